Context: an optimization exercise on an open-source flow, tuned for small area. The choices shown serve that exercise and are no tape-out recipe. RTL that was checked went through simulation tests only; none was proved equivalent to the original. Order is by start time. A run may have started before the one above it ended, and the first run may already hold edits. Not every run is shown, and edits may drop behaviour that the tests do not exercise. Function not checked in run 13: the RTL went through the layout flow alone. The clock cells of runs 8 to 16 come from the design's own scripts or RTL, not from TritonCTS. No driver is modelled on the clock port, so clock power and skew are understated where the tree is cut down; a real chip needs a root buffer or a tree. No activity file was given, so power comes from the tool's default toggle rates.

## config.mk

```make
export PLATFORM = sky130hd
export DESIGN_NAME = step_tracker
export DESIGN_NICKNAME = step_tracker
export VERILOG_FILES = /design/flow/design.v
export SDC_FILE = /design/flow/constraint.sdc
export NUM_CORES = 4
export LEC_CHECK = 0
export CAP_MARGIN = 20
export CORE_MARGIN = 2
export CORE_UTILIZATION = 40
export PLACE_DENSITY = 0.6
export SLEW_MARGIN = 20
```

## constraint.sdc

```tcl
create_clock -name core_clock -period 20.0 [get_ports {clk}]
set_input_delay 4.0000 -clock core_clock [delete_from_list [all_inputs] [get_ports {clk}]]
set_output_delay 4.0000 -clock core_clock [all_outputs]
set_load 0.01 [all_outputs]
```

## design.v

```verilog
module tracker(clk, reset, step, one_Hz_clk, si, step_counter_bcd3, step_counter_bcd2, step_counter_bcd1, step_counter_bcd0,
               distance_covered_bcd3, distance_covered_bcd2, distance_covered_bcd1, distance_covered_bcd0, active_secs);
input clk, reset, step, one_Hz_clk;
output si;
output [4:0] step_counter_bcd3, step_counter_bcd2, step_counter_bcd1, step_counter_bcd0;
output [4:0] distance_covered_bcd3, distance_covered_bcd2, distance_covered_bcd1, distance_covered_bcd0;
output [3:0] active_secs;
reg [15:0] step_counter; 
reg [5:0] shift_register;
reg [15:0] steps_in_one_sec_counter;
reg [3:0] up_to_nine_sec_counter;
reg [3:0] steps_over_32_per_sec_counter;
wire one_Hz_clk_SP, adder_sel, adder_in, clk_sel, first_nine_sec_pulse; 
always @(posedge clk or posedge reset) 
begin
	if(reset == 1'b1) step_counter <= 16'b0;
	else if(step) step_counter <= step_counter + 1;
end
assign si = (step_counter > 9999) ?	1'b1 : 1'b0;
assign step_counter_bcd0 = (step_counter > 9999) ? 5'd9 : (step_counter % 10); 
assign step_counter_bcd1 = (step_counter > 9999) ? 5'd9 : ((step_counter/10) % 10);
assign step_counter_bcd2 = (step_counter > 9999) ? 5'd9 : ((step_counter/100) % 10);
assign step_counter_bcd3 = (step_counter > 9999) ? 5'd9 : ((step_counter/1000) % 10);
always @(posedge clk or posedge reset)
begin
	if(reset == 1'b1) shift_register <= 6'b0;
	else if(step) shift_register <= step_counter[15:10];  
end													 
assign distance_covered_bcd3 = 5'd0;
assign distance_covered_bcd2 = shift_register[5:1];  
assign distance_covered_bcd1 = 5'h1F;
assign distance_covered_bcd0 = (shift_register[0] == 1'b1) ? 5'd5 : 5'd0;
single_pulse single_pulser(clk, reset, one_Hz_clk, one_Hz_clk_SP);
always @(posedge clk or posedge reset)   
begin
	if(reset == 1'b1) steps_in_one_sec_counter <= 16'b0;
	else if(one_Hz_clk_SP) steps_in_one_sec_counter <= 16'b0;
	else if(step) steps_in_one_sec_counter <= steps_in_one_sec_counter + 1;
end
always @(posedge clk or posedge reset)  
begin
	if(reset == 1'b1) up_to_nine_sec_counter <= 4'b0;
	else if(first_nine_sec_pulse) up_to_nine_sec_counter <= up_to_nine_sec_counter + 1;
end
always @(posedge clk or posedge reset)  
begin
	if(reset == 1'b1) steps_over_32_per_sec_counter <= 4'b0;
	else if(first_nine_sec_pulse) steps_over_32_per_sec_counter <= steps_over_32_per_sec_counter + adder_in;
end
assign adder_sel = (steps_in_one_sec_counter > 32) ? 1'b1 : 1'b0;
assign clk_sel = (up_to_nine_sec_counter < 9) ? 1'b1 : 1'b0;
assign adder_in = adder_sel ? 1'b1 : 1'b0;
assign first_nine_sec_pulse = clk_sel ? one_Hz_clk_SP : 1'b0;
assign active_secs = steps_over_32_per_sec_counter;
endmodule 
module AND(a, b, out);
input a, b;
output out;
assign out = a & b;
endmodule
module DFF(clk, reset, d, q, q_bar);
input clk, reset, d;
output q, q_bar;
reg q, q_bar;
always @(posedge clk or posedge reset)
begin
  if (reset) begin
    q <= 1'b0;
    q_bar <= 1'b1;
  end else begin
    q <= d;
    q_bar <= ~d;
  end
end
endmodule
module debounce(clk, reset, D, SYNCPRESS);
input clk, reset, D;
output SYNCPRESS;
wire flop1_Q, unused1, unused2;
DFF flop1(clk, reset, D, flop1_Q, unused1);
DFF flop2(clk, reset, flop1_Q, SYNCPRESS, unused2);
endmodule
module single_pulse(clk, reset, press, SP);
input clk, reset, press;
output SP;
wire sync_press, unused, q_bar;
debounce debouncer(clk, reset, press, sync_press);
DFF flip_flop(clk, reset, sync_press, unused, q_bar);
AND and_gate(sync_press, q_bar, SP);
endmodule
module seven_seg_display( input clk, input reset,
 input [4:0] bcd0, bcd1, bcd2, bcd3,   
 output a, b, c, d, e, f, g, dp,  
 output [3:0] an    
 );
localparam N = 17;  
reg [N-1:0]count;  
reg [4:0]sseg;  
reg [3:0]an_temp;  
reg [7:1] sseg_temp;  
always @ (posedge clk or posedge reset)
begin
   if (reset) count <= 0;
   else count <= count + 1;
end
always @ (*)
 begin
  case(count[N-1:N-2])  
   2'b00 :   
    begin
     sseg = bcd0;
     an_temp = 4'b1110;
    end
   2'b01:   
    begin
     sseg = bcd1;
     an_temp = 4'b1101;
    end
   2'b10:   
    begin
     sseg = bcd2;
     an_temp = 4'b1011;
    end
   2'b11:   
    begin
     sseg = bcd3;
     an_temp = 4'b0111;
    end
  endcase
 end
assign an = an_temp;
always @ (*)
 begin
  case(sseg)
   5'd0 : sseg_temp = 7'b1000000;  
   5'd1 : sseg_temp = 7'b1111001;  
   5'd2 : sseg_temp = 7'b0100100;  
   5'd3 : sseg_temp = 7'b0110000;  
   5'd4 : sseg_temp = 7'b0011001;  
   5'd5 : sseg_temp = 7'b0010010;  
   5'd6 : sseg_temp = 7'b0000010;  
   5'd7 : sseg_temp = 7'b1111000;  
   5'd8 : sseg_temp = 7'b0000000;  
   5'd9 : sseg_temp = 7'b0010000;  
   5'h0A : sseg_temp = 7'b0001000;  
   5'h0B : sseg_temp = 7'b0000011;  
   5'h0C : sseg_temp = 7'b1000110;  
   5'h0D : sseg_temp = 7'b0100001;  
   5'h0E : sseg_temp = 7'b0000110;  
   5'h0F : sseg_temp = 7'b0001110;  
   5'h1F : sseg_temp = 7'b1111111;  
   default : sseg_temp = 7'b1111111;  
  endcase
 end
assign {g, f, e, d, c, b, a} = sseg_temp;  
assign dp = 1'b1;  
endmodule
module step_tracker(clk, rst, step, one_hz, disp_sel, si, steps_bcd, miles, half_mile, active_secs, seg, an);
input clk, rst, step, one_hz;
input [1:0] disp_sel;
output si;
output [15:0] steps_bcd;    
output [4:0] miles;         
output half_mile;           
output [3:0] active_secs;   
output [6:0] seg;           
output [3:0] an;            
wire [4:0] bcd0, bcd1, bcd2, bcd3;   
wire [4:0] s3, s2, s1, s0, d3, d2, d1, d0;
wire a, b, c, d, e, f, g, dp;
tracker tracker_inst(clk, rst, step, one_hz, si, s3, s2, s1, s0, d3, d2, d1, d0, active_secs);
assign steps_bcd = {s3[3:0], s2[3:0], s1[3:0], s0[3:0]};
assign miles = d2;
assign half_mile = (d0 == 5'd5);
assign bcd0 = (disp_sel == 2'b00) ? s0 : (disp_sel == 2'b01) ? d0 : {1'b0, active_secs};
assign bcd1 = (disp_sel == 2'b00) ? s1 : (disp_sel == 2'b01) ? d1 : 5'd0;
assign bcd2 = (disp_sel == 2'b00) ? s2 : (disp_sel == 2'b01) ? d2 : 5'd0;
assign bcd3 = (disp_sel == 2'b00) ? s3 : (disp_sel == 2'b01) ? d3 : 5'd0;
seven_seg_display seven_seg_display_inst(clk, rst, bcd0, bcd1, bcd2, bcd3, a, b, c, d, e, f, g, dp, an);
assign seg = {g, f, e, d, c, b, a};
endmodule
```

## run.sh

```bash
#!/bin/bash
# synth_recipe.tcl (not shown) runs the flow's synth.tcl, then flattens the netlist and writes it again
# the make line also repeats each setting of config.mk as NAME=value (left out here)
make -C /OpenROAD-flow-scripts/flow DESIGN_CONFIG=/design/flow/config.mk WORK_HOME=/design/flow/orfs CLKGATE_MAP_FILE= SYNTH_SCRIPT=/design/flow/synth_recipe.tcl finish
```

==> results of run 1 <==
## path summary, 6_finish.rpt
check	cells past startpoint	slack (ns)	endpoint	start
max	41	1.59	seg[4]	tracker_inst.step_counter[14]
min	0	0.35	tracker_inst.single_pulser.debouncer.flop2.q	tracker_inst.single_pulser.debouncer.flop1.q
max in group asynchronous	3	15.17	seven_seg_display_inst.count[1]	rst
min in group asynchronous	3	4.24	tracker_inst.single_pulser.debouncer.flop2.q	rst
min reg2reg	0	0.35	tracker_inst.single_pulser.debouncer.flop2.q	tracker_inst.single_pulser.debouncer.flop1.q
max reg2reg	7	16.84	tracker_inst.step_counter[14]	tracker_inst.step_counter[5]
## per-stage QoR
stage               total power (µW)  setup WS (ns)  utilization [%]  area, µm²  hold WS, ns
detailed placement              1190           2.23             42.2      15800        0.346
finish                          1380           1.59             43.0      16100        0.348
global route                    1500          0.536             43.0      16100        0.369
global placement                1170           2.42             42.2      15800        0.335
floorplan                        971           5.58                -      15100        0.331
CTS                             1370           1.77             43.0      16100        0.356
## power groups by stage
stage,combinational (µW),sequential (µW),clock (µW)
5_1_grt,1140,179,178
3_3_place_gp,998,177,0
4_1_cts,1020,175,173
2_1_floorplan,806,165,0
6_report,1040,176,170
3_5_place_dp,1010,178,0
## cells in the mapped netlist, types with 18 or more instances
cell	count
nor2_1	227
nand2_1	202
a21oi_1	132
o21ai_0	123
nand3_1	103
xnor2_1	103
nor3_1	82
clkbuf_1	77
dfrtp_1	65
inv_1	57
nand4_1	42
and3_1	41
mux2i_1	38
o211ai_1	38
a31oi_1	37
nor4_1	35
ha_1	34
and2_1	30
buf_2	29
a211oi_1	28
nand2b_1	27
xor2_1	24
or2_2	23
o2111ai_1	21
o31ai_1	21
a311oi_1	20
nor2b_1	20
o21a_1	20
a21o_1	19
maj3_1	19
a211o_1	18
or3_1	18
## layout by cell type (no fill, tap or decap), types with 12 or more instances in the layout
cell	count
nand3_1	103
mux2_2	14
a2111oi_0	13
and2_1	30
or3_1	18
or2_2	23
a211o_1	18
xor2_1	24
dfrtp_1	65
mux2i_1	38
o22ai_1	17
nor3_1	82
clkdlybuf4s50_1	43
maj3_1	19
nand2b_1	27
o21a_1	20
o21ai_0	123
o2111ai_1	21
a311oi_1	20
a31oi_1	37
o31a_1	12
buf_4	31
xnor2_1	103
o211a_1	12
nor2_1	225
a21oi_1	132
ha_1	34
nand4_1	42
a21o_1	19
o211ai_1	38
inv_1	56
nor4_1	35
nor2b_1	20
o31ai_1	21
a211oi_1	27
a221oi_1	12
and3_1	41
nand2_1	202
o21ai_1	17
## logic make-up (layout without fill, tap and decap cells)
group | after synthesis | count (layout) | share of synthesized area [%]
XOR/XNOR | 127 | 127 | 7.36
buffers and inverters | 209 | 160 | 5.99
AO/OA/AOI/OAI | 750 | 750 | 36.3
adder cells (fa/ha/maj) | 54 | 54 | 4.15
multiplexers | 55 | 55 | 3.81
AND/OR/NAND/NOR | 929 | 929 | 31.4
flip-flops | 66 | 66 | 10.9
## layer usage
layer / wire [µm] / global-route usage (%) / share of wire [%] / up-vias
met5: 0 / 0 / 0 / -
met4: 1800 / 9.89 / 3.4 / 0
met3: 3300 / 2.33 / 6.3 / 117
met2: 24200 / 43.8 / 46 / 781
met1: 23200 / 35.6 / 44 / 8401
li1: - / - / - / 8289
## state kept, by name, summed over array words and instances (netlist names)
register and flops:
tracker_inst.single_pulser.flip_flop.q_bar 1, seven_seg_display_inst.count 17, tracker_inst.up_to_nine_sec_counter 4, tracker_inst.single_pulser.debouncer.flop2.q 1, tracker_inst.steps_over_32_per_sec_counter 4, tracker_inst.steps_in_one_sec_counter 16, tracker_inst.single_pulser.debouncer.flop1.q 1, tracker_inst.step_counter 16
tracker_inst.shift_register 6
## final cells by class
class / instances / share of cell area (%)
Multi-Input combinational cell: 1915 / 78.1
Clock inverter: 7 / 0.467
Timing Repair Buffer: 74 / 4.12
Clock buffer: 9 / 1.40
Tap cell: 511 / 3.98
Sequential cell: 66 / 10.3
Inverter: 70 / 1.64
==> impl_summary.txt, run 1 <==
----------------------------------------------------
[Critical path]
  Critical path type ... register to primary output
  Data arrival time of the worst path ... 14.41 ns
  Crit path max-delay cell type ... a211oi_2
  Startpoint Class ... register
  Critical path required time ... 16.00 ns
  Critical path peak fanout ... 39
  Capturing element type of the critical path ... primary output
  CP delay by family, top ... compound AO/OA/AOI/OAI gates
  Max stage delay on crit path ... 0.76 ns
  Bufs and invs on worst path ... 6

[Logic synthesis]
  Synth warn ... 3
  Async set-or-reset flop fraction in the synthesized netlist ... 100%
  Top cells by area in the synthesized netlist ... dfrtp_1, xnor2_1, nor2_1
  Prevailing post-synth register cell ... dfrtp_1
  Sequential-to-total area share from yosys stat ... 10.9%
  Syn_nets ... 2230
  Synthesis-stage register bit count ... 66
  Number of enable-type register cells in the synthesized netlist ... 0
  Fraction of post-synthesis cell area in the top cell type by area ... 10.8%
  Post-synthesis cell type count ... 127
  Area of the mapped netlist ... 15100 µm²
  Cell taking the most area after synthesis ... dfrtp_1
  Number of instances in the synthesized netlist ... 2190
  Synthesized area per cell ... 6.90 µm²

[STA]
  Worst Max-Slew Pin Slew ... 1.00 ns
  Max Slew Vio Count ... 0
  Period utilization ... 92.0%
  Relative slew margins ... 32.8%
  Setup Skew ... 0.0230 ns
  Final hold violation count ... 0
  Setup repair after global routing missed its margin ... no
  Max Clock Freq ... 54.3 MHz
  Final count of negative-setup-slack endpoints ... 0
  Setup total negative slack ... 0 ns
  Clock period minus worst slack ... 18.41 ns

[GRT]
  Via count of the first global-routing pass ... 16.3k
  Overall Global Routing Usage ... 26.4%
  Largest net degree at the start of global routing ... 67
  Number of antenna violations at the first check in global routing ... 0
  First-pass GRT wire length ... 85400 µm
  Overflow left after global routing ... 0

[Pwr]
  Total power divided by cell area ... 86.0 nW/µm²
  Switching pwr ... 743 µW
  Share of total power in the clock network ... 12.3%
  IR drop worst, VDD ... 0.102 mV
  Leakage dissipation ... 0.00611 µW
  Switching share of power ... 53.8%
  Fraction of power consumed by combinational cells ... 75.0%
  Share of power burned in registers ... 12.7%
  Cell internal power dissipation ... 640 µW

[Routing]
  Iteration count of the initial detailed-routing pass ... 6
  Average vias per placed instance ... 6.63
  Total number of vias ... 17.6k
  DRT antenna net count ... 0
  Total wire length after detailed routing ... 52500 µm
  DR DRC count ... 0
  Average wire per cell in the routed design ... 19.8 µm
  Starting DRC count in detailed routing ... 1919

[Clock tree]
  Clock tree from TritonCTS ... built
  Later-pin clock latency in the skew report ... 0.36 ns
  Number of H-tree levels ... 3
  CTS hold repair buffers ... 0
  Postcts setup bufs ... 0
  Clock transition at the registers of the reported paths ... 0.07 ns
  Buffer depth of the longest clock path ... 2
  Sink Count ... 66
  Clock root buffer ... clkbuf_16
  Clock buffer count from CTS ... 9
  Post-cts sizing count ... 0

[Placement]
  Count of buffers inserted at the top-level ports ... 43
  Total placed cells including tap cells ... 2636
  HPWL after DPL ... 39200 µm
  Weighted congestion reported at the end of routability-driven placement ... 0.924

[Die]
  Count of pins on the block boundary ... 44
  Full die area ... 39300 µm²
  Row count ... 71
  Width of the chip ... 198 µm
  Die Y-Extent ... 198 µm
  Effective utilization at floorplan ... 40.4%
  Core footprint ... 37400 µm²

[Finish]
  Fin cells ... 2652
  Multi-input logic area ... 12600 µm²
  Area added between synthesis and finish ... 6.44%
  FILL cells ... 3869
  Sequential cell area ... 1650 µm²
  Net count of the finished layout ... 2176
  Share of cells above drive strength 1 ... 8.08%
  Number of antenna cells inserted ... 0

[Hold path]
  Path class of the lowest-slack min-delay path ... register to register

[Run status]
  Result of the run ... no timing/DRC/antenna violations

[Run]
  Max Cap Viol ... 0

----------------------------------------------------
==> inputs of run 2 (changes only) <==
==> design.v (replaced) <==
module tracker(clk, rst, step, one_hz, count, miles_reg, active);
input clk, rst, step, one_hz;
output reg [15:0] count;    
output [5:0] miles_reg;     
output reg [3:0] active;    
reg no_step;
reg s1, s2, s3;
reg [15:0] sec;
reg [3:0] nsec;
wire tick = s2 & ~s3;
wire nine = nsec[3] & nsec[0];
assign miles_reg = count[15:10] - {5'd0, ~no_step & (count[9:0] == 10'd0)};
always @(posedge clk or posedge rst) begin
  if (rst) begin
    count <= 16'd0;
    no_step <= 1'b1;
    s1 <= 1'b0; s2 <= 1'b0; s3 <= 1'b0;
    sec <= 16'd0;
    nsec <= 4'd0;
    active <= 4'd0;
  end else begin
    if (step) begin
      count <= count + 16'd1;
      no_step <= 1'b0;
    end
    s1 <= one_hz; s2 <= s1; s3 <= s2;
    if (tick) sec <= 16'd0;
    else if (step) sec <= sec + 16'd1;
    if (tick & ~nine) begin
      nsec <= nsec + 4'd1;
      if (sec > 16'd32) active <= active + 4'd1;
    end
  end
end
endmodule
module bcd(clk, rst, step, wrap, dec);
input clk, rst, step, wrap;
output reg [15:0] dec;
wire [3:0] nine;
genvar i;
generate for (i = 0; i < 4; i = i + 1) begin : g
  assign nine[i] = dec[4*i+3] & dec[4*i];
end endgenerate
wire full = &nine;
wire [3:0] inc = {step & ~full & nine[2] & nine[1] & nine[0],
                  step & ~full & nine[1] & nine[0],
                  step & ~full & nine[0],
                  step & ~full};
integer j;
always @(posedge clk or posedge rst) begin
  if (rst) dec <= 16'd0;
  else if (wrap) dec <= 16'd0;
  else
    for (j = 0; j < 4; j = j + 1)
      if (inc[j]) dec[4*j +: 4] <= nine[j] ? 4'd0 : dec[4*j +: 4] + 4'd1;
end
endmodule
module step_tracker(clk, rst, step, one_hz, disp_sel, si, steps_bcd, miles, half_mile, active_secs, seg, an);
input clk, rst, step, one_hz;
input [1:0] disp_sel;
output si;
output [15:0] steps_bcd;    
output [4:0] miles;         
output half_mile;           
output [3:0] active_secs;   
output reg [6:0] seg;       
output reg [3:0] an;        
wire [15:0] count;
wire [5:0] miles_reg;
tracker tracker_inst(clk, rst, step, one_hz, count, miles_reg, active_secs);
bcd bcd_inst(clk, rst, step, step & (&count), steps_bcd);
assign si = (count > 16'd9999);
assign miles = miles_reg[5:1];
assign half_mile = miles_reg[0];
reg [14:0] lfsr;
reg [1:0] k;
wire lz = (lfsr[13:0] == 14'd0);
always @(posedge clk or posedge rst)
  if (rst) begin
    lfsr <= 15'd0;
    k <= 2'd0;
  end else begin
    lfsr <= {lfsr[13:0], lfsr[14] ^ lfsr[13] ^ lz};
    if (lfsr[14] & lz) k <= k + 2'd1;
  end
reg [4:0] code;
always @(*) begin
  case (disp_sel)
    2'd0: code = {1'b0, steps_bcd[4*k +: 4]};
    2'd1: case (k)
            2'd0: code = half_mile ? 5'd5 : 5'd0;
            2'd1: code = 5'd31;
            2'd2: code = miles;
            default: code = 5'd0;
          endcase
    default: code = (k == 2'd0) ? {1'b0, active_secs} : 5'd0;
  endcase
  case (k)
    2'd0: an = 4'b1110;
    2'd1: an = 4'b1101;
    2'd2: an = 4'b1011;
    default: an = 4'b0111;
  endcase
  case (code)
    5'd0: seg = 7'b1000000;
    5'd1: seg = 7'b1111001;
    5'd2: seg = 7'b0100100;
    5'd3: seg = 7'b0110000;
    5'd4: seg = 7'b0011001;
    5'd5: seg = 7'b0010010;
    5'd6: seg = 7'b0000010;
    5'd7: seg = 7'b1111000;
    5'd8: seg = 7'b0000000;
    5'd9: seg = 7'b0010000;
    5'd10: seg = 7'b0001000;
    5'd11: seg = 7'b0000011;
    5'd12: seg = 7'b1000110;
    5'd13: seg = 7'b0100001;
    5'd14: seg = 7'b0000110;
    5'd15: seg = 7'b0001110;
    default: seg = 7'b1111111;
  endcase
end
endmodule
==> run 2 against run 1 <==
  * Largest power group is now registers
  * Sequential share of layout area up 29 points
  * Sequential cell count up 11
  * Maximum frequency up 68%
  * Synthesized cell count down 82%
  * Combinational power down 89%
  * Critical endpoint unchanged
  * Sequential power up 14%
  * Clock skew down 0.011 ns
  * Wire length down 84%
  * Cell count down 78%
  * Hold slack better by 0.0055 ns
==> impl_summary.txt, run 2 <==
----------------------------------------------------
[Critical path]
  Critical path type ... primary input to primary output (was register to primary output)
  Startpoint Class ... primary input (was register)
  Data arrival time of the worst path ... 6.96 ns (was 14.41 ns)
  Worst r2r path cells ... 6 (was 7)
  Critical path peak fanout ... 9 (was 39)
  Critical path required time ... 16.00 ns (about the same)
  Capturing element type of the critical path ... primary output (unchanged)

[Logic synthesis]
  Synthesized area per cell ... 10.5 µm² (was 6.90 µm²)
  Async set-or-reset flop fraction in the synthesized netlist ... 100% (unchanged)
  Area of the mapped netlist ... 4130 µm² (was 15100 µm²)
  Syn_nets ... 423 (was 2230)
  Number of enable-type register cells in the synthesized netlist ... 0 (unchanged)
  Synth warn ... 3 (unchanged)
  Prevailing post-synth register cell ... dfrtp_1 (unchanged)
  Sequential-to-total area share from yosys stat ... 46.7% (was 10.9%)
  Cell taking the most area after synthesis ... dfrtp_1 (unchanged)
  Most instantiated library cell after synthesis ... dfrtp_1 (was nor2_1)
  Top cells by area in the synthesized netlist ... dfrtp_1, ha_1, xnor2_1 (was dfrtp_1, xnor2_1, nor2_1)
  Fraction of post-synthesis cell area in the top cell type by area ... 46.1% (was 10.8%)
  Synthesis-stage register bit count ... 77 (was 66)
  Most instantiated cells after synthesis ... dfrtp_1, nor2_1, nand2_1 (was nor2_1, nand2_1, a21oi_1)
  Number of instances in the synthesized netlist ... 393 (was 2190)
  Post-synthesis cell type count ... 64 (was 127)

[Placement]
  HPWL after DPL ... 5970 µm (was 39200 µm)
  Count of buffers inserted at the top-level ports ... 43 (unchanged)
  Post-place instance area ... 4670 µm² (was 15800 µm²)
  Total placed cells including tap cells ... 561 (was 2636)
  Weighted congestion reported at the end of routability-driven placement ... 0.797 (was 0.924)
  Setup WS pre-CTS ... 8.77 ns (was 2.23 ns)

[Die]
  Effective utilization at floorplan ... 40.5% (was 40.4%)
  Count of pins on the block boundary ... 44 (unchanged)
  Width of the chip ... 106 µm (was 198 µm)
  Core footprint ... 10200 µm² (was 37400 µm²)
  Row count ... 37 (was 71)
  Die Y-Extent ... 106 µm (was 198 µm)
  Full die area ... 11100 µm² (was 39300 µm²)

[Routing]
  DR DRC count ... 0 (unchanged)
  Starting DRC count in detailed routing ... 171 (was 1919)
  Total number of vias ... 2992 (was 17.6k)
  DRT antenna net count ... 0 (unchanged)
  Average wire per cell in the routed design ... 14.5 µm (was 19.8 µm)
  Total wire length after detailed routing ... 8380 µm (was 52500 µm)
  Average vias per placed instance ... 5.18 (was 6.63)
  Iteration count of the initial detailed-routing pass ... 4 (was 6)

[Finish]
  FILL cells ... 965 (was 3869)
  Net count of the finished layout ... 467 (was 2176)
  Share of cells above drive strength 1 ... 9.73% (was 8.08%)
  Most common cell after layout, fill and taps aside ... dfrtp_1 (was nor2_1)
  Number of antenna cells inserted ... 0 (unchanged)
  Area added between synthesis and finish ... 18.0% (was 6.44%)
  Top Registers ... bcd_inst.dec: 16 flops, tracker_inst.count: 16 flops, tracker_inst.sec: 16 flops (was seven_seg_display_inst.count: 17 flops, tracker_inst.step_counter: 16 flops, tracker_inst.steps_in_one_sec_counter: 16 flops)
  Fin cells ... 578 (was 2652)
  Final instance area ... 4870 µm² (was 16100 µm²)
  Commonest cells after routing, fill and taps aside ... dfrtp_1, clkdlybuf4s50_1, nor2_1, nand2_1 (was nor2_1, nand2_1, a21oi_1, o21ai_0)

[Clock tree]
  Clock root buffer ... clkbuf_8 (was clkbuf_16)
  Clock tree from TritonCTS ... built (unchanged)
  Clock buffer count from CTS ... 9 (unchanged)
  Post-cts sizing count ... 0 (unchanged)
  CTS hold repair buffers ... 0 (unchanged)
  Postcts setup bufs ... 0 (unchanged)
  Sink Count ... 77 (was 66)
  Number of H-tree levels ... 3 (unchanged)
  Later-pin clock latency in the skew report ... 0.35 ns (was 0.36 ns)
  Buffer depth of the longest clock path ... 2 (unchanged)
  Clock transition at the registers of the reported paths ... 0.09 ns (was 0.07 ns)

[STA]
  Setup total negative slack ... 0 ns (unchanged)
  Setup repair after global routing missed its margin ... no (unchanged)
  Relative slew margins ... 46.6% (was 32.8%)
  Worst Max-Slew Pin Slew ... 0.798 ns (was 1.00 ns)
  Final hold violation count ... 0 (unchanged)
  Final count of negative-setup-slack endpoints ... 0 (unchanged)
  Clock period minus worst slack ... 10.96 ns (was 18.41 ns)
  Max Clock Freq ... 91.3 MHz (was 54.3 MHz)
  Max Slew Vio Count ... 0 (unchanged)
  Post-layout worst setup margin ... 9.04 ns (was 1.59 ns)
  Setup Skew ... 0.0123 ns (was 0.0230 ns)
  Period utilization ... 54.8% (was 92.0%)

[Run status]
  Result of the run ... no timing/DRC/antenna violations (unchanged)

[GRT]
  Via count of the first global-routing pass ... 2942 (was 16.3k)
  Overflow left after global routing ... 0 (unchanged)
  Largest net degree at the start of global routing ... 78 (was 67)
  First-pass GRT wire length ... 14600 µm (was 85400 µm)
  Overall Global Routing Usage ... 16.3% (was 26.4%)
  Number of antenna violations at the first check in global routing ... 0 (unchanged)

[Pwr]
  Total power divided by cell area ... 86.2 nW/µm² (was 86.0 nW/µm²)
  Leakage dissipation ... 0.00211 µW (was 0.00611 µW)
  IR drop worst, VDD ... 0.0598 mV (was 0.102 mV)

[Hold path]
  Number of cells on the worst hold path ... 0 (unchanged)
  Path class of the lowest-slack min-delay path ... register to register (unchanged)

[Run]
  Max Cap Viol ... 0 (unchanged)

----------------------------------------------------
-- run 2: layout make-up --
class,instances,area [µm²],area share [%]
tap,136,170,3.50
clock inverter,7,57.6,1.18
clock buffer,9,124,2.54
sequential,77,1930,39.6
multi-input combinational,281,2040,41.9
timing repair buffer,46,465,9.56
inverter,22,82.6,1.70
-- run 2: cells by family (layout without fill, tap and decap cells) --
logic type               after synthesis  after routing  synth area share [%]
adder cells (fa/ha/maj)               24             24                  7.28
AND/OR/NAND/NOR                      141            141                  18.0
AO/OA/AOI/OAI                         56             56                  9.98
flip-flops                            77             77                  46.7
buffers and inverters                 35             84                  3.82
XOR/XNOR                              44             44                  9.52
multiplexers                          16             16                  4.67
-- run 2: critical path, stage by stage --
cell,delay [ns]
clkdlybuf4s50_1,0.55
nand2b_1,0.26
o21ai_0,0.55
inv_1,0.20
ha_1,0.32
or2_2,0.32
o211ai_1,0.09
o311ai_0,0.14
clkdlybuf4s50_1,0.52
-- run 2: per-stage QoR --
stage	utilization, %	hold slack, ns	power, µW
6_report	47.8	0.353	419
5_1_grt	47.8	0.376	449
4_1_cts	47.6	0.357	426
3_5_place_dp	45.8	0.336	314
3_3_place_gp	45.8	0.334	309
2_1_floorplan	-	0.331	268
-- run 2: power breakdown --
| group | total (µW) | leakage [µW] | internal (µW) | switching [µW] |
|---|---|---|---|---|
| logic | 110 | 0.00101 | 57.9 | 52.2 |
| registers | 200 | 0.00101 | 175 | 25.2 |
| clock network | 110 | 0.0000881 | 46.7 | 62.8 |
| total | 419 | 0.00211 | 279 | 140 |
-- run 2: final timing paths --
kind | slack [ns] | from | endpoint
hold reg to reg | 0.35 | tracker_inst.s1 | tracker_inst.s2
max in group asynchronous | 15.37 | rst | tracker_inst.active[0]
min in group asynchronous | 4.04 | rst | tracker_inst.s1
hold / removal | 0.35 | tracker_inst.s1 | tracker_inst.s2
setup reg to reg | 17.61 | tracker_inst.sec[0] | tracker_inst.active[1]
setup / recovery | 9.04 | disp_sel[1] | seg[4]
-- run 2: layer usage --
metal  global-route usage [%]  vias up  routed length (µm)  part of all wire (%)
met2                     26.1       43                3950                    47
met1                     22.1     1467                3990                    48
met4                     5.26        0                 123                   1.5
met3                     3.65       10                 306                   3.7
li1                         -     1472                   -                     -
met5                        0        -                   0                     0
==> inputs of run 3 (changes only) <==
--- a/design.v
+++ b/design.v
@@ -42,14 +42,14 @@
   assign nine[i] = dec[4*i+3] & dec[4*i];
 end endgenerate
 wire full = &nine;
-wire [3:0] inc = {step & ~full & nine[2] & nine[1] & nine[0],
-                  step & ~full & nine[1] & nine[0],
-                  step & ~full & nine[0],
-                  step & ~full};
+wire [3:0] inc;
+assign inc[0] = step & (~full | wrap);
+assign inc[1] = inc[0] & nine[0];
+assign inc[2] = inc[1] & nine[1];
+assign inc[3] = inc[2] & nine[2];
 integer j;
 always @(posedge clk or posedge rst) begin
   if (rst) dec <= 16'd0;
-  else if (wrap) dec <= 16'd0;
   else
     for (j = 0; j < 4; j = j + 1)
       if (inc[j]) dec[4*j +: 4] <= nine[j] ? 4'd0 : dec[4*j +: 4] + 4'd1;
@@ -86,7 +86,12 @@
 reg [4:0] code;
 always @(*) begin
   case (disp_sel)
-    2'd0: code = {1'b0, steps_bcd[4*k +: 4]};
+    2'd0: case (k)
+            2'd0: code = {1'b0, steps_bcd[3:0]};
+            2'd1: code = {1'b0, steps_bcd[7:4]};
+            2'd2: code = {1'b0, steps_bcd[11:8]};
+            default: code = {1'b0, steps_bcd[15:12]};
+          endcase
     2'd1: case (k)
             2'd0: code = half_mile ? 5'd5 : 5'd0;
             2'd1: code = 5'd31;
--- a/config.mk
+++ b/config.mk
@@ -8,5 +8,8 @@
 export CAP_MARGIN = 20
 export CORE_MARGIN = 2
 export CORE_UTILIZATION = 40
+export CTS_BUF_LIST = sky130_fd_sc_hd__clkbuf_8
+export CTS_CLUSTER_DIAMETER = 100
+export CTS_CLUSTER_SIZE = 40
 export PLACE_DENSITY = 0.6
 export SLEW_MARGIN = 20
==> run 3 against run 2 <==
  * Synthesized cell count rose by 1.3%
  * Non-clock buffer count did not move
  * Area after synthesis fell by 0.45%
  * Highest routed layer unchanged
  * Critical endpoint is now seg[3]
  * Combinational power barely moved
  * Global-route usage fell by 0.23 points
  * Largest cell class unchanged
  * Sequential cell count did not move
  * Clock-buffer cell count rose by 1
  * Core utilization rose by 1.3 points
  * Hold slack improved by 0.00094 ns
  * First-iteration DRC count fell by 18%
==> impl_summary.txt, run 3 <==
----------------------------------------------------
[Pwr]
  Total design power ... 414 µW (was 419 µW)
  Total power divided by cell area ... 85.5 nW/µm² (was 86.2 nW/µm²)
  Cell internal power dissipation ... 281 µW (was 279 µW)
  Switching pwr ... 133 µW (was 140 µW)
  Switching share of power ... 32.1% (was 33.4%)
  IR drop worst, VDD ... 0.0427 mV (was 0.0598 mV)
  Fraction of power consumed by combinational cells ... 25.8% (was 26.2%)
  Share of power burned in registers ... 49.3% (was 47.7%)
  Share of total power in the clock network ... 24.8% (was 26.1%)
  Leakage dissipation ... 0.00213 µW (was 0.00211 µW)

[Critical path]
  Worst setup path startpoint ... disp_sel[1] (unchanged)
  Source of the worst register-to-register timing path ... tracker_inst.sec[0] (unchanged)
  Critical path peak fanout ... 8 (was 9)
  Capturing element type of the critical path ... primary output (unchanged)
  Startpoint Class ... primary input (unchanged)
  Critical path type ... primary input to primary output (unchanged)
  Max stage delay on crit path ... 0.55 ns (about the same)
  Critical path required time ... 16.00 ns (about the same)
  Crit path max-delay cell type ... clkdlybuf4s50_1 (unchanged)
  Cell-by-cell listing of the critical path ... clkdlybuf4s50_1 > nand2b_1 > nand2b_1 > o211ai_1 > inv_1 > ha_1 > o21ai_0 > o21ai_0 > a32oi_1 > clkdlybuf4s50_1 (was clkdlybuf4s50_1 > nand2b_1 > o21ai_0 > inv_1 > ha_1 > or2_2 > o211ai_1 > o311ai_0 > clkdlybuf4s50_1)
  Data arrival time of the worst path ... 6.72 ns (was 6.96 ns)

[Logic synthesis]
  Cell taking the most area after synthesis ... dfrtp_1 (unchanged)
  Post-synthesis cell type count ... 66 (was 64)
  Most instantiated library cell after synthesis ... dfrtp_1 (unchanged)
  Synthesis-stage register bit count ... 77 (unchanged)
  Async set-or-reset flop fraction in the synthesized netlist ... 100% (unchanged)
  Syn_nets ... 428 (was 423)
  Synthesized area per cell ... 10.3 µm² (was 10.5 µm²)
  Most instantiated cells after synthesis ... dfrtp_1, nor2_1, nand2_1 (unchanged)
  Top cells by area in the synthesized netlist ... dfrtp_1, ha_1, xnor2_1 (unchanged)
  Area of the mapped netlist ... 4110 µm² (was 4130 µm²)
  Number of enable-type register cells in the synthesized netlist ... 0 (unchanged)
  Fraction of post-synthesis cell area in the top cell type by area ... 46.3% (was 46.1%)
  Sequential-to-total area share from yosys stat ... 47.0% (was 46.7%)
  Synth warn ... 3 (unchanged)
  Number of instances in the synthesized netlist ... 398 (was 393)
  Prevailing post-synth register cell ... dfrtp_1 (unchanged)

[STA]
  Final hold violation count ... 0 (unchanged)
  Final count of negative-setup-slack endpoints ... 0 (unchanged)
  Setup repair after global routing missed its margin ... no (unchanged)
  Setup total negative slack ... 0 ns (unchanged)
  Setup Skew ... 0.0109 ns (was 0.0123 ns)
  Max Clock Freq ... 93.3 MHz (was 91.3 MHz)
  Period utilization ... 53.6% (was 54.8%)
  Max Slew Vio Count ... 0 (unchanged)
  Relative slew margins ... 36.0% (was 46.6%)
  Clock period minus worst slack ... 10.72 ns (was 10.96 ns)
  Worst Max-Slew Pin Slew ... 0.960 ns (was 0.798 ns)

[Finish]
  Final standard cell utilization of the core ... 49.1% (was 47.8%)
  FILL cells ... 940 (was 965)
  Sequential cell area ... 1930 µm² (unchanged)
  Commonest cells after routing, fill and taps aside ... dfrtp_1, clkdlybuf4s50_1, nor2_1, nand2_1, inv_1 (was dfrtp_1, clkdlybuf4s50_1, nor2_1, nand2_1)
  Multi-input logic area ... 2020 µm² (was 2040 µm²)
  Number of antenna cells inserted ... 0 (unchanged)
  Top Registers ... bcd_inst.dec: 16 flops, tracker_inst.count: 16 flops, tracker_inst.sec: 16 flops (unchanged)
  Share of cells above drive strength 1 ... 7.33% (was 9.73%)
  Area added between synthesis and finish ... 17.9% (was 18.0%)
  Net count of the finished layout ... 475 (was 467)
  Most common cell after layout, fill and taps aside ... dfrtp_1 (unchanged)

[Placement]
  HPWL after DPL ... 5960 µm (was 5970 µm)
  Weighted congestion reported at the end of routability-driven placement ... 0.862 (was 0.797)
  Count of buffers inserted at the top-level ports ... 43 (unchanged)

[Hold path]
  Worst Min Path Start ... tracker_inst.s1 (unchanged)
  Path class of the lowest-slack min-delay path ... register to register (unchanged)

[Clock tree]
  Later-pin clock latency in the skew report ... 0.34 ns (was 0.35 ns)
  Clock buffer count from CTS ... 9 (unchanged)
  Post-cts sizing count ... 0 (unchanged)
  Postcts setup bufs ... 0 (unchanged)
  Clock transition at the registers of the reported paths ... 0.08 ns (was 0.09 ns)
  Sink Count ... 77 (unchanged)
  Buffer depth of the longest clock path ... 2 (unchanged)
  Clock tree from TritonCTS ... built (unchanged)
  CTS hold repair buffers ... 0 (unchanged)
  Number of H-tree levels ... 3 (unchanged)
  Clock root buffer ... clkbuf_8 (unchanged)

[GRT]
  Largest net degree at the start of global routing ... 78 (unchanged)
  Overflow left after global routing ... 0 (unchanged)
  First-pass GRT wire length ... 14400 µm (was 14600 µm)
  Number of antenna violations at the first check in global routing ... 0 (unchanged)
  Via count of the first global-routing pass ... 3035 (was 2942)
  Overall Global Routing Usage ... 16.1% (was 16.3%)

[Die]
  Core footprint ... 9860 µm² (was 10200 µm²)
  Die Y-Extent ... 105 µm (was 106 µm)
  Count of pins on the block boundary ... 44 (unchanged)
  Width of the chip ... 105 µm (was 106 µm)
  Effective utilization at floorplan ... 41.6% (was 40.5%)
  Full die area ... 11100 µm² (about the same)
  Row count ... 36 (was 37)

[Run]
  Max Cap Viol ... 0 (unchanged)

[Routing]
  Total wire length after detailed routing ... 8270 µm (was 8380 µm)
  Starting DRC count in detailed routing ... 140 (was 171)
  DR DRC count ... 0 (unchanged)
  Average vias per placed instance ... 5.22 (was 5.18)
  Total number of vias ... 3044 (was 2992)
  DRT antenna net count ... 0 (unchanged)
  Average wire per cell in the routed design ... 14.2 µm (was 14.5 µm)
  Iteration count of the initial detailed-routing pass ... 4 (unchanged)

[Run status]
  Result of the run ... no timing/DRC/antenna violations (unchanged)

----------------------------------------------------
[run 3: path summary, 6_finish.rpt]
| path | endpoint | slack, ns | depth (start not counted) |
|---|---|---|---|
| worst max-delay path | seg[3] | 9.28 | 10 |
| worst min-delay path | tracker_inst.s2 | 0.35 | 0 |
| worst max register to register | tracker_inst.active[1] | 17.64 | 6 |
| worst min register to register | tracker_inst.s2 | 0.35 | 0 |
| max in group asynchronous | tracker_inst.sec[15] | 15.11 | 3 |
| min in group asynchronous | lfsr[7] | 4.27 | 3 |
[run 3: power groups by stage]
stage / Sequential, µW / Combinational [µW] / Clock (µW)
final: 204 / 107 / 103
after global routing: 209 / 120 / 115
after CTS: 204 / 109 / 108
after detailed placement: 207 / 108 / 0
after global placement: 207 / 106 / 0
after floorplan: 203 / 66.8 / 0
[run 3: critical path, delay by kind of cell]
| family | cells | cell delay [ns] |
|---|---|---|
| AND/OR/NAND/NOR | 2 | 0.44 |
| AO/OA/AOI/OAI | 4 | 0.72 |
| buffers and inverters | 3 | 1.25 |
| adder cells (fa/ha/maj) | 1 | 0.32 |
[run 3: stage by stage]
stage	cell area [µm²]	setup slack [ns]	std cells	hold WS, ns
after global routing	4840	8.96	583	0.361
final	4840	9.28	583	0.354
after floorplan	4110	10.50	398	0.331
after detailed placement	4670	9.28	567	0.340
after global placement	4670	9.34	567	0.331
after CTS	4840	9.27	583	0.358
[run 3: logic make-up (layout without fill, tap and decap cells)]
| family | Yosys count | after routing | share of synthesized area [%] |
|---|---|---|---|
| XOR/XNOR | 39 | 39 | 8.32 |
| adder cells (fa/ha/maj) | 24 | 24 | 7.31 |
| AO/OA/AOI/OAI | 61 | 61 | 11.4 |
| flip-flops | 77 | 77 | 47.0 |
| buffers and inverters | 37 | 89 | 3.78 |
| multiplexers | 10 | 10 | 2.56 |
| AND/OR/NAND/NOR | 150 | 150 | 19.7 |
[run 3: per-layer routing]
metal  up-vias  wire length, µm  track usage (%)
met3        10              275             4.51
li1       1517                -                -
met4         0              114             5.90
met2        53             3920             25.8
met5         -                0                0
met1      1464             3960             20.7
[run 3: final cells by class]
type / count / share of cell area, %
Clock buffer: 10 / 2.84
Clock inverter: 6 / 0.672
Sequential cell: 77 / 39.8
Multi-Input combinational cell: 284 / 41.8
Timing Repair Buffer: 46 / 9.35
Inverter: 27 / 2.09
Tap cell: 133 / 3.44
==> inputs of run 4 (changes only) <==
--- a/config.mk
+++ b/config.mk
@@ -8,8 +8,6 @@
 export CAP_MARGIN = 20
 export CORE_MARGIN = 2
 export CORE_UTILIZATION = 40
-export CTS_BUF_LIST = sky130_fd_sc_hd__clkbuf_8
-export CTS_CLUSTER_DIAMETER = 100
-export CTS_CLUSTER_SIZE = 40
+export CTS_BUF_LIST = sky130_fd_sc_hd__clkbuf_4
 export PLACE_DENSITY = 0.6
 export SLEW_MARGIN = 20
==> run 4 against run 3 <==
  * Still clean on timing, DRC and antenna
  * Area after synthesis stayed put
  * Maximum frequency barely moved
  * Sequential cell count unchanged
  * Non-clock buffer count unchanged
  * Final area decreased by 1.2%
  * Critical path type unchanged
==> impl_summary.txt, run 4 <==
----------------------------------------------------
[Logic synthesis]
  Top cells by area in the synthesized netlist ... dfrtp_1, ha_1, xnor2_1 (unchanged)
  Number of instances in the synthesized netlist ... 398 (unchanged)
  Area of the mapped netlist ... 4110 µm² (unchanged)
  Sequential-to-total area share from yosys stat ... 47.0% (unchanged)
  Most instantiated library cell after synthesis ... dfrtp_1 (unchanged)
  Syn_nets ... 428 (unchanged)
  Prevailing post-synth register cell ... dfrtp_1 (unchanged)
  Cell taking the most area after synthesis ... dfrtp_1 (unchanged)
  Number of enable-type register cells in the synthesized netlist ... 0 (unchanged)
  Synthesis-stage register bit count ... 77 (unchanged)
  Synth warn ... 3 (unchanged)
  Fraction of post-synthesis cell area in the top cell type by area ... 46.3% (unchanged)
  Post-synthesis cell type count ... 66 (unchanged)
  Synthesized area per cell ... 10.3 µm² (unchanged)
  Most instantiated cells after synthesis ... dfrtp_1, nor2_1, nand2_1 (unchanged)
  Async set-or-reset flop fraction in the synthesized netlist ... 100% (unchanged)

[Pwr]
  Switching pwr ... 131 µW (was 133 µW)
  IR drop worst, VDD ... 0.0437 mV (was 0.0427 mV)
  Fraction of power consumed by combinational cells ... 27.3% (was 25.8%)
  Cell internal power dissipation ... 261 µW (was 281 µW)
  Leakage dissipation ... 0.00210 µW (was 0.00213 µW)
  Share of power burned in registers ... 52.1% (was 49.3%)
  Switching share of power ... 33.4% (was 32.1%)
  Share of total power in the clock network ... 20.6% (was 24.8%)
  Total power divided by cell area ... 81.9 nW/µm² (was 85.5 nW/µm²)

[Routing]
  Average wire per cell in the routed design ... 14.1 µm (was 14.2 µm)
  Total number of vias ... 3058 (was 3044)
  Average vias per placed instance ... 5.25 (was 5.22)
  DR DRC count ... 0 (unchanged)
  DRT antenna net count ... 0 (unchanged)
  Iteration count of the initial detailed-routing pass ... 4 (unchanged)
  Starting DRC count in detailed routing ... 140 (unchanged)
  Total wire length after detailed routing ... 8240 µm (was 8270 µm)

[Finish]
  Top Registers ... bcd_inst.dec: 16 flops, tracker_inst.count: 16 flops, tracker_inst.sec: 16 flops (unchanged)
  Commonest cells after routing, fill and taps aside ... dfrtp_1, clkdlybuf4s50_1, nor2_1, nand2_1, inv_1 (unchanged)
  FILL cells ... 947 (was 940)
  Most common cell after layout, fill and taps aside ... dfrtp_1 (unchanged)
  Net count of the finished layout ... 475 (unchanged)
  Number of antenna cells inserted ... 0 (unchanged)
  Final standard cell utilization of the core ... 48.5% (was 49.1%)
  Fin cells ... 583 (unchanged)
  Area added between synthesis and finish ... 16.5% (was 17.9%)
  Share of cells above drive strength 1 ... 7.56% (was 7.33%)

[STA]
  Final count of negative-setup-slack endpoints ... 0 (unchanged)
  Relative slew margins ... 35.6% (was 36.0%)
  Final worst hold slack ... 0.365 ns (was 0.354 ns)
  Setup total negative slack ... 0 ns (unchanged)
  Max Slew Vio Count ... 0 (unchanged)
  Final hold violation count ... 0 (unchanged)
  Period utilization ... 53.6% (about the same)
  Max Clock Freq ... 93.2 MHz (was 93.3 MHz)
  Setup Skew ... 0.00931 ns (was 0.0109 ns)
  Clock period minus worst slack ... 10.73 ns (was 10.72 ns)
  Worst Max-Slew Pin Slew ... 0.966 ns (was 0.960 ns)
  Post-layout worst setup margin ... 9.27 ns (was 9.28 ns)
  Setup repair after global routing missed its margin ... no (unchanged)

[Critical path]
  Reg2Reg Setup Slack ... 17.62 ns (was 17.64 ns)
  Startpoint Class ... primary input (unchanged)
  Source of the worst register-to-register timing path ... tracker_inst.sec[0] (unchanged)
  Worst r2r path cells ... 6 (unchanged)
  Critical path peak fanout ... 8 (unchanged)
  Worst R2R End ... tracker_inst.active[1] (unchanged)
  Critical path required time ... 16.00 ns (about the same)
  Data arrival time of the worst path ... 6.73 ns (was 6.72 ns)
  Capturing element type of the critical path ... primary output (unchanged)
  Critical path type ... primary input to primary output (unchanged)

[Clock tree]
  Number of H-tree levels ... 3 (unchanged)
  Later-pin clock latency in the skew report ... 0.42 ns (was 0.34 ns)
  Sink Count ... 77 (unchanged)
  Postcts setup bufs ... 0 (unchanged)
  Clock transition at the registers of the reported paths ... 0.12 ns (was 0.08 ns)
  Buffer depth of the longest clock path ... 2 (unchanged)
  CTS hold repair buffers ... 0 (unchanged)
  Clock tree from TritonCTS ... built (unchanged)
  Clock root buffer ... clkbuf_4 (was clkbuf_8)
  Post-cts sizing count ... 0 (unchanged)
  Clock buffer count from CTS ... 9 (unchanged)

[GRT]
  Fraction of met2 tracks used by global routing ... 25.6% (was 25.8%)
  Via count of the first global-routing pass ... 3034 (was 3035)
  Overflow left after global routing ... 0 (unchanged)
  Global routing met3 resource utilization ... 3.77% (was 4.51%)
  Number of antenna violations at the first check in global routing ... 0 (unchanged)
  Largest net degree at the start of global routing ... 78 (unchanged)
  Met1 demand-to-capacity share in global routing ... 20.5% (was 20.7%)
  Grt peak-use layer ... met2 (unchanged)
  First-pass GRT wire length ... 14300 µm (was 14400 µm)
  Overall Global Routing Usage ... 15.9% (was 16.1%)

[Placement]
  HPWL after DPL ... 5960 µm (unchanged)
  Setup WS pre-CTS ... 9.28 ns (unchanged)
  Weighted congestion reported at the end of routability-driven placement ... 0.862 (unchanged)
  Total placed cells including tap cells ... 567 (unchanged)
  Count of buffers inserted at the top-level ports ... 43 (unchanged)

[Die]
  Row count ... 36 (unchanged)
  Full die area ... 11100 µm² (unchanged)
  Core footprint ... 9860 µm² (unchanged)
  Die Y-Extent ... 105 µm (unchanged)
  Width of the chip ... 105 µm (unchanged)
  Count of pins on the block boundary ... 44 (unchanged)
  Effective utilization at floorplan ... 41.6% (unchanged)

[Hold path]
  Worst hold endpoint ... tracker_inst.s2 (unchanged)
  Number of cells on the worst hold path ... 0 (unchanged)
  Path class of the lowest-slack min-delay path ... register to register (unchanged)
  Worst Min Path Start ... tracker_inst.s1 (unchanged)

[Run status]
  Result of the run ... no timing/DRC/antenna violations (unchanged)

[Run]
  Max Cap Viol ... 0 (unchanged)

----------------------------------------------------
## run 4: cell types whose count changed in the layout (fill, tap and decap cells not counted), sizes merged
| cell | before | now |
|---|---|---|
| clkinv | 3 | 4 |
| inv | 28 | 26 |
| clkbuf | 10 | 11 |
## run 4: cells by family (layout without fill, tap and decap cells)
| kind of cell | Yosys count | after routing | share of synthesized area (%) |
|---|---|---|---|
| simple gates | 150 | 150 | 19.7 |
| flops | 77 | 77 | 47.0 |
| compound gates | 61 | 61 | 11.4 |
| xor+xnor | 39 | 39 | 8.32 |
| buf+inv | 37 | 89 | 3.78 |
| fa+ha+maj | 24 | 24 | 7.31 |
| mux | 10 | 10 | 2.56 |
## run 4: worst max path at each step
stage | startpoint | end | slack [ns] | cells after the start
6_report | disp_sel[1] | seg[3] | 9.27 | 10
5_1_grt | disp_sel[1] | seg[0] | 8.96 | 8
4_1_cts | disp_sel[1] | seg[3] | 9.27 | 10
3_5_place_dp | disp_sel[1] | seg[3] | 9.28 | 10
3_3_place_gp | disp_sel[1] | seg[3] | 9.34 | 10
2_1_floorplan | disp_sel[1] | seg[3] | 10.50 | 8
## run 4: stage by stage
stage                     total power (µW)  cell area, µm²
final                                  392            4780
after floorplan                        269            4110
after CTS                              398            4780
after global routing                   421            4780
after global placement                 313            4670
after detailed placement               316            4670
## run 4: layer usage
layer  vias to the layer above  wire length [µm]  part of all wire, %
met3                        17               300                  3.6
met4                         0               174                  2.1
met1                      1468              3910                   47
li1                       1518                 -                    -
met2                        55              3850                   47
met5                         -                 0                    0
## run 4: cell type report
| cell class | count | area, µm² | area share, % |
|---|---|---|---|
| clock inverters | 5 | 28.8 | 0.602 |
| flip-flops and latches | 77 | 1930 | 40.3 |
| repair buffers | 46 | 453 | 9.47 |
| well taps | 133 | 166 | 3.48 |
| inverters | 27 | 101 | 2.12 |
| clock buffers | 11 | 82.6 | 1.73 |
| multi-input cells | 284 | 2020 | 42.3 |
## run 4: power by group through the flow
stage | Clock, µW | Combinational, µW | Sequential [µW]
6_report | 80.8 | 107 | 204
5_1_grt | 91.1 | 120 | 209
4_1_cts | 84.9 | 109 | 204
3_5_place_dp | 0 | 108 | 207
3_3_place_gp | 0 | 106 | 207
2_1_floorplan | 0 | 66.8 | 203
## run 4: critical path, cell delays in order
cell             delay (ns)
clkdlybuf4s50_1        0.53
nand2b_1               0.25
nand2b_1               0.19
o211ai_1               0.38
inv_1                  0.17
ha_1                   0.32
o21ai_0                0.08
o21ai_0                0.10
a32oi_1                0.16
clkdlybuf4s50_1        0.55
==> inputs of run 5 (changes only) <==
==> flow/run.sh (new file) <==
#!/bin/bash
# Layout flow: the standard flow, with three changes to how it maps the
# design to cells:
#  - synthesis maps the logic with an area-oriented ABC script
#    (flow/abc_area.script) and without Yosys's full-adder extraction;
#  - ports are buffered with the smallest buffer, buf_1;
#  - CTS builds the clock tree from small clock buffers, without dummy loads.
# Registers, their names and cell types are those of the standard synthesis.
set -euo pipefail
work=$(pwd)
rm -rf "$work/scripts"
cp -r "$FLOW_HOME/scripts" "$work/scripts"
cp "$work/flow/abc_area.script" "$work/scripts/abc_area.script"

bash standard.sh SCRIPTS_DIR="$work/scripts" ABC_AREA=1 ADDER_MAP_FILE= synth > "$work/synth.log" 2>&1

export BUFFER_PORTS_ARGS="-buffer_cell sky130_fd_sc_hd__buf_1"
export CTS_ARGS="-sink_clustering_enable -repair_clock_nets -dont_use_dummy_load -buf_list sky130_fd_sc_hd__clkbuf_4 sky130_fd_sc_hd__clkbuf_8"
bash standard.sh > "$work/layout.log" 2>&1
==> flow/abc_area.script (new file) <==
strash
&get -n
&deepsyn -T 20
&put
dch -f
amap
topo
stime -c
==> standard.sh (new file) <==
#!/bin/bash
# synth_recipe.tcl (not shown) runs the flow's synth.tcl, then flattens the netlist and writes it again
# the make line also repeats each setting of config.mk as NAME=value (left out here)
make -C /OpenROAD-flow-scripts/flow DESIGN_CONFIG=/design/flow/config.mk WORK_HOME=/design/flow/orfs CLKGATE_MAP_FILE= SYNTH_SCRIPT=/design/flow/synth_recipe.tcl "${@:-finish}"
--- a/config.mk
+++ b/config.mk
@@ -8,6 +8,5 @@
 export CAP_MARGIN = 20
 export CORE_MARGIN = 2
 export CORE_UTILIZATION = 40
-export CTS_BUF_LIST = sky130_fd_sc_hd__clkbuf_4
 export PLACE_DENSITY = 0.6
 export SLEW_MARGIN = 20
removed: run.sh
==> run 5 against run 4 <==
  * The flow now stops in clock tree synthesis (4_1_cts)
  * Synthesized cell count shrank 8.3%
  * Area after synthesis shrank 19%
==> impl_summary.txt, run 5 <==
----------------------------------------------------
[Logic synthesis]
  Cell taking the most area after synthesis ... dfrtp_1 (unchanged)
  Most instantiated cells after synthesis ... nor2_1, dfrtp_1, clkinv_1 (was dfrtp_1, nor2_1, nand2_1)
  Fraction of post-synthesis cell area in the top cell type by area ... 57.5% (was 46.3%)
  Number of enable-type register cells in the synthesized netlist ... 0 (unchanged)
  Synth warn ... 3 (unchanged)
  Most instantiated library cell after synthesis ... nor2_1 (was dfrtp_1)
  Prevailing post-synth register cell ... dfrtp_1 (unchanged)
  Area of the mapped netlist ... 3310 µm² (was 4110 µm²)
  Synthesized area per cell ... 9.07 µm² (was 10.3 µm²)
  Sequential-to-total area share from yosys stat ... 58.3% (was 47.0%)
  Top cells by area in the synthesized netlist ... dfrtp_1, nor2_1, clkinv_1 (was dfrtp_1, ha_1, xnor2_1)
  Syn_nets ... 371 (was 428)
  Async set-or-reset flop fraction in the synthesized netlist ... 100% (unchanged)
  Number of instances in the synthesized netlist ... 365 (was 398)
  Post-synthesis cell type count ... 32 (was 66)
  Synthesis-stage register bit count ... 77 (unchanged)

[Placement]
  HPWL after DPL ... 4830 µm (was 5960 µm)
  Total placed cells including tap cells ... 515 (was 567)
  Count of buffers inserted at the top-level ports ... 43 (unchanged)
  Weighted congestion reported at the end of routability-driven placement ... 0.789 (was 0.862)
  Post-place instance area ... 3620 µm² (was 4670 µm²)

[Die]
  Die Y-Extent ... 95.0 µm (was 105 µm)
  Count of pins on the block boundary ... 44 (unchanged)
  Effective utilization at floorplan ... 40.7% (was 41.6%)
  Width of the chip ... 95.0 µm (was 105 µm)
  Row count ... 33 (was 36)

[Run status]
  Halt Stage ... clock tree synthesis (4_1_cts)
  First error message ... [ERROR STA-0564] clock_tree_synthesis positional arguments not supported.
  Result of the run ... did not finish (was no timing/DRC/antenna violations)

----------------------------------------------------
==> run 5: cells by family after synthesis <==
group / Yosys count / share of synthesized area (%)
buf+inv: 44 / 4.99
simple gates: 179 / 24.4
flops: 77 / 58.3
compound gates: 65 / 12.3
==> run 5: per-stage QoR <==
stage	hold WS (ns)	setup slack (ns)
detailed placement	0.348	9.17
global placement	0.339	9.30
floorplan	0.331	9.70
==> run 5: power groups by stage <==
stage / registers [µW] / clock network, µW / logic [µW]
after global placement: 207 / 0 / 86.4
after detailed placement: 208 / 0 / 88.5
after floorplan: 208 / 0 / 55.3
==> run 5: worst max-delay path by stage <==
stage	slack, ns	depth (start not counted)	end
2_1_floorplan	9.70	10	seg[0]
3_3_place_gp	9.30	13	seg[6]
3_5_place_dp	9.17	13	seg[6]
==> inputs of run 6 (changes only) <==
--- a/flow/run.sh
+++ b/flow/run.sh
@@ -15,5 +15,5 @@
 bash standard.sh SCRIPTS_DIR="$work/scripts" ABC_AREA=1 ADDER_MAP_FILE= synth > "$work/synth.log" 2>&1
 
 export BUFFER_PORTS_ARGS="-buffer_cell sky130_fd_sc_hd__buf_1"
-export CTS_ARGS="-sink_clustering_enable -repair_clock_nets -dont_use_dummy_load -buf_list sky130_fd_sc_hd__clkbuf_4 sky130_fd_sc_hd__clkbuf_8"
+export CTS_ARGS="-sink_clustering_enable -repair_clock_nets -dont_use_dummy_load -buf_list {sky130_fd_sc_hd__clkbuf_4 sky130_fd_sc_hd__clkbuf_8}"
 bash standard.sh > "$work/layout.log" 2>&1
==> run 6 against run 5 <==
  * Area after synthesis barely moved
  * Now clean on timing, DRC and antenna
  * Synthesized cell count fell by 0.55%
==> impl_summary.txt, run 6 <==
----------------------------------------------------
[Routing]
  Average vias per placed instance ... 4.98
  Total wire length after detailed routing ... 6530 µm
  DRT antenna net count ... 0
  DR DRC count ... 0
  Starting DRC count in detailed routing ... 136
  Total number of vias ... 2600
  Iteration count of the initial detailed-routing pass ... 5
  Average wire per cell in the routed design ... 12.5 µm

[Pwr]
  Leakage dissipation ... 0.00156 µW
  IR drop worst, VDD ... 0.0362 mV
  Switching pwr ... 128 µW
  Total power divided by cell area ... 103 nW/µm²
  Switching share of power ... 33.3%
  Share of total power in the clock network ... 22.7%
  Share of power burned in registers ... 54.1%
  Cell internal power dissipation ... 256 µW
  Fraction of power consumed by combinational cells ... 23.1%

[Critical path]
  Startpoint Class ... primary input
  Critical path type ... primary input to primary output
  Source of the worst register-to-register timing path ... tracker_inst.count[0]
  Reg2Reg Setup Slack ... 15.75 ns
  Data arrival time of the worst path ... 6.60 ns
  Cell-by-cell listing of the critical path ... buf_1 > nor2_1 > o21ai_0 > o311ai_0 > clkinv_1 > nor2_1 > clkinv_1 > nor2_1 > o21ai_0 > a311o_1 > buf_1
  Crit path max-delay cell type ... o311ai_0
  Max stage delay on crit path ... 0.77 ns
  Worst R2R End ... bcd_inst.dec[15]
  Critical path required time ... 16.00 ns
  Capturing element type of the critical path ... primary output
  Worst r2r path cells ... 25
  Most frequent cell on the critical path ... nor2_1
  Critical path peak fanout ... 5

[GRT]
  Global routing met3 resource utilization ... 3.51%
  Fraction of met2 tracks used by global routing ... 23.2%
  Largest net degree at the start of global routing ... 78
  Via count of the first global-routing pass ... 2423
  Grt peak-use layer ... met2
  Overflow left after global routing ... 0
  First-pass GRT wire length ... 11300 µm
  Met1 demand-to-capacity share in global routing ... 23.0%
  Overall Global Routing Usage ... 16.1%
  Number of antenna violations at the first check in global routing ... 0

[Logic synthesis]
  Number of enable-type register cells in the synthesized netlist ... 0 (unchanged)
  Post-synthesis cell type count ... 32 (unchanged)
  Synthesized area per cell ... 9.11 µm² (was 9.07 µm²)
  Syn_nets ... 369 (was 371)
  Most instantiated cells after synthesis ... nor2_1, dfrtp_1, clkinv_1 (unchanged)
  Async set-or-reset flop fraction in the synthesized netlist ... 100% (unchanged)
  Cell taking the most area after synthesis ... dfrtp_1 (unchanged)
  Prevailing post-synth register cell ... dfrtp_1 (unchanged)
  Most instantiated library cell after synthesis ... nor2_1 (unchanged)
  Number of instances in the synthesized netlist ... 363 (was 365)
  Synthesis-stage register bit count ... 77 (unchanged)
  Area of the mapped netlist ... 3310 µm² (about the same)
  Sequential-to-total area share from yosys stat ... 58.3% (about the same)
  Fraction of post-synthesis cell area in the top cell type by area ... 57.5% (about the same)
  Top cells by area in the synthesized netlist ... dfrtp_1, nor2_1, clkinv_1 (unchanged)
  Synth warn ... 3 (unchanged)

[Clock tree]
  Clock transition at the registers of the reported paths ... 0.07 ns
  Number of H-tree levels ... 3
  Clock tree from TritonCTS ... built
  Post-cts sizing count ... 0
  Buffer depth of the longest clock path ... 2
  Later-pin clock latency in the skew report ... 0.34 ns
  Postcts setup bufs ... 0
  CTS hold repair buffers ... 0
  Sink Count ... 77
  Clock root buffer ... clkbuf_8
  Clock buffer count from CTS ... 9

[Finish]
  Top Registers ... bcd_inst.dec: 16 flops, tracker_inst.count: 16 flops, tracker_inst.sec: 16 flops
  FILL cells ... 803
  Most common cell after layout, fill and taps aside ... nor2_1
  Share of cells above drive strength 1 ... 3.12%
  Area added between synthesis and finish ... 13.1%
  Commonest cells after routing, fill and taps aside ... nor2_1, dfrtp_1, clkinv_1, buf_1, nand2_1
  Sequential cell area ... 1930 µm²
  Number of antenna cells inserted ... 0
  Net count of the finished layout ... 425
  Final standard cell utilization of the core ... 46.0%
  Multi-input logic area ... 1210 µm²

[Hold path]
  Worst Min Path Start ... tracker_inst.s1
  Path class of the lowest-slack min-delay path ... register to register
  Number of cells on the worst hold path ... 0
  Worst hold endpoint ... tracker_inst.s2

[STA]
  Final count of negative-setup-slack endpoints ... 0
  Setup Skew ... 0.0229 ns
  Clock period minus worst slack ... 10.60 ns
  Worst Max-Slew Pin Slew ... 0.951 ns
  Final worst hold slack ... 0.361 ns
  Max Slew Vio Count ... 0
  Setup repair after global routing missed its margin ... no
  Relative slew margins ... 36.6%
  Final hold violation count ... 0
  Max Clock Freq ... 94.3 MHz
  Setup total negative slack ... 0 ns
  Period utilization ... 53.0%

[Die]
  Die Y-Extent ... 94.9 µm (was 95.0 µm)
  Full die area ... 9010 µm²
  Core footprint ... 8130 µm²
  Count of pins on the block boundary ... 44 (unchanged)
  Row count ... 33 (unchanged)
  Width of the chip ... 94.9 µm (was 95.0 µm)
  Effective utilization at floorplan ... 40.7% (about the same)

[Placement]
  HPWL after DPL ... 4800 µm (was 4830 µm)
  Weighted congestion reported at the end of routability-driven placement ... 0.811 (was 0.789)
  Count of buffers inserted at the top-level ports ... 43 (unchanged)

[Run]
  Max Cap Viol ... 0

[Run status]
  Result of the run ... no timing/DRC/antenna violations (was did not finish)

----------------------------------------------------
==> run 6: critical path: cells and delay by family <==
| kind | cells | cell delay, ns |
|---|---|---|
| buf+inv | 4 | 0.61 |
| compound gates | 4 | 1.40 |
| simple gates | 3 | 0.60 |
==> run 6: metal layers <==
metal / share of wire [%] / vias to the layer above
met5: 0 / -
met4: 2.1 / 0
met3: 5.1 / 13
met2: 43 / 65
met1: 50 / 1180
li1: - / 1342
==> run 6: power groups by stage <==
stage                     logic, µW  registers (µW)  clock network (µW)
after global routing            103             212                99.5
after CTS                      90.5             208                91.4
final                          89.0             208                87.4
after floorplan                56.1             211                   0
after global placement         88.0             210                   0
after detailed placement       90.1             211                   0
==> run 6: kinds of logic after synthesis <==
logic type	Yosys count	share of synthesized area, %
flip-flops	77	58.3
buffers and inverters	45	5.11
AND/OR/NAND/NOR	174	23.6
AO/OA/AOI/OAI	67	12.9
==> run 6: how the worst max path moves through the flow <==
stage / depth (start not counted) / end / slack [ns] / startpoint
finish: 11 / seg[1] / 9.40 / disp_sel[1]
floorplan: 9 / seg[1] / 10.09 / disp_sel[1]
CTS: 11 / seg[1] / 9.46 / disp_sel[1]
detailed placement: 11 / seg[1] / 9.47 / disp_sel[1]
global route: 11 / seg[1] / 9.07 / disp_sel[1]
global placement: 11 / seg[1] / 9.64 / disp_sel[1]
==> run 6: final cells by class <==
cell class	count	area share (%)
sequential	77	51.6
multi-input combinational	241	32.4
timing repair buffer	45	4.72
inverter	45	4.52
tap	105	3.51
clock buffer	9	3.31
==> run 6: metrics by stage <==
stage	instances	area, µm²	power (µW)	setup slack, ns
detailed placement	513	3610	301	9.47
global route	522	3740	414	9.07
finish	522	3740	384	9.40
global placement	513	3610	298	9.64
floorplan	363	3310	267	10.09
CTS	522	3740	389	9.46
==> inputs of run 7 (changes only) <==
--- a/flow/run.sh
+++ b/flow/run.sh
@@ -15,5 +15,5 @@
 bash standard.sh SCRIPTS_DIR="$work/scripts" ABC_AREA=1 ADDER_MAP_FILE= synth > "$work/synth.log" 2>&1
 
 export BUFFER_PORTS_ARGS="-buffer_cell sky130_fd_sc_hd__buf_1"
-export CTS_ARGS="-sink_clustering_enable -repair_clock_nets -dont_use_dummy_load -buf_list {sky130_fd_sc_hd__clkbuf_4 sky130_fd_sc_hd__clkbuf_8}"
+export CTS_ARGS="-sink_clustering_enable -repair_clock_nets -dont_use_dummy_load -sink_clustering_size 80 -sink_clustering_max_diameter 500 -buf_list {sky130_fd_sc_hd__clkbuf_8 sky130_fd_sc_hd__clkbuf_16}"
 bash standard.sh > "$work/layout.log" 2>&1
==> run 7 against run 6 <==
  * Critical endpoint is now seg[3]
  * Hold slack got worse by 0.013 ns
  * Highest routed layer unchanged
  * Area after synthesis unchanged
  * Via count shrank 2.0%
  * Register-to-register slack worse by 0.36 ns
==> impl_summary.txt, run 7 <==
----------------------------------------------------
[Logic synthesis]
  Sequential-to-total area share from yosys stat ... 58.3% (unchanged)
  Prevailing post-synth register cell ... dfrtp_1 (unchanged)
  Most instantiated library cell after synthesis ... nor2_1 (unchanged)
  Number of instances in the synthesized netlist ... 360 (was 363)
  Post-synthesis cell type count ... 34 (was 32)
  Async set-or-reset flop fraction in the synthesized netlist ... 100% (unchanged)
  Fraction of post-synthesis cell area in the top cell type by area ... 57.5% (unchanged)
  Cell taking the most area after synthesis ... dfrtp_1 (unchanged)
  Top cells by area in the synthesized netlist ... dfrtp_1, nor2_1, clkinv_1 (unchanged)
  Synth warn ... 3 (unchanged)
  Synthesis-stage register bit count ... 77 (unchanged)
  Most instantiated cells after synthesis ... nor2_1, dfrtp_1, clkinv_1 (unchanged)
  Number of enable-type register cells in the synthesized netlist ... 0 (unchanged)
  Syn_nets ... 366 (was 369)
  Synthesized area per cell ... 9.19 µm² (was 9.11 µm²)
  Area of the mapped netlist ... 3310 µm² (unchanged)

[Clock tree]
  Postcts setup bufs ... 0 (unchanged)
  CTS hold repair buffers ... 0 (unchanged)
  Number of H-tree levels ... 3 (unchanged)
  Clock tree from TritonCTS ... built (unchanged)
  Sink Count ... 77 (unchanged)
  Post-cts sizing count ... 0 (unchanged)
  Buffer depth of the longest clock path ... 2 (unchanged)
  Clock buffer count from CTS ... 9 (unchanged)
  Clock root buffer ... clkbuf_8 (unchanged)
  Later-pin clock latency in the skew report ... 0.34 ns (about the same)
  Clock transition at the registers of the reported paths ... 0.06 ns (was 0.07 ns)

[GRT]
  Overall Global Routing Usage ... 16.0% (was 16.1%)
  Number of antenna violations at the first check in global routing ... 0 (unchanged)
  Largest net degree at the start of global routing ... 78 (unchanged)
  Via count of the first global-routing pass ... 2484 (was 2423)
  First-pass GRT wire length ... 11300 µm (about the same)
  Overflow left after global routing ... 0 (unchanged)

[Die]
  Full die area ... 9010 µm² (unchanged)
  Effective utilization at floorplan ... 40.7% (unchanged)
  Die Y-Extent ... 94.9 µm (unchanged)
  Row count ... 33 (unchanged)
  Core footprint ... 8130 µm² (unchanged)
  Width of the chip ... 94.9 µm (unchanged)
  Count of pins on the block boundary ... 44 (unchanged)

[Finish]
  Final instance area ... 3740 µm² (unchanged)
  Number of antenna cells inserted ... 0 (unchanged)
  Share of cells above drive strength 1 ... 3.14% (was 3.12%)
  Final standard cell utilization of the core ... 46.0% (unchanged)
  Net count of the finished layout ... 422 (was 425)
  FILL cells ... 807 (was 803)
  Most common cell after layout, fill and taps aside ... nor2_1 (unchanged)
  Top Registers ... bcd_inst.dec: 16 flops, tracker_inst.count: 16 flops, tracker_inst.sec: 16 flops (unchanged)
  Area added between synthesis and finish ... 13.1% (unchanged)
  Commonest cells after routing, fill and taps aside ... nor2_1, dfrtp_1, buf_1, clkinv_1, nand2_1 (was nor2_1, dfrtp_1, clkinv_1, buf_1, nand2_1)

[Pwr]
  Total power divided by cell area ... 98.2 nW/µm² (was 103 nW/µm²)
  Switching share of power ... 32.0% (was 33.3%)
  Share of power burned in registers ... 54.8% (was 54.1%)
  Leakage dissipation ... 0.00160 µW (was 0.00156 µW)
  Fraction of power consumed by combinational cells ... 21.4% (was 23.1%)
  IR drop worst, VDD ... 0.0380 mV (was 0.0362 mV)
  Switching pwr ... 117 µW (was 128 µW)
  Share of total power in the clock network ... 23.8% (was 22.7%)
  Cell internal power dissipation ... 250 µW (was 256 µW)

[Placement]
  Post-place instance area ... 3610 µm² (unchanged)
  HPWL after DPL ... 4800 µm (about the same)
  Count of buffers inserted at the top-level ports ... 43 (unchanged)
  Weighted congestion reported at the end of routability-driven placement ... 0.745 (was 0.811)
  Setup WS pre-CTS ... 9.62 ns (was 9.47 ns)

[Critical path]
  Worst r2r path cells ... 26 (was 25)
  Stages on the worst setup path ... 10 (was 11)
  Crit path max-delay cell type ... a2111oi_0 (was o311ai_0)
  CP delay by family, top ... compound AO/OA/AOI/OAI gates (unchanged)
  Bufs and invs on worst path ... 3 (was 4)
  Critical path required time ... 16.00 ns (about the same)
  Capturing element type of the critical path ... primary output (unchanged)
  Most frequent cell on the critical path ... buf_1 (was nor2_1)
  Startpoint Class ... primary input (unchanged)
  Data arrival time of the worst path ... 6.46 ns (was 6.60 ns)
  Max stage delay on crit path ... 0.80 ns (was 0.77 ns)
  Cell-by-cell listing of the critical path ... buf_1 > nand2b_1 > nor2_1 > a2111oi_0 > clkinv_1 > o21ai_0 > or2_0 > or3_1 > a31o_1 > buf_1 (was buf_1 > nor2_1 > o21ai_0 > o311ai_0 > clkinv_1 > nor2_1 > clkinv_1 > nor2_1 > o21ai_0 > a311o_1 > buf_1)
  Critical path peak fanout ... 5 (unchanged)
  Critical path type ... primary input to primary output (unchanged)

[Hold path]
  Path class of the lowest-slack min-delay path ... register to register (unchanged)
  Number of cells on the worst hold path ... 0 (unchanged)

[Run]
  Max Cap Viol ... 0 (unchanged)

[STA]
  Setup repair after global routing missed its margin ... no (unchanged)
  Clock period minus worst slack ... 10.46 ns (was 10.60 ns)
  Final hold violation count ... 0 (unchanged)
  Worst Max-Slew Pin Slew ... 0.957 ns (was 0.951 ns)
  Relative slew margins ... 36.2% (was 36.6%)
  Setup Skew ... 0.0286 ns (was 0.0229 ns)
  Period utilization ... 52.3% (was 53.0%)
  Final worst hold slack ... 0.348 ns (was 0.361 ns)
  Max Clock Freq ... 95.6 MHz (was 94.3 MHz)
  Final count of negative-setup-slack endpoints ... 0 (unchanged)
  Setup total negative slack ... 0 ns (unchanged)
  Max Slew Vio Count ... 0 (unchanged)
  Post-layout worst setup margin ... 9.54 ns (was 9.40 ns)

[Routing]
  Total number of vias ... 2549 (was 2600)
  Average wire per cell in the routed design ... 12.6 µm (was 12.5 µm)
  Total wire length after detailed routing ... 6560 µm (was 6530 µm)
  DR DRC count ... 0 (unchanged)
  DRT antenna net count ... 0 (unchanged)
  Average vias per placed instance ... 4.91 (was 4.98)
  Iteration count of the initial detailed-routing pass ... 4 (was 5)
  Starting DRC count in detailed routing ... 99 (was 136)

[Run status]
  Result of the run ... no timing/DRC/antenna violations (unchanged)

----------------------------------------------------
## run 7: layer usage
layer,part of all wire [%],up-vias,global-route usage (%)
met1,50,1177,21.8
met3,3.4,4,3.99
met4,0.90,0,5.07
met5,0,-,0
met2,46,36,25.3
li1,-,1332,-
## run 7: power groups by stage
stage | clock [µW] | sequential, µW | combinational, µW
2_1_floorplan | 0 | 203 | 51.1
3_3_place_gp | 0 | 203 | 77.4
3_5_place_dp | 0 | 204 | 79.2
4_1_cts | 92.0 | 201 | 79.5
5_1_grt | 97.0 | 205 | 91.6
6_report | 87.3 | 201 | 78.5
## run 7: worst paths after layout
| path | slack [ns] | endpoint | from |
|---|---|---|---|
| min in group asynchronous | 3.92 | tracker_inst.count[4] | rst |
| hold / removal | 0.35 | tracker_inst.s2 | tracker_inst.s1 |
| max in group asynchronous | 15.43 | tracker_inst.active[1] | rst |
| setup / recovery | 9.54 | seg[3] | disp_sel[1] |
| hold reg to reg | 0.35 | tracker_inst.s2 | tracker_inst.s1 |
| setup reg to reg | 15.39 | bcd_inst.dec[15] | tracker_inst.count[0] |
## run 7: cell type report
| type | count | area, µm² | share of cell area, % |
|---|---|---|---|
| Sequential cell | 77 | 1930 | 51.6 |
| Multi-Input combinational cell | 242 | 1220 | 32.8 |
| Timing Repair Buffer | 45 | 176 | 4.72 |
| Inverter | 41 | 154 | 4.12 |
| Tap cell | 105 | 131 | 3.51 |
| Clock buffer | 9 | 124 | 3.31 |
## run 7: kinds of logic after synthesis
logic type | synth area share [%]
DFF | 58.3
buffers and inverters | 4.65
AOI/OAI and AO/OA | 11.1
and+or+nand+nor | 26.0
## run 7: per-stage QoR
stage	std cells	total power, µW
floorplan	360	254
global placement	510	281
detailed placement	510	283
CTS	519	372
global route	519	393
finish	519	367
## run 7: worst reg2reg max path, cell delays in order (launching register included)
cell      delay [ns]
dfrtp_1         0.39
nor2b_1         0.22
and3_1          0.23
and3_1          0.22
and3_1          0.21
nand2_1         0.09
nor2_1          0.17
clkinv_1        0.10
nor2_1          0.14
clkinv_1        0.09
nor2_1          0.13
clkinv_1        0.10
nor2_1          0.15
clkinv_1        0.10
nor2_1          0.14
clkinv_1        0.10
nor2_1          0.17
o311a_1         0.24
and2_0          0.28
and2_0          0.25
nand2_1         0.11
clkinv_1        0.11
and3_1          0.28
and2_0          0.21
and3_1          0.18
nor2_1          0.04
nor2_1          0.10
==> inputs of run 8 (changes only) <==
--- a/design.v
+++ b/design.v
@@ -3,17 +3,17 @@
 output reg [15:0] count;    
 output [5:0] miles_reg;     
 output reg [3:0] active;    
-reg no_step;
+reg stepped;
 reg s1, s2, s3;
 reg [15:0] sec;
 reg [3:0] nsec;
 wire tick = s2 & ~s3;
 wire nine = nsec[3] & nsec[0];
-assign miles_reg = count[15:10] - {5'd0, ~no_step & (count[9:0] == 10'd0)};
+assign miles_reg = count[15:10] - {5'd0, stepped & (count[9:0] == 10'd0)};
 always @(posedge clk or posedge rst) begin
   if (rst) begin
     count <= 16'd0;
-    no_step <= 1'b1;
+    stepped <= 1'b0;
     s1 <= 1'b0; s2 <= 1'b0; s3 <= 1'b0;
     sec <= 16'd0;
     nsec <= 4'd0;
@@ -21,7 +21,7 @@
   end else begin
     if (step) begin
       count <= count + 16'd1;
-      no_step <= 1'b0;
+      stepped <= 1'b1;
     end
     s1 <= one_hz; s2 <= s1; s3 <= s2;
     if (tick) sec <= 16'd0;
==> flow/run.sh (replaced) <==
#!/bin/bash
# Layout flow: the standard flow (ORFS), with these changes to how it maps
# the design to cells:
#  - synthesis maps the logic with an area-oriented ABC script
#    (flow/abc_area.script) and without Yosys's full-adder extraction;
#  - ports are buffered with the smallest buffer, buf_1;
#  - in place of clock_tree_synthesis, the registers are split into
#    CLOCK_GROUPS groups by position, each with one clock buffer driven by the
#    clock port (flow/clock.tcl).
# Registers, their names and cell types are those of the standard synthesis.
set -euo pipefail
work=$(pwd)
rm -rf "$work/scripts"
cp -r "$FLOW_HOME/scripts" "$work/scripts"
cp "$work/flow/abc_area.script" "$work/scripts/abc_area.script"
sed -i 's|^log_cmd clock_tree_synthesis {\*}\$cts_args$|source $::env(OWN_CTS_TCL)|' "$work/scripts/cts.tcl"
grep -q OWN_CTS_TCL "$work/scripts/cts.tcl"
export SCRIPTS_DIR="$work/scripts"
export OWN_CTS_TCL="$work/flow/clock.tcl"
export CLOCK_BUFFER_CELL=sky130_fd_sc_hd__clkbuf_16
export CLOCK_GROUPS=3
export BUFFER_PORTS_ARGS="-buffer_cell sky130_fd_sc_hd__buf_1"

bash standard.sh SCRIPTS_DIR="$work/scripts" ABC_AREA=1 ADDER_MAP_FILE= synth > "$work/synth.log" 2>&1
bash standard.sh SCRIPTS_DIR="$work/scripts" > "$work/layout.log" 2>&1
==> flow/clock.tcl (new file) <==
# Clock distribution in place of clock_tree_synthesis: the registers are split
# into CLOCK_GROUPS groups by position (k-means), and one clock buffer at the
# centre of each group, driven by the clock port, drives the group's clock pins.
set block [ord::get_db_block]
set dbu [$block getDbUnitsPerMicron]
set k $::env(CLOCK_GROUPS)
set pins {}
set xs {}
set ys {}
foreach inst [$block getInsts] {
  if { [[$inst getMaster] isSequential] } {
    set box [$inst getBBox]
    lappend xs [expr { ([$box xMin] + [$box xMax]) / 2.0 / $dbu }]
    lappend ys [expr { ([$box yMin] + [$box yMax]) / 2.0 / $dbu }]
    set clkpin ""
    foreach it [$inst getITerms] {
      if { [[$it getMTerm] getSigType] == "CLOCK" || [[$it getMTerm] getName] == "CLK" } {
        set clkpin "[$inst getName]/[[$it getMTerm] getName]"
      }
    }
    lappend pins $clkpin
  }
}
set n [llength $pins]
# initial centres: registers spread over the list sorted by x
set order [lsort -real -indices $xs]
set cx {}
set cy {}
for { set c 0 } { $c < $k } { incr c } {
  set i [lindex $order [expr { int(($c + 0.5) * $n / $k) }]]
  lappend cx [lindex $xs $i]
  lappend cy [lindex $ys $i]
}
for { set iter 0 } { $iter < 50 } { incr iter } {
  set assign {}
  for { set i 0 } { $i < $n } { incr i } {
    set best 0
    set bd 1e30
    for { set c 0 } { $c < $k } { incr c } {
      set d [expr { abs([lindex $xs $i] - [lindex $cx $c]) + abs([lindex $ys $i] - [lindex $cy $c]) }]
      if { $d < $bd } { set bd $d; set best $c }
    }
    lappend assign $best
  }
  for { set c 0 } { $c < $k } { incr c } {
    set sx 0.0; set sy 0.0; set m 0
    for { set i 0 } { $i < $n } { incr i } {
      if { [lindex $assign $i] == $c } {
        set sx [expr { $sx + [lindex $xs $i] }]
        set sy [expr { $sy + [lindex $ys $i] }]
        incr m
      }
    }
    if { $m > 0 } {
      lset cx $c [expr { $sx / $m }]
      lset cy $c [expr { $sy / $m }]
    }
  }
}
for { set c 0 } { $c < $k } { incr c } {
  set loads {}
  for { set i 0 } { $i < $n } { incr i } {
    if { [lindex $assign $i] == $c } { lappend loads [get_pins [lindex $pins $i]] }
  }
  if { [llength $loads] == 0 } { continue }
  puts "clock buffer $c: [llength $loads] registers at ([lindex $cx $c], [lindex $cy $c])"
  insert_buffer -buffer_cell $::env(CLOCK_BUFFER_CELL) -load_pins $loads \
    -location [list [lindex $cx $c] [lindex $cy $c]] \
    -buffer_name clkbuf_$c -net_name clk_$c
}
set_propagated_clock [all_clocks]
==> run 8 against run 7 <==
  * Sequential cell count is the same
  * Global-route usage decreased by 1.9 points
  * Critical endpoint is now seg[6]
  * Clock skew shrank 0.0059 ns
  * Still clean on timing, DRC and antenna
  * Final area fell by 1.5%
  * Highest routed layer unchanged
==> impl_summary.txt, run 8 <==
----------------------------------------------------
[Run status]
  Result of the run ... no timing/DRC/antenna violations (unchanged)

[Finish]
  Area added between synthesis and finish ... 11.6% (was 13.1%)
  Multi-input logic area ... 1220 µm² (about the same)
  Fin cells ... 512 (was 519)
  Number of antenna cells inserted ... 0 (unchanged)
  Most common cell after layout, fill and taps aside ... nor2_1 (unchanged)
  Sequential cell area ... 1930 µm² (about the same)
  Top Registers ... bcd_inst.dec: 16 flops, tracker_inst.count: 16 flops, tracker_inst.sec: 16 flops (unchanged)
  FILL cells ... 819 (was 807)
  Net count of the finished layout ... 415 (was 422)
  Commonest cells after routing, fill and taps aside ... nor2_1, dfrtp_1, buf_1, clkinv_1, nand2_1 (unchanged)
  Share of cells above drive strength 1 ... 1.47% (was 3.14%)

[Hold path]
  Path class of the lowest-slack min-delay path ... register to register (unchanged)
  Number of cells on the worst hold path ... 0 (unchanged)
  Worst Min Path Start ... tracker_inst.s1 (unchanged)
  Worst hold endpoint ... tracker_inst.s2 (unchanged)

[Critical path]
  Capturing element type of the critical path ... primary output (unchanged)
  Max stage delay on crit path ... 0.43 ns (was 0.80 ns)
  Worst r2r path cells ... 22 (was 26)
  Startpoint Class ... primary input (unchanged)
  Data arrival time of the worst path ... 6.74 ns (was 6.46 ns)
  Reg2Reg Setup Slack ... 15.66 ns (was 15.39 ns)
  Critical path type ... primary input to primary output (unchanged)
  Crit path max-delay cell type ... o2111ai_1 (was a2111oi_0)
  Bufs and invs on worst path ... 4 (was 3)
  Source of the worst register-to-register timing path ... tracker_inst.count[0] (unchanged)
  Critical path required time ... 16.00 ns (about the same)
  CP delay by family, top ... compound AO/OA/AOI/OAI gates (unchanged)
  Critical path peak fanout ... 5 (unchanged)
  Worst R2R End ... bcd_inst.dec[14] (was bcd_inst.dec[15])
  Cell-by-cell listing of the critical path ... buf_1 > nor2_1 > o21ai_0 > o2111ai_1 > clkinv_1 > nor2_1 > o21ai_0 > nor2_1 > nor2b_1 > a21oi_1 > o21ai_0 > o221ai_1 > clkinv_1 > o22ai_1 > buf_1 (was buf_1 > nand2b_1 > nor2_1 > a2111oi_0 > clkinv_1 > o21ai_0 > or2_0 > or3_1 > a31o_1 > buf_1)

[STA]
  Setup repair after global routing missed its margin ... no (unchanged)
  Final count of negative-setup-slack endpoints ... 0 (unchanged)
  Final worst hold slack ... 0.361 ns (was 0.348 ns)
  Relative slew margins ... 37.5% (was 36.2%)
  Worst Max-Slew Pin Slew ... 0.938 ns (was 0.957 ns)
  Max Clock Freq ... 93.1 MHz (was 95.6 MHz)
  Setup Skew ... 0.0227 ns (was 0.0286 ns)
  Clock period minus worst slack ... 10.74 ns (was 10.46 ns)
  Setup total negative slack ... 0 ns (unchanged)
  Max Slew Vio Count ... 0 (unchanged)
  Period utilization ... 53.7% (was 52.3%)
  Final hold violation count ... 0 (unchanged)
  Post-layout worst setup margin ... 9.26 ns (was 9.54 ns)

[Logic synthesis]
  Number of instances in the synthesized netlist ... 359 (was 360)
  Fraction of post-synthesis cell area in the top cell type by area ... 58.4% (was 57.5%)
  Top cells by area in the synthesized netlist ... dfrtp_1, nor2_1, clkinv_1 (unchanged)
  Synth warn ... 3 (unchanged)
  Sequential-to-total area share from yosys stat ... 58.4% (was 58.3%)
  Syn_nets ... 365 (was 366)
  Number of enable-type register cells in the synthesized netlist ... 0 (unchanged)
  Post-synthesis cell type count ... 33 (was 34)
  Async set-or-reset flop fraction in the synthesized netlist ... 100% (unchanged)
  Synthesized area per cell ... 9.19 µm² (about the same)
  Cell taking the most area after synthesis ... dfrtp_1 (unchanged)
  Synthesis-stage register bit count ... 77 (unchanged)
  Area of the mapped netlist ... 3300 µm² (was 3310 µm²)
  Most instantiated library cell after synthesis ... nor2_1 (unchanged)
  Most instantiated cells after synthesis ... nor2_1, dfrtp_1, clkinv_1 (unchanged)
  Prevailing post-synth register cell ... dfrtp_1 (unchanged)

[Routing]
  WL met1 ... 3170 µm (was 3280 µm)
  Met3 Wirelength ... 299 µm (was 225 µm)
  Average wire per cell in the routed design ... 12.7 µm (was 12.6 µm)
  Total number of vias ... 2598 (was 2549)
  Average vias per placed instance ... 5.07 (was 4.91)
  Iteration count of the initial detailed-routing pass ... 5 (was 4)
  Starting DRC count in detailed routing ... 144 (was 99)
  Detailed-routed wire length on met2 ... 2880 µm (was 3000 µm)
  DR DRC count ... 0 (unchanged)
  Uppermost signal routing layer after detailed routing ... met4 (unchanged)
  Total wire length after detailed routing ... 6500 µm (was 6560 µm)
  DRT antenna net count ... 0 (unchanged)

[GRT]
  Number of antenna violations at the first check in global routing ... 0 (unchanged)
  Largest net degree at the start of global routing ... 78 (unchanged)
  First-pass GRT wire length ... 10600 µm (was 11300 µm)
  Via count of the first global-routing pass ... 2251 (was 2484)
  Overflow left after global routing ... 0 (unchanged)
  Overall Global Routing Usage ... 14.2% (was 16.0%)

[Die]
  Width of the chip ... 94.8 µm (was 94.9 µm)
  Full die area ... 8990 µm² (was 9010 µm²)
  Die Y-Extent ... 94.8 µm (was 94.9 µm)
  Count of pins on the block boundary ... 44 (unchanged)
  Core footprint ... 8090 µm² (was 8130 µm²)
  Row count ... 33 (unchanged)
  Effective utilization at floorplan ... 40.8% (was 40.7%)

[Placement]
  Setup WS pre-CTS ... 9.36 ns (was 9.62 ns)
  Total placed cells including tap cells ... 509 (was 510)
  Weighted congestion reported at the end of routability-driven placement ... 0.849 (was 0.745)
  Count of buffers inserted at the top-level ports ... 43 (unchanged)
  HPWL after DPL ... 4850 µm (was 4800 µm)

[Pwr]
  Total power divided by cell area ... 98.1 nW/µm² (was 98.2 nW/µm²)
  IR drop worst, VDD ... 0.0406 mV (was 0.0380 mV)
  Leakage dissipation ... 0.00152 µW (was 0.00160 µW)

[Clock tree]
  Postcts setup bufs ... 0 (unchanged)
  CTS hold repair buffers ... 0 (unchanged)
  Post-cts sizing count ... 0 (unchanged)
  Clock transition at the registers of the reported paths ... 0.10 ns (was 0.06 ns)
  Later-pin clock latency in the skew report ... 0.17 ns (was 0.34 ns)

[Run]
  Max Cap Viol ... 0 (unchanged)

----------------------------------------------------
## run 8: area by class of cell, clock buffers not listed
class | instances | share of cell area, %
inverters | 40 | 4.08
repair buffers | 45 | 4.79
well taps | 105 | 3.57
flip-flops and latches | 77 | 52.3
multi-input cells | 242 | 33.2
## run 8: metal layers
| metal | GRT usage, % | vias to the layer above |
|---|---|---|
| met2 | 22.7 | 59 |
| met5 | 0 | - |
| met1 | 21.4 | 1206 |
| li1 | - | 1319 |
| met3 | 1.04 | 14 |
| met4 | 2.42 | 0 |
## run 8: worst max path at each step
stage / slack [ns] / to / start / cells past startpoint
2_1_floorplan: 9.72 / seg[6] / disp_sel[1] / 13
3_3_place_gp: 9.60 / seg[6] / disp_sel[1] / 15
3_5_place_dp: 9.36 / seg[6] / disp_sel[0] / 15
4_1_cts: 9.35 / seg[6] / disp_sel[0] / 15
5_1_grt: 8.96 / seg[6] / disp_sel[0] / 15
6_report: 9.26 / seg[6] / disp_sel[0] / 15
## run 8: metrics by stage
step	power [µW]	utilization [%]	instance area [µm²]
2_1_floorplan	265	-	3300
3_3_place_gp	296	44.6	3610
3_5_place_dp	300	44.6	3610
4_1_cts	365	45.5	3680
5_1_grt	387	45.5	3680
6_report	361	45.5	3680
## run 8: power by group
group	internal [µW]	leakage, µW	switching (µW)
Sequential	182	0.000938	27.5
Combinational	32.5	0.000550	53.8
Clock	27.6	0.0000370	37.5
Total	242	0.00152	119
## run 8: logic make-up after synthesis
family                 Yosys count  synth area share [%]
and+or+nand+nor                170                  23.6
DFF                             77                  58.4
AOI/OAI and AO/OA               72                  13.4
buffers and inverters           40                  4.55
==> inputs of run 9 (changes only) <==
--- a/config.mk
+++ b/config.mk
@@ -7,6 +7,6 @@
 export LEC_CHECK = 0
 export CAP_MARGIN = 20
 export CORE_MARGIN = 2
-export CORE_UTILIZATION = 40
-export PLACE_DENSITY = 0.6
+export CORE_UTILIZATION = 65
+export PLACE_DENSITY = 0.8
 export SLEW_MARGIN = 20
==> run 9 against run 8 <==
  * Still clean on timing, DRC and antenna
  * Clock skew decreased by 0.0050 ns
  * Hold slack improved by 0.019 ns
  * Critical path depth unchanged
  * Synthesized cell count unchanged
  * Cell count decreased by 7.4%
  * Combinational power increased by 1%
==> impl_summary.txt, run 9 <==
----------------------------------------------------
[Run status]
  Result of the run ... no timing/DRC/antenna violations (unchanged)

[Clock tree]
  Post-cts sizing count ... 0 (unchanged)
  Later-pin clock latency in the skew report ... 0.16 ns (was 0.17 ns)
  Clock transition at the registers of the reported paths ... 0.10 ns (about the same)
  Postcts setup bufs ... 0 (unchanged)
  CTS hold repair buffers ... 0 (unchanged)

[Logic synthesis]
  Top cells by area in the synthesized netlist ... dfrtp_1, nor2_1, clkinv_1 (unchanged)
  Synthesis-stage register bit count ... 77 (unchanged)
  Sequential-to-total area share from yosys stat ... 58.4% (unchanged)
  Area of the mapped netlist ... 3300 µm² (unchanged)
  Fraction of post-synthesis cell area in the top cell type by area ... 58.4% (unchanged)
  Most instantiated cells after synthesis ... nor2_1, dfrtp_1, clkinv_1 (unchanged)
  Synth warn ... 3 (unchanged)
  Most instantiated library cell after synthesis ... nor2_1 (unchanged)
  Cell taking the most area after synthesis ... dfrtp_1 (unchanged)
  Prevailing post-synth register cell ... dfrtp_1 (unchanged)
  Number of enable-type register cells in the synthesized netlist ... 0 (unchanged)
  Syn_nets ... 365 (unchanged)
  Synthesized area per cell ... 9.19 µm² (unchanged)
  Async set-or-reset flop fraction in the synthesized netlist ... 100% (unchanged)
  Post-synthesis cell type count ... 33 (unchanged)
  Number of instances in the synthesized netlist ... 359 (unchanged)

[GRT]
  First-pass GRT wire length ... 10300 µm (was 10600 µm)
  Largest net degree at the start of global routing ... 78 (unchanged)
  Overflow left after global routing ... 0 (unchanged)
  Overall Global Routing Usage ... 22.8% (was 14.2%)
  Grt peak-use layer ... met2 (unchanged)
  Number of antenna violations at the first check in global routing ... 0 (unchanged)
  Via count of the first global-routing pass ... 2350 (was 2251)
  Met1 demand-to-capacity share in global routing ... 33.2% (was 21.4%)
  Fraction of met2 tracks used by global routing ... 39.7% (was 22.7%)
  Global routing met3 resource utilization ... 1.34% (was 1.04%)

[Finish]
  Area added between synthesis and finish ... 10.2% (was 11.6%)
  Top Registers ... bcd_inst.dec: 16 flops, tracker_inst.count: 16 flops, tracker_inst.sec: 16 flops (unchanged)
  Most common cell after layout, fill and taps aside ... nor2_1 (unchanged)
  Net count of the finished layout ... 415 (unchanged)
  Share of cells above drive strength 1 ... 1.47% (unchanged)
  Commonest cells after routing, fill and taps aside ... nor2_1, dfrtp_1, buf_1, clkinv_1, nand2_1 (unchanged)
  Number of antenna cells inserted ... 0 (unchanged)
  Final instance area ... 3630 µm² (was 3680 µm²)

[Die]
  Row count ... 25 (was 33)
  Die Y-Extent ... 75.2 µm (was 94.8 µm)
  Effective utilization at floorplan ... 68.5% (was 40.8%)
  Full die area ... 5660 µm² (was 8990 µm²)
  Width of the chip ... 75.2 µm (was 94.8 µm)
  Core footprint ... 4820 µm² (was 8090 µm²)
  Count of pins on the block boundary ... 44 (unchanged)

[STA]
  Period utilization ... 53.4% (was 53.7%)
  Setup total negative slack ... 0 ns (unchanged)
  Final hold violation count ... 0 (unchanged)
  Worst Max-Slew Pin Slew ... 0.910 ns (was 0.938 ns)
  Max Clock Freq ... 93.6 MHz (was 93.1 MHz)
  Setup Skew ... 0.0178 ns (was 0.0227 ns)
  Final count of negative-setup-slack endpoints ... 0 (unchanged)
  Relative slew margins ... 39.4% (was 37.5%)
  Max Slew Vio Count ... 0 (unchanged)
  Setup repair after global routing missed its margin ... no (unchanged)
  Clock period minus worst slack ... 10.69 ns (was 10.74 ns)

[Routing]
  Average wire per cell in the routed design ... 13.4 µm (was 12.7 µm)
  DR DRC count ... 0 (unchanged)
  DRT antenna net count ... 0 (unchanged)
  Iteration count of the initial detailed-routing pass ... 4 (was 5)
  Average vias per placed instance ... 5.52 (was 5.07)
  Total number of vias ... 2618 (was 2598)
  Starting DRC count in detailed routing ... 147 (was 144)
  Total wire length after detailed routing ... 6340 µm (was 6500 µm)

[Placement]
  Count of buffers inserted at the top-level ports ... 43 (unchanged)
  Post-place instance area ... 3560 µm² (was 3610 µm²)
  Weighted congestion reported at the end of routability-driven placement ... 0.933 (was 0.849)
  HPWL after DPL ... 4680 µm (was 4850 µm)

[Critical path]
  Critical path required time ... 16.00 ns (about the same)
  Data arrival time of the worst path ... 6.69 ns (was 6.74 ns)
  Crit path max-delay cell type ... o2111ai_1 (unchanged)
  Startpoint Class ... primary input (unchanged)
  Max stage delay on crit path ... 0.43 ns (about the same)
  Bufs and invs on worst path ... 4 (unchanged)
  Capturing element type of the critical path ... primary output (unchanged)
  CP delay by family, top ... compound AO/OA/AOI/OAI gates (unchanged)
  Cell-by-cell listing of the critical path ... buf_1 > nor2_1 > o21ai_0 > o2111ai_1 > clkinv_1 > nor2_1 > o21ai_0 > nor2_1 > nor2b_1 > a21oi_1 > o21ai_0 > o221ai_1 > clkinv_1 > o22ai_1 > buf_1 (unchanged)
  Critical path type ... primary input to primary output (unchanged)
  Critical path peak fanout ... 5 (unchanged)

[Pwr]
  IR drop worst, VDD ... 0.0590 mV (was 0.0406 mV)
  Total power divided by cell area ... 99.2 nW/µm² (was 98.1 nW/µm²)
  Leakage dissipation ... 0.00152 µW (unchanged)

[Hold path]
  Path class of the lowest-slack min-delay path ... register to register (unchanged)

[Run]
  Max Cap Viol ... 0 (unchanged)

----------------------------------------------------
run 9: layout make-up, clock buffers not listed:
cell class / count / area [µm²]
tap: 67 / 83.8
multi-input combinational: 242 / 1220
inverter: 40 / 150
fill: 361 / 1180
sequential: 77 / 1930
timing repair buffer: 45 / 176
run 9: report_power, final:
| part | total [µW] | internal, µW | switching (µW) |
|---|---|---|---|
| clock | 64.0 | 27.6 | 36.4 |
| sequential | 209 | 182 | 27.1 |
| combinational | 87.1 | 32.5 | 54.6 |
| total | 360 | 242 | 118 |
run 9: cell families after synthesis:
group / count (synthesis) / share of synthesized area, %
AND/OR/NAND/NOR: 170 / 23.6
buffers and inverters: 40 / 4.55
AO/OA/AOI/OAI: 72 / 13.4
flip-flops: 77 / 58.4
run 9: layer usage:
layer	vias to the layer above	share of wire, %
met2	80	46
met4	0	1.8
met1	1208	47
met3	17	5.5
li1	1313	-
met5	-	0
run 9: worst paths after layout:
check	cells past startpoint	startpoint	end	slack [ns]
setup / recovery	15	disp_sel[0]	seg[6]	9.31
hold / removal	0	tracker_inst.s1	tracker_inst.s2	0.38
setup reg to reg	22	tracker_inst.count[0]	bcd_inst.dec[14]	15.70
hold reg to reg	0	tracker_inst.s1	tracker_inst.s2	0.38
max in group asynchronous	3	rst	tracker_inst.count[11]	15.32
min in group asynchronous	3	rst	lfsr[9]	4.08
run 9: metrics by stage:
stage	instances	hold WS (ns)	power (µW)	worst slack (ns)	util, %
floorplan	359	0.331	265	9.72	-
global placement	471	0.333	295	9.60	73.9
detailed placement	471	0.348	299	9.40	73.9
CTS	474	0.372	362	9.38	75.4
global route	474	0.384	385	9.01	75.4
finish	474	0.380	360	9.31	75.4
run 9: worst register-to-register path: cells and delay by family (launching register included):
| family | cells | cell delay (ns) |
|---|---|---|
| buffers and inverters | 3 | 0.30 |
| AO/OA/AOI/OAI | 3 | 0.53 |
| AND/OR/NAND/NOR | 16 | 2.99 |
| flip-flops | 1 | 0.40 |
==> inputs of run 10 (changes only) <==
--- a/flow/run.sh
+++ b/flow/run.sh
@@ -5,8 +5,8 @@
 #    (flow/abc_area.script) and without Yosys's full-adder extraction;
 #  - ports are buffered with the smallest buffer, buf_1;
 #  - in place of clock_tree_synthesis, the registers are split into
-#    CLOCK_GROUPS groups by position, each with one clock buffer driven by the
-#    clock port (flow/clock.tcl).
+#    CLOCK_GROUPS groups of nearly equal size by position, each with one clock
+#    buffer, which the clock port drives (flow/clock.tcl).
 # Registers, their names and cell types are those of the standard synthesis.
 set -euo pipefail
 work=$(pwd)
@@ -17,8 +17,8 @@
 grep -q OWN_CTS_TCL "$work/scripts/cts.tcl"
 export SCRIPTS_DIR="$work/scripts"
 export OWN_CTS_TCL="$work/flow/clock.tcl"
-export CLOCK_BUFFER_CELL=sky130_fd_sc_hd__clkbuf_16
-export CLOCK_GROUPS=3
+export CLOCK_BUFFER_CELL=sky130_fd_sc_hd__clkbuf_8
+export CLOCK_GROUPS=4
 export BUFFER_PORTS_ARGS="-buffer_cell sky130_fd_sc_hd__buf_1"
 
 bash standard.sh SCRIPTS_DIR="$work/scripts" ABC_AREA=1 ADDER_MAP_FILE= synth > "$work/synth.log" 2>&1
==> flow/clock.tcl (replaced) <==
set block [ord::get_db_block]
set dbu [$block getDbUnitsPerMicron]
set regs {}
foreach inst [$block getInsts] {
  if { [[$inst getMaster] isSequential] } {
    set box [$inst getBBox]
    set x [expr { ([$box xMin] + [$box xMax]) / 2.0 / $dbu }]
    set y [expr { ([$box yMin] + [$box yMax]) / 2.0 / $dbu }]
    set clkpin ""
    foreach it [$inst getITerms] {
      if { [$it isClocked] } { set clkpin "[$inst getName]/[[$it getMTerm] getName]" }
    }
    if { $clkpin == "" } { error "no clock pin on [$inst getName]" }
    lappend regs [list $x $y $clkpin]
  }
}

# split regs into k groups of nearly equal size, cutting across the longer side
proc bisect { regs k } {
  if { $k <= 1 } { return [list $regs] }
  set xs {}
  set ys {}
  foreach r $regs { lappend xs [lindex $r 0]; lappend ys [lindex $r 1] }
  set xs [lsort -real $xs]
  set ys [lsort -real $ys]
  set w [expr { [lindex $xs end] - [lindex $xs 0] }]
  set h [expr { [lindex $ys end] - [lindex $ys 0] }]
  set axis [expr { $w >= $h ? 0 : 1 }]
  set sorted [lsort -real -index $axis $regs]
  set k1 [expr { $k / 2 }]
  set n1 [expr { int(round([llength $regs] * double($k1) / $k)) }]
  return [concat [bisect [lrange $sorted 0 [expr { $n1 - 1 }]] $k1] \
                 [bisect [lrange $sorted $n1 end] [expr { $k - $k1 }]]]
}

set groups [bisect $regs $::env(CLOCK_GROUPS)]
set c 0
set rx 0.0
set ry 0.0
foreach g $groups {
  set sx 0.0
  set sy 0.0
  set loads {}
  foreach r $g {
    set sx [expr { $sx + [lindex $r 0] }]
    set sy [expr { $sy + [lindex $r 1] }]
    lappend loads [get_pins [lindex $r 2]]
  }
  set x [expr { $sx / [llength $g] }]
  set y [expr { $sy / [llength $g] }]
  set rx [expr { $rx + $x / [llength $groups] }]
  set ry [expr { $ry + $y / [llength $groups] }]
  puts "clock buffer $c: [llength $g] registers at ($x, $y)"
  insert_buffer -buffer_cell $::env(CLOCK_BUFFER_CELL) -load_pins $loads \
    -location [list $x $y] -buffer_name clkbuf_$c -net_name clk_$c
  incr c
}
if { [info exists ::env(CLOCK_ROOT_CELL)] && $::env(CLOCK_ROOT_CELL) != "" } {
  puts "clock root buffer at ($rx, $ry)"
  insert_buffer -buffer_cell $::env(CLOCK_ROOT_CELL) -net clk -location [list $rx $ry] \
    -buffer_name clkbuf_root -net_name clk_root
}
set_propagated_clock [all_clocks]
==> run 10 against run 9 <==
  * Still clean on timing, DRC and antenna
  * Critical path depth did not move
  * Sequential cell count unchanged
  * Area after synthesis did not move
  * Setup slack gained 0.020 ns
  * Die area unchanged
  * Register-to-register slack got worse by 0.08 ns
  * Clock skew down 0.0018 ns
  * Hold slack lost 0.012 ns
  * Global-route usage down 0.051 points
  * Wire length shrank 0.87%
==> impl_summary.txt, run 10 <==
----------------------------------------------------
[Logic synthesis]
  Synthesis-stage register bit count ... 77 (unchanged)
  Most instantiated cells after synthesis ... nor2_1, dfrtp_1, clkinv_1 (unchanged)
  Number of enable-type register cells in the synthesized netlist ... 0 (unchanged)
  Fraction of post-synthesis cell area in the top cell type by area ... 58.4% (unchanged)
  Synth warn ... 3 (unchanged)
  Syn_nets ... 365 (unchanged)
  Synthesized area per cell ... 9.19 µm² (unchanged)
  Cell taking the most area after synthesis ... dfrtp_1 (unchanged)
  Top cells by area in the synthesized netlist ... dfrtp_1, nor2_1, clkinv_1 (unchanged)
  Post-synthesis cell type count ... 33 (unchanged)
  Prevailing post-synth register cell ... dfrtp_1 (unchanged)
  Sequential-to-total area share from yosys stat ... 58.4% (unchanged)
  Number of instances in the synthesized netlist ... 359 (unchanged)
  Area of the mapped netlist ... 3300 µm² (unchanged)
  Most instantiated library cell after synthesis ... nor2_1 (unchanged)
  Async set-or-reset flop fraction in the synthesized netlist ... 100% (unchanged)

[Critical path]
  Reg2Reg Setup Slack ... 15.62 ns (was 15.70 ns)
  Critical path type ... primary input to primary output (unchanged)
  Data arrival time of the worst path ... 6.67 ns (was 6.69 ns)
  CP delay by family, top ... compound AO/OA/AOI/OAI gates (unchanged)
  Source of the worst register-to-register timing path ... tracker_inst.count[0] (unchanged)
  Cell-by-cell listing of the critical path ... buf_1 > nor2_1 > o21ai_0 > o2111ai_1 > clkinv_1 > nor2_1 > o21ai_0 > nor2_1 > nor2b_1 > a21oi_1 > o21ai_0 > o221ai_1 > clkinv_1 > o22ai_1 > buf_1 (unchanged)
  Worst r2r path cells ... 22 (unchanged)
  Capturing element type of the critical path ... primary output (unchanged)
  Critical path peak fanout ... 5 (unchanged)
  Bufs and invs on worst path ... 4 (unchanged)
  Max stage delay on crit path ... 0.43 ns (about the same)
  Critical path required time ... 16.00 ns (about the same)
  Startpoint Class ... primary input (unchanged)
  Crit path max-delay cell type ... o2111ai_1 (unchanged)
  Stages on the worst setup path ... 15 (unchanged)
  Worst R2R End ... bcd_inst.dec[14] (unchanged)

[Die]
  Row count ... 25 (unchanged)
  Effective utilization at floorplan ... 68.5% (unchanged)
  Full die area ... 5660 µm² (unchanged)
  Die Y-Extent ... 75.2 µm (unchanged)
  Core footprint ... 4820 µm² (unchanged)
  Count of pins on the block boundary ... 44 (unchanged)
  Width of the chip ... 75.2 µm (unchanged)

[Placement]
  Post-place instance area ... 3560 µm² (unchanged)
  Total placed cells including tap cells ... 471 (unchanged)
  Count of buffers inserted at the top-level ports ... 43 (unchanged)
  HPWL after DPL ... 4680 µm (unchanged)
  Weighted congestion reported at the end of routability-driven placement ... 0.933 (unchanged)

[Hold path]
  Path class of the lowest-slack min-delay path ... register to register (unchanged)
  Number of cells on the worst hold path ... 0 (unchanged)
  Worst hold endpoint ... tracker_inst.s2 (unchanged)
  Worst Min Path Start ... tracker_inst.s1 (unchanged)

[STA]
  Final hold violation count ... 0 (unchanged)
  Max Clock Freq ... 93.8 MHz (was 93.6 MHz)
  Setup repair after global routing missed its margin ... no (unchanged)
  Period utilization ... 53.3% (was 53.4%)
  Setup Skew ... 0.0159 ns (was 0.0178 ns)
  Final count of negative-setup-slack endpoints ... 0 (unchanged)
  Setup total negative slack ... 0 ns (unchanged)
  Max Slew Vio Count ... 0 (unchanged)
  Worst Max-Slew Pin Slew ... 0.910 ns (about the same)
  Clock period minus worst slack ... 10.67 ns (was 10.69 ns)
  Relative slew margins ... 39.3% (was 39.4%)

[Finish]
  Share of cells above drive strength 1 ... 1.72% (was 1.47%)
  Final instance area ... 3610 µm² (was 3630 µm²)
  Number of antenna cells inserted ... 0 (unchanged)
  Top Registers ... bcd_inst.dec: 16 flops, tracker_inst.count: 16 flops, tracker_inst.sec: 16 flops (unchanged)
  Commonest cells after routing, fill and taps aside ... nor2_1, dfrtp_1, buf_1, clkinv_1, nand2_1 (unchanged)
  Net count of the finished layout ... 416 (was 415)
  Fin cells ... 475 (was 474)
  Most common cell after layout, fill and taps aside ... nor2_1 (unchanged)
  Final standard cell utilization of the core ... 75.0% (was 75.4%)
  Area added between synthesis and finish ... 9.56% (was 10.2%)

[Routing]
  Total number of vias ... 2641 (was 2618)
  Iteration count of the initial detailed-routing pass ... 6 (was 4)
  Starting DRC count in detailed routing ... 221 (was 147)
  Average vias per placed instance ... 5.56 (was 5.52)
  DR DRC count ... 0 (unchanged)
  DRT antenna net count ... 0 (unchanged)
  Average wire per cell in the routed design ... 13.2 µm (was 13.4 µm)
  Total wire length after detailed routing ... 6280 µm (was 6340 µm)

[Clock tree]
  Clock transition at the registers of the reported paths ... 0.10 ns (about the same)
  Post-cts sizing count ... 0 (unchanged)
  CTS hold repair buffers ... 0 (unchanged)
  Later-pin clock latency in the skew report ... 0.17 ns (was 0.16 ns)
  Postcts setup bufs ... 0 (unchanged)

[Pwr]
  Leakage dissipation ... 0.00152 µW (about the same)
  Cell internal power dissipation ... 233 µW (was 242 µW)
  IR drop worst, VDD ... 0.0818 mV (was 0.0590 mV)
  Fraction of power consumed by combinational cells ... 24.8% (was 24.2%)
  Share of power burned in registers ... 59.5% (was 58.1%)
  Total power divided by cell area ... 97.3 nW/µm² (was 99.2 nW/µm²)
  Switching share of power ... 33.7% (was 32.8%)
  Switching pwr ... 118 µW (about the same)
  Share of total power in the clock network ... 15.8% (was 17.7%)

[Run]
  Max Cap Viol ... 0 (unchanged)

[GRT]
  Via count of the first global-routing pass ... 2325 (was 2350)
  Largest net degree at the start of global routing ... 78 (unchanged)
  Overall Global Routing Usage ... 22.7% (was 22.8%)
  Overflow left after global routing ... 0 (unchanged)
  First-pass GRT wire length ... 10200 µm (was 10300 µm)
  Number of antenna violations at the first check in global routing ... 0 (unchanged)

[Run status]
  Result of the run ... no timing/DRC/antenna violations (unchanged)

----------------------------------------------------
## run 10: cell counts after synthesis
Identical to the previous run, type by type.
## run 10: layer usage
metal	wire (µm)	global-route usage, %	part of all wire (%)	vias up
met5	0	0	0	-
met4	111	3.51	1.8	0
met3	378	2.01	6.0	11
met2	2860	37.9	45	100
met1	2930	33.8	47	1217
li1	-	-	-	1313
## run 10: power groups by stage
stage / logic, µW / registers, µW / clock network (µW)
detailed placement: 87.3 / 212 / 0
floorplan: 53.6 / 212 / 0
CTS: 87.7 / 209 / 56.7
global route: 100 / 213 / 62.6
finish: 87.1 / 209 / 55.5
global placement: 84.0 / 210 / 0
## run 10: final cells by class, clock buffers not listed
cell class | instances | area (µm²)
Sequential cell | 77 | 1930
Tap cell | 67 | 83.8
Timing Repair Buffer | 45 | 176
Inverter | 40 | 150
Fill cell | 364 | 1200
Multi-Input combinational cell | 242 | 1220
## run 10: kinds of logic after synthesis
kind of cell    Yosys count  synth area share (%)
simple gates            170                  23.6
flops                    77                  58.4
compound gates           72                  13.4
buf+inv                  40                  4.55
## run 10: metrics by stage
step           power [µW]  setup slack, ns  hold slack, ns
6_report              352             9.33           0.368
5_1_grt               376             9.01           0.384
4_1_cts               353             9.38           0.371
3_5_place_dp          299             9.40           0.348
3_3_place_gp          295             9.60           0.333
2_1_floorplan         265             9.72           0.331
## run 10: worst reg2reg max path, stage by stage (launching register included)
cell and delay, ns:
dfrtp_1 0.40, and2_0 0.20, and3_1 0.21, and3_1 0.22, and3_1 0.21, nand2_1 0.10
nor2_1 0.19, nand2_1 0.12, nor2_1 0.15, clkinv_1 0.10, nor2_1 0.14, clkinv_1 0.10
nor2_1 0.14, clkinv_1 0.10, nor2_1 0.13, o211a_1 0.24, and3_1 0.25, nand2_1 0.11
nor2_1 0.30, and3_1 0.29, o21ai_0 0.17, or2_0 0.28, o22ai_1 0.16
## run 10: worst max path at each step
stage          endpoint        start  slack [ns]
3_5_place_dp     seg[6]  disp_sel[0]        9.40
2_1_floorplan    seg[6]  disp_sel[1]        9.72
3_3_place_gp     seg[6]  disp_sel[1]        9.60
6_report         seg[6]  disp_sel[0]        9.33
4_1_cts          seg[6]  disp_sel[0]        9.38
5_1_grt          seg[6]  disp_sel[0]        9.01
==> inputs of run 11 (changes only) <==
--- a/config.mk
+++ b/config.mk
@@ -7,6 +7,6 @@
 export LEC_CHECK = 0
 export CAP_MARGIN = 20
 export CORE_MARGIN = 2
-export CORE_UTILIZATION = 65
-export PLACE_DENSITY = 0.8
+export CORE_UTILIZATION = 80
+export PLACE_DENSITY = 0.9
 export SLEW_MARGIN = 20
==> run 11 against run 10 <==
  * Global-route usage is 12 points higher
  * Sequential power hardly changed
  * Clock skew is 0.0016 ns higher
  * Largest cell class unchanged
==> impl_summary.txt, run 11 <==
----------------------------------------------------
[STA]
  Max Clock Freq ... 92.0 MHz (was 93.8 MHz)
  Clock period minus worst slack ... 10.87 ns (was 10.67 ns)
  Final count of negative-setup-slack endpoints ... 0 (unchanged)
  Final hold violation count ... 0 (unchanged)
  Period utilization ... 54.4% (was 53.3%)
  Setup repair after global routing missed its margin ... no (unchanged)
  Max Slew Vio Count ... 0 (unchanged)
  Relative slew margins ... 38.3% (was 39.3%)
  Post-layout worst setup margin ... 9.13 ns (was 9.33 ns)
  Setup total negative slack ... 0 ns (unchanged)
  Worst Max-Slew Pin Slew ... 0.926 ns (was 0.910 ns)
  Setup Skew ... 0.0176 ns (was 0.0159 ns)

[Clock tree]
  Clock transition at the registers of the reported paths ... 0.12 ns (was 0.10 ns)
  Post-cts sizing count ... 0 (unchanged)
  Postcts setup bufs ... 0 (unchanged)
  CTS hold repair buffers ... 0 (unchanged)
  Later-pin clock latency in the skew report ... 0.17 ns (about the same)

[Die]
  Full die area ... 4650 µm² (was 5660 µm²)
  Row count ... 23 (was 25)
  Effective utilization at floorplan ... 83.0% (was 68.5%)
  Die Y-Extent ... 68.2 µm (was 75.2 µm)
  Width of the chip ... 68.2 µm (was 75.2 µm)
  Core footprint ... 3970 µm² (was 4820 µm²)
  Count of pins on the block boundary ... 44 (unchanged)

[GRT]
  First-pass GRT wire length ... 12300 µm (was 10200 µm)
  Overall Global Routing Usage ... 35.2% (was 22.7%)
  Overflow left after global routing ... 0 (unchanged)
  Number of antenna violations at the first check in global routing ... 0 (unchanged)
  Largest net degree at the start of global routing ... 78 (unchanged)
  Via count of the first global-routing pass ... 2621 (was 2325)

[Finish]
  Number of antenna cells inserted ... 0 (unchanged)
  Commonest cells after routing, fill and taps aside ... nor2_1, dfrtp_1, buf_1, clkinv_1, nand2_1 (unchanged)
  Final instance area ... 3590 µm² (was 3610 µm²)
  Top Registers ... bcd_inst.dec: 16 flops, tracker_inst.count: 16 flops, tracker_inst.sec: 16 flops (unchanged)
  Net count of the finished layout ... 415 (was 416)
  Area added between synthesis and finish ... 8.76% (was 9.56%)
  Most common cell after layout, fill and taps aside ... nor2_1 (unchanged)
  Share of cells above drive strength 1 ... 1.72% (about the same)

[Critical path]
  Capturing element type of the critical path ... primary output (unchanged)
  CP delay by family, top ... compound AO/OA/AOI/OAI gates (unchanged)
  Reg2Reg Setup Slack ... 15.53 ns (was 15.62 ns)
  Critical path type ... primary input to primary output (unchanged)
  Startpoint Class ... primary input (unchanged)
  Cell-by-cell listing of the critical path ... buf_1 > nor2_1 > o21ai_0 > o2111ai_1 > clkinv_1 > nor2_1 > o21ai_0 > nor2_1 > nor2b_1 > a21oi_1 > o21ai_0 > o221ai_1 > clkinv_1 > o22ai_1 > buf_1 (unchanged)
  Max stage delay on crit path ... 0.42 ns (was 0.43 ns)
  Critical path required time ... 16.00 ns (about the same)
  Data arrival time of the worst path ... 6.87 ns (was 6.67 ns)
  Critical path peak fanout ... 5 (unchanged)
  Bufs and invs on worst path ... 4 (unchanged)
  Crit path max-delay cell type ... o2111ai_1 (unchanged)

[Run]
  Max Cap Viol ... 0 (unchanged)

[Run status]
  Result of the run ... no timing/DRC/antenna violations (unchanged)

[Routing]
  DRT antenna net count ... 0 (unchanged)
  Met3 Wirelength ... 505 µm (was 378 µm)
  WL met1 ... 3030 µm (was 2930 µm)
  Starting DRC count in detailed routing ... 328 (was 221)
  Uppermost signal routing layer after detailed routing ... met4 (unchanged)
  Total number of vias ... 2836 (was 2641)
  Average vias per placed instance ... 6.21 (was 5.56)
  Average wire per cell in the routed design ... 17.0 µm (was 13.2 µm)
  Iteration count of the initial detailed-routing pass ... 5 (was 6)
  Total wire length after detailed routing ... 7760 µm (was 6280 µm)
  DR DRC count ... 0 (unchanged)
  Detailed-routed wire length on met2 ... 3970 µm (was 2860 µm)

[Logic synthesis]
  Most instantiated cells after synthesis ... nor2_1, dfrtp_1, clkinv_1 (unchanged)
  Prevailing post-synth register cell ... dfrtp_1 (unchanged)
  Sequential-to-total area share from yosys stat ... 58.4% (unchanged)
  Most instantiated library cell after synthesis ... nor2_1 (unchanged)
  Syn_nets ... 365 (unchanged)
  Fraction of post-synthesis cell area in the top cell type by area ... 58.4% (unchanged)
  Post-synthesis cell type count ... 33 (unchanged)
  Synthesis-stage register bit count ... 77 (unchanged)
  Area of the mapped netlist ... 3300 µm² (unchanged)
  Number of enable-type register cells in the synthesized netlist ... 0 (unchanged)
  Async set-or-reset flop fraction in the synthesized netlist ... 100% (unchanged)
  Cell taking the most area after synthesis ... dfrtp_1 (unchanged)
  Top cells by area in the synthesized netlist ... dfrtp_1, nor2_1, clkinv_1 (unchanged)
  Number of instances in the synthesized netlist ... 359 (unchanged)
  Synth warn ... 3 (unchanged)
  Synthesized area per cell ... 9.19 µm² (unchanged)

[Pwr]
  Total power divided by cell area ... 100 nW/µm² (was 97.3 nW/µm²)
  IR drop worst, VDD ... 0.0897 mV (was 0.0818 mV)
  Leakage dissipation ... 0.00151 µW (was 0.00152 µW)

[Placement]
  HPWL after DPL ... 5520 µm (was 4680 µm)
  Count of buffers inserted at the top-level ports ... 43 (unchanged)
  Setup WS pre-CTS ... 9.31 ns (was 9.40 ns)
  Post-place instance area ... 3530 µm² (was 3560 µm²)
  Weighted congestion reported at the end of routability-driven placement ... 0.882 (was 0.933)

[Hold path]
  Path class of the lowest-slack min-delay path ... register to register (unchanged)

----------------------------------------------------
run 11: worst paths after layout:
path / start / to / cells past startpoint
max: disp_sel[1] / seg[6] / 15
min: tracker_inst.s1 / tracker_inst.s2 / 0
max reg2reg: tracker_inst.count[0] / bcd_inst.dec[15] / 22
min reg2reg: tracker_inst.s1 / tracker_inst.s2 / 0
max in group asynchronous: rst / lfsr[2] / 3
min in group asynchronous: rst / tracker_inst.active[1] / 3
run 11: logic make-up (layout without fill, tap and decap cells):
logic type / Yosys count / count (layout) / synth area share (%)
compound gates: 72 / 72 / 13.4
buf+inv: 40 / 88 / 4.55
simple gates: 170 / 170 / 23.6
flops: 77 / 77 / 58.4
run 11: layout make-up, clock buffers not listed:
class	instances	area [µm²]
Tap cell	50	62.6
Fill cell	168	384
Inverter	40	150
Sequential cell	77	1930
Timing Repair Buffer	44	169
Multi-Input combinational cell	242	1220
run 11: metal layers:
| metal | vias to the layer above | track usage [%] |
|---|---|---|
| li1 | 1320 | - |
| met1 | 1339 | 46.0 |
| met2 | 141 | 62.6 |
| met3 | 36 | 4.61 |
| met4 | 0 | 9.25 |
| met5 | - | 0 |
run 11: per-stage QoR:
step	total power, µW	hold WS [ns]	util (%)	std cells
2_1_floorplan	265	0.331	-	359
3_3_place_gp	293	0.333	88.9	453
3_5_place_dp	303	0.350	88.9	453
4_1_cts	356	0.360	90.3	457
5_1_grt	380	0.367	90.3	457
6_report	359	0.352	90.3	457
run 11: where the power goes:
group / internal (µW) / leakage, µW / switching (µW)
clock network: 18.7 / 0.0000288 / 37.1
logic: 32.4 / 0.000546 / 58.7
registers: 182 / 0.000938 / 29.6
total: 233 / 0.00151 / 125
==> inputs of run 12 (changes only) <==
==> flow/abc_area.script (replaced) <==
strash
&get -n
&deepsyn -T 30
&put
&get -n
&dch
&nf -R 1000
&put
topo
stime -c
--- a/config.mk
+++ b/config.mk
@@ -7,6 +7,6 @@
 export LEC_CHECK = 0
 export CAP_MARGIN = 20
 export CORE_MARGIN = 2
-export CORE_UTILIZATION = 80
-export PLACE_DENSITY = 0.9
+export CORE_UTILIZATION = 65
+export PLACE_DENSITY = 0.8
 export SLEW_MARGIN = 20
==> run 12 against run 11 <==
  * Still clean on timing, DRC and antenna
  * Register-to-register slack better by 0.19 ns
  * Hold slack better by 0.018 ns
  * Cell count is 5.3% lower
  * Core utilization is 15 points lower
  * Sequential power is 7% lower
  * Combinational power is 33% lower
  * Sequential share of layout area is 0.075 points higher
  * Global-route usage is 12 points lower
  * Critical path type unchanged
  * Largest cell class unchanged
==> impl_summary.txt, run 12 <==
----------------------------------------------------
[Run status]
  Result of the run ... no timing/DRC/antenna violations (unchanged)

[Finish]
  Area added between synthesis and finish ... 9.40% (was 8.76%)
  Final instance area ... 3580 µm² (was 3590 µm²)
  Most common cell after layout, fill and taps aside ... dfrtp_1 (was nor2_1)
  Final standard cell utilization of the core ... 74.8% (was 90.3%)
  Commonest cells after routing, fill and taps aside ... dfrtp_1, buf_1, nor2_1, a21oi_1 (was nor2_1, dfrtp_1, buf_1, clkinv_1, nand2_1)
  FILL cells ... 369 (was 168)
  Net count of the finished layout ... 374 (was 415)
  Top Registers ... bcd_inst.dec: 16 flops, tracker_inst.count: 16 flops, tracker_inst.sec: 16 flops (unchanged)
  Number of antenna cells inserted ... 0 (unchanged)
  Share of cells above drive strength 1 ... 1.64% (was 1.72%)
  Fin cells ... 433 (was 457)

[Critical path]
  Startpoint Class ... primary input (unchanged)
  Critical path required time ... 16.00 ns (about the same)
  Reg2Reg Setup Slack ... 15.72 ns (was 15.53 ns)
  Worst r2r path cells ... 17 (was 22)
  Worst R2R End ... bcd_inst.dec[14] (was bcd_inst.dec[15])
  Critical path peak fanout ... 6 (was 5)
  Critical path type ... primary input to primary output (unchanged)
  Data arrival time of the worst path ... 6.50 ns (was 6.87 ns)
  Capturing element type of the critical path ... primary output (unchanged)
  Source of the worst register-to-register timing path ... tracker_inst.count[0] (unchanged)

[Clock tree]
  Postcts setup bufs ... 0 (unchanged)
  Later-pin clock latency in the skew report ... 0.17 ns (about the same)
  Post-cts sizing count ... 0 (unchanged)
  Clock transition at the registers of the reported paths ... 0.10 ns (was 0.12 ns)
  CTS hold repair buffers ... 0 (unchanged)

[STA]
  Period utilization ... 52.5% (was 54.4%)
  Worst Max-Slew Pin Slew ... 0.929 ns (was 0.926 ns)
  Setup Skew ... 0.00690 ns (was 0.0176 ns)
  Setup total negative slack ... 0 ns (unchanged)
  Setup repair after global routing missed its margin ... no (unchanged)
  Max Slew Vio Count ... 0 (unchanged)
  Final count of negative-setup-slack endpoints ... 0 (unchanged)
  Max Clock Freq ... 95.2 MHz (was 92.0 MHz)
  Clock period minus worst slack ... 10.50 ns (was 10.87 ns)
  Final hold violation count ... 0 (unchanged)
  Relative slew margins ... 38.1% (was 38.3%)

[Logic synthesis]
  Number of enable-type register cells in the synthesized netlist ... 0 (unchanged)
  Most instantiated library cell after synthesis ... dfrtp_1 (was nor2_1)
  Synthesis-stage register bit count ... 77 (unchanged)
  Post-synthesis cell type count ... 35 (was 33)
  Fraction of post-synthesis cell area in the top cell type by area ... 58.8% (was 58.4%)
  Synthesized area per cell ... 10.3 µm² (was 9.19 µm²)
  Prevailing post-synth register cell ... dfrtp_1 (unchanged)
  Synth warn ... 3 (unchanged)
  Async set-or-reset flop fraction in the synthesized netlist ... 100% (unchanged)
  Area of the mapped netlist ... 3270 µm² (was 3300 µm²)
  Most instantiated cells after synthesis ... dfrtp_1, nor2_1, a21oi_1 (was nor2_1, dfrtp_1, clkinv_1)
  Syn_nets ... 324 (was 365)
  Number of instances in the synthesized netlist ... 318 (was 359)
  Cell taking the most area after synthesis ... dfrtp_1 (unchanged)
  Sequential-to-total area share from yosys stat ... 58.8% (was 58.4%)
  Top cells by area in the synthesized netlist ... dfrtp_1, nor2_1, a21oi_1 (was dfrtp_1, nor2_1, clkinv_1)

[Die]
  Row count ... 25 (was 23)
  Full die area ... 5620 µm² (was 4650 µm²)
  Width of the chip ... 75.0 µm (was 68.2 µm)
  Core footprint ... 4790 µm² (was 3970 µm²)
  Effective utilization at floorplan ... 68.4% (was 83.0%)
  Die Y-Extent ... 75.0 µm (was 68.2 µm)
  Count of pins on the block boundary ... 44 (unchanged)

[GRT]
  First-pass GRT wire length ... 10300 µm (was 12300 µm)
  Number of antenna violations at the first check in global routing ... 0 (unchanged)
  Overall Global Routing Usage ... 22.9% (was 35.2%)
  Largest net degree at the start of global routing ... 78 (unchanged)
  Overflow left after global routing ... 0 (unchanged)
  Via count of the first global-routing pass ... 2312 (was 2621)

[Placement]
  Weighted congestion reported at the end of routability-driven placement ... 0.898 (was 0.882)
  HPWL after DPL ... 4480 µm (was 5520 µm)
  Total placed cells including tap cells ... 429 (was 453)
  Count of buffers inserted at the top-level ports ... 43 (unchanged)
  Post-place instance area ... 3530 µm² (about the same)

[Routing]
  Total number of vias ... 2492 (was 2836)
  Average vias per placed instance ... 5.76 (was 6.21)
  Total wire length after detailed routing ... 6210 µm (was 7760 µm)
  Iteration count of the initial detailed-routing pass ... 4 (was 5)
  Starting DRC count in detailed routing ... 181 (was 328)
  Average wire per cell in the routed design ... 14.4 µm (was 17.0 µm)
  DRT antenna net count ... 0 (unchanged)
  DR DRC count ... 0 (unchanged)

[Pwr]
  IR drop worst, VDD ... 0.0576 mV (was 0.0897 mV)
  Total power divided by cell area ... 87.9 nW/µm² (was 100 nW/µm²)
  Leakage dissipation ... 0.00165 µW (was 0.00151 µW)
  Total design power ... 315 µW (was 359 µW)

[Run]
  Max Cap Viol ... 0 (unchanged)

[Hold path]
  Path class of the lowest-slack min-delay path ... register to register (unchanged)
  Worst Min Path Start ... tracker_inst.s1 (unchanged)
  Worst hold endpoint ... tracker_inst.s2 (unchanged)
  Number of cells on the worst hold path ... 0 (unchanged)

----------------------------------------------------
-- run 12: cell types whose count changed after synthesis, sizes merged, moves of 4 or more --
cell    before  now
nor2        85   41
clkinv      40   10
xnor2        0   14
xor2         0   11
a21oi       19   28
nand3        5   12
a211oi       5    0
nand2       26   21
a31oi        0    4
and3         9   13
nand2b       1    5
-- run 12: how the worst max path moves through the flow --
stage,startpoint,endpoint,slack (ns),depth (start not counted)
after floorplan,disp_sel[1],seg[6],9.87,12
after global placement,disp_sel[1],seg[6],9.68,14
after detailed placement,disp_sel[1],seg[6],9.56,14
after CTS,disp_sel[1],seg[6],9.55,14
after global routing,disp_sel[1],seg[6],9.25,14
final,disp_sel[1],seg[6],9.50,14
-- run 12: cell type report, clock buffers not listed --
type / instances / area, µm² / area share [%]
inverters: 10 / 37.5 / 1.05
multi-input cells: 231 / 1310 / 36.6
flip-flops and latches: 77 / 1930 / 53.8
well taps: 67 / 83.8 / 2.34
repair buffers: 44 / 169 / 4.72
-- run 12: kinds of logic after synthesis --
| group | after synthesis | share of synthesized area (%) |
|---|---|---|
| AOI/OAI and AO/OA | 75 | 13.5 |
| xor gates and xnor gates | 25 | 6.69 |
| buffers and inverters | 10 | 1.15 |
| DFF | 77 | 58.8 |
| muxes | 1 | 0.344 |
| and+or+nand+nor | 130 | 19.5 |
-- run 12: layer usage --
layer	global-route usage [%]	routed length, µm
met1	35.3	2970
met2	38.1	2830
met3	1.20	348
met4	2.58	65
met5	0	0
-- run 12: through the flow --
stage                     setup slack, ns  hold slack, ns
after floorplan                      9.87           0.331
after global placement               9.68           0.334
after detailed placement             9.56           0.347
after CTS                            9.55           0.371
after global routing                 9.25           0.378
final                                9.50           0.370
-- run 12: report_power, final --
group	leakage, µW	switching, µW	internal, µW
clock	0.0000288	37.0	18.7
combinational	0.000634	35.5	25.7
sequential	0.000989	22.8	175
total	0.00165	95.4	219
-- run 12: worst max-delay path, stage by stage --
cell       delay (ns)
buf_1            0.20
nand2b_1         0.23
or2_0            0.17
a21oi_1          0.05
a311o_1          0.40
nor4_1           0.31
nor2_1           0.11
and2_0           0.18
a21oi_1          0.14
nand2_1          0.09
o211ai_1         0.23
clkinv_1         0.09
o2bb2ai_1        0.14
buf_1            0.16
==> inputs of run 13 (changes only) <==
--- a/design.v
+++ b/design.v
@@ -1,6 +1,6 @@
-module tracker(clk, rst, step, one_hz, count, miles_reg, active);
+module tracker(clk, rst, step, one_hz, cm1, miles_reg, active);
 input clk, rst, step, one_hz;
-output reg [15:0] count;    
+output reg [15:0] cm1;      
 output [5:0] miles_reg;     
 output reg [3:0] active;    
 reg stepped;
@@ -9,10 +9,10 @@
 reg [3:0] nsec;
 wire tick = s2 & ~s3;
 wire nine = nsec[3] & nsec[0];
-assign miles_reg = count[15:10] - {5'd0, stepped & (count[9:0] == 10'd0)};
+assign miles_reg = stepped ? cm1[15:10] : 6'd0;
 always @(posedge clk or posedge rst) begin
   if (rst) begin
-    count <= 16'd0;
+    cm1 <= 16'hffff;
     stepped <= 1'b0;
     s1 <= 1'b0; s2 <= 1'b0; s3 <= 1'b0;
     sec <= 16'd0;
@@ -20,7 +20,7 @@
     active <= 4'd0;
   end else begin
     if (step) begin
-      count <= count + 16'd1;
+      cm1 <= cm1 + 16'd1;
       stepped <= 1'b1;
     end
     s1 <= one_hz; s2 <= s1; s3 <= s2;
@@ -65,11 +65,11 @@
 output [3:0] active_secs;   
 output reg [6:0] seg;       
 output reg [3:0] an;        
-wire [15:0] count;
+wire [15:0] cm1;             
 wire [5:0] miles_reg;
-tracker tracker_inst(clk, rst, step, one_hz, count, miles_reg, active_secs);
-bcd bcd_inst(clk, rst, step, step & (&count), steps_bcd);
-assign si = (count > 16'd9999);
+tracker tracker_inst(clk, rst, step, one_hz, cm1, miles_reg, active_secs);
+bcd bcd_inst(clk, rst, step, step & (cm1 == 16'hfffe), steps_bcd);
+assign si = (cm1 >= 16'd9999) & ~(&cm1);
 assign miles = miles_reg[5:1];
 assign half_mile = miles_reg[0];
 reg [14:0] lfsr;
==> run 13 against run 12 <==
  * Core utilization grew 0.10 points
  * Maximum frequency grew 2.4%
  * Sequential cell count is the same
  * Critical path depth shrank 1
  * Global-route usage shrank 0.65 points
  * Clock skew grew 0.0045 ns
  * Via count grew 2.4%
  * Wire length shrank 0.35%
  * Setup slack gained 0.24 ns
  * Sequential power grew 4%
  * Area after synthesis grew 0.15%
==> impl_summary.txt, run 13 <==
----------------------------------------------------
[Pwr]
  Switching share of power ... 29.5% (was 30.3%)
  Total power divided by cell area ... 88.5 nW/µm² (was 87.9 nW/µm²)
  Share of power burned in registers ... 64.7% (was 62.8%)
  Switching pwr ... 93.6 µW (was 95.4 µW)
  Share of total power in the clock network ... 17.3% (was 17.7%)
  Cell internal power dissipation ... 224 µW (was 219 µW)
  Fraction of power consumed by combinational cells ... 18.1% (was 19.4%)
  Leakage dissipation ... 0.00160 µW (was 0.00165 µW)
  IR drop worst, VDD ... 0.0861 mV (was 0.0576 mV)

[Clock tree]
  Clock transition at the registers of the reported paths ... 0.10 ns (about the same)
  CTS hold repair buffers ... 0 (unchanged)
  Later-pin clock latency in the skew report ... 0.17 ns (about the same)
  Postcts setup bufs ... 0 (unchanged)
  Post-cts sizing count ... 0 (unchanged)

[Routing]
  DR DRC count ... 0 (unchanged)
  DRT antenna net count ... 0 (unchanged)
  Average vias per placed instance ... 5.91 (was 5.76)
  Total wire length after detailed routing ... 6190 µm (was 6210 µm)
  Average wire per cell in the routed design ... 14.3 µm (was 14.4 µm)
  Total number of vias ... 2553 (was 2492)
  Iteration count of the initial detailed-routing pass ... 5 (was 4)
  Starting DRC count in detailed routing ... 181 (unchanged)

[Logic synthesis]
  Synthesis-stage register bit count ... 77 (unchanged)
  Synthesized area per cell ... 10.3 µm² (about the same)
  Async set-or-reset flop fraction in the synthesized netlist ... 100% (unchanged)
  Most instantiated cells after synthesis ... dfrtp_1, nor2_1, a21oi_1 (unchanged)
  Number of instances in the synthesized netlist ... 317 (was 318)
  Cell taking the most area after synthesis ... dfrtp_1 (unchanged)
  Dominant combinational cell family by area after synthesis ... simple AND/OR/NAND/NOR gates (unchanged)
  Area of the mapped netlist ... 3280 µm² (was 3270 µm²)
  Top cells by area in the synthesized netlist ... dfrtp_1, dfstp_2, nor2_1 (was dfrtp_1, nor2_1, a21oi_1)
  Syn_nets ... 323 (was 324)
  Arithmetic-cell share of the synthesized area counting full adders, half adders and majority gates ... 0% (unchanged)
  Prevailing post-synth register cell ... dfrtp_1 (unchanged)
  Most instantiated library cell after synthesis ... dfrtp_1 (unchanged)
  Post-Synth XOR/XNOR Area ... 6.14% (was 6.69%)
  Multiplexer fraction of the synthesized cell area ... 0% (was 0.344%)
  Number of enable-type register cells in the synthesized netlist ... 0 (unchanged)
  Complex-gate fraction of the synthesized area ... 12.0% (was 13.5%)
  Post-synthesis cell type count ... 34 (was 35)
  Synth warn ... 3 (unchanged)
  Sequential-to-total area share from yosys stat ... 59.4% (was 58.8%)
  Simple-gate share of the synthesized area ... 21.8% (was 19.5%)
  Fraction of post-synthesis cell area in the top cell type by area ... 46.5% (was 58.8%)

[Placement]
  HPWL after DPL ... 4450 µm (was 4480 µm)
  Weighted congestion reported at the end of routability-driven placement ... 0.871 (was 0.898)
  Count of buffers inserted at the top-level ports ... 43 (unchanged)

[Finish]
  FILL cells ... 354 (was 369)
  Most common cell after layout, fill and taps aside ... dfrtp_1 (unchanged)
  Share of cells above drive strength 1 ... 6.03% (was 1.64%)
  Top Registers ... bcd_inst.dec: 16 flops, tracker_inst.cm1: 16 flops, tracker_inst.sec: 16 flops (was bcd_inst.dec: 16 flops, tracker_inst.count: 16 flops, tracker_inst.sec: 16 flops)
  Net count of the finished layout ... 373 (was 374)
  Number of antenna cells inserted ... 0 (unchanged)
  Commonest cells after routing, fill and taps aside ... dfrtp_1, nor2_1, buf_1, a21oi_1, nand2_1 (was dfrtp_1, buf_1, nor2_1, a21oi_1)
  Area added between synthesis and finish ... 9.39% (was 9.40%)

[Die]
  Count of pins on the block boundary ... 44 (unchanged)
  Full die area ... 5630 µm² (was 5620 µm²)
  Core footprint ... 4790 µm² (unchanged)
  Effective utilization at floorplan ... 68.5% (was 68.4%)
  Width of the chip ... 75.0 µm (about the same)
  Die Y-Extent ... 75.0 µm (about the same)
  Row count ... 25 (unchanged)

[Run]
  Max Cap Viol ... 0 (unchanged)

[STA]
  Clock period minus worst slack ... 10.26 ns (was 10.50 ns)
  Max Slew Vio Count ... 0 (unchanged)
  Period utilization ... 51.3% (was 52.5%)
  Final count of negative-setup-slack endpoints ... 0 (unchanged)
  Setup total negative slack ... 0 ns (unchanged)
  Worst Max-Slew Pin Slew ... 0.905 ns (was 0.929 ns)
  Max Clock Freq ... 97.5 MHz (was 95.2 MHz)
  Relative slew margins ... 39.7% (was 38.1%)
  Final worst hold slack ... 0.360 ns (was 0.370 ns)
  Setup Skew ... 0.0114 ns (was 0.00690 ns)
  Setup repair after global routing missed its margin ... no (unchanged)
  Final hold violation count ... 0 (unchanged)

[Hold path]
  Number of cells on the worst hold path ... 0 (unchanged)
  Path class of the lowest-slack min-delay path ... register to register (unchanged)
  Worst hold endpoint ... tracker_inst.s2 (unchanged)
  Worst Min Path Start ... tracker_inst.s1 (unchanged)

[Run status]
  Result of the run ... no timing/DRC/antenna violations (unchanged)

[Critical path]
  Startpoint Class ... primary input (unchanged)
  Source of the worst register-to-register timing path ... tracker_inst.cm1[10] (was tracker_inst.count[0])
  Critical path required time ... 16.00 ns (about the same)
  Critical path type ... primary input to primary output (unchanged)
  Critical path peak fanout ... 6 (unchanged)
  Worst r2r path cells ... 11 (was 17)
  Data arrival time of the worst path ... 6.26 ns (was 6.50 ns)
  Capturing element type of the critical path ... primary output (unchanged)
  Worst R2R End ... bcd_inst.dec[13] (was bcd_inst.dec[14])
  Reg2Reg Setup Slack ... 16.89 ns (was 15.72 ns)

[GRT]
  First-pass GRT wire length ... 10100 µm (was 10300 µm)
  Via count of the first global-routing pass ... 2304 (was 2312)
  Largest net degree at the start of global routing ... 78 (unchanged)
  Number of antenna violations at the first check in global routing ... 0 (unchanged)
  Overflow left after global routing ... 0 (unchanged)
  Overall Global Routing Usage ... 22.3% (was 22.9%)

----------------------------------------------------
==> run 13: cell types whose count changed in the layout (fill, tap and decap cells not counted), sizes merged, moves of 3 or more <==
cell	change
dfrtp	-16
dfstp	+16
nor3	+7
and2	+5
clkinv	-4
nand3	-4
nand4	+3
o21a	-3
==> run 13: logic make-up (layout without fill, tap and decap cells) <==
kind of cell	after synthesis	after routing
AND/OR/NAND/NOR	144	144
flip-flops	77	77
AO/OA/AOI/OAI	67	67
XOR/XNOR	23	23
buffers and inverters	6	54
==> run 13: worst max-delay path, cell delays in order <==
cell      delay, ns
buf_1          0.10
clkinv_1       0.08
nand2_1        0.09
nor2_1         0.09
a21o_1         0.19
a211oi_1       0.53
a21oi_1        0.13
nand2_1        0.14
o21ai_0        0.12
a22oi_1        0.25
nor3_1         0.06
or3_1          0.34
buf_1          0.13
==> run 13: power groups by stage <==
stage          Sequential (µW)  Clock [µW]  Combinational (µW)
4_1_cts                    204        56.5                58.1
5_1_grt                    208        62.0                65.3
2_1_floorplan              205           0                38.7
3_3_place_gp               207           0                55.5
3_5_place_dp               207           0                57.6
6_report                   205        54.8                57.3
==> run 13: worst max path at each step <==
stage	depth (start not counted)	slack (ns)	startpoint	to
2_1_floorplan	10	10.08	disp_sel[1]	seg[3]
3_3_place_gp	13	9.90	disp_sel[1]	seg[3]
3_5_place_dp	13	9.81	disp_sel[1]	seg[3]
4_1_cts	13	9.80	disp_sel[1]	seg[3]
5_1_grt	13	9.46	disp_sel[1]	seg[3]
6_report	13	9.74	disp_sel[1]	seg[3]
==> run 13: cell type report, clock buffers not listed <==
type | instances | area [µm²] | area share, %
flip-flops and latches | 77 | 1950 | 54.3
multi-input cells | 234 | 1310 | 36.5
repair buffers | 44 | 169 | 4.71
well taps | 67 | 83.8 | 2.34
inverters | 6 | 22.5 | 0.628
==> run 13: layer usage <==
layer | part of all wire [%] | routed length [µm] | track usage, %
met5 | 0 | 0 | 0
met1 | 46 | 2860 | 33.1
met2 | 46 | 2870 | 37.3
met4 | 1.2 | 74 | 3.37
met3 | 6.2 | 384 | 2.01
==> run 13: through the flow <==
| step | area [µm²] | utilization [%] | setup WS [ns] | cells | total power (µW) |
|---|---|---|---|---|---|
| 4_1_cts | 3590 | 75.0 | 9.80 | 432 | 319 |
| 5_1_grt | 3590 | 75.0 | 9.46 | 432 | 335 |
| 3_5_place_dp | 3530 | 73.8 | 9.81 | 428 | 265 |
| 6_report | 3590 | 75.0 | 9.74 | 432 | 317 |
| 2_1_floorplan | 3280 | - | 10.08 | 317 | 244 |
| 3_3_place_gp | 3530 | 73.8 | 9.90 | 428 | 262 |
==> inputs of run 14 (changes only) <==
--- a/design.v
+++ b/design.v
@@ -1,34 +1,43 @@
-module tracker(clk, rst, step, one_hz, cm1, miles_reg, active);
+module tracker(clk, rst, step, one_hz, count, miles_reg, active);
 input clk, rst, step, one_hz;
-output reg [15:0] cm1;      
+output reg [15:0] count;    
 output [5:0] miles_reg;     
 output reg [3:0] active;    
 reg stepped;
 reg s1, s2, s3;
-reg [15:0] sec;
+reg [5:0] sec_lo;
+reg [9:0] sec_hi;
+wire sec_cy = step & (&sec_lo);
+wire sec_hz = (sec_hi[8:0] == 9'd0);
 reg [3:0] nsec;
 wire tick = s2 & ~s3;
 wire nine = nsec[3] & nsec[0];
-assign miles_reg = stepped ? cm1[15:10] : 6'd0;
+assign miles_reg = count[15:10] - {5'd0, stepped & (count[9:0] == 10'd0)};
 always @(posedge clk or posedge rst) begin
   if (rst) begin
-    cm1 <= 16'hffff;
+    count <= 16'd0;
     stepped <= 1'b0;
     s1 <= 1'b0; s2 <= 1'b0; s3 <= 1'b0;
-    sec <= 16'd0;
+    sec_lo <= 6'd0;
+    sec_hi <= 10'd0;
     nsec <= 4'd0;
     active <= 4'd0;
   end else begin
     if (step) begin
-      cm1 <= cm1 + 16'd1;
+      count <= count + 16'd1;
       stepped <= 1'b1;
     end
     s1 <= one_hz; s2 <= s1; s3 <= s2;
-    if (tick) sec <= 16'd0;
-    else if (step) sec <= sec + 16'd1;
+    if (tick) begin
+      sec_lo <= 6'd0;
+      sec_hi <= 10'd0;
+    end else begin
+      if (step) sec_lo <= sec_lo + 6'd1;
+      if (sec_cy) sec_hi <= {sec_hi[8:0], sec_hi[9] ^ sec_hi[6] ^ sec_hz};
+    end
     if (tick & ~nine) begin
       nsec <= nsec + 4'd1;
-      if (sec > 16'd32) active <= active + 4'd1;
+      if ((sec_hi != 10'd0) | (sec_lo > 6'd32)) active <= active + 4'd1;
     end
   end
 end
@@ -47,13 +56,17 @@
 assign inc[1] = inc[0] & nine[0];
 assign inc[2] = inc[1] & nine[1];
 assign inc[3] = inc[2] & nine[2];
-integer j;
-always @(posedge clk or posedge rst) begin
+wire [15:0] t;
+generate for (i = 0; i < 4; i = i + 1) begin : h
+  wire e = inc[i] & dec[4*i];
+  assign t[4*i]   = inc[i];
+  assign t[4*i+1] = e & ~dec[4*i+3];
+  assign t[4*i+2] = e & dec[4*i+1];
+  assign t[4*i+3] = e & (dec[4*i+3] | (dec[4*i+1] & dec[4*i+2]));
+end endgenerate
+always @(posedge clk or posedge rst)
   if (rst) dec <= 16'd0;
-  else
-    for (j = 0; j < 4; j = j + 1)
-      if (inc[j]) dec[4*j +: 4] <= nine[j] ? 4'd0 : dec[4*j +: 4] + 4'd1;
-end
+  else dec <= dec ^ t;
 endmodule
 module step_tracker(clk, rst, step, one_hz, disp_sel, si, steps_bcd, miles, half_mile, active_secs, seg, an);
 input clk, rst, step, one_hz;
@@ -65,11 +78,11 @@
 output [3:0] active_secs;   
 output reg [6:0] seg;       
 output reg [3:0] an;        
-wire [15:0] cm1;             
+wire [15:0] count;
 wire [5:0] miles_reg;
-tracker tracker_inst(clk, rst, step, one_hz, cm1, miles_reg, active_secs);
-bcd bcd_inst(clk, rst, step, step & (cm1 == 16'hfffe), steps_bcd);
-assign si = (cm1 >= 16'd9999) & ~(&cm1);
+tracker tracker_inst(clk, rst, step, one_hz, count, miles_reg, active_secs);
+bcd bcd_inst(clk, rst, step, step & (&count), steps_bcd);
+assign si = (count > 16'd9999);
 assign miles = miles_reg[5:1];
 assign half_mile = miles_reg[0];
 reg [14:0] lfsr;
==> run 14 against run 13 <==
  * Still clean
  * Synthesized cell count fell by 4.1%
  * Combinational power up 13%
  * Clock skew about the same
  * Sequential cell count stayed put
  * Via count down 6.1%
  * Sequential share of layout area about the same
  * Sequential power down 3%
  * Core utilization is 0.22 points lower
  * Clock power shrank 1%
  * Area after synthesis down 1.0%
  * Maximum frequency decreased by 2.5%
  * Final area fell by 0.94%
==> impl_summary.txt, run 14 <==
----------------------------------------------------
[Run status]
  Result of the run ... no timing/DRC/antenna violations (unchanged)

[Finish]
  Share of cells above drive strength 1 ... 1.70% (was 6.03%)
  Top Registers ... bcd_inst.dec: 16 flops, tracker_inst.count: 16 flops, lfsr: 15 flops (was bcd_inst.dec: 16 flops, tracker_inst.cm1: 16 flops, tracker_inst.sec: 16 flops)
  Fin cells ... 419 (was 432)
  Number of antenna cells inserted ... 0 (unchanged)
  Area added between synthesis and finish ... 9.48% (was 9.39%)
  Most common cell after layout, fill and taps aside ... dfrtp_1 (unchanged)
  Final instance area ... 3550 µm² (was 3590 µm²)
  Commonest cells after routing, fill and taps aside ... dfrtp_1, buf_1, nor2_1, nand2_1, a21oi_1 (was dfrtp_1, nor2_1, buf_1, a21oi_1, nand2_1)
  Net count of the finished layout ... 360 (was 373)

[Logic synthesis]
  Number of instances in the synthesized netlist ... 304 (was 317)
  Simple-gate share of the synthesized area ... 18.9% (was 21.8%)
  Complex-gate fraction of the synthesized area ... 12.4% (was 12.0%)
  Post-Synth XOR/XNOR Area ... 8.64% (was 6.14%)
  Async set-or-reset flop fraction in the synthesized netlist ... 100% (unchanged)
  Most instantiated cells after synthesis ... dfrtp_1, nor2_1, nand2_1 (was dfrtp_1, nor2_1, a21oi_1)
  Arithmetic-cell share of the synthesized area counting full adders, half adders and majority gates ... 0% (unchanged)
  Synthesis-stage register bit count ... 77 (unchanged)
  Cell taking the most area after synthesis ... dfrtp_1 (unchanged)
  Syn_nets ... 310 (was 323)
  Synth warn ... 3 (unchanged)
  Multiplexer fraction of the synthesized cell area ... 0% (unchanged)
  Prevailing post-synth register cell ... dfrtp_1 (unchanged)
  Sequential-to-total area share from yosys stat ... 59.4% (about the same)
  Most instantiated library cell after synthesis ... dfrtp_1 (unchanged)
  Dominant combinational cell family by area after synthesis ... simple AND/OR/NAND/NOR gates (unchanged)
  Area of the mapped netlist ... 3250 µm² (was 3280 µm²)
  Fraction of post-synthesis cell area in the top cell type by area ... 59.4% (was 46.5%)
  Number of enable-type register cells in the synthesized netlist ... 0 (unchanged)
  Top cells by area in the synthesized netlist ... dfrtp_1, xnor2_1, nor2_1 (was dfrtp_1, dfstp_2, nor2_1)
  Post-synthesis cell type count ... 32 (was 34)
  Synthesized area per cell ... 10.7 µm² (was 10.3 µm²)

[Clock tree]
  Clock transition at the registers of the reported paths ... 0.11 ns (was 0.10 ns)
  Postcts setup bufs ... 0 (unchanged)
  Later-pin clock latency in the skew report ... 0.16 ns (was 0.17 ns)
  Post-cts sizing count ... 0 (unchanged)
  CTS hold repair buffers ... 0 (unchanged)

[GRT]
  Largest net degree at the start of global routing ... 78 (unchanged)
  First-pass GRT wire length ... 10300 µm (was 10100 µm)
  Number of antenna violations at the first check in global routing ... 0 (unchanged)
  Overflow left after global routing ... 0 (unchanged)
  Overall Global Routing Usage ... 23.3% (was 22.3%)
  Via count of the first global-routing pass ... 2223 (was 2304)

[Critical path]
  Max stage delay on crit path ... 0.66 ns (was 0.53 ns)
  Data arrival time of the worst path ... 6.51 ns (was 6.26 ns)
  Critical path type ... primary input to primary output (unchanged)
  Critical path required time ... 16.00 ns (about the same)
  Startpoint Class ... primary input (unchanged)
  Capturing element type of the critical path ... primary output (unchanged)
  Cell-by-cell listing of the critical path ... buf_1 > clkinv_1 > nand2_1 > nor2_1 > a221oi_1 > and2_0 > xnor2_1 > nand2b_1 > and3_1 > o21ai_0 > clkinv_1 > o21ai_0 > nand3_1 > buf_1 (was buf_1 > clkinv_1 > nand2_1 > nor2_1 > a21o_1 > a211oi_1 > a21oi_1 > nand2_1 > o21ai_0 > a22oi_1 > nor3_1 > or3_1 > buf_1)
  Critical path peak fanout ... 7 (was 6)
  Crit path max-delay cell type ... a221oi_1 (was a211oi_1)

[Placement]
  Total placed cells including tap cells ... 415 (was 428)
  Weighted congestion reported at the end of routability-driven placement ... 1.00 (was 0.871)
  Post-place instance area ... 3500 µm² (was 3530 µm²)
  Count of buffers inserted at the top-level ports ... 43 (unchanged)
  HPWL after DPL ... 4510 µm (was 4450 µm)

[STA]
  Setup total negative slack ... 0 ns (unchanged)
  Final worst hold slack ... 0.360 ns (about the same)
  Clock period minus worst slack ... 10.51 ns (was 10.26 ns)
  Max Slew Vio Count ... 0 (unchanged)
  Final count of negative-setup-slack endpoints ... 0 (unchanged)
  Setup repair after global routing missed its margin ... no (unchanged)
  Final hold violation count ... 0 (unchanged)
  Period utilization ... 52.6% (was 51.3%)
  Worst Max-Slew Pin Slew ... 0.914 ns (was 0.905 ns)
  Max Clock Freq ... 95.1 MHz (was 97.5 MHz)
  Setup Skew ... 0.0110 ns (was 0.0114 ns)
  Relative slew margins ... 39.0% (was 39.7%)

[Routing]
  Total wire length after detailed routing ... 6220 µm (was 6190 µm)
  Iteration count of the initial detailed-routing pass ... 4 (was 5)
  Average vias per placed instance ... 5.72 (was 5.91)
  DR DRC count ... 0 (unchanged)
  Average wire per cell in the routed design ... 14.8 µm (was 14.3 µm)
  Met3 Wirelength ... 301 µm (was 384 µm)
  Uppermost signal routing layer after detailed routing ... met4 (unchanged)
  WL met1 ... 3020 µm (was 2860 µm)
  Starting DRC count in detailed routing ... 162 (was 181)
  DRT antenna net count ... 0 (unchanged)
  Detailed-routed wire length on met2 ... 2800 µm (was 2870 µm)
  Total number of vias ... 2397 (was 2553)

[Pwr]
  IR drop worst, VDD ... 0.0793 mV (was 0.0861 mV)
  Switching share of power ... 30.3% (was 29.5%)
  Switching pwr ... 96.1 µW (was 93.6 µW)
  Fraction of power consumed by combinational cells ... 20.3% (was 18.1%)
  Share of power burned in registers ... 62.7% (was 64.7%)
  Leakage dissipation ... 0.00164 µW (was 0.00160 µW)
  Total power divided by cell area ... 89.3 nW/µm² (was 88.5 nW/µm²)
  Cell internal power dissipation ... 221 µW (was 224 µW)
  Share of total power in the clock network ... 17.0% (was 17.3%)

[Die]
  Count of pins on the block boundary ... 44 (unchanged)
  Row count ... 25 (unchanged)
  Effective utilization at floorplan ... 68.3% (was 68.5%)
  Die Y-Extent ... 74.7 µm (was 75.0 µm)
  Core footprint ... 4750 µm² (was 4790 µm²)
  Full die area ... 5570 µm² (was 5630 µm²)
  Width of the chip ... 74.7 µm (was 75.0 µm)

[Run]
  Max Cap Viol ... 0 (unchanged)

[Hold path]
  Path class of the lowest-slack min-delay path ... register to register (unchanged)

----------------------------------------------------
## run 14: cell types whose count changed after synthesis, sizes merged, moves of 5 or more
cell,before,now
dfrtp,61,77
dfstp,16,0
nor3,19,9
a22o,1,10
and2,14,7
nor2,43,36
a21oi,26,21
o21ai,19,14
xnor2,13,18
## run 14: critical path: cells and delay by family
family	cells	cell delay (ns)
AO/OA/AOI/OAI	3	1.05
XOR/XNOR	1	0.15
AND/OR/NAND/NOR	6	0.85
buffers and inverters	4	0.46
## run 14: final timing paths
kind                                            start                      to  slack [ns]  depth (start not counted)
worst min-delay path                  tracker_inst.s1         tracker_inst.s2        0.36                          0
worst max register to register  tracker_inst.count[0]        bcd_inst.dec[14]       16.12                         14
worst max-delay path                      disp_sel[1]                  seg[6]        9.49                         14
worst min register to register        tracker_inst.s1         tracker_inst.s2        0.36                          0
min in group asynchronous                         rst  tracker_inst.sec_lo[3]        4.06                          3
max in group asynchronous                         rst                 lfsr[4]       15.33                          3
## run 14: per-stage QoR
stage / setup WS [ns] / utilization (%) / total power, µW
2_1_floorplan: 10.05 / - / 242
3_3_place_gp: 9.70 / 73.6 / 263
3_5_place_dp: 9.49 / 73.6 / 267
4_1_cts: 9.47 / 74.7 / 319
5_1_grt: 9.20 / 74.7 / 339
6_report: 9.49 / 74.7 / 317
## run 14: area by class of cell, clock buffers not listed
| class | count | area (µm²) |
|---|---|---|
| Timing Repair Buffer | 44 | 169 |
| Sequential cell | 77 | 1930 |
| Fill cell | 345 | 1200 |
| Multi-Input combinational cell | 221 | 1300 |
| Tap cell | 67 | 83.8 |
| Inverter | 6 | 22.5 |
## run 14: cells by family after synthesis
kind of cell	after synthesis
AND/OR/NAND/NOR	125
XOR/XNOR	32
AO/OA/AOI/OAI	64
flip-flops	77
buffers and inverters	6
## run 14: power groups by stage
| stage | clock [µW] | sequential (µW) | combinational (µW) |
|---|---|---|---|
| floorplan | 0 | 199 | 43.2 |
| global placement | 0 | 200 | 62.5 |
| detailed placement | 0 | 202 | 65.1 |
| CTS | 55.6 | 199 | 65.2 |
| global route | 62.8 | 202 | 74.6 |
| finish | 54.0 | 199 | 64.5 |
## run 14: per-layer routing
layer	vias up	track usage, %
li1	1165	-
met1	1150	36.0
met2	73	37.9
met3	9	1.47
met4	0	3.77
met5	-	0
==> inputs of run 15 (changes only) <==
--- a/design.v
+++ b/design.v
@@ -5,10 +5,10 @@
 output reg [3:0] active;    
 reg stepped;
 reg s1, s2, s3;
-reg [5:0] sec_lo;
-reg [9:0] sec_hi;
+reg [4:0] sec_lo;
+reg [10:0] sec_hi;
 wire sec_cy = step & (&sec_lo);
-wire sec_hz = (sec_hi[8:0] == 9'd0);
+wire sec_hz = (sec_hi[9:0] == 10'd0);
 reg [3:0] nsec;
 wire tick = s2 & ~s3;
 wire nine = nsec[3] & nsec[0];
@@ -18,8 +18,8 @@
     count <= 16'd0;
     stepped <= 1'b0;
     s1 <= 1'b0; s2 <= 1'b0; s3 <= 1'b0;
-    sec_lo <= 6'd0;
-    sec_hi <= 10'd0;
+    sec_lo <= 5'd0;
+    sec_hi <= 11'd0;
     nsec <= 4'd0;
     active <= 4'd0;
   end else begin
@@ -29,15 +29,15 @@
     end
     s1 <= one_hz; s2 <= s1; s3 <= s2;
     if (tick) begin
-      sec_lo <= 6'd0;
-      sec_hi <= 10'd0;
+      sec_lo <= 5'd0;
+      sec_hi <= 11'd0;
     end else begin
-      if (step) sec_lo <= sec_lo + 6'd1;
-      if (sec_cy) sec_hi <= {sec_hi[8:0], sec_hi[9] ^ sec_hi[6] ^ sec_hz};
+      if (step) sec_lo <= sec_lo + 5'd1;
+      if (sec_cy) sec_hi <= {sec_hi[9:0], sec_hi[10] ^ sec_hi[8] ^ sec_hz};
     end
     if (tick & ~nine) begin
       nsec <= nsec + 4'd1;
-      if ((sec_hi != 10'd0) | (sec_lo > 6'd32)) active <= active + 4'd1;
+      if ((sec_hi[10:1] != 10'd0) | (sec_hi[0] & (sec_lo != 5'd0))) active <= active + 4'd1;
     end
   end
 end
==> run 15 against run 14 <==
  * First-iteration DRC count grew 3.1%
  * Sequential share of layout area increased by 0.13 points
  * Sequential power hardly changed
  * Critical endpoint is now seg[2]
  * Sequential cell count did not move
  * Still clean
  * Final area fell by 0.25%
==> impl_summary.txt, run 15 <==
----------------------------------------------------
[Die]
  Effective utilization at floorplan ... 68.1% (was 68.3%)
  Count of pins on the block boundary ... 44 (unchanged)
  Row count ... 25 (unchanged)
  Width of the chip ... 74.6 µm (was 74.7 µm)
  Die Y-Extent ... 74.6 µm (was 74.7 µm)
  Full die area ... 5560 µm² (was 5570 µm²)
  Core footprint ... 4750 µm² (unchanged)

[Critical path]
  Data arrival time of the worst path ... 5.95 ns (was 6.51 ns)
  Critical path required time ... 16.00 ns (about the same)
  Bufs and invs on worst path ... 4 (unchanged)
  Startpoint Class ... primary input (unchanged)
  Cell-by-cell listing of the critical path ... buf_1 > clkinv_1 > nand2_1 > nor2_1 > a221oi_1 > clkinv_1 > o21a_1 > o21ai_0 > nand2_1 > buf_1 (was buf_1 > clkinv_1 > nand2_1 > nor2_1 > a221oi_1 > and2_0 > xnor2_1 > nand2b_1 > and3_1 > o21ai_0 > clkinv_1 > o21ai_0 > nand3_1 > buf_1)
  Critical path type ... primary input to primary output (unchanged)
  Capturing element type of the critical path ... primary output (unchanged)
  CP delay by family, top ... compound AO/OA/AOI/OAI gates (unchanged)
  Max stage delay on crit path ... 0.78 ns (was 0.66 ns)
  Critical path peak fanout ... 8 (was 7)
  Crit path max-delay cell type ... a221oi_1 (unchanged)

[Logic synthesis]
  Most instantiated cells after synthesis ... dfrtp_1, nor2_1, nand2_1 (unchanged)
  Top cells by area in the synthesized netlist ... dfrtp_1, xnor2_1, nor2_1 (unchanged)
  Dominant combinational cell family by area after synthesis ... simple AND/OR/NAND/NOR gates (unchanged)
  Number of enable-type register cells in the synthesized netlist ... 0 (unchanged)
  Cell taking the most area after synthesis ... dfrtp_1 (unchanged)
  Sequential-to-total area share from yosys stat ... 59.5% (was 59.4%)
  Synth warn ... 3 (unchanged)
  Synthesized area per cell ... 10.9 µm² (was 10.7 µm²)
  Area of the mapped netlist ... 3240 µm² (was 3250 µm²)
  Most instantiated library cell after synthesis ... dfrtp_1 (unchanged)
  Number of instances in the synthesized netlist ... 298 (was 304)
  Syn_nets ... 304 (was 310)
  Async set-or-reset flop fraction in the synthesized netlist ... 100% (unchanged)
  Fraction of post-synthesis cell area in the top cell type by area ... 59.5% (was 59.4%)
  Post-Synth XOR/XNOR Area ... 8.39% (was 8.64%)
  Synthesis-stage register bit count ... 77 (unchanged)
  Arithmetic-cell share of the synthesized area counting full adders, half adders and majority gates ... 0% (unchanged)
  Complex-gate fraction of the synthesized area ... 14.4% (was 12.4%)
  Prevailing post-synth register cell ... dfrtp_1 (unchanged)
  Post-synthesis cell type count ... 33 (was 32)
  Simple-gate share of the synthesized area ... 16.7% (was 18.9%)
  Multiplexer fraction of the synthesized cell area ... 0% (unchanged)

[STA]
  Worst Max-Slew Pin Slew ... 0.927 ns (was 0.914 ns)
  Period utilization ... 49.7% (was 52.6%)
  Final hold violation count ... 0 (unchanged)
  Setup repair after global routing missed its margin ... no (unchanged)
  Final count of negative-setup-slack endpoints ... 0 (unchanged)
  Setup Skew ... 0.0163 ns (was 0.0110 ns)
  Max Slew Vio Count ... 0 (unchanged)
  Setup total negative slack ... 0 ns (unchanged)
  Max Clock Freq ... 101 MHz (was 95.1 MHz)
  Relative slew margins ... 38.2% (was 39.0%)
  Clock period minus worst slack ... 9.95 ns (was 10.51 ns)

[Routing]
  Total wire length after detailed routing ... 6020 µm (was 6220 µm)
  Total number of vias ... 2351 (was 2397)
  Average vias per placed instance ... 5.69 (was 5.72)
  DR DRC count ... 0 (unchanged)
  Iteration count of the initial detailed-routing pass ... 4 (unchanged)
  Average wire per cell in the routed design ... 14.6 µm (was 14.8 µm)
  DRT antenna net count ... 0 (unchanged)
  Starting DRC count in detailed routing ... 167 (was 162)

[Finish]
  Net count of the finished layout ... 354 (was 360)
  Top Registers ... bcd_inst.dec: 16 flops, tracker_inst.count: 16 flops, lfsr: 15 flops (unchanged)
  Most common cell after layout, fill and taps aside ... dfrtp_1 (unchanged)
  Final instance area ... 3540 µm² (was 3550 µm²)
  Number of antenna cells inserted ... 0 (unchanged)
  Share of cells above drive strength 1 ... 1.73% (was 1.70%)
  Commonest cells after routing, fill and taps aside ... dfrtp_1, buf_1, nor2_1, nand2_1, a21oi_1 (unchanged)
  Area added between synthesis and finish ... 9.51% (was 9.48%)
  Final standard cell utilization of the core ... 74.6% (was 74.7%)

[Placement]
  Weighted congestion reported at the end of routability-driven placement ... 0.888 (was 1.00)
  HPWL after DPL ... 4370 µm (was 4510 µm)
  Post-place instance area ... 3490 µm² (was 3500 µm²)
  Count of buffers inserted at the top-level ports ... 43 (unchanged)

[Hold path]
  Path class of the lowest-slack min-delay path ... register to register (unchanged)

[Run]
  Max Cap Viol ... 0 (unchanged)

[Clock tree]
  Clock transition at the registers of the reported paths ... 0.10 ns (was 0.11 ns)
  Postcts setup bufs ... 0 (unchanged)
  CTS hold repair buffers ... 0 (unchanged)
  Post-cts sizing count ... 0 (unchanged)
  Later-pin clock latency in the skew report ... 0.17 ns (was 0.16 ns)

[Pwr]
  Leakage dissipation ... 0.00165 µW (was 0.00164 µW)
  Total power divided by cell area ... 90.6 nW/µm² (was 89.3 nW/µm²)
  IR drop worst, VDD ... 0.0775 mV (was 0.0793 mV)

[GRT]
  Overall Global Routing Usage ... 21.8% (was 23.3%)
  Largest net degree at the start of global routing ... 78 (unchanged)
  Via count of the first global-routing pass ... 2118 (was 2223)
  Number of antenna violations at the first check in global routing ... 0 (unchanged)
  Overflow left after global routing ... 0 (unchanged)
  First-pass GRT wire length ... 9670 µm (was 10300 µm)

[Run status]
  Result of the run ... no timing/DRC/antenna violations (unchanged)

----------------------------------------------------
## run 15: stage by stage
| step | power, µW | hold slack [ns] | setup WS (ns) | std cells |
|---|---|---|---|---|
| after floorplan | 246 | 0.331 | 10.50 | 298 |
| after global routing | 341 | 0.382 | 9.81 | 413 |
| after CTS | 323 | 0.375 | 10.05 | 413 |
| after detailed placement | 269 | 0.349 | 10.05 | 409 |
| final | 321 | 0.367 | 10.05 | 413 |
| after global placement | 266 | 0.334 | 10.16 | 409 |
## run 15: final timing paths
path                                          end  cells past startpoint  slack (ns)                   from
min in group asynchronous   tracker_inst.count[1]                      3        4.07                    rst
setup / recovery                           seg[2]                     10       10.05            disp_sel[1]
hold / removal                    tracker_inst.s2                      0        0.37        tracker_inst.s1
setup reg to reg                 bcd_inst.dec[13]                     15       16.07  tracker_inst.count[0]
max in group asynchronous  tracker_inst.sec_lo[3]                      3       15.33                    rst
hold reg to reg                   tracker_inst.s2                      0        0.37        tracker_inst.s1
## run 15: area by class of cell, clock buffers not listed
class	instances	area (µm²)
fillers	355	1210
inverters	8	30.0
multi-input cells	213	1280
flip-flops and latches	77	1930
well taps	67	83.8
repair buffers	44	169
## run 15: kinds of logic after synthesis
family / after synthesis
AOI/OAI and AO/OA: 72
xor gates and xnor gates: 31
and+or+nand+nor: 110
buffers and inverters: 8
DFF: 77
## run 15: worst reg2reg max path, cell delays in order, from the launching register on
cell	delay, ns
dfrtp_1	0.42
and3_1	0.25
and3_1	0.26
nand3_1	0.13
nor2_1	0.13
and2_0	0.27
and3_1	0.25
and2_0	0.22
nand3_1	0.16
nor2_1	0.23
a32o_1	0.23
and2_0	0.31
and3_1	0.40
and3_1	0.30
nand2b_1	0.10
xnor2_1	0.18
## run 15: report_power, final
group          switching, µW  internal (µW)  leakage, µW
clock network           36.9           18.7    0.0000288
logic                   38.3           28.1     0.000626
registers               23.2            176     0.000999
## run 15: metal layers
metal | part of all wire (%) | GRT usage, % | vias to the layer above
met5 | 0 | 0 | -
met4 | 0.65 | 1.59 | 0
met3 | 3.7 | 1.22 | 4
met2 | 47 | 36.0 | 47
met1 | 49 | 34.0 | 1142
li1 | - | - | 1158
==> inputs of run 16 (changes only) <==
--- a/design.v
+++ b/design.v
@@ -42,9 +42,11 @@
   end
 end
 endmodule
-module bcd(clk, rst, step, wrap, dec);
-input clk, rst, step, wrap;
-output reg [15:0] dec;
+module bcd(clk, rst, step, wrap, count0, si, dec);
+input clk, rst, step, wrap, count0, si;
+output [15:0] dec;
+reg [15:1] d;
+assign dec = {d, count0 | si};
 wire [3:0] nine;
 genvar i;
 generate for (i = 0; i < 4; i = i + 1) begin : g
@@ -65,8 +67,8 @@
   assign t[4*i+3] = e & (dec[4*i+3] | (dec[4*i+1] & dec[4*i+2]));
 end endgenerate
 always @(posedge clk or posedge rst)
-  if (rst) dec <= 16'd0;
-  else dec <= dec ^ t;
+  if (rst) d <= 15'd0;
+  else d <= d ^ t[15:1];
 endmodule
 module step_tracker(clk, rst, step, one_hz, disp_sel, si, steps_bcd, miles, half_mile, active_secs, seg, an);
 input clk, rst, step, one_hz;
@@ -81,7 +83,7 @@
 wire [15:0] count;
 wire [5:0] miles_reg;
 tracker tracker_inst(clk, rst, step, one_hz, count, miles_reg, active_secs);
-bcd bcd_inst(clk, rst, step, step & (&count), steps_bcd);
+bcd bcd_inst(clk, rst, step, step & (&count), count[0], si, steps_bcd);
 assign si = (count > 16'd9999);
 assign miles = miles_reg[5:1];
 assign half_mile = miles_reg[0];
==> run 16 against run 15 <==
  * Still clean
  * Cell count is 0.73% higher
  * Setup slack better by 0.082 ns
  * Die area is 0.15% lower
  * Register-to-register slack better by 0.52 ns
  * First-iteration DRC count is 24% lower
  * Critical path depth is 1 higher
  * Critical path type unchanged
  * Largest power group unchanged
==> impl_summary.txt, run 16 <==
----------------------------------------------------
[Pwr]
  Total power divided by cell area ... 92.0 nW/µm² (was 90.6 nW/µm²)
  Fraction of power consumed by combinational cells ... 22.8% (was 20.7%)
  Switching share of power ... 31.4% (was 30.6%)
  Cell internal power dissipation ... 224 µW (was 223 µW)
  Leakage dissipation ... 0.00160 µW (was 0.00165 µW)
  Share of power burned in registers ... 60.8% (was 62.0%)
  Share of total power in the clock network ... 16.4% (was 17.3%)
  IR drop worst, VDD ... 0.0611 mV (was 0.0775 mV)
  Switching pwr ... 102 µW (was 98.3 µW)

[Critical path]
  Data arrival time of the worst path ... 5.86 ns (was 5.95 ns)
  Startpoint Class ... primary input (unchanged)
  Crit path max-delay cell type ... nor3b_1 (was a221oi_1)
  Cell-by-cell listing of the critical path ... buf_1 > nand2b_1 > nor3b_1 > a211oi_1 > nand2_1 > o21ai_0 > o21a_1 > a21oi_1 > nor2b_1 > o31ai_1 > buf_1 (was buf_1 > clkinv_1 > nand2_1 > nor2_1 > a221oi_1 > clkinv_1 > o21a_1 > o21ai_0 > nand2_1 > buf_1)
  Max stage delay on crit path ... 0.32 ns (was 0.78 ns)
  Critical path type ... primary input to primary output (unchanged)
  Source of the worst register-to-register timing path ... tracker_inst.count[0] (unchanged)
  Bufs and invs on worst path ... 2 (was 4)
  Critical path required time ... 16.00 ns (about the same)
  CP delay by family, top ... simple AND/OR/NAND/NOR gates (was compound AO/OA/AOI/OAI gates)
  Most frequent cell on the critical path ... buf_1
  Worst setup path startpoint ... disp_sel[1] (unchanged)
  Capturing element type of the critical path ... primary output (unchanged)
  Critical path peak fanout ... 8 (unchanged)
  Reg2Reg Setup Slack ... 16.59 ns (was 16.07 ns)

[Finish]
  Largest register by flop count ... tracker_inst.count
  Share of cells above drive strength 1 ... 1.72% (was 1.73%)
  Max FFs per register ... 16
  Top Registers ... tracker_inst.count: 16 flops, bcd_inst.d: 15 flops, lfsr: 15 flops (was bcd_inst.dec: 16 flops, tracker_inst.count: 16 flops, lfsr: 15 flops)
  Number of antenna cells inserted ... 0 (unchanged)
  Most common cell after layout, fill and taps aside ... dfrtp_1 (unchanged)
  Area added between synthesis and finish ... 9.52% (was 9.51%)
  FILL cells ... 357 (was 355)
  Fin cells ... 416 (was 413)
  Net count of the finished layout ... 357 (was 354)
  Commonest cells after routing, fill and taps aside ... dfrtp_1, buf_1, nor2_1, xnor2_1 (was dfrtp_1, buf_1, nor2_1, nand2_1, a21oi_1)

[STA]
  Relative slew margins ... 40.3% (was 38.2%)
  Setup repair after global routing missed its margin ... no (unchanged)
  Clock period minus worst slack ... 9.86 ns (was 9.95 ns)
  Setup Skew ... 0.0113 ns (was 0.0163 ns)
  Final count of negative-setup-slack endpoints ... 0 (unchanged)
  Final hold violation count ... 0 (unchanged)
  Max Clock Freq ... 101 MHz (about the same)
  Worst Max-Slew Pin Slew ... 0.896 ns (was 0.927 ns)
  Max Slew Vio Count ... 0 (unchanged)
  Setup total negative slack ... 0 ns (unchanged)
  Period utilization ... 49.3% (was 49.7%)

[Placement]
  HPWL after DPL ... 4380 µm (was 4370 µm)
  Total placed cells including tap cells ... 412 (was 409)
  Weighted congestion reported at the end of routability-driven placement ... 0.976 (was 0.888)
  Count of buffers inserted at the top-level ports ... 43 (unchanged)

[Die]
  Die Y-Extent ... 74.5 µm (was 74.6 µm)
  Core footprint ... 4750 µm² (unchanged)
  Count of pins on the block boundary ... 44 (unchanged)
  Row count ... 25 (unchanged)
  Width of the chip ... 74.5 µm (was 74.6 µm)
  Effective utilization at floorplan ... 68.0% (was 68.1%)
  Full die area ... 5550 µm² (was 5560 µm²)

[Logic synthesis]
  Prevailing post-synth register cell ... dfrtp_1 (unchanged)
  Sequential-to-total area share from yosys stat ... 58.8% (was 59.5%)
  Number of enable-type register cells in the synthesized netlist ... 0 (unchanged)
  Syn_nets ... 307 (was 304)
  Synthesized area per cell ... 10.7 µm² (was 10.9 µm²)
  Number of instances in the synthesized netlist ... 301 (was 298)
  Most instantiated library cell after synthesis ... dfrtp_1 (unchanged)
  Fraction of post-synthesis cell area in the top cell type by area ... 58.8% (was 59.5%)
  Top cells by area in the synthesized netlist ... dfrtp_1, xnor2_1, nor2_1 (unchanged)
  Async set-or-reset flop fraction in the synthesized netlist ... 100% (unchanged)
  Cell taking the most area after synthesis ... dfrtp_1 (unchanged)
  Synthesis-stage register bit count ... 76 (was 77)
  Area of the mapped netlist ... 3230 µm² (was 3240 µm²)
  Post-synthesis cell type count ... 36 (was 33)
  Most instantiated cells after synthesis ... dfrtp_1, nor2_1, xnor2_1 (was dfrtp_1, nor2_1, nand2_1)
  Synth warn ... 3 (unchanged)

[Clock tree]
  CTS hold repair buffers ... 0 (unchanged)
  Clock transition at the registers of the reported paths ... 0.11 ns (was 0.10 ns)
  Later-pin clock latency in the skew report ... 0.16 ns (was 0.17 ns)
  Post-cts sizing count ... 0 (unchanged)
  Postcts setup bufs ... 0 (unchanged)

[GRT]
  Largest net degree at the start of global routing ... 77 (was 78)
  Overall Global Routing Usage ... 22.2% (was 21.8%)
  First-pass GRT wire length ... 9920 µm (was 9670 µm)
  Via count of the first global-routing pass ... 2131 (was 2118)
  Number of antenna violations at the first check in global routing ... 0 (unchanged)
  Overflow left after global routing ... 0 (unchanged)

[Routing]
  Total wire length after detailed routing ... 5980 µm (was 6020 µm)
  Average wire per cell in the routed design ... 14.4 µm (was 14.6 µm)
  DR DRC count ... 0 (unchanged)
  DRT antenna net count ... 0 (unchanged)
  Starting DRC count in detailed routing ... 127 (was 167)
  Average vias per placed instance ... 5.72 (was 5.69)
  Iteration count of the initial detailed-routing pass ... 4 (unchanged)
  Total number of vias ... 2378 (was 2351)

[Hold path]
  Path class of the lowest-slack min-delay path ... register to register (unchanged)
  Worst Min Path Start ... lfsr[1] (was tracker_inst.s1)

[Run status]
  Result of the run ... no timing/DRC/antenna violations (unchanged)

[Run]
  Max Cap Viol ... 0 (unchanged)

----------------------------------------------------
run 16: cell types whose count changed after synthesis, moves of 3 or more:
cell and change:
nor2_1 +5, o31ai_1 +3, o221ai_1 -3, nand2_1 -5, nand3_1 +3
run 16: worst paths after layout:
path,end,cells after the start
max,seg[0],11
min,lfsr[2],0
max reg2reg,bcd_inst.d[14],15
min reg2reg,lfsr[2],0
max in group asynchronous,lfsr[3],3
min in group asynchronous,tracker_inst.sec_lo[0],3
run 16: cells by family after synthesis:
logic type	Yosys count	synth area share, %
compound gates	71	14.2
xor+xnor	31	8.40
buf+inv	9	1.05
flops	76	58.8
mux	1	0.310
simple gates	113	17.2
run 16: final cells by class, clock buffers not listed:
class | count | area, µm² | area share [%]
flip-flops and latches | 76 | 1900 | 53.7
multi-input cells | 216 | 1300 | 36.6
inverters | 9 | 33.8 | 0.954
repair buffers | 44 | 169 | 4.77
well taps | 67 | 83.8 | 2.37
run 16: layer usage:
layer  GRT usage [%]  vias up  share of wire (%)
li1                -     1168                  -
met1            35.7     1141                 48
met2            34.7       67                 46
met3            2.03        2                5.2
met4            1.79        0               0.69
met5               0        -                  0
run 16: power by group through the flow:
stage | sequential (µW) | clock, µW | combinational, µW
2_1_floorplan | 199 | 0 | 50.3
3_3_place_gp | 200 | 0 | 72.3
3_5_place_dp | 201 | 0 | 74.8
4_1_cts | 198 | 55.1 | 75.3
5_1_grt | 202 | 60.3 | 83.8
6_report | 198 | 53.5 | 74.3
run 16: worst register-to-register path: stages (launching register included):
cell and delay, ns:
dfrtp_1 0.43, and3_1 0.26, and3_1 0.27, nand3_1 0.13, nor2_1 0.20, nand3_1 0.15
clkinv_1 0.09, and3_1 0.24, and3_1 0.27, nand4_1 0.13, a21oi_1 0.24, and3_1 0.34
nand2_1 0.10, nor2_1 0.23, nand2_1 0.10, xnor2_1 0.13
run 16: stage by stage:
stage,total power (µW),setup WS (ns),area [µm²],hold WS (ns),utilization [%]
floorplan,249,10.55,3230,0.331,-
CTS,328,10.16,3540,0.378,74.4
global placement,272,10.23,3480,0.334,73.3
finish,326,10.14,3540,0.378,74.4
detailed placement,276,10.18,3480,0.363,73.3
global route,346,9.92,3540,0.391,74.4

-- static timing again, ports no longer ideal --
The results above use ideal ports. As a check the final layouts listed here were re-extracted and re-timed, cells and wires unchanged. Step 1 assumes that a clkbuf_16 drives the clock port and a buf_2 every other input. Step 2 also shifts input and output timing later by t, the mid clock arrival at the registers, as if the neighbouring blocks saw the same clock. Three values: ideal, step 1, step 2; two values: the first two.
| run | t, ns | slack for setup (ns) | hold slack, ns | worst setup path after step 2 |
|---|---|---|---|---|
| run 1 | 0.398 | 1.592 / 1.542 / 1.940 | 0.348 / 0.348 / 0.348 | register to output |
| run 2 | 0.379 | 9.042 / 9.014 / 9.014 | 0.353 / 0.353 / 0.353 | input to output |
| run 3 | 0.371 | 9.277 / 9.250 / 9.250 | 0.354 / 0.354 / 0.354 | input to output |
| run 4 | 0.441 | 9.275 / 9.248 / 9.248 | 0.365 / 0.365 / 0.365 | input to output |
| run 6 | 0.358 | 9.400 / 9.379 / 9.379 | 0.361 / 0.361 / 0.361 | input to output |
| run 7 | 0.355 | 9.542 / 9.506 / 9.506 | 0.348 / 0.348 / 0.348 | input to output |
| run 8 | 0.217 | 9.262 / 9.241 / 9.241 | 0.361 / 0.361 / 0.361 | input to output |
| run 9 | 0.213 | 9.314 / 9.294 / 9.294 | 0.380 / 0.380 / 0.380 | input to output |
| run 10 | 0.220 | 9.334 / 9.314 / 9.314 | 0.368 / 0.368 / 0.368 | input to output |
| run 11 | 0.222 | 9.130 / 9.108 / 9.108 | 0.352 / 0.352 / 0.352 | input to output |
| run 12 | 0.218 | 9.500 / 9.476 / 9.476 | 0.370 / 0.370 / 0.370 | input to output |
| run 13 | 0.216 | 9.745 / 9.722 / 9.722 | 0.360 / 0.360 / 0.360 | input to output |
| run 14 | 0.216 | 9.486 / 9.463 / 9.463 | 0.360 / 0.360 / 0.360 | input to output |
| run 15 | 0.216 | 10.054 / 10.031 / 10.031 | 0.367 / 0.367 / 0.367 | input to output |
| run 16 | 0.215 | 10.137 / 10.116 / 10.116 | 0.378 / 0.378 / 0.378 | input to output |
After both steps setup and hold are still met in every run listed. The setup slack of run 7, which loses most, moves by -0.036 ns with the drivers and by -0.036 ns with both steps.
